This is an optimization exercise on Yosys and OpenROAD, whose aim is small area, not a production implementation.
The RTL was checked by simulation tests, not by an equivalence proof against the original design.
The runs stand in the order in which they began. Some may have run side by side, so a run need not build on the results above it, and the first need not be the original design.
Some runs may be left out. An edit can pass the tests and still lose a function that they never use.
In runs 14 to 18 the design's own scripts or RTL, not TritonCTS, make the clock network.
No driver is modelled on the clock port, so clock power and skew are understated where the tree is cut down; a real chip needs a root buffer or a tree.
Power figures rest on the tool's default switching activity, not on a simulated workload.

`flow/design.v`:
```
module frame (
    input clk,
    input reset,
    input [7:0] data,
    input tx_en,
    output reg [9:0] frame_out, 
    output reg frame_ready   
);
always @(posedge clk or posedge reset) begin
    if (reset) begin
        frame_out <= 10'b1111111111;
        frame_ready <= 1'b0;
    end
    else if (tx_en) begin
        frame_out <= {1'b1, data, 1'b0};
        frame_ready <= 1'b1;
    end
    else begin
        frame_ready <= 1'b0;
    end
end
endmodule
module baud_counter_TX (
    input clk,
    input reset,
    input frame_ready,
    output reg baud_tick,
    output reg done
);
parameter BAUD_DIV = 10417;
parameter BITS_PER_FRAME = 10;    
reg [13:0] baud_count;
reg [3:0] bit_count;
always @(posedge clk or posedge reset) begin
    if (reset) begin
        baud_count <= 14'b00000000000000;
        baud_tick <= 1'b0;
    end
    else if (frame_ready) begin
        if (baud_count < BAUD_DIV - 1) begin
            baud_count <= baud_count + 1'b1;
            baud_tick <= 1'b0;
        end 
        else begin
            baud_count <= 14'b00000000000000;
            baud_tick <= 1'b1;
        end
    end 
    else begin
        baud_count <= 14'b00000000000000;
        baud_tick <= 1'b0;
    end
end
always @(posedge clk or posedge reset) begin
    if (reset) begin
        bit_count <= 4'b0000;
        done <= 1'b0;
    end 
    else if (frame_ready) begin
        if (baud_tick) begin
            if (bit_count < BITS_PER_FRAME - 2) begin
                bit_count <= bit_count + 1'b1;
                done <= 1'b0;
            end 
            else begin
                bit_count <= 4'b0000;
                done <= 1'b1;
            end
        end
    end 
    else begin
        bit_count <= 4'b0000;
        done <= 1'b0;
    end
end
endmodule
module bit_select (
    input clk,
    input reset,
    input baud_tick,
    input frame_ready,
    output reg [3:0] bit_select
);
always @(posedge clk or posedge reset) begin
    if (reset) begin
        bit_select <= 4'b0000;
    end
    else if (frame_ready) begin
        if (baud_tick) begin
            if (bit_select >= 4'd1 && bit_select <= 4'd8) begin
                bit_select <= bit_select + 1'b1;
            end 
            else if (bit_select == 4'd8) begin
                bit_select <= 4'd1;
            end 
            else begin
                bit_select <= 4'd1;
            end
        end
    end 
    else begin
        bit_select <= 4'b0000;
    end
end
endmodule
module multiplexer (
    input clk,
    input reset,
    input [9:0] frame_data,
    input [3:0] bit_select,
    input frame_ready,
    output reg tx_out,
    output reg busy
);
always @(posedge clk or posedge reset) begin
    if (reset) begin
        tx_out <= 1'b1;    
    end
    else if (frame_ready) begin
        case (bit_select)
            4'b0000: tx_out <= frame_data[0];    
            4'b0001: tx_out <= frame_data[1];    
            4'b0010: tx_out <= frame_data[2];    
            4'b0011: tx_out <= frame_data[3];    
            4'b0100: tx_out <= frame_data[4];    
            4'b0101: tx_out <= frame_data[5];    
            4'b0110: tx_out <= frame_data[6];    
            4'b0111: tx_out <= frame_data[7];    
            4'b1000: tx_out <= frame_data[8];    
            4'b1001: tx_out <= frame_data[9];    
            default: tx_out <= 1'b1;             
        endcase
    end else begin
        tx_out <= 1'b1;    
    end
end
always @(posedge clk or posedge reset) begin
    if (reset) begin
        busy <= 1'b0;
    end else if (frame_ready) begin
        busy <= 1'b1;
    end else begin
        busy <= 1'b0;
    end
end
endmodule
module UART_TX (
    input clk,
    input reset,
    input [7:0] data,
    input tx_en,
    output tx,
    output busy,
    output done
);
wire [9:0] frame_data;
wire frame_ready;
wire baud_tick;
wire [3:0] bit_select;
frame u_frame  (
    .clk(clk),
    .reset(reset),
    .data(data),
    .tx_en(tx_en),
    .frame_out(frame_data),
    .frame_ready(frame_ready)
);
baud_counter_TX u_baud_counter_TX  (
    .clk(clk),
    .reset(reset),
    .frame_ready(frame_ready),
    .baud_tick(baud_tick),
    .done(done)
);
bit_select u_bit_select  (
    .clk(clk),
    .reset(reset),
    .baud_tick(baud_tick),
    .frame_ready(frame_ready),
    .bit_select(bit_select)
);
multiplexer u_multiplexer  (
    .clk(clk),
    .reset(reset),
    .frame_data(frame_data),
    .bit_select(bit_select),
    .frame_ready(frame_ready),
    .tx_out(tx),
    .busy(busy)
);
endmodule
module edge_detector (   
    input clk,
    input reset,
    input rx,
    output reg edge_out
);
    localparam IDLE = 1'b0;
    localparam START = 1'b1; 
    reg cs, ns; 
    always @(posedge clk or posedge reset) begin
        if (reset)
            cs <= IDLE;
        else
            cs <= ns;
    end
    always @(*) begin
        case (cs)
            IDLE: begin
                if (~rx)  
                    ns = START;
                else
                    ns = IDLE;
            end
            START: begin
                if (rx)   
                    ns = IDLE;
                else
                    ns = START;
            end
            default: ns = IDLE;
        endcase
    end
    always @(*) begin
        case (cs)
            IDLE: begin
                edge_out = (~rx) ? 1'b1 : 1'b0;
            end
            START: begin
                edge_out = 1'b0;
            end
            default: edge_out = 1'b0;
        endcase
    end
endmodule
module baud_counter (
    input clk ,
    input reset, 
    input enable,   
    input start_counting ,
    output reg baud_out  
);
    localparam CLK_FREQ = 100_000_000;   
    localparam BAUD_RATE = 9600;         
    localparam COUNTER_MAX = CLK_FREQ / BAUD_RATE;   
    localparam ONE_HALF_BAUD_PERIOD = (COUNTER_MAX * 3) / 2;   
    reg [14:0] counter;
    always @(posedge clk or posedge reset) begin
        if (reset) begin
            counter <= 15'd0;
        end else if (start_counting) begin
            counter <= ONE_HALF_BAUD_PERIOD;   
        end else if (enable && (counter > 0)) begin
            counter <= counter - 1'b1;   
        end else if (enable && (counter == 0)) begin
                counter <= COUNTER_MAX;
        end
    end
    always @(posedge clk or posedge reset) begin
        if (reset)
            baud_out <= 1'b0;
        else
            baud_out <= (counter == 0) && enable;
    end
endmodule
module FSM (
    input clk,     
    input reset,        
    input edge_out,        
    input baud_out,
    input byte_complete,
    input rx,        
    output reg enable_baud,       
    output reg enable_SIPO,   
    output reg start_counting,
    output reg data_valid
);
    localparam  IDLE  = 3'b000,
                START = 3'b001, 
                DATA  = 3'b010,
                STOP  = 3'b011,
                ERR   = 3'b100, 
                DONE  = 3'b101;
    reg [2:0] cs, ns;
    always @ (posedge clk or posedge reset) begin
        if (reset)begin
            cs <= IDLE;
        end else begin
            cs <= ns;
        end
    end
    always @(*) begin
        case (cs)
            IDLE: begin
                if (edge_out)
                    ns = START;
                else
                    ns = IDLE;
            end
            START: begin
                if (baud_out)
                    ns = DATA;
                else
                    ns = START;
            end
            DATA: begin
                if (byte_complete)
                    ns = STOP;
                else
                    ns = DATA;
            end
            STOP: begin
                if (baud_out) begin
                    if (rx == 1'b1)
                        ns = DONE;   
                    else
                        ns = ERR;    
                end else
                    ns = STOP;
            end
            ERR:begin
                ns=ERR;
            end
            DONE:begin
                ns=DONE;
            end
            default: begin
                ns = IDLE;
            end
        endcase
    end
    always @(*) begin
        enable_baud    = 1'b0;
        enable_SIPO    = 1'b0;
        start_counting = 1'b0;
        data_valid     = 1'b0;
        case (cs)
            IDLE: begin
                enable_baud     = 1'b0;
                enable_SIPO     = 1'b0;
                start_counting  = 1'b0;
                data_valid      = 1'b0;
            end
            START: begin
                enable_baud     = 1'b1;
                enable_SIPO     = 1'b0;
                start_counting  = 1'b1;   
                data_valid      = 1'b0;
            end
            DATA: begin
                enable_baud     = 1'b1;
                enable_SIPO     = 1'b1;   
                start_counting  = 1'b0;
                data_valid      = 1'b0;
            end
            STOP: begin
                enable_baud     = 1'b1;
                enable_SIPO     = 1'b0; 
                start_counting  = 1'b0;
                data_valid      = 1'b0;
            end
            ERR: begin
                enable_baud     = 1'b0;
                enable_SIPO     = 1'b0;
                start_counting  = 1'b0;
                data_valid      = 1'b0;   
            end
            DONE: begin
                enable_baud     = 1'b0;
                enable_SIPO     = 1'b0;
                start_counting  = 1'b0;
                data_valid      = 1'b1;   
            end
        endcase
    end    
endmodule
module SIPO_shift_register #(
    parameter WIDTH = 8
)(
    input clk,
    input reset,
    input baud_out,
    input enable_SIPO,
    input rx,
    output reg [WIDTH-1:0] data,
    output reg busy,
    output reg byte_complete
);
    reg [WIDTH-1:0] shift_reg;
    reg [3:0] bit_count;  
    always @(posedge clk or posedge reset) begin
        if (reset) begin
            shift_reg <= {WIDTH{1'b0}};
            bit_count <= 4'd0;
            busy <= 1'b0;
            byte_complete <= 1'b0;
        end 
        else if (enable_SIPO && baud_out) begin
            shift_reg <= {rx, shift_reg[WIDTH-1:1]};
            if (bit_count == 4'd0)
                busy <= 1'b1;
            if (bit_count == WIDTH-1) begin
                bit_count <= 4'd0;
                busy <= 1'b0;
                byte_complete <= 1'b1;   
            end 
            else begin
                bit_count <= bit_count + 1'd1;
            end
        end
    end
    always @(posedge clk or posedge reset) begin
        if (reset) begin
            data <= {WIDTH{1'b0}};
        end else if (enable_SIPO && baud_out && (bit_count == WIDTH-1)) begin
            data <= {rx, shift_reg[WIDTH-1:1]};
        end
    end
endmodule
module UART_RX #(  
    parameter WIDTH = 8
)(
    input clk,
    input reset,
    input rx,
    output [WIDTH-1:0] data,
    output data_valid,
    output busy
);
    wire edge_out;
    wire baud_out;
    wire enable_baud;
    wire enable_SIPO;
    wire start_counting;
    wire byte_complete;
    edge_detector u_edge_detector (
        .clk(clk),
        .reset(reset),
        .rx(rx),
        .edge_out(edge_out)
    );
    baud_counter u_baud_counter (
        .clk(clk),
        .reset(reset),
        .enable(enable_baud),
        .start_counting(start_counting),
        .baud_out(baud_out)
    );
    FSM u_fsm (
        .clk(clk),
        .reset(reset),
        .edge_out(edge_out),
        .baud_out(baud_out),
        .byte_complete(byte_complete),
        .rx(rx),
        .enable_baud(enable_baud),
        .enable_SIPO(enable_SIPO),
        .start_counting(start_counting),
        .data_valid(data_valid)
    );
    SIPO_shift_register #(.WIDTH(WIDTH)) u_SIPO_shift_register  (
        .clk(clk),
        .reset(reset),
        .baud_out(baud_out),
        .enable_SIPO(enable_SIPO),
        .rx(rx),
        .data(data),
        .busy(busy),
        .byte_complete(byte_complete)
    );
endmodule
module UART #(
    parameter WIDTH = 8
)(
    input clk,
    input reset,
    input rx,                     
    output tx,                    
    input [WIDTH-1:0] tx_data,    
    input tx_en,                  
    output tx_busy,               
    output tx_done,               
    output [WIDTH-1:0] rx_data,   
    output rx_data_valid,         
    output rx_busy                
);
UART_TX uart_tx (
    .clk(clk),
    .reset(reset),
    .data(tx_data),
    .tx_en(tx_en),
    .tx(tx),
    .busy(tx_busy),
    .done(tx_done)
);
UART_RX #(.WIDTH(WIDTH)) uart_rx (
    .clk(clk),
    .reset(reset),
    .rx(rx),
    .data(rx_data),
    .data_valid(rx_data_valid),
    .busy(rx_busy)
);
endmodule
```
`flow/run.sh`:
```
#!/bin/bash
# synth_recipe.tcl (not shown) runs the flow's synth.tcl, then flattens the netlist and writes it again
# the make line also repeats each setting of config.mk as NAME=value (left out here)
make -C /OpenROAD-flow-scripts/flow DESIGN_CONFIG=/design/flow/config.mk WORK_HOME=/design/flow/orfs CLKGATE_MAP_FILE= SYNTH_SCRIPT=/design/flow/synth_recipe.tcl finish
```
`flow/config.mk`:
```
export PLATFORM = sky130hd
export DESIGN_NAME = UART
export DESIGN_NICKNAME = UART
export VERILOG_FILES = /design/flow/design.v
export SDC_FILE = /design/flow/constraint.sdc
export NUM_CORES = 4
export LEC_CHECK = 0
export CAP_MARGIN = 20
export CORE_MARGIN = 2
export CORE_UTILIZATION = 40
export SLEW_MARGIN = 20
```
`flow/constraint.sdc`:
```
create_clock -name core_clock -period 10.0 [get_ports {clk}]
set_input_delay 2.0000 -clock core_clock [delete_from_list [all_inputs] [get_ports {clk}]]
set_output_delay 2.0000 -clock core_clock [all_outputs]
set_load 0.01 [all_outputs]
```
==> run summary, run 1 <==
- Status: timing/DRC/antenna clean
- Combinational family with the most area after synthesis: simple AND/OR/NAND/NOR gates
- Final setup fails: 0
- CTS tree: built
- Largest cells by area after synthesis: dfrtp_1 (44%), mux2_2 (7.3%), dfstp_2 (6.8%), ha_1 (3.3%), a211oi_1 (2.3%)
- Final Instance Area: 4436 um2
- Buf/Inv on CP: 1
- Metal2 WL: 3.305 mm
- Primary FF master, synth: dfrtp_1
- Maximum VDD drop: roughly 0.000073 V
- Crit-path max FO: 8
- TNS Setup: 0 ps
- Adder-Cell Fraction of Synth Area: under 10%
- Slew HR: 36.97%
- Startpoint Class: register
- Worst stage delay on the critical path: 550 ps
- Global-route wire length before repair: 12.70 mm
- Total Wirelength: 7.212 mm
- Vias in the first global route: 2,653
- Layout cells sized above 1: 18.16%
- Number of vias per cell: between 5 and 6
- Setup crit end kind: primary output
- N_diodes: 0
- Power Density: 149.2 nW/um2
- Total grt overflow: 0
- Setup Buffers After CTS: 0
- Final period util: about 40%
- WHS Path Cells: 1
- Worst R2R Path Depth: 4
- Final Core Density: 47.78%
- Synth Register Bits: 77
- Placed Cells: 482
- Hold Path Class: register to register
- Slowest cell on crit path: dfrtp_1
- Pleak: 1.858 nW
- Final Critical Period: 4039 ps
- GRT Overall Usage: 15.54%
- Cell taking the most area after synthesis: dfrtp_1
- Hpwl dp: about 4.8 mm
- Clock-pin slew on the worst setup and hold paths: 90 ps
- Hold-fix buffer count after cts: 0
- Yosys warning count: 8
- CP delay by family, top: simple AND/OR/NAND/NOR gates
- Cells after Synth: 341
- IO Count: 25
- Die area: between 10,000 and 15,000 um2
- Max Slew Vio Count: 0
- Clock Latency Late Sink: 350 ps
- RR Endpoint: uart_rx.u_SIPO_shift_register.bit_count[3]$_DFFE_PP0P_
- Met3 wire len: 278 um
- Min-Delay Startpoint: uart_rx.u_SIPO_shift_register.byte_complete$_DFFE_PP0P_
- Largest register by flop count: uart_rx.u_baud_counter.counter
- Die H: 102.0 um
- Largest regs: uart_rx.u_baud_counter.counter (15), uart_tx.u_baud_counter_TX.baud_count (14), uart_tx.u_frame.frame_out (9)
- Max_cap viols: 0
- Final Hold Viols: 0
- Crit-path cells: nor2b_1 -> and2_1 -> clkdlybuf4s50_1
- Cell Rows: 35
- Total CTS buffers: 9
- Worst Hold End: uart_rx.u_SIPO_shift_register.byte_complete$_DFFE_PP0P_
- Required time of the critical path: ~8000 ps
- Wire length on met1: about 3.5 mm
- Pin count of the biggest net entering global routing: 78
- Post-synth EDFFs: 0
- FF-to-FF setup slack: 7880 ps
- Vias: 2,698
- Avg Cell Area, Syn: around 11 um2
- Simple-gate area share of the yosys netlist: 16.75%
- Xor/xnor share of the synthesized area: about 3.0%
- Buffers added on ports: 24
- Root Buffer: clkbuf_8
- Die Wd: 102.0 um
- Final Skew: 14.53 ps
- DRT Pass-1 Iters: 4
- Worst path arrival time: 2040 ps
- Highest metal layer with signal wires: met4
- Fmax: 247.6 MHz
- Final Wtd Congestion: 0.8664
- Asr flop ratio synth: 100.0%
- Max FFs per register: 15
- Initial antenna violation count: 0
- Post-CTS sizing: 0
- Final Net Count: 386
- Syn_nets: around 360
- Post-Layout Cell Count: 498
- Placed Area: around 4200 um2
- Layout area overhead: 15.51%
- Worst-Margin Slew: 945.5 ps
- Mux contribution to synthesized area: 8.113%
- Setup WS pre-CTS: 6367 ps
- Initial Util: between 40 and 50%
- Yosys top cell area share: 43.66%
- Netlist cell types: 59
- Remaining antenna violation count: 0
- WL per Instance: 14.48 um
- Fin worst setup slack: 5961 ps
- Crit path kind: register to primary output
- RSZ-0062 raised after global routing: no
- R2R Path Start: uart_rx.u_fsm.cs[1]$_DFF_PP0_
- DR iter-0 viols: 131
- CTS Buffer Depth: 2
- Synth Area in Compound Gates: 15.12%
- CTS H-Tree Depth: 3
- Drc violations: 0
- CTS Sinks: 77
- Syn Std Cell Area: between 3000 and 4000 um2
- Seq/Total Area, Yosys: 50.51%
- Core Area: 9284 um2
how the worst max path moves through the flow:
| stage | start | to | slack [ps] | depth (start not counted) |
|---|---|---|---|---|
| finish | uart_rx.u_fsm.cs[0]$_DFF_PP0_ | rx_data_valid | 5960 | 3 |
| CTS | uart_rx.u_fsm.cs[0]$_DFF_PP0_ | rx_data_valid | 5950 | 3 |
| detailed placement | uart_rx.u_fsm.cs[0]$_DFF_PP0_ | rx_data_valid | 6370 | 3 |
| global route | uart_rx.u_fsm.cs[0]$_DFF_PP0_ | rx_data_valid | 5790 | 3 |
| floorplan | reset | uart_rx.u_SIPO_shift_register.bit_count[0]$_DFFE_PP0P_ | 6050 | 1 |
| global placement | uart_rx.u_fsm.cs[0]$_DFF_PP0_ | rx_data_valid | 6370 | 3 |
synthesized netlist by cell type, types with 3 or more instances:
| library cell | number |
|---|---|
| a211oi_1 | 12 |
| a21o_1 | 3 |
| a21oi_1 | 12 |
| a2bb2oi_1 | 3 |
| a31oi_1 | 9 |
| a41oi_1 | 4 |
| and2_1 | 4 |
| and3_1 | 3 |
| clkbuf_1 | 9 |
| dfrtp_1 | 67 |
| dfstp_2 | 10 |
| ha_1 | 10 |
| inv_1 | 17 |
| mux2_2 | 25 |
| mux2i_1 | 3 |
| nand2_1 | 11 |
| nand2b_1 | 8 |
| nand3_1 | 12 |
| nand4_1 | 8 |
| nor2_1 | 15 |
| nor2b_1 | 6 |
| nor3_1 | 8 |
| nor3_4 | 3 |
| nor4_1 | 5 |
| o21ai_0 | 16 |
| o2bb2ai_1 | 4 |
| or3_1 | 3 |
| xnor2_1 | 8 |
| xor2_1 | 5 |
per-layer routing:
layer | GRT usage, % | up-vias
met2 | 23.84 | 48
li1 | - | 1308
met1 | 21.63 | 1333
met3 | 4.104 | 9
met4 | 4.923 | 0
met5 | 0 | -
cells in the final DEF (no fill, tap or decap), drive strengths merged, types with 3 or more instances in the layout:
master / count
dfrtp: 67
mux2: 25
nand3: 12
a21oi: 12
a2bb2oi: 3
a41oi: 5
bufinv: 3
inv: 17
nand2b: 8
nor2: 15
clkdlybuf4s50: 24
xnor2: 8
o2bb2ai: 4
clkbuf: 11
and3: 3
nor2b: 6
a31oi: 9
ha: 10
dfstp: 10
nor4: 7
and2: 5
a211oi: 12
xor2: 5
nand4: 9
nor3: 12
or3: 3
nand2: 11
o21ai: 18
mux2i: 3
a21o: 4
metrics by stage:
stage / hold WS (ps) / total power, W
after floorplan: 432.5 / 0.0003631
after global placement: 462.5 / 0.0003763
after detailed placement: 451.0 / 0.0003778
after CTS: 479.6 / 0.0006712
after global routing: 500.2 / 0.0006908
final: 479.1 / 0.0006618
cell type report:
class | count | area (um2)
flip-flops and latches | 77 | 1939
inverters | 17 | 63.81
multi-input cells | 234 | 1774
well taps | 129 | 161.4
fillers | 869 | 4848
clock buffers | 11 | 141.4
repair buffers | 25 | 247.7
clock inverters | 5 | 107.6
cell families (layout without fill, tap and decap cells):
group	Yosys count	after routing
xor+xnor	13	13
fa+ha+maj	10	10
simple gates	101	101
mux	28	28
compound gates	82	82
buf+inv	30	58
flops	77	77
where the power goes:
part	internal, W	leakage [nW]	switching, W	total, W
combinational	0.0000174	0.747	0.0000221	0.0000395
clock	0.000174	0.124	0.000117	0.000291
sequential	0.000322	0.988	0.00000949	0.000331
total	0.000513	1.86	0.000149	0.000662
==> run 2, diff against run 1 <==
==> flow/design.v (replaced) <==
module UART_TX (
    input clk,
    input reset,
    input [7:0] data,
    input tx_en,
    output tx,
    output busy,
    output done
);
reg fr, busy_r, txo, tick, sel;
reg [13:0] cnt;
reg [3:0] bs;
wire wrap = cnt[13] & cnt[11] & cnt[7] & cnt[5] & cnt[4];    
wire last = bs[3] & bs[0];                                    
reg [3:0] bs_n;
always @(*) begin
    if (!fr)
        bs_n = 4'd0;
    else if (tick)
        bs_n = last ? 4'd1 : bs + 4'd1;
    else
        bs_n = bs;
end
reg sel_n;
always @(*) begin
    case (bs_n)
        4'd0: sel_n = 1'b0;
        4'd1: sel_n = data[0];
        4'd2: sel_n = data[1];
        4'd3: sel_n = data[2];
        4'd4: sel_n = data[3];
        4'd5: sel_n = data[4];
        4'd6: sel_n = data[5];
        4'd7: sel_n = data[6];
        4'd8: sel_n = data[7];
        default: sel_n = 1'b1;
    endcase
end
always @(posedge clk or posedge reset) begin
    if (reset) begin
        fr     <= 1'b0;
        busy_r <= 1'b0;
        txo    <= 1'b1;
        bs     <= 4'd0;
    end else begin
        fr     <= tx_en;
        busy_r <= fr;
        txo    <= ~fr | sel;
        bs     <= bs_n;
    end
end
always @(posedge clk) begin
    cnt  <= (~fr | wrap) ? 14'd0 : cnt + 14'd1;
    tick <= fr & wrap;
    sel  <= sel_n;
end
assign tx   = txo;
assign busy = busy_r;
assign done = last;
endmodule
module UART_RX (
    input clk,
    input reset,
    input rx,
    output [7:0] data,
    output data_valid,
    output busy
);
localparam IDLE = 4'd15, DONE = 4'd9, ERR = 4'd10;
reg [3:0] st;
reg [13:0] cnt;
reg [7:0] sh;
wire ev  = cnt[13] & cnt[12] & cnt[11] & cnt[10] & cnt[8] & cnt[3] & cnt[1] & cnt[0];   
wire run = ~st[3] | (st == 4'd8);
always @(posedge clk or posedge reset) begin
    if (reset)
        st <= IDLE;
    else if (st == IDLE) begin
        if (~rx) st <= 4'd0;
    end else if (run && ev) begin
        if (st == 4'd8)
            st <= rx ? DONE : ERR;
        else
            st <= st + 4'd1;
    end
end
always @(posedge clk) begin
    if (st == IDLE)
        cnt <= 14'd0;
    else if (ev)
        cnt <= 14'd5211;
    else
        cnt <= cnt + 14'd1;
    if (ev && ~st[3])
        sh <= {rx, sh[7:1]};
end
assign data       = sh;
assign data_valid = (st == DONE);
assign busy       = ~st[3] & (st[2:0] != 3'd0);
endmodule
module UART #(
    parameter WIDTH = 8
)(
    input clk,
    input reset,
    input rx,
    output tx,
    input [WIDTH-1:0] tx_data,
    input tx_en,
    output tx_busy,
    output tx_done,
    output [WIDTH-1:0] rx_data,
    output rx_data_valid,
    output rx_busy
);
UART_TX uart_tx (
    .clk(clk),
    .reset(reset),
    .data(tx_data),
    .tx_en(tx_en),
    .tx(tx),
    .busy(tx_busy),
    .done(tx_done)
);
UART_RX uart_rx (
    .clk(clk),
    .reset(reset),
    .rx(rx),
    .data(rx_data),
    .data_valid(rx_data_valid),
    .busy(rx_busy)
);
endmodule
==> run 2 against run 1 <==
Against the previous run:
- still clean
- core utilization is 1.7 points higher
- final cell count decreased by 34%
- register-to-register slack better by 120 ps
- synthesized cell count fell by 32%
- hold slack lost 42 ps
- global-route usage decreased by 2.0 points
- critical path depth grew 2
- sequential cell count is 28 lower
- critical path type unchanged
- critical endpoint is now rx_busy
==> run summary, run 2 <==
- Layout cells sized above 1: 7.782% (was 18.16%)
- Most common cell after layout, fill and taps aside: nor2_1 (was dfrtp_1)
- GR Util met1: 18.71% (was 21.63%)
- CTS tree: built (unchanged)
- Vias: 1,647 (was 2,698)
- Most numerous cell in the Yosys netlist: nor2_1 (was dfrtp_1)
- Minimum hold slack: 437.2 ps (was 479.1 ps)
- CTS Buffer Depth: 2 (unchanged)
- Max Slew Vio Count: 0 (unchanged)
- Die Wd: 77.93 um (was 102.0 um)
- Flop pwr share: 57.0% (was 50.1%)
- Startpoint Class: register (unchanged)
- Total grt overflow: 0 (unchanged)
- IO Count: 25 (unchanged)
- GRT met3 Usage: 4.419% (was 4.104%)
- Asr flop ratio synth: 22.45% (was 100.0%)
- Root Buffer: clkbuf_8 (unchanged)
- Min-Delay Startpoint: uart_tx.sel$_DFF_P_ (was uart_rx.u_SIPO_shift_register.byte_complete$_DFFE_PP0P_)
- Avg Cell Area, Syn: 9.463 um2 (was 11.26 um2)
- Total Wirelength: 3.822 mm (was 7.212 mm)
- Total CTS buffers: 5 (was 9)
- Cell taking the most area after synthesis: dfxtp_1 (was dfrtp_1)
- GRT Overall Usage: 13.54% (was 15.54%)
- Fin worst setup slack: 6092 ps (was 5961 ps)
- Final Skew: 8.455 ps (was 14.53 ps)
- Worst setup path startpoint: uart_rx.st[0]$_DFFE_PP1P_ (was uart_rx.u_fsm.cs[0]$_DFF_PP0_)
- N_diodes: 0 (unchanged)
- Psw: 0.0001225 W (was 0.0001489 W)
- Most frequent cells in the layout: nor2_1 (33), dfxtp_1 (30), nand2_1 (26) (was dfrtp_1 (67), mux2_2 (25), clkdlybuf4s50_1 (24))
- Die H: 77.93 um (was 102.0 um)
- Status: timing/DRC/antenna clean (unchanged)
- Initial antenna violation count: 0 (unchanged)
- Worst path arrival time: 1910 ps (was 2040 ps)
- Crit path kind: register to primary output (unchanged)
- Post-synth EDFFs: 8 (was 0)
- Seq/Total Area, Yosys: 51.35% (was 50.51%)
- GR peak layer: met2 (unchanged)
- Final period util: 39.08% (was 40.39%)
- Yosys warning count: 2 (was 8)
- Final Hold Viols: 0 (unchanged)
- Number of vias per cell: 5.037 (was 5.418)
- Required time of the critical path: 8000 ps (about the same)
- Drc violations: 0 (unchanged)
- Primary FF master, synth: dfxtp_1 (was dfrtp_1)
- Synth top cells by count: nor2_1 (33), dfxtp_1 (30), nand2_1 (26), a21oi_1 (12), inv_1 (11) (was dfrtp_1 (67), mux2_2 (25), inv_1 (17), o21ai_0 (16), nor2_1 (15))
- Cells after Synth: 231 (was 341)
- Syn_nets: 249 (was 363)
- Final Net Count: 274 (was 386)
- Clock-pin slew on the worst setup and hold paths: 80 ps (was 90 ps)
- WL per Instance: 11.69 um (was 14.48 um)
- Max_cap viols: 0 (unchanged)
- Vias in the first global route: 1,516 (was 2,653)
- Hpwl dp: 2.747 mm (was 4.812 mm)
- Buffers added on ports: 24 (unchanged)
- Final Wtd Congestion: 0.7870 (was 0.8664)
- Synth Register Bits: 49 (was 77)
- Setup Buffers After CTS: 0 (unchanged)
- CTS H-Tree Depth: 2 (was 3)
- Crit-path max FO: 4 (was 8)
- Sw Share: 27.41% (was 22.50%)
- Met2 usage: 19.83% (was 23.84%)
- Largest cells by area after synthesis: dfxtp_1 (27%), edfxtp_1 (11%), dfrtp_1 (6.9%), dfstp_2 (6.0%), nor2_1 (5.7%) (was dfrtp_1 (44%), mux2_2 (7.3%), dfstp_2 (6.8%), ha_1 (3.3%), a211oi_1 (2.3%))
- RSZ-0062 raised after global routing: no (unchanged)
- Final Critical Period: 3908 ps (was 4039 ps)
- Initial Util: 42.00% (was 41.36%)
- Layout area overhead: 17.92% (was 15.51%)
- Largest regs: uart_rx.cnt (14), uart_tx.cnt (14), uart_rx.sh (8) (was uart_rx.u_baud_counter.counter (15), uart_tx.u_baud_counter_TX.baud_count (14), uart_tx.u_frame.frame_out (9))
- TNS Setup: 0 ps (unchanged)
- Syn Std Cell Area: 2186 um2 (was 3840 um2)
- Clock power share: 26.4% (was 44.0%)
- Worst-Margin Slew: 590.3 ps (was 945.5 ps)
- Yosys top cell area share: 27.48% (was 43.66%)
- Remaining antenna violation count: 0 (unchanged)
- Final setup fails: 0 (unchanged)
- CTS Sinks: 49 (was 77)
- Hold-fix buffer count after cts: 0 (unchanged)
- Setup crit end kind: primary output (unchanged)
- Global-route wire length before repair: 6.637 mm (was 12.70 mm)
- Core Area: 5205 um2 (was 9284 um2)
- Maximum VDD drop: 0.00008019 V (was 0.00007313 V)
- DR iter-0 viols: 112 (was 131)
- Slew HR: 60.50% (was 36.97%)
- Die area: 6072 um2 (was 10,400 um2)
- Internal Power: 0.0003244 W (was 0.0005129 W)
- Post-CTS sizing: 0 (unchanged)
- Fmax: 255.9 MHz (was 247.6 MHz)
- R2R Path Start: uart_rx.cnt[8]$_SDFF_PP0_ (was uart_rx.u_fsm.cs[1]$_DFF_PP0_)
- DRT Pass-1 Iters: 4 (unchanged)
- Clock Latency Late Sink: 300 ps (was 350 ps)
- Power Density: 173.4 nW/um2 (was 149.2 nW/um2)
- Combinational share of power: 16.5% (was 6.0%)
- Netlist cell types: 44 (was 59)
- Cell Rows: 26 (was 35)
- Pleak: 0.9789 nW (was 1.858 nW)
- Setup WS pre-CTS: 6408 ps (was 6367 ps)
- Pin count of the biggest net entering global routing: 16 (was 78)
- Hold Path Class: register to register (unchanged)
-- run 2: changes by cell type after synthesis, moves of 6 or more --
cell and change:
mux2_2 -25, a211oi_1 -12, dfxtp_1 +30, o21ai_0 -7, dfrtp_1 -61, nand2b_1 -7
edfxtp_1 +8, nor2_1 +18, nand2_1 +15, inv_1 -6
-- run 2: metal layers --
metal | wire, um | vias up
met2 | 1621 | 34
met1 | 1969 | 753
li1 | - | 853
met5 | 0 | -
met3 | 171 | 7
met4 | 59 | 0
-- run 2: cell type report --
| type | instances | area [um2] |
|---|---|---|
| fillers | 489 | 2628 |
| flip-flops and latches | 49 | 1122 |
| multi-input cells | 165 | 992.2 |
| repair buffers | 24 | 240.2 |
| well taps | 70 | 87.58 |
| clock buffers | 7 | 86.33 |
| inverters | 11 | 41.29 |
| clock inverters | 1 | 7.507 |
-- run 2: critical path: stages (launching register included) --
cell	delay, ps
dfstp_2	560
inv_1	70
ha_1	200
nor2b_1	160
nor2_1	90
clkdlybuf4s50_1	530
-- run 2: power groups by stage --
stage	combinational, W	clock [W]	sequential [W]
6_report	0.0000738	0.000118	0.000255
5_1_grt	0.0000855	0.000130	0.000260
4_1_cts	0.0000751	0.000123	0.000255
3_5_place_dp	0.0000747	0	0.000259
3_3_place_gp	0.0000732	0	0.000258
2_1_floorplan	0.0000595	0	0.000250
-- run 2: worst paths after layout --
path / to / slack [ps] / depth (start not counted)
hold reg to reg: uart_tx.txo$_DFF_PP1_ / 440 / 1
hold / removal: uart_tx.txo$_DFF_PP1_ / 440 / 1
setup / recovery: rx_busy / 6090 / 5
max in group asynchronous: uart_rx.st[1]$_DFFE_PP1P_ / 7710 / 2
min in group asynchronous: uart_tx.busy_r$_DFF_PP0_ / 1980 / 2
setup reg to reg: uart_rx.sh[2]$_DFFE_PP_ / 8000 / 3
-- run 2: cells by family after synthesis --
kind of cell             Yosys count  synth area share [%]
AND/OR/NAND/NOR                  101                 22.61
flip-flops                        49                 51.35
AO/OA/AOI/OAI                     40                 11.85
XOR/XNOR                          17                 6.812
buffers and inverters             17                 3.263
adder cells (fa/ha/maj)            6                 3.434
multiplexers                       1                0.6867
-- run 2: stage by stage --
step           util (%)  instance area [um2]  std cells  power (W)
2_1_floorplan         -                 2186        231  0.0003096
3_3_place_gp      47.72                 2484        319  0.0003316
3_5_place_dp      47.72                 2484        319  0.0003338
4_1_cts           49.52                 2577        327  0.0004529
5_1_grt           49.52                 2577        327  0.0004751
6_report          49.52                 2577        327  0.0004468
==> run 3, diff against run 2 <==
==> flow/design.v (replaced) <==
module UART_TX (
    input clk,
    input reset,
    input [7:0] data,
    input tx_en,
    output tx,
    output busy,
    output done
);
localparam [13:0] START = 14'd15191, LAST = 14'd8157, LAST_MASK = 14'd8149;
localparam [13:0] POL = 14'b01010101010101;
localparam [3:0] Q0 = 4'd8, Q9 = 4'd9;
reg fr, busy_r, txo, done_r, sel;
reg [13:0] cnt;
reg [3:0] q;
wire wrap = ((cnt ^ LAST ^ POL) & LAST_MASK) == 14'd0;
reg [3:0] q_inc;
always @(*) begin
    case (q)
        4'd8: q_inc = 4'd0;
        4'd0: q_inc = 4'd1;
        4'd1: q_inc = 4'd3;
        4'd3: q_inc = 4'd2;
        4'd2: q_inc = 4'd6;
        4'd6: q_inc = 4'd7;
        4'd7: q_inc = 4'd5;
        4'd5: q_inc = 4'd4;
        4'd4: q_inc = 4'd9;
        4'd9: q_inc = 4'd0;
        default: q_inc = 4'bxxxx;
    endcase
end
reg sel_n;
always @(*) begin
    case (q)
        4'd8: sel_n = 0;
        4'd0: sel_n = data[0];
        4'd1: sel_n = data[1];
        4'd3: sel_n = data[2];
        4'd2: sel_n = data[3];
        4'd6: sel_n = data[4];
        4'd7: sel_n = data[5];
        4'd5: sel_n = data[6];
        4'd4: sel_n = data[7];
        4'd9: sel_n = 1;
        default: sel_n = 1'bx;
    endcase
end
always @(posedge clk or posedge reset) begin
    if (reset) begin
        fr     <= 1'b0;
        busy_r <= 1'b0;
        txo    <= 1'b1;
        done_r <= 1'b0;
    end else begin
        fr     <= tx_en;
        busy_r <= fr;
        txo    <= ~fr | sel;
        done_r <= fr & (q == Q9);
    end
end
always @(posedge clk) begin
    cnt <= (~fr | wrap) ? START ^ POL : {~cnt[12:0], cnt[13] ^ cnt[12] ^ POL[0]};
    q   <= (tx_en & fr) ? (wrap ? q_inc : q) : Q0;
    sel <= sel_n;
end
assign tx   = txo;
assign busy = busy_r;
assign done = done_r;
endmodule
module UART_RX (
    input clk,
    input reset,
    input rx,
    output [7:0] data,
    output data_valid,
    output busy
);
localparam [13:0] SB = 14'd7529, S0 = 14'd7531, END = 14'd9252, END_MASK = 14'd6139;
localparam [13:0] POL = 14'b01010101010101;
localparam [3:0] IDLE = 4'd12,
           HALF = 4'd13,
           R0 = 4'd0,
           R1 = 4'd1,
           R2 = 4'd2,
           R3 = 4'd3,
           R4 = 4'd4,
           R5 = 4'd5,
           R6 = 4'd6,
           R7 = 4'd7,
           BIT8 = 4'd8,
           DONE = 4'd10,
           ERR = 4'd9;
reg [3:0] st;      
reg [13:0] cnt;
reg [7:0] sh;
wire ev = ((cnt ^ END ^ POL) & END_MASK) == 14'd0;
reg shift, busy_n;
always @(*) begin
    case (st)
        R0, R1, R2, R3, R4, R5, R6, R7: shift = 1'b1;
        default: shift = 1'b0;
    endcase
    case (st)
        R1, R2, R3, R4, R5, R6, R7: busy_n = 1'b1;
        default: busy_n = 1'b0;
    endcase
end
always @(posedge clk or posedge reset) begin
    if (reset)
        st <= IDLE;
    else begin
        case (st)
            IDLE: if (~rx) st <= HALF;
            HALF: if (ev) st <= R0;
            R0: if (ev) st <= R1;
            R1: if (ev) st <= R2;
            R2: if (ev) st <= R3;
            R3: if (ev) st <= R4;
            R4: if (ev) st <= R5;
            R5: if (ev) st <= R6;
            R6: if (ev) st <= R7;
            R7: if (ev) st <= BIT8;
            BIT8: if (ev) st <= rx ? DONE : ERR;
            default: ;
        endcase
    end
end
always @(posedge clk) begin
    if (st == IDLE)
        cnt <= S0 ^ POL;
    else if (ev)
        cnt <= SB ^ POL;
    else
        cnt <= {~cnt[12:0], cnt[13] ^ cnt[12] ^ POL[0]};
    if (ev && shift)
        sh <= {rx, sh[7:1]};
end
assign data       = sh;
assign data_valid = (st == DONE);
assign busy       = busy_n;
endmodule
module UART #(
    parameter WIDTH = 8
)(
    input clk,
    input reset,
    input rx,
    output tx,
    input [WIDTH-1:0] tx_data,
    input tx_en,
    output tx_busy,
    output tx_done,
    output [WIDTH-1:0] rx_data,
    output rx_data_valid,
    output rx_busy
);
UART_TX uart_tx (
    .clk(clk),
    .reset(reset),
    .data(tx_data),
    .tx_en(tx_en),
    .tx(tx),
    .busy(tx_busy),
    .done(tx_done)
);
UART_RX uart_rx (
    .clk(clk),
    .reset(reset),
    .rx(rx),
    .data(rx_data),
    .data_valid(rx_data_valid),
    .busy(rx_busy)
);
endmodule
==> run 3 against run 2 <==
Against the previous run:
- fmax grew 5.3%
- sequential power shrank 19%
- clock-buffer cell count shrank 1
- hold slack lost 67 ps
- routed wire length shrank 28%
- register-to-register slack gained 320 ps
- total power shrank 22%
- worst setup slack gained 200 ps
- critical endpoint is now rx_data_valid
==> run summary, run 3 <==
- Required time of the critical path: 8000 ps (about the same)
- Global-route wire length before repair: 4.802 mm (was 6.637 mm)
- Total Wirelength: 2.733 mm (was 3.822 mm)
- Setup WS pre-CTS: 6600 ps (was 6408 ps)
- Synth top cells by count: dfxtp_1 (33), nor2_1 (23), nand2_1 (21), edfxtp_1 (8) (was nor2_1 (33), dfxtp_1 (30), nand2_1 (26), a21oi_1 (12), inv_1 (11))
- Largest cells by area after synthesis: dfxtp_1 (38%), edfxtp_1 (14%), dfrtp_1 (7.3%), nor2_1 (5.0%), dfstp_2 (4.6%) (was dfxtp_1 (27%), edfxtp_1 (11%), dfrtp_1 (6.9%), dfstp_2 (6.0%), nor2_1 (5.7%))
- Vias in the first global route: 1,107 (was 1,516)
- Startpoint Class: register (unchanged)
- Setup Buffers After CTS: 0 (unchanged)
- Clock Latency Late Sink: 290 ps (was 300 ps)
- Most numerous cell in the Yosys netlist: dfxtp_1 (was nor2_1)
- Syn Std Cell Area: 1725 um2 (was 2186 um2)
- Asr flop ratio synth: 16.33% (was 22.45%)
- Drc violations: 0 (unchanged)
- Hold Path Class: register to register (unchanged)
- Worst-Margin Slew: 616.6 ps (was 590.3 ps)
- Slew HR: 58.74% (was 60.50%)
- Final Hold Viols: 0 (unchanged)
- Post-CTS sizing: 0 (unchanged)
- Number of vias per cell: 5.009 (was 5.037)
- CTS Sinks: 49 (unchanged)
- Worst path arrival time: 1710 ps (was 1910 ps)
- Clock-pin slew on the worst setup and hold paths: 80 ps (about the same)
- Core Area: 4086 um2 (was 5205 um2)
- Final Wtd Congestion: 0.8459 (was 0.7870)
- Worst setup path startpoint: uart_rx.st[3]$_DFFE_PP1P_ (was uart_rx.st[0]$_DFFE_PP1P_)
- FF-to-FF setup slack: 8320 ps (was 8000 ps)
- Netlist cell types: 35 (was 44)
- Filler instances: 357 (was 489)
- Hold-fix buffer count after cts: 0 (unchanged)
- IO Count: 25 (unchanged)
- N_diodes: 0 (unchanged)
- Remaining antenna violation count: 0 (unchanged)
- Post-Layout Cell Count: 233 (was 327)
- TNS Setup: 0 ps (unchanged)
- RSZ-0062 raised after global routing: no (unchanged)
- Maximum VDD drop: 0.00007059 V (was 0.00008019 V)
- Most common cell after layout, fill and taps aside: dfxtp_1 (was nor2_1)
- RR Endpoint: uart_rx.sh[0]$_DFFE_PP_ (was uart_rx.sh[2]$_DFFE_PP_)
- Final Skew: 8.494 ps (was 8.455 ps)
- R2R Path Start: uart_rx.cnt[9]$_SDFF_PP0_ (was uart_rx.cnt[8]$_SDFF_PP0_)
- Total grt overflow: 0 (unchanged)
- Synth Register Bits: 49 (unchanged)
- Avg Cell Area, Syn: 10.99 um2 (was 9.463 um2)
- Initial Util: 42.22% (was 42.00%)
- Setup crit end kind: primary output (unchanged)
- Final Core Density: 51.68% (was 49.52%)
- Layout area overhead: 22.41% (was 17.92%)
- Die area: 4855 um2 (was 6072 um2)
- Root Buffer: clkbuf_8 (unchanged)
- Die H: 69.68 um (was 77.93 um)
- Worst R2R Path Depth: 3 (unchanged)
- Pleak: 0.8534 nW (was 0.9789 nW)
- CTS Buffer Depth: 2 (unchanged)
- Yosys top cell area share: 38.29% (was 27.48%)
- DR iter-0 viols: 103 (was 112)
- Final Critical Period: 3711 ps (was 3908 ps)
- GRT Overall Usage: 12.44% (was 13.54%)
- Total CTS buffers: 5 (unchanged)
- Cell Rows: 23 (was 26)
- Post-synth EDFFs: 8 (unchanged)
- Vias: 1,167 (was 1,647)
- Final period util: 37.11% (was 39.08%)
- Die Wd: 69.68 um (was 77.93 um)
- CTS tree: built (unchanged)
- Max Slew Vio Count: 0 (unchanged)
- Syn_nets: 169 (was 249)
- Power Density: 165.9 nW/um2 (was 173.4 nW/um2)
- Placed Area: 2006 um2 (was 2484 um2)
- Seq/Total Area, Yosys: 64.03% (was 51.35%)
- Initial antenna violation count: 0 (unchanged)
- Buffers added on ports: 24 (unchanged)
- Placed Cells: 225 (was 319)
- Crit-path max FO: 13 (was 4)
- Cell taking the most area after synthesis: dfxtp_1 (unchanged)
- Hpwl dp: 2.027 mm (was 2.747 mm)
- Primary FF master, synth: dfxtp_1 (unchanged)
- Status: timing/DRC/antenna clean (unchanged)
- Cells after Synth: 157 (was 231)
- Most frequent cells in the layout: dfxtp_1 (33), clkdlybuf4s50_1 (24), nor2_1 (23) (was nor2_1 (33), dfxtp_1 (30), nand2_1 (26))
- Final setup fails: 0 (unchanged)
- Crit path kind: register to primary output (unchanged)
- Max_cap viols: 0 (unchanged)
- CP Capture Point: rx_data_valid (was rx_busy)
- Largest regs: uart_rx.cnt (14), uart_tx.cnt (14), uart_rx.sh (8) (unchanged)
- Fin worst setup slack: 6289 ps (was 6092 ps)
- WL per Instance: 11.73 um (was 11.69 um)
- Yosys warning count: 2 (unchanged)
- Final Net Count: 194 (was 274)
- DRT Pass-1 Iters: 4 (unchanged)
- CTS H-Tree Depth: 2 (unchanged)
- Pin count of the biggest net entering global routing: 15 (was 16)
- Fmax: 269.5 MHz (was 255.9 MHz)
- Final Instance Area: 2112 um2 (was 2577 um2)
- Layout cells sized above 1: 8.743% (was 7.782%)
run 3: cell count changes after synthesis, sizes merged, moves of 4 or more:
cell / before / now
ha: 6 / 0
xor2: 8 / 2
inv: 11 / 3
nand2: 27 / 21
xnor2: 9 / 0
o21ai: 9 / 5
nand3: 8 / 3
nor2: 33 / 23
and3: 6 / 2
a21oi: 12 / 6
nand4: 5 / 0
run 3: how the worst min path moves through the flow:
stage,start,end,slack [ps],depth (start not counted)
after detailed placement,uart_rx.cnt[2]$_SDFF_PP1_,uart_rx.cnt[3]$_SDFF_PP1_,350,1
after global placement,uart_rx.cnt[2]$_SDFF_PP1_,uart_rx.cnt[3]$_SDFF_PP1_,350,1
after global routing,uart_rx.cnt[0]$_SDFF_PP0_,uart_rx.cnt[1]$_SDFF_PP1_,400,1
after floorplan,uart_rx.cnt[2]$_SDFF_PP1_,uart_rx.cnt[3]$_SDFF_PP1_,340,1
final,uart_rx.cnt[2]$_SDFF_PP1_,uart_rx.cnt[3]$_SDFF_PP1_,370,1
after CTS,uart_rx.cnt[2]$_SDFF_PP1_,uart_rx.cnt[3]$_SDFF_PP1_,370,1
run 3: area by class of cell:
type,count,area (um2),share of cell area [%]
Inverter,3,11.26,0.5332
Tap cell,50,62.56,2.962
Timing Repair Buffer,24,240.2,11.37
Multi-Input combinational cell,99,586.8,27.78
Clock inverter,2,33.78,1.600
Clock buffer,6,72.57,3.436
Sequential cell,49,1105,52.31
run 3: cell families after synthesis:
group,after synthesis,synth area share [%]
flops,49,64.03
buf+inv,9,1.958
mux,5,3.118
xor+xnor,2,1.015
compound gates,20,7.035
simple gates,72,22.84
run 3: through the flow:
step,total power (W),hold WS [ps]
2_1_floorplan,0.0002166,343.4
6_report,0.0003503,370.3
3_5_place_dp,0.0002234,350.5
5_1_grt,0.0003648,395.5
4_1_cts,0.0003545,369.7
3_3_place_gp,0.0002232,345.8
run 3: power by group:
part | internal, W | switching [W] | total [W] | leakage (nW)
registers | 0.000204 | 0.00000297 | 0.000207 | 0.436
logic | 0.00000723 | 0.00000421 | 0.0000114 | 0.365
clock network | 0.0000738 | 0.0000578 | 0.000132 | 0.0528
run 3: layer usage:
layer | vias up | GRT usage [%] | share of wire [%]
met5 | - | 0 | 0
met4 | 0 | 5.769 | 1.8
met3 | 5 | 4.797 | 6.7
met1 | 539 | 15.82 | 49
li1 | 583 | - | -
met2 | 40 | 18.70 | 43
run 3: critical path, cell delays in order (launching register included):
cell and delay [ps]:
dfstp_2 640, nand2_1 90, nor3_1 140, clkdlybuf4s50_1 560
==> run 4, diff against run 3 <==
--- a/flow/config.mk
+++ b/flow/config.mk
@@ -8,4 +8,7 @@
 export CAP_MARGIN = 20
 export CORE_MARGIN = 2
 export CORE_UTILIZATION = 40
+export CTS_BUF_LIST = sky130_fd_sc_hd__clkbuf_16
+export CTS_CLUSTER_DIAMETER = 500
+export CTS_CLUSTER_SIZE = 50
 export SLEW_MARGIN = 20
==> run 4 against run 3 <==
Against the previous run:
- first-iteration DRC count decreased by 1.9%
- sequential share of layout area is 1.4 points lower
- via count grew 0.77%
- synthesized cell count unchanged
- routed wire length is 0.95% higher
- final cell count unchanged
- non-clock buffer count is the same
- clock power grew 36%
- area after synthesis unchanged
- combinational power is essentially flat
- die area did not move
- total power rose by 14%
- largest cell class unchanged
==> run summary, run 4 <==
- Multi-input gate area: 586.8 um2 (unchanged)
- Avg Cell Area, Syn: 10.99 um2 (unchanged)
- Final period util: 36.99% (was 37.11%)
- Crit path kind: register to primary output (unchanged)
- Hold Path Class: register to register (unchanged)
- Synth top cells by count: dfxtp_1 (33), nor2_1 (23), nand2_1 (21), edfxtp_1 (8) (unchanged)
- RSZ-0062 raised after global routing: no (unchanged)
- Sw Share: 17.75% (was 18.55%)
- Setup WS pre-CTS: 6600 ps (unchanged)
- CTS tree: built (unchanged)
- Layout cells sized above 1: 8.743% (unchanged)
- Asr flop ratio synth: 16.33% (unchanged)
- Post-CTS sizing: 0 (unchanged)
- Yosys top cell area share: 38.29% (unchanged)
- Setup Buffers After CTS: 0 (unchanged)
- Minimum hold slack: 365.1 ps (was 370.3 ps)
- Initial Util: 42.22% (unchanged)
- Startpoint Class: register (unchanged)
- WHS Path Cells: 1 (unchanged)
- DRT Pass-1 Iters: 4 (unchanged)
- Worst Hold End: uart_rx.cnt[3]$_SDFF_PP1_ (unchanged)
- Buffers added on ports: 24 (unchanged)
- CTS H-Tree Depth: 2 (unchanged)
- Largest cells by area after synthesis: dfxtp_1 (38%), edfxtp_1 (14%), dfrtp_1 (7.3%), nor2_1 (5.0%), dfstp_2 (4.6%) (unchanged)
- Final Wtd Congestion: 0.8459 (unchanged)
- Synth Register Bits: 49 (unchanged)
- Syn_nets: 169 (unchanged)
- Fmax: 270.3 MHz (was 269.5 MHz)
- Worst setup path startpoint: uart_rx.st[3]$_DFFE_PP1P_ (unchanged)
- Initial antenna violation count: 0 (unchanged)
- Worst path arrival time: 1700 ps (was 1710 ps)
- Setup crit end kind: primary output (unchanged)
- Final Critical Period: 3699 ps (was 3711 ps)
- WL per Instance: 11.84 um (was 11.73 um)
- Register Area: 1105 um2 (unchanged)
- Root Buffer: clkbuf_16 (was clkbuf_8)
- Final setup fails: 0 (unchanged)
- Status: timing/DRC/antenna clean (unchanged)
- Placed Area: 2006 um2 (unchanged)
- Pin count of the biggest net entering global routing: 15 (unchanged)
- Netlist cell types: 35 (unchanged)
- Seq/Total Area, Yosys: 64.03% (unchanged)
- Most numerous cell in the Yosys netlist: dfxtp_1 (unchanged)
- RR Endpoint: uart_rx.sh[0]$_DFFE_PP_ (unchanged)
- Final Skew: 5.546 ps (was 8.494 ps)
- Combinational share of power: 2.9% (was 3.3%)
- CTS Buffer Depth: 2 (unchanged)
- Required time of the critical path: 8000 ps (about the same)
- Clock power share: 45.1% (was 37.6%)
- FF-to-FF setup slack: 8330 ps (was 8320 ps)
- Hpwl dp: 2.027 mm (unchanged)
- Yosys warning count: 2 (unchanged)
- Total grt overflow: 0 (unchanged)
- Post-synth EDFFs: 8 (unchanged)
- Primary FF master, synth: dfxtp_1 (unchanged)
- CTS Sinks: 49 (unchanged)
- Total CTS buffers: 5 (unchanged)
- Final Hold Viols: 0 (unchanged)
- IO Count: 25 (unchanged)
- Number of vias per cell: 5.047 (was 5.009)
- Final Net Count: 194 (unchanged)
- Core Area: 4086 um2 (unchanged)
- Die Wd: 69.68 um (unchanged)
- Maximum VDD drop: 0.00007831 V (was 0.00007059 V)
- Remaining antenna violation count: 0 (unchanged)
- Cell Rows: 23 (unchanged)
- GRT Overall Usage: 12.68% (was 12.44%)
- Worst-Margin Slew: 608.6 ps (was 616.6 ps)
- Min-Delay Startpoint: uart_rx.cnt[2]$_SDFF_PP1_ (unchanged)
- Largest regs: uart_rx.cnt (14), uart_tx.cnt (14), uart_rx.sh (8) (unchanged)
- Max_cap viols: 0 (unchanged)
- Die area: 4855 um2 (unchanged)
- N_diodes: 0 (unchanged)
- TNS Setup: 0 ps (unchanged)
- Layout area overhead: 25.67% (was 22.41%)
- Pleak: 0.8832 nW (was 0.8534 nW)
- Vias: 1,176 (was 1,167)
- Crit-path max FO: 13 (unchanged)
- Worst R2R Path Depth: 3 (unchanged)
- Power Density: 183.8 nW/um2 (was 165.9 nW/um2)
- Syn Std Cell Area: 1725 um2 (unchanged)
- Clock Latency Late Sink: 280 ps (was 290 ps)
- Flop pwr share: 52.1% (was 59.2%)
- Die H: 69.68 um (unchanged)
- Filler instances: 353 (was 357)
- Slew HR: 59.28% (was 58.74%)
- Final Instance Area: 2168 um2 (was 2112 um2)
- Global-route wire length before repair: 4.774 mm (was 4.802 mm)
- Clock-pin slew on the worst setup and hold paths: 60 ps (was 80 ps)
- Cell taking the most area after synthesis: dfxtp_1 (unchanged)
- Vias in the first global route: 1,104 (was 1,107)
- Psw: 0.00007076 W (was 0.00006499 W)
- Most common cell after layout, fill and taps aside: dfxtp_1 (unchanged)
- Max Slew Vio Count: 0 (unchanged)
- Drc violations: 0 (unchanged)
- R2R Path Start: uart_rx.cnt[9]$_SDFF_PP0_ (unchanged)
- Internal Power: 0.0003278 W (was 0.0002853 W)
- Total Wirelength: 2.759 mm (was 2.733 mm)
- Most frequent cells in the layout: dfxtp_1 (33), clkdlybuf4s50_1 (24), nor2_1 (23) (unchanged)
- DR iter-0 viols: 101 (was 103)
- Fin worst setup slack: 6301 ps (was 6289 ps)
- Hold-fix buffer count after cts: 0 (unchanged)
- Cells after Synth: 157 (unchanged)
run 4: cells by family after synthesis:
family / Yosys count / synth area share [%]
xor+xnor: 2 / 1.015
compound gates: 20 / 7.035
buf+inv: 9 / 1.958
flops: 49 / 64.03
mux: 5 / 3.118
simple gates: 72 / 22.84
run 4: layer usage:
metal | track usage [%] | share of wire (%) | routed length, um | vias to the layer above
met1 | 15.43 | 47 | 1303 | 554
met2 | 18.70 | 44 | 1225 | 35
li1 | - | - | - | 582
met4 | 7.692 | 2.9 | 79 | 0
met3 | 5.233 | 5.5 | 151 | 5
met5 | 0 | 0 | 0 | -
run 4: area by class of cell:
class,count,share of cell area [%]
well taps,50,2.885
inverters,3,0.5193
clock buffers,5,5.770
repair buffers,24,11.08
multi-input cells,99,27.06
flip-flops and latches,49,50.95
clock inverters,3,1.731
run 4: worst max path at each step:
stage | end | slack, ps
6_report | rx_data_valid | 6300
5_1_grt | rx_data_valid | 6210
2_1_floorplan | rx_data_valid | 6880
3_3_place_gp | rx_data_valid | 6620
3_5_place_dp | rx_data_valid | 6600
4_1_cts | rx_data_valid | 6290
run 4: worst max-delay path: stages, from the launching register on:
cell and delay (ps):
dfstp_2 630, nand2_1 90, nor3_1 140, clkdlybuf4s50_1 560
run 4: per-stage QoR:
step,total power (W),std cells,util [%]
final,0.0003986,233,53.06
after global routing,0.0004123,233,53.06
after CTS,0.0004042,233,53.06
after detailed placement,0.0002234,225,49.08
after global placement,0.0002232,225,49.08
after floorplan,0.0002166,157,-
run 4: power groups by stage:
stage | clock network [W] | logic, W | registers (W)
final | 0.000180 | 0.0000114 | 0.000208
after global routing | 0.000191 | 0.0000128 | 0.000208
after CTS | 0.000185 | 0.0000117 | 0.000208
after detailed placement | 0 | 0.0000117 | 0.000212
after global placement | 0 | 0.0000115 | 0.000212
after floorplan | 0 | 0.00000570 | 0.000211
==> run 5, diff against run 4 <==
--- a/flow/config.mk
+++ b/flow/config.mk
@@ -8,7 +8,6 @@
 export CAP_MARGIN = 20
 export CORE_MARGIN = 2
 export CORE_UTILIZATION = 40
-export CTS_BUF_LIST = sky130_fd_sc_hd__clkbuf_16
 export CTS_CLUSTER_DIAMETER = 500
 export CTS_CLUSTER_SIZE = 50
 export SLEW_MARGIN = 20
==> run 5 against run 4 <==
Against the previous run:
- cell area down 2.6%
- non-clock buffer count stayed put
- sequential power about the same
- worst setup slack got worse by 12 ps
- synthesized cell count did not move
- sequential share of layout area grew 1.4 points
- critical endpoint unchanged
- hold slack better by 5.2 ps
- clock-buffer cell count increased by 1
- routed wire length down 0.94%
- core utilization shrank 1.4 points
- critical path type unchanged
- final cell count did not move
- die area did not move
- still clean on timing, DRC and antenna
==> run summary, run 5 <==
- Status: timing/DRC/antenna clean (unchanged)
- Final setup fails: 0 (unchanged)
- Fin worst setup slack: 6289 ps (was 6301 ps)
- Maximum VDD drop: 0.00007059 V (was 0.00007831 V)
- Max_cap viols: 0 (unchanged)
- Final Net Count: 194 (unchanged)
- WHS Path Cells: 1 (unchanged)
- Internal Power: 0.0002853 W (was 0.0003278 W)
- Cells after Synth: 157 (unchanged)
- Hold-fix buffer count after cts: 0 (unchanged)
- Max Slew Vio Count: 0 (unchanged)
- IO Count: 25 (unchanged)
- CTS tree: built (unchanged)
- Power Density: 165.9 nW/um2 (was 183.8 nW/um2)
- Most frequent cells in the layout: dfxtp_1 (33), clkdlybuf4s50_1 (24), nor2_1 (23) (unchanged)
- Setup Buffers After CTS: 0 (unchanged)
- Hpwl dp: 2.027 mm (unchanged)
- Post-CTS sizing: 0 (unchanged)
- Clock-pin slew on the worst setup and hold paths: 80 ps (was 60 ps)
- CTS Buffer Depth: 2 (unchanged)
- RSZ-0062 raised after global routing: no (unchanged)
- Pin count of the biggest net entering global routing: 15 (unchanged)
- Flop pwr share: 59.2% (was 52.1%)
- Asr flop ratio synth: 16.33% (unchanged)
- Synth top cells by count: dfxtp_1 (33), nor2_1 (23), nand2_1 (21), edfxtp_1 (8) (unchanged)
- Worst R2R Path Depth: 3 (unchanged)
- Startpoint Class: register (unchanged)
- Yosys warning count: 2 (unchanged)
- Min-Delay Startpoint: uart_rx.cnt[2]$_SDFF_PP1_ (unchanged)
- FF-to-FF setup slack: 8320 ps (was 8330 ps)
- Die H: 69.68 um (unchanged)
- Buffers added on ports: 24 (unchanged)
- Root Buffer: clkbuf_8 (was clkbuf_16)
- R2R Path Start: uart_rx.cnt[9]$_SDFF_PP0_ (unchanged)
- Required time of the critical path: 8000 ps (about the same)
- Slew HR: 58.74% (was 59.28%)
- Clock power share: 37.6% (was 45.1%)
- Die Wd: 69.68 um (unchanged)
- Most numerous cell in the Yosys netlist: dfxtp_1 (unchanged)
- Cell taking the most area after synthesis: dfxtp_1 (unchanged)
- Primary FF master, synth: dfxtp_1 (unchanged)
- Layout area overhead: 22.41% (was 25.67%)
- Crit-path max FO: 13 (unchanged)
- Syn_nets: 169 (unchanged)
- GR Util met1: 15.82% (was 15.43%)
- Initial Util: 42.22% (unchanged)
- Combinational share of power: 3.3% (was 2.9%)
- Global-route wire length before repair: 4.802 mm (was 4.774 mm)
- Netlist cell types: 35 (unchanged)
- GRT Overall Usage: 12.44% (was 12.68%)
- Core Area: 4086 um2 (unchanged)
- Sw Share: 18.55% (was 17.75%)
- Remaining antenna violation count: 0 (unchanged)
- Number of vias per cell: 5.009 (was 5.047)
- Avg Cell Area, Syn: 10.99 um2 (unchanged)
- DRT Pass-1 Iters: 4 (unchanged)
- TNS Setup: 0 ps (unchanged)
- Final Skew: 8.494 ps (was 5.546 ps)
- RR Endpoint: uart_rx.sh[0]$_DFFE_PP_ (unchanged)
- Total CTS buffers: 5 (unchanged)
- GR peak layer: met2 (unchanged)
- WL per Instance: 11.73 um (was 11.84 um)
- Vias in the first global route: 1,107 (was 1,104)
- Cell Rows: 23 (unchanged)
- Worst path arrival time: 1710 ps (was 1700 ps)
- Final Hold Viols: 0 (unchanged)
- GRT met3 Usage: 4.797% (was 5.233%)
- Final Wtd Congestion: 0.8459 (unchanged)
- Total grt overflow: 0 (unchanged)
- Setup crit end kind: primary output (unchanged)
- Largest cells by area after synthesis: dfxtp_1 (38%), edfxtp_1 (14%), dfrtp_1 (7.3%), nor2_1 (5.0%), dfstp_2 (4.6%) (unchanged)
- DR iter-0 viols: 103 (was 101)
- Worst-Margin Slew: 616.6 ps (was 608.6 ps)
- Hold Path Class: register to register (unchanged)
- Final Critical Period: 3711 ps (was 3699 ps)
- Pleak: 0.8534 nW (was 0.8832 nW)
- Layout cells sized above 1: 8.743% (unchanged)
- N_diodes: 0 (unchanged)
- Synth Register Bits: 49 (unchanged)
- Crit path kind: register to primary output (unchanged)
- Initial antenna violation count: 0 (unchanged)
- Drc violations: 0 (unchanged)
- Yosys top cell area share: 38.29% (unchanged)
- Worst Hold End: uart_rx.cnt[3]$_SDFF_PP1_ (unchanged)
- Syn Std Cell Area: 1725 um2 (unchanged)
- Setup WS pre-CTS: 6600 ps (unchanged)
- Psw: 0.00006499 W (was 0.00007076 W)
- Met2 usage: 18.70% (unchanged)
- Vias: 1,167 (was 1,176)
- CTS H-Tree Depth: 2 (unchanged)
- Seq/Total Area, Yosys: 64.03% (unchanged)
- Post-synth EDFFs: 8 (unchanged)
- Clock Latency Late Sink: 290 ps (was 280 ps)
- Final period util: 37.11% (was 36.99%)
- CTS Sinks: 49 (unchanged)
- Die area: 4855 um2 (unchanged)
- Fmax: 269.5 MHz (was 270.3 MHz)
- Largest regs: uart_rx.cnt (14), uart_tx.cnt (14), uart_rx.sh (8) (unchanged)
- Most common cell after layout, fill and taps aside: dfxtp_1 (unchanged)
- Total Wirelength: 2.733 mm (was 2.759 mm)
## run 5: cell counts after synthesis
No cell type changed its count.
## run 5: power groups by stage
stage	Combinational (W)	Sequential, W	Clock [W]
3_3_place_gp	0.0000115	0.000212	0
6_report	0.0000114	0.000207	0.000132
2_1_floorplan	0.00000570	0.000211	0
5_1_grt	0.0000128	0.000208	0.000144
4_1_cts	0.0000117	0.000207	0.000135
3_5_place_dp	0.0000117	0.000212	0
## run 5: cell type report
type                       instances  area, um2
clock buffer                       6      72.57
clock inverter                     2      33.78
fill                             357       1974
inverter                           3      11.26
multi-input combinational         99      586.8
sequential                        49       1105
tap                               50      62.56
timing repair buffer              24      240.2
## run 5: kinds of logic after synthesis
family / synth area share (%)
buf+inv: 1.958
flops: 64.03
compound gates: 7.035
simple gates: 22.84
xor+xnor: 1.015
mux: 3.118
## run 5: how the worst max path moves through the flow
stage | slack [ps] | from | endpoint | cells past startpoint
floorplan | 6880 | uart_rx.st[3]$_DFFE_PP1P_ | rx_data_valid | 3
global placement | 6620 | uart_rx.st[3]$_DFFE_PP1P_ | rx_data_valid | 3
detailed placement | 6600 | uart_rx.st[3]$_DFFE_PP1P_ | rx_data_valid | 3
CTS | 6270 | uart_rx.st[3]$_DFFE_PP1P_ | rx_data_valid | 3
global route | 6180 | uart_rx.st[3]$_DFFE_PP1P_ | rx_data_valid | 3
finish | 6290 | uart_rx.st[3]$_DFFE_PP1P_ | rx_data_valid | 3
## run 5: per-layer routing
layer  part of all wire [%]  wire [um]
met1                     49       1334
met2                     43       1166
met3                    6.7        182
met4                    1.8         49
met5                      0          0
## run 5: worst max-delay path, cell delays in order, from the launching register on
cell             delay, ps
dfstp_2                640
nand2_1                 90
nor3_1                 140
clkdlybuf4s50_1        560
## run 5: stage by stage
stage | total power [W] | utilization, % | area [um2] | std cells | hold slack, ps
6_report | 0.0003503 | 51.68 | 2112 | 233 | 370.3
5_1_grt | 0.0003648 | 51.68 | 2112 | 233 | 395.5
4_1_cts | 0.0003545 | 51.68 | 2112 | 233 | 369.7
3_5_place_dp | 0.0002234 | 49.08 | 2006 | 225 | 350.5
3_3_place_gp | 0.0002232 | 49.08 | 2006 | 225 | 345.8
2_1_floorplan | 0.0002166 | - | 1725 | 157 | 343.4
==> run 6, diff against run 5 <==
--- a/flow/config.mk
+++ b/flow/config.mk
@@ -8,6 +8,6 @@
 export CAP_MARGIN = 20
 export CORE_MARGIN = 2
 export CORE_UTILIZATION = 40
-export CTS_CLUSTER_DIAMETER = 500
-export CTS_CLUSTER_SIZE = 50
+export CTS_CLUSTER_DIAMETER = 200
+export CTS_CLUSTER_SIZE = 25
 export SLEW_MARGIN = 20
==> run 6 against run 5 <==
Against the previous run:
- still clean on timing, DRC and antenna
- combinational power about the same
- via count unchanged
- die area unchanged
- routed wire length unchanged
- sequential cell count unchanged
- largest cell class unchanged
- largest power group unchanged
==> run summary, run 6 <==
- GRT Overall Usage: 12.44% (unchanged)
- Max Slew Vio Count: 0 (unchanged)
- Initial antenna violation count: 0 (unchanged)
- Remaining antenna violation count: 0 (unchanged)
- CTS H-Tree Depth: 2 (unchanged)
- Most common cell after layout, fill and taps aside: dfxtp_1 (unchanged)
- Yosys warning count: 2 (unchanged)
- Setup crit end kind: primary output (unchanged)
- Worst path arrival time: 1710 ps (about the same)
- Most frequent cells in the layout: dfxtp_1 (33), clkdlybuf4s50_1 (24), nor2_1 (23) (unchanged)
- GRT met3 Usage: 4.797% (unchanged)
- Hold Path Class: register to register (unchanged)
- Drc violations: 0 (unchanged)
- Initial Util: 42.22% (unchanged)
- Vias in the first global route: 1,107 (unchanged)
- Total grt overflow: 0 (unchanged)
- Status: timing/DRC/antenna clean (unchanged)
- CTS Sinks: 49 (unchanged)
- Syn_nets: 169 (unchanged)
- IO Count: 25 (unchanged)
- Buffers added on ports: 24 (unchanged)
- Final Core Density: 51.68% (unchanged)
- Post-synth EDFFs: 8 (unchanged)
- Final Skew: 8.494 ps (unchanged)
- Die Wd: 69.68 um (unchanged)
- Die H: 69.68 um (unchanged)
- Final period util: 37.11% (unchanged)
- Setup Buffers After CTS: 0 (unchanged)
- Fmax: 269.5 MHz (unchanged)
- Crit-path cells: nand2_1 -> nor3_1 -> clkdlybuf4s50_1 (unchanged)
- TNS Setup: 0 ps (unchanged)
- Yosys top cell area share: 38.29% (unchanged)
- Global-route wire length before repair: 4.802 mm (unchanged)
- Cell Rows: 23 (unchanged)
- Total Wirelength: 2.733 mm (unchanged)
- RSZ-0062 raised after global routing: no (unchanged)
- Crit-path max FO: 13 (unchanged)
- Core Area: 4086 um2 (unchanged)
- Register Area: 1105 um2 (unchanged)
- DRT Pass-1 Iters: 4 (unchanged)
- Final Wtd Congestion: 0.8459 (unchanged)
- Largest regs: uart_rx.cnt (14), uart_tx.cnt (14), uart_rx.sh (8) (unchanged)
- Layout cells sized above 1: 8.743% (unchanged)
- DR iter-0 viols: 103 (unchanged)
- Die area: 4855 um2 (unchanged)
- Final setup fails: 0 (unchanged)
- CTS Buffer Depth: 2 (unchanged)
- Power Density: 165.9 nW/um2 (unchanged)
- Placed Area: 2006 um2 (unchanged)
- Clock-pin slew on the worst setup and hold paths: 80 ps (about the same)
- GR Util met1: 15.82% (unchanged)
- Final Critical Period: 3711 ps (unchanged)
- Slowest cell on crit path: dfstp_2 (unchanged)
- Required time of the critical path: 8000 ps (about the same)
- Final Hold Viols: 0 (unchanged)
- Seq/Total Area, Yosys: 64.03% (unchanged)
- Layout area overhead: 22.41% (unchanged)
- Primary FF master, synth: dfxtp_1 (unchanged)
- Cells after Synth: 157 (unchanged)
- Final Instance Area: 2112 um2 (unchanged)
- Netlist cell types: 35 (unchanged)
- Total CTS buffers: 5 (unchanged)
- Number of vias per cell: 5.009 (unchanged)
- Worst stage delay on the critical path: 640 ps (about the same)
- Synth top cells by count: dfxtp_1 (33), nor2_1 (23), nand2_1 (21), edfxtp_1 (8) (unchanged)
- Startpoint Class: register (unchanged)
- Largest cells by area after synthesis: dfxtp_1 (38%), edfxtp_1 (14%), dfrtp_1 (7.3%), nor2_1 (5.0%), dfstp_2 (4.6%) (unchanged)
- Vias: 1,167 (unchanged)
- Post-CTS sizing: 0 (unchanged)
- Multi-input gate area: 586.8 um2 (unchanged)
- Avg Cell Area, Syn: 10.99 um2 (unchanged)
- Pin count of the biggest net entering global routing: 15 (unchanged)
- Slew HR: 58.74% (unchanged)
- Worst-Margin Slew: 616.6 ps (unchanged)
- Filler instances: 357 (unchanged)
- Asr flop ratio synth: 16.33% (unchanged)
- Crit path kind: register to primary output (unchanged)
- Hpwl dp: 2.027 mm (unchanged)
- Root Buffer: clkbuf_8 (unchanged)
- Hold-fix buffer count after cts: 0 (unchanged)
- Syn Std Cell Area: 1725 um2 (unchanged)
- Cell taking the most area after synthesis: dfxtp_1 (unchanged)
- CTS tree: built (unchanged)
- Final Net Count: 194 (unchanged)
- Synth Register Bits: 49 (unchanged)
- Met2 usage: 18.70% (unchanged)
- Power Total: 0.0003503 W (unchanged)
- Max_cap viols: 0 (unchanged)
- Most numerous cell in the Yosys netlist: dfxtp_1 (unchanged)
- WL per Instance: 11.73 um (unchanged)
- Pleak: 0.8534 nW (unchanged)
- N_diodes: 0 (unchanged)
- Maximum VDD drop: 0.00007059 V (unchanged)
- Clock Latency Late Sink: 290 ps (about the same)
- GR peak layer: met2 (unchanged)
==> run 6: cell counts in the layout (fill, tap and decap cells not counted) <==
No cell type changed its count.
==> run 6: kinds of logic (layout without fill, tap and decap cells) <==
kind of cell	Yosys count	after routing	synth area share, %
buffers and inverters	9	35	1.958
AND/OR/NAND/NOR	72	72	22.84
XOR/XNOR	2	2	1.015
multiplexers	5	5	3.118
flip-flops	49	49	64.03
AO/OA/AOI/OAI	20	20	7.035
==> run 6: critical path: cells and delay by family (launching register included) <==
family | cells | cell delay [ps]
DFF | 1 | 640
and+or+nand+nor | 2 | 230
buffers and inverters | 1 | 560
==> run 6: layout make-up <==
class	instances	area share, %
clock buffer	6	3.436
clock inverter	2	1.600
inverter	3	0.5332
multi-input combinational	99	27.78
sequential	49	52.31
tap	50	2.962
timing repair buffer	24	11.37
==> run 6: stage by stage <==
| step | hold WS (ps) | setup slack [ps] | instances |
|---|---|---|---|
| 6_report | 370.3 | 6289 | 233 |
| 5_1_grt | 395.5 | 6185 | 233 |
| 4_1_cts | 369.7 | 6271 | 233 |
| 3_5_place_dp | 350.5 | 6600 | 225 |
| 3_3_place_gp | 345.8 | 6625 | 225 |
| 2_1_floorplan | 343.4 | 6875 | 157 |
==> run 6: where the power goes <==
part / internal (W) / switching, W
combinational: 0.00000723 / 0.00000421
clock: 0.0000738 / 0.0000578
sequential: 0.000204 / 0.00000297
==> run 6: metal layers <==
layer	vias up	share of wire, %
li1	583	-
met1	539	49
met2	40	43
met3	5	6.7
met4	0	1.8
met5	-	0
==> run 6: worst paths after layout <==
kind                                            from                        end  depth (start not counted)  slack, ps
hold / removal             uart_rx.cnt[2]$_SDFF_PP1_  uart_rx.cnt[3]$_SDFF_PP1_                          1        370
setup / recovery           uart_rx.st[3]$_DFFE_PP1P_              rx_data_valid                          3       6290
setup reg to reg           uart_rx.cnt[9]$_SDFF_PP0_    uart_rx.sh[0]$_DFFE_PP_                          3       8320
min in group asynchronous                      reset  uart_rx.st[1]$_DFFE_PP0P_                          2       1950
max in group asynchronous                      reset      uart_tx.txo$_DFF_PP1_                          2       7750
hold reg to reg            uart_rx.cnt[2]$_SDFF_PP1_  uart_rx.cnt[3]$_SDFF_PP1_                          1        370
==> run 7, diff against run 6 <==
--- a/flow/config.mk
+++ b/flow/config.mk
@@ -8,6 +8,5 @@
 export CAP_MARGIN = 20
 export CORE_MARGIN = 2
 export CORE_UTILIZATION = 40
-export CTS_CLUSTER_DIAMETER = 200
-export CTS_CLUSTER_SIZE = 25
+export CTS_BUF_LIST = sky130_fd_sc_hd__clkbuf_4
 export SLEW_MARGIN = 20
==> run 7 against run 6 <==
Against the previous run:
- cell area fell by 1.3%
- critical endpoint unchanged
- register-to-register slack barely moved
- core utilization fell by 0.67 points
- combinational power barely moved
- sequential share of layout area rose by 0.69 points
- still clean
==> run summary, run 7 <==
- Number of vias per cell: 5.047 (was 5.009)
- Status: timing/DRC/antenna clean (unchanged)
- Yosys warning count: 2 (unchanged)
- Final setup fails: 0 (unchanged)
- Final Wtd Congestion: 0.8459 (unchanged)
- Hpwl dp: 2.027 mm (unchanged)
- Initial antenna violation count: 0 (unchanged)
- Internal Power: 0.0002665 W (was 0.0002853 W)
- Total Wirelength: 2.711 mm (was 2.733 mm)
- IO Count: 25 (unchanged)
- WL per Instance: 11.64 um (was 11.73 um)
- Crit-path cells: nand2_1 -> nor3_1 -> clkdlybuf4s50_1 (unchanged)
- Placed Cells: 225 (unchanged)
- Root Buffer: clkbuf_4 (was clkbuf_8)
- Fin worst setup slack: 6215 ps (was 6289 ps)
- Hold Path Class: register to register (unchanged)
- Psw: 0.00006102 W (was 0.00006499 W)
- RSZ-0062 raised after global routing: no (unchanged)
- Hold-fix buffer count after cts: 0 (unchanged)
- Global-route wire length before repair: 4.774 mm (was 4.802 mm)
- Cells after Synth: 157 (unchanged)
- Crit-path max FO: 13 (unchanged)
- Die area: 4855 um2 (unchanged)
- Crit path kind: register to primary output (unchanged)
- Largest cells by area after synthesis: dfxtp_1 (38%), edfxtp_1 (14%), dfrtp_1 (7.3%), nor2_1 (5.0%), dfstp_2 (4.6%) (unchanged)
- Pin count of the biggest net entering global routing: 15 (unchanged)
- Slew HR: 59.18% (was 58.74%)
- Syn_nets: 169 (unchanged)
- Layout area overhead: 20.81% (was 22.41%)
- Buf/Inv on CP: 1 (unchanged)
- Remaining antenna violation count: 0 (unchanged)
- Sw Share: 18.63% (was 18.55%)
- Cell taking the most area after synthesis: dfxtp_1 (unchanged)
- Required time of the critical path: 8000 ps (about the same)
- Startpoint Class: register (unchanged)
- Clock-pin slew on the worst setup and hold paths: 120 ps (was 80 ps)
- Yosys top cell area share: 38.29% (unchanged)
- Syn Std Cell Area: 1725 um2 (unchanged)
- Worst stage delay on the critical path: 660 ps (was 640 ps)
- Avg Cell Area, Syn: 10.99 um2 (unchanged)
- Clock power share: 33.2% (was 37.6%)
- CTS H-Tree Depth: 2 (unchanged)
- Flop pwr share: 63.3% (was 59.2%)
- WHS Path Cells: 1 (unchanged)
- TNS Setup: 0 ps (unchanged)
- Synth Register Bits: 49 (unchanged)
- Combinational share of power: 3.5% (was 3.3%)
- Post-Layout Cell Count: 233 (unchanged)
- Die Wd: 69.68 um (unchanged)
- Most common cell after layout, fill and taps aside: dfxtp_1 (unchanged)
- Final Net Count: 194 (unchanged)
- Total grt overflow: 0 (unchanged)
- Post-synth EDFFs: 8 (unchanged)
- WP depth: 3 (unchanged)
- Asr flop ratio synth: 16.33% (unchanged)
- Final period util: 37.85% (was 37.11%)
- GRT Overall Usage: 12.39% (was 12.44%)
- Primary FF master, synth: dfxtp_1 (unchanged)
- Cell Rows: 23 (unchanged)
- DR iter-0 viols: 116 (was 103)
- Synth top cells by count: dfxtp_1 (33), nor2_1 (23), nand2_1 (21), edfxtp_1 (8) (unchanged)
- Register Area: 1105 um2 (unchanged)
- Fmax: 264.2 MHz (was 269.5 MHz)
- Worst R2R Path Depth: 3 (unchanged)
- DRT Pass-1 Iters: 4 (unchanged)
- Buffers added on ports: 24 (unchanged)
- Netlist cell types: 35 (unchanged)
- Most frequent cells in the layout: dfxtp_1 (33), clkdlybuf4s50_1 (24), nor2_1 (23) (unchanged)
- Core Area: 4086 um2 (unchanged)
- CTS Buffer Depth: 2 (unchanged)
- Final Core Density: 51.01% (was 51.68%)
- Pleak: 0.8438 nW (was 0.8534 nW)
- Multi-input gate area: 586.8 um2 (unchanged)
- CTS tree: built (unchanged)
- Seq/Total Area, Yosys: 64.03% (unchanged)
- Setup crit end kind: primary output (unchanged)
- Setup WS pre-CTS: 6600 ps (unchanged)
- Power Density: 157.1 nW/um2 (was 165.9 nW/um2)
- Power Total: 0.0003275 W (was 0.0003503 W)
- Filler instances: 363 (was 357)
- Drc violations: 0 (unchanged)
- Slowest cell on crit path: dfstp_2 (unchanged)
- Total CTS buffers: 5 (unchanged)
- Final Critical Period: 3785 ps (was 3711 ps)
- Vias: 1,176 (was 1,167)
- Initial Util: 42.22% (unchanged)
- Worst-Margin Slew: 610.1 ps (was 616.6 ps)
- CP delay by family, top: flip-flops (unchanged)
- Layout cells sized above 1: 9.290% (was 8.743%)
- Clock Latency Late Sink: 340 ps (was 290 ps)
- Die H: 69.68 um (unchanged)
- Largest regs: uart_rx.cnt (14), uart_tx.cnt (14), uart_rx.sh (8) (unchanged)
- Max_cap viols: 0 (unchanged)
- Final Skew: 9.353 ps (was 8.494 ps)
- Most numerous cell in the Yosys netlist: dfxtp_1 (unchanged)
- Maximum VDD drop: 0.00006225 V (was 0.00007059 V)
- Post-CTS sizing: 0 (unchanged)
- CTS Sinks: 49 (unchanged)
- Worst path arrival time: 1780 ps (was 1710 ps)
- N_diodes: 0 (unchanged)
- Setup Buffers After CTS: 0 (unchanged)
- Max Slew Vio Count: 0 (unchanged)
- Vias in the first global route: 1,115 (was 1,107)
- Final Hold Viols: 0 (unchanged)
## run 7: per-stage QoR
| step | hold slack, ps | instance area (um2) |
|---|---|---|
| 2_1_floorplan | 343.4 | 1725 |
| 3_3_place_gp | 345.8 | 2006 |
| 3_5_place_dp | 350.5 | 2006 |
| 4_1_cts | 380.1 | 2085 |
| 5_1_grt | 409.8 | 2085 |
| 6_report | 380.1 | 2085 |
## run 7: final timing paths
kind / from / end / slack, ps
max: uart_rx.st[3]$_DFFE_PP1P_ / rx_data_valid / 6220
min: uart_rx.cnt[2]$_SDFF_PP1_ / uart_rx.cnt[3]$_SDFF_PP1_ / 380
max reg2reg: uart_rx.cnt[9]$_SDFF_PP0_ / uart_rx.sh[0]$_DFFE_PP_ / 8320
min reg2reg: uart_rx.cnt[2]$_SDFF_PP1_ / uart_rx.cnt[3]$_SDFF_PP1_ / 380
max in group asynchronous: reset / uart_tx.txo$_DFF_PP1_ / 7820
min in group asynchronous: reset / uart_rx.st[1]$_DFFE_PP0P_ / 1890
## run 7: cells by family after synthesis
kind of cell | synth area share [%]
buffers and inverters | 1.958
AND/OR/NAND/NOR | 22.84
multiplexers | 3.118
AO/OA/AOI/OAI | 7.035
XOR/XNOR | 1.015
flip-flops | 64.03
## run 7: metal layers
metal	vias up	global-route usage (%)	share of wire (%)
met4	0	5.769	2.0
met5	-	0	0
met2	36	18.91	44
met1	549	15.48	48
li1	586	-	-
met3	5	4.797	6.2
## run 7: final cells by class
| type | count | area share, % |
|---|---|---|
| Tap cell | 50 | 3.001 |
| Timing Repair Buffer | 24 | 11.52 |
| Clock buffer | 6 | 2.161 |
| Multi-Input combinational cell | 99 | 28.15 |
| Inverter | 3 | 0.5402 |
| Clock inverter | 2 | 1.621 |
| Sequential cell | 49 | 53.00 |
## run 7: power groups by stage
stage	registers, W	logic, W	clock network, W
6_report	0.000207	0.0000114	0.000109
5_1_grt	0.000208	0.0000128	0.000122
4_1_cts	0.000208	0.0000117	0.000114
3_5_place_dp	0.000212	0.0000117	0
3_3_place_gp	0.000212	0.0000115	0
2_1_floorplan	0.000211	0.00000570	0
==> run 8, diff against run 7 <==
==> flow/flow/run.sh (new file) <==
#!/bin/bash
# Layout flow: the standard flow (standard.sh) unchanged except for two
# arguments ORFS takes from the environment:
#  - the port buffers buffer_ports inserts are buf_1 cells;
#  - CTS inserts no dummy loads and builds the tree from clkbuf_4 cells.
# The full output of the flow goes to flow.log in the work folder; ORFS
# keeps each step's own log under orfs/logs/.
set -euo pipefail
export BUFFER_PORTS_ARGS="-buffer_cell sky130_fd_sc_hd__buf_1"
export CTS_ARGS="-sink_clustering_enable -repair_clock_nets -dont_use_dummy_load -buf_list {sky130_fd_sc_hd__clkbuf_2 sky130_fd_sc_hd__clkbuf_4 sky130_fd_sc_hd__clkbuf_8}"
bash standard.sh > flow.log 2>&1
==> flow/standard.sh (new file) <==
#!/bin/bash
# synth_recipe.tcl (not shown) runs the flow's synth.tcl, then flattens the netlist and writes it again
# the make line also repeats each setting of config.mk as NAME=value (left out here)
make -C /OpenROAD-flow-scripts/flow DESIGN_CONFIG=/design/flow/config.mk WORK_HOME=/design/flow/orfs CLKGATE_MAP_FILE= SYNTH_SCRIPT=/design/flow/synth_recipe.tcl "${@:-finish}"
--- a/flow/config.mk
+++ b/flow/config.mk
@@ -8,5 +8,4 @@
 export CAP_MARGIN = 20
 export CORE_MARGIN = 2
 export CORE_UTILIZATION = 40
-export CTS_BUF_LIST = sky130_fd_sc_hd__clkbuf_4
 export SLEW_MARGIN = 20
removed: flow/run.sh
==> run 8 against run 7 <==
Against the previous run:
- cell area decreased by 7.7%
- total power shrank 3.8%
- clock-buffer cell count shrank 1
- sequential cell count unchanged
- final cell count decreased by 1.3%
- clock power decreased by 9%
- register-to-register slack hardly changed
- critical path depth unchanged
- sequential share of layout area grew 4.4 points
- area after synthesis unchanged
- synthesized cell count stayed put
- sequential power hardly changed
- critical path type unchanged
- critical endpoint unchanged
==> run summary, run 8 <==
- Placed Cells: 225 (unchanged)
- Crit path kind: register to primary output (unchanged)
- Max_cap viols: 0 (unchanged)
- Required time of the critical path: 8000 ps (about the same)
- Largest cells by area after synthesis: dfxtp_1 (38%), edfxtp_1 (14%), dfrtp_1 (7.3%), nor2_1 (5.0%), dfstp_2 (4.6%) (unchanged)
- Most frequent cells in the layout: dfxtp_1 (33), buf_1 (24), nor2_1 (23) (was dfxtp_1 (33), clkdlybuf4s50_1 (24), nor2_1 (23))
- Cell Rows: 23 (unchanged)
- Remaining antenna violation count: 0 (unchanged)
- WL per Instance: 12.47 um (was 11.64 um)
- Hpwl dp: 2.141 mm (was 2.027 mm)
- CP delay by family, top: flip-flops (unchanged)
- IO Count: 25 (unchanged)
- RSZ-0062 raised after global routing: no (unchanged)
- Final setup fails: 0 (unchanged)
- CTS Sinks: 49 (unchanged)
- Avg Cell Area, Syn: 10.99 um2 (unchanged)
- CTS H-Tree Depth: 2 (unchanged)
- Max Slew Vio Count: 0 (unchanged)
- DRT Pass-1 Iters: 4 (unchanged)
- Syn_nets: 169 (unchanged)
- Synth top cells by count: dfxtp_1 (33), nor2_1 (23), nand2_1 (21), edfxtp_1 (8) (unchanged)
- Clock-pin slew on the worst setup and hold paths: 90 ps (was 120 ps)
- Hold-fix buffer count after cts: 0 (unchanged)
- Post-synth EDFFs: 8 (unchanged)
- N_diodes: 0 (unchanged)
- CTS tree: built (unchanged)
- Final Skew: 16.10 ps (was 9.353 ps)
- Root Buffer: clkbuf_8 (was clkbuf_4)
- Largest regs: uart_rx.cnt (14), uart_tx.cnt (14), uart_rx.sh (8) (unchanged)
- Total grt overflow: 0 (unchanged)
- GRT Overall Usage: 12.55% (was 12.39%)
- Power Density: 163.7 nW/um2 (was 157.1 nW/um2)
- Synth Register Bits: 49 (unchanged)
- Netlist cell types: 35 (unchanged)
- Total CTS buffers: 5 (unchanged)
- Core Area: 4086 um2 (unchanged)
- Yosys warning count: 2 (unchanged)
- Startpoint Class: register (unchanged)
- Worst stage delay on the critical path: 640 ps (was 660 ps)
- Power Total: 0.0003151 W (was 0.0003275 W)
- Final Net Count: 194 (unchanged)
- Die Wd: 69.68 um (unchanged)
- Most common cell after layout, fill and taps aside: dfxtp_1 (unchanged)
- Buffers added on ports: 24 (unchanged)
- CTS Buffer Depth: 2 (unchanged)
- Hold Path Class: register to register (unchanged)
- Final Wtd Congestion: 0.7639 (was 0.8459)
- Syn Std Cell Area: 1725 um2 (unchanged)
- Final Instance Area: 1924 um2 (was 2085 um2)
- Final Critical Period: 3372 ps (was 3785 ps)
- Initial antenna violation count: 0 (unchanged)
- Most numerous cell in the Yosys netlist: dfxtp_1 (unchanged)
- Number of vias per cell: 5.204 (was 5.047)
- Pin count of the biggest net entering global routing: 15 (unchanged)
- Asr flop ratio synth: 16.33% (unchanged)
- Vias in the first global route: 1,095 (was 1,115)
- Cells after Synth: 157 (unchanged)
- Fmax: 296.6 MHz (was 264.2 MHz)
- Primary FF master, synth: dfxtp_1 (unchanged)
- Post-Layout Cell Count: 230 (was 233)
- Status: timing/DRC/antenna clean (unchanged)
- Total Wirelength: 2.868 mm (was 2.711 mm)
- Vias: 1,197 (was 1,176)
- Setup Buffers After CTS: 0 (unchanged)
- Placed Area: 1856 um2 (was 2006 um2)
- Clock Latency Late Sink: 300 ps (was 340 ps)
- Drc violations: 0 (unchanged)
- Final Hold Viols: 0 (unchanged)
- Crit-path max FO: 13 (unchanged)
- Final period util: 33.72% (was 37.85%)
- Crit-path cells: nand2_1 -> nor3_1 -> buf_1 (was nand2_1 -> nor3_1 -> clkdlybuf4s50_1)
- Post-CTS sizing: 0 (unchanged)
- Die area: 4855 um2 (unchanged)
- Pleak: 0.7715 nW (was 0.8438 nW)
- Yosys top cell area share: 38.29% (unchanged)
- Maximum VDD drop: 0.00005405 V (was 0.00006225 V)
- Setup crit end kind: primary output (unchanged)
- Cell taking the most area after synthesis: dfxtp_1 (unchanged)
- Initial Util: 42.22% (unchanged)
- Seq/Total Area, Yosys: 64.03% (unchanged)
- Worst path arrival time: 1370 ps (was 1780 ps)
- Global-route wire length before repair: 4.767 mm (was 4.774 mm)
- TNS Setup: 0 ps (unchanged)
- Slew HR: 58.20% (was 59.18%)
- DR iter-0 viols: 91 (was 116)
- Layout cells sized above 1: 8.333% (was 9.290%)
- Slowest cell on crit path: dfstp_2 (unchanged)
- Worst-Margin Slew: 624.8 ps (was 610.1 ps)
- Die H: 69.68 um (unchanged)
- Buf/Inv on CP: 1 (unchanged)
- Layout area overhead: 11.53% (was 20.81%)
==> run 8: cell types whose count changed in the layout (fill, tap and decap cells not counted), sizes merged <==
cell	previous run	this run
clkbuf	6	5
bufinv	1	0
clkdlybuf4s50	24	0
clkinv	1	0
buf	0	24
==> run 8: area by class of cell <==
| class | count | area [um2] |
|---|---|---|
| clock buffers | 5 | 68.82 |
| repair buffers | 24 | 90.09 |
| inverters | 3 | 11.26 |
| multi-input cells | 99 | 586.8 |
| fillers | 389 | 2162 |
| flip-flops and latches | 49 | 1105 |
| well taps | 50 | 62.56 |
==> run 8: path summary, 6_finish.rpt <==
kind / start / end / slack [ps] / cells past startpoint
hold reg to reg: uart_rx.cnt[0]$_SDFF_PP0_ / uart_rx.cnt[1]$_SDFF_PP1_ / 370 / 1
min in group asynchronous: reset / uart_tx.busy_r$_DFF_PP0_ / 1610 / 2
max in group asynchronous: reset / uart_tx.txo$_DFF_PP1_ / 8080 / 2
setup / recovery: uart_rx.st[3]$_DFFE_PP1P_ / rx_data_valid / 6630 / 3
hold / removal: uart_rx.cnt[0]$_SDFF_PP0_ / uart_rx.cnt[1]$_SDFF_PP1_ / 370 / 1
setup reg to reg: uart_rx.cnt[9]$_SDFF_PP0_ / uart_rx.sh[6]$_DFFE_PP_ / 8320 / 3
==> run 8: cell families (layout without fill, tap and decap cells) <==
family | count (synthesis) | in the layout | share of synthesized area, %
and+or+nand+nor | 72 | 72 | 22.84
DFF | 49 | 49 | 64.03
AOI/OAI and AO/OA | 20 | 20 | 7.035
buffers and inverters | 9 | 32 | 1.958
muxes | 5 | 5 | 3.118
xor gates and xnor gates | 2 | 2 | 1.015
==> run 8: layer usage <==
layer | wire length, um | global-route usage (%) | vias to the layer above
met5 | 0 | 0 | -
met4 | 52 | 7.051 | 0
met3 | 181 | 4.506 | 5
met2 | 1327 | 20.09 | 34
met1 | 1308 | 14.55 | 575
li1 | - | - | 583
==> run 8: power by group <==
part / internal, W / switching [W] / total, W
clock network: 0.0000451 / 0.0000543 / 0.0000994
registers: 0.000204 / 0.00000289 / 0.000207
logic: 0.00000395 / 0.00000448 / 0.00000843
total: 0.000253 / 0.0000617 / 0.000315
==> run 8: stage by stage <==
step           util, %  worst slack [ps]  hold WS [ps]
4_1_cts          47.09              6599         374.9
6_report         47.09              6628         367.8
2_1_floorplan        -              6875         343.4
3_3_place_gp     45.41              7015         346.0
5_1_grt          47.09              6535         382.0
3_5_place_dp     45.41              6934         355.3
==> run 9, diff against run 8 <==
--- a/flow/flow/run.sh
+++ b/flow/flow/run.sh
@@ -7,5 +7,5 @@
 # keeps each step's own log under orfs/logs/.
 set -euo pipefail
 export BUFFER_PORTS_ARGS="-buffer_cell sky130_fd_sc_hd__buf_1"
-export CTS_ARGS="-sink_clustering_enable -repair_clock_nets -dont_use_dummy_load -buf_list {sky130_fd_sc_hd__clkbuf_2 sky130_fd_sc_hd__clkbuf_4 sky130_fd_sc_hd__clkbuf_8}"
+export CTS_ARGS="-sink_clustering_enable -repair_clock_nets -dont_use_dummy_load -buf_list {sky130_fd_sc_hd__clkbuf_4 sky130_fd_sc_hd__clkbuf_8}"
 bash standard.sh > flow.log 2>&1
==> run 9 against run 8 <==
Against the previous run:
- still clean
- final cell count stayed put
- sequential power is essentially flat
- first-iteration DRC count unchanged
- fmax stayed put
- hold slack unchanged
- critical path type unchanged
==> run summary, run 9 <==
- Avg Cell Area, Syn: 10.99 um2 (unchanged)
- Most numerous cell in the Yosys netlist: dfxtp_1 (unchanged)
- Final Skew: 16.10 ps (unchanged)
- Global-route wire length before repair: 4.767 mm (unchanged)
- Power Density: 163.7 nW/um2 (unchanged)
- Pleak: 0.7715 nW (unchanged)
- Final Instance Area: 1924 um2 (unchanged)
- Synth top cells by count: dfxtp_1 (33), nor2_1 (23), nand2_1 (21), edfxtp_1 (8) (unchanged)
- Fmax: 296.6 MHz (unchanged)
- Syn_nets: 169 (unchanged)
- Pin count of the biggest net entering global routing: 15 (unchanged)
- CTS Sinks: 49 (unchanged)
- Register Area: 1105 um2 (unchanged)
- Slew HR: 58.20% (unchanged)
- Core Area: 4086 um2 (unchanged)
- Cells after Synth: 157 (unchanged)
- Hpwl dp: 2.141 mm (unchanged)
- WL per Instance: 12.47 um (unchanged)
- DR iter-0 viols: 91 (unchanged)
- Number of vias per cell: 5.204 (unchanged)
- Hold-fix buffer count after cts: 0 (unchanged)
- Layout cells sized above 1: 8.333% (unchanged)
- Die Wd: 69.68 um (unchanged)
- Startpoint Class: register (unchanged)
- Total grt overflow: 0 (unchanged)
- Most frequent cells in the layout: dfxtp_1 (33), buf_1 (24), nor2_1 (23) (unchanged)
- CTS H-Tree Depth: 2 (unchanged)
- Clock Latency Late Sink: 300 ps (about the same)
- Yosys warning count: 2 (unchanged)
- Seq/Total Area, Yosys: 64.03% (unchanged)
- Syn Std Cell Area: 1725 um2 (unchanged)
- Initial Util: 42.22% (unchanged)
- RSZ-0062 raised after global routing: no (unchanged)
- CTS Buffer Depth: 2 (unchanged)
- Crit-path max FO: 13 (unchanged)
- Final setup fails: 0 (unchanged)
- Yosys top cell area share: 38.29% (unchanged)
- CTS tree: built (unchanged)
- Buffers added on ports: 24 (unchanged)
- Initial antenna violation count: 0 (unchanged)
- Remaining antenna violation count: 0 (unchanged)
- DRT Pass-1 Iters: 4 (unchanged)
- GRT Overall Usage: 12.55% (unchanged)
- Die area: 4855 um2 (unchanged)
- Vias in the first global route: 1,095 (unchanged)
- Final Hold Viols: 0 (unchanged)
- Vias: 1,197 (unchanged)
- Status: timing/DRC/antenna clean (unchanged)
- Crit path kind: register to primary output (unchanged)
- Post-synth EDFFs: 8 (unchanged)
- Max_cap viols: 0 (unchanged)
- Maximum VDD drop: 0.00005405 V (unchanged)
- Largest cells by area after synthesis: dfxtp_1 (38%), edfxtp_1 (14%), dfrtp_1 (7.3%), nor2_1 (5.0%), dfstp_2 (4.6%) (unchanged)
- Setup Buffers After CTS: 0 (unchanged)
- Setup crit end kind: primary output (unchanged)
- Most common cell after layout, fill and taps aside: dfxtp_1 (unchanged)
- Max Slew Vio Count: 0 (unchanged)
- Final Critical Period: 3372 ps (unchanged)
- Die H: 69.68 um (unchanged)
- Cell Rows: 23 (unchanged)
- Primary FF master, synth: dfxtp_1 (unchanged)
- Asr flop ratio synth: 16.33% (unchanged)
- Final Wtd Congestion: 0.7639 (unchanged)
- Post-CTS sizing: 0 (unchanged)
- N_diodes: 0 (unchanged)
- FF-to-FF setup slack: 8320 ps (about the same)
- Worst-Margin Slew: 624.8 ps (unchanged)
- Placed Area: 1856 um2 (unchanged)
- Root Buffer: clkbuf_8 (unchanged)
- Layout area overhead: 11.53% (unchanged)
- Total CTS buffers: 5 (unchanged)
- Worst path arrival time: 1370 ps (about the same)
- Required time of the critical path: 8000 ps (about the same)
- Placed Cells: 225 (unchanged)
- IO Count: 25 (unchanged)
- TNS Setup: 0 ps (unchanged)
- Largest regs: uart_rx.cnt (14), uart_tx.cnt (14), uart_rx.sh (8) (unchanged)
- Post-Layout Cell Count: 230 (unchanged)
- Total Wirelength: 2.868 mm (unchanged)
- Hold Path Class: register to register (unchanged)
- Multi-input gate area: 586.8 um2 (unchanged)
- Clock-pin slew on the worst setup and hold paths: 90 ps (about the same)
- Final Net Count: 194 (unchanged)
- Final period util: 33.72% (unchanged)
- Drc violations: 0 (unchanged)
- Netlist cell types: 35 (unchanged)
- Synth Register Bits: 49 (unchanged)
- Filler instances: 389 (unchanged)
- Cell taking the most area after synthesis: dfxtp_1 (unchanged)
## run 9: cell counts after synthesis
Identical to the previous run, type by type.
## run 9: per-layer routing
metal	vias up	GRT usage (%)	share of wire, %
met4	0	7.051	1.8
met3	5	4.506	6.3
met2	34	20.09	46
met5	-	0	0
li1	583	-	-
met1	575	14.55	46
## run 9: report_power, final
| group | leakage, nW | internal [W] | total (W) | switching [W] |
|---|---|---|---|---|
| clock | 0.0359 | 0.0000451 | 0.0000994 | 0.0000543 |
| combinational | 0.300 | 0.00000395 | 0.00000843 | 0.00000448 |
| sequential | 0.436 | 0.000204 | 0.000207 | 0.00000289 |
| total | 0.771 | 0.000253 | 0.000315 | 0.0000617 |
## run 9: cell type report
cell class / count / area share, %
Multi-Input combinational cell: 99 / 30.49
Timing Repair Buffer: 24 / 4.681
Tap cell: 50 / 3.251
Clock buffer: 5 / 3.576
Inverter: 3 / 0.5852
Sequential cell: 49 / 57.41
## run 9: through the flow
step           hold WS, ps  worst slack (ps)  utilization, %  total power [W]
2_1_floorplan        343.4              6875               -        0.0002166
3_3_place_gp         346.0              7015           45.41        0.0002199
3_5_place_dp         355.3              6934           45.41        0.0002204
4_1_cts              374.9              6599           47.09        0.0003198
5_1_grt              382.0              6535           47.09        0.0003316
6_report             367.8              6628           47.09        0.0003151
## run 9: final timing paths
check / from / end / cells past startpoint
min: uart_rx.cnt[0]$_SDFF_PP0_ / uart_rx.cnt[1]$_SDFF_PP1_ / 1
min reg2reg: uart_rx.cnt[0]$_SDFF_PP0_ / uart_rx.cnt[1]$_SDFF_PP1_ / 1
max in group asynchronous: reset / uart_tx.txo$_DFF_PP1_ / 2
max: uart_rx.st[3]$_DFFE_PP1P_ / rx_data_valid / 3
min in group asynchronous: reset / uart_tx.busy_r$_DFF_PP0_ / 2
max reg2reg: uart_rx.cnt[9]$_SDFF_PP0_ / uart_rx.sh[6]$_DFFE_PP_ / 3
## run 9: cells by family after synthesis
| logic type | share of synthesized area, % |
|---|---|
| AOI/OAI and AO/OA | 7.035 |
| xor gates and xnor gates | 1.015 |
| buffers and inverters | 1.958 |
| DFF | 64.03 |
| muxes | 3.118 |
| and+or+nand+nor | 22.84 |
## run 9: critical path, stage by stage (launching register included)
cell and delay (ps):
dfstp_2 640, nand2_1 100, nor3_1 150, buf_1 170
==> run 10, diff against run 9 <==
--- a/flow/flow/run.sh
+++ b/flow/flow/run.sh
@@ -7,5 +7,5 @@
 # keeps each step's own log under orfs/logs/.
 set -euo pipefail
 export BUFFER_PORTS_ARGS="-buffer_cell sky130_fd_sc_hd__buf_1"
-export CTS_ARGS="-sink_clustering_enable -repair_clock_nets -dont_use_dummy_load -buf_list {sky130_fd_sc_hd__clkbuf_4 sky130_fd_sc_hd__clkbuf_8}"
+export CTS_ARGS="-sink_clustering_enable -repair_clock_nets -dont_use_dummy_load -buf_list sky130_fd_sc_hd__clkbuf_8"
 bash standard.sh > flow.log 2>&1
==> run 10 against run 9 <==
Against the previous run:
- area after synthesis stayed put
- first-iteration DRC count stayed put
- register-to-register slack hardly changed
- critical path depth stayed put
- critical endpoint unchanged
- highest routed layer unchanged
- critical path type unchanged
- clock-buffer cell count stayed put
- sequential power hardly changed
- combinational power hardly changed
- still clean
==> run summary, run 10 <==
- Vias in the first global route: 1,095 (unchanged)
- Worst stage delay on the critical path: 640 ps (about the same)
- Final setup fails: 0 (unchanged)
- Final Critical Period: 3372 ps (unchanged)
- Simple-gate area share of the yosys netlist: 22.84% (unchanged)
- Hpwl dp: 2.141 mm (unchanged)
- Maximum VDD drop: 0.00005405 V (unchanged)
- Final period util: 33.72% (unchanged)
- Yosys top cell area share: 38.29% (unchanged)
- CTS tree: built (unchanged)
- Post-synth EDFFs: 8 (unchanged)
- Setup Buffers After CTS: 0 (unchanged)
- Hold Path Class: register to register (unchanged)
- CP Capture Point: rx_data_valid (unchanged)
- CTS H-Tree Depth: 2 (unchanged)
- WL per Instance: 12.47 um (unchanged)
- Clock Latency Late Sink: 300 ps (about the same)
- GRT Overall Usage: 12.55% (unchanged)
- Asr flop ratio synth: 16.33% (unchanged)
- RSZ-0062 raised after global routing: no (unchanged)
- Final Net Count: 194 (unchanged)
- Most numerous cell in the Yosys netlist: dfxtp_1 (unchanged)
- Cells after Synth: 157 (unchanged)
- Seq/Total Area, Yosys: 64.03% (unchanged)
- Avg Cell Area, Syn: 10.99 um2 (unchanged)
- Largest cells by area after synthesis: dfxtp_1 (38%), edfxtp_1 (14%), dfrtp_1 (7.3%), nor2_1 (5.0%), dfstp_2 (4.6%) (unchanged)
- Setup crit end kind: primary output (unchanged)
- Synth Area in Compound Gates: 7.034% (unchanged)
- Worst R2R Path Depth: 3 (unchanged)
- TNS Setup: 0 ps (unchanged)
- Pleak: 0.7715 nW (unchanged)
- Most frequent cells in the layout: dfxtp_1 (33), buf_1 (24), nor2_1 (23) (unchanged)
- Synth Register Bits: 49 (unchanged)
- Netlist cell types: 35 (unchanged)
- Post-CTS sizing: 0 (unchanged)
- Worst path arrival time: 1370 ps (about the same)
- DRT Pass-1 Iters: 4 (unchanged)
- DR iter-0 viols: 91 (unchanged)
- Mux contribution to synthesized area: 3.118% (unchanged)
- Die H: 69.68 um (unchanged)
- Sw Share: 19.57% (unchanged)
- Adder-Cell Fraction of Synth Area: 0% (unchanged)
- Register Area: 1105 um2 (unchanged)
- Layout area overhead: 11.53% (unchanged)
- Root Buffer: clkbuf_8 (unchanged)
- Crit-path cells: nand2_1 -> nor3_1 -> buf_1 (unchanged)
- Hold-fix buffer count after cts: 0 (unchanged)
- Slowest cell on crit path: dfstp_2 (unchanged)
- Final Hold Viols: 0 (unchanged)
- Crit-path max FO: 13 (unchanged)
- Combinational share of power: 2.7% (about the same)
- Post-Layout Cell Count: 230 (unchanged)
- Total Wirelength: 2.868 mm (unchanged)
- Clock power share: 31.5% (about the same)
- Global-route wire length before repair: 4.767 mm (unchanged)
- Fmax: 296.6 MHz (unchanged)
- Total grt overflow: 0 (unchanged)
- Syn Std Cell Area: 1725 um2 (unchanged)
- Cell taking the most area after synthesis: dfxtp_1 (unchanged)
- Filler instances: 389 (unchanged)
- Die Wd: 69.68 um (unchanged)
- Max_cap viols: 0 (unchanged)
- Primary FF master, synth: dfxtp_1 (unchanged)
- Pin count of the biggest net entering global routing: 15 (unchanged)
- FF-to-FF setup slack: 8320 ps (about the same)
- Buffers added on ports: 24 (unchanged)
- Flop pwr share: 65.8% (about the same)
- Layout cells sized above 1: 8.333% (unchanged)
- Final Wtd Congestion: 0.7639 (unchanged)
- Number of vias per cell: 5.204 (unchanged)
- Most common cell after layout, fill and taps aside: dfxtp_1 (unchanged)
- Clock-pin slew on the worst setup and hold paths: 90 ps (about the same)
- Max Slew Vio Count: 0 (unchanged)
- Yosys warning count: 2 (unchanged)
- R2R Path Start: uart_rx.cnt[9]$_SDFF_PP0_ (unchanged)
- Worst-Margin Slew: 624.8 ps (unchanged)
- Die area: 4855 um2 (unchanged)
- N_diodes: 0 (unchanged)
- Power Density: 163.7 nW/um2 (unchanged)
- Psw: 0.00006166 W (unchanged)
- Syn_nets: 169 (unchanged)
- Initial antenna violation count: 0 (unchanged)
- CTS Sinks: 49 (unchanged)
- Final Skew: 16.10 ps (unchanged)
- Multi-input gate area: 586.8 um2 (unchanged)
- Placed Cells: 225 (unchanged)
- Total CTS buffers: 5 (unchanged)
- Startpoint Class: register (unchanged)
- Drc violations: 0 (unchanged)
- Slew HR: 58.20% (unchanged)
- Combinational family with the most area after synthesis: simple AND/OR/NAND/NOR gates (unchanged)
- CTS Buffer Depth: 2 (unchanged)
- Cell Rows: 23 (unchanged)
- Initial Util: 42.22% (unchanged)
- Worst setup path startpoint: uart_rx.st[3]$_DFFE_PP1P_ (unchanged)
- Internal Power: 0.0002534 W (unchanged)
- Xor/xnor share of the synthesized area: 1.015% (unchanged)
- Status: timing/DRC/antenna clean (unchanged)
- Largest regs: uart_rx.cnt (14), uart_tx.cnt (14), uart_rx.sh (8) (unchanged)
- Required time of the critical path: 8000 ps (about the same)
- Core Area: 4086 um2 (unchanged)
- Crit path kind: register to primary output (unchanged)
- RR Endpoint: uart_rx.sh[6]$_DFFE_PP_ (unchanged)
- Remaining antenna violation count: 0 (unchanged)
- IO Count: 25 (unchanged)
- Synth top cells by count: dfxtp_1 (33), nor2_1 (23), nand2_1 (21), edfxtp_1 (8) (unchanged)
- Vias: 1,197 (unchanged)
-- run 10: cell counts after synthesis --
No cell type changed its count.
-- run 10: worst min path at each step --
stage | slack (ps) | depth (start not counted) | startpoint | endpoint
after CTS | 370 | 1 | uart_rx.cnt[2]$_SDFF_PP1_ | uart_rx.cnt[3]$_SDFF_PP1_
after global routing | 380 | 1 | uart_rx.cnt[0]$_SDFF_PP0_ | uart_rx.cnt[1]$_SDFF_PP1_
after global placement | 350 | 1 | uart_rx.cnt[2]$_SDFF_PP1_ | uart_rx.cnt[3]$_SDFF_PP1_
after detailed placement | 360 | 1 | uart_rx.cnt[2]$_SDFF_PP1_ | uart_rx.cnt[3]$_SDFF_PP1_
after floorplan | 340 | 1 | uart_rx.cnt[2]$_SDFF_PP1_ | uart_rx.cnt[3]$_SDFF_PP1_
final | 370 | 1 | uart_rx.cnt[0]$_SDFF_PP0_ | uart_rx.cnt[1]$_SDFF_PP1_
-- run 10: layer usage --
| metal | track usage, % | wire (um) | vias to the layer above |
|---|---|---|---|
| met5 | 0 | 0 | - |
| met2 | 20.09 | 1327 | 34 |
| li1 | - | - | 583 |
| met1 | 14.55 | 1308 | 575 |
| met4 | 7.051 | 52 | 0 |
| met3 | 4.506 | 181 | 5 |
-- run 10: stage by stage --
stage	setup WS (ps)	utilization, %	cell area, um2	power [W]	hold slack (ps)
after global routing	6535	47.09	1924	0.0003316	382.0
after floorplan	6875	-	1725	0.0002166	343.4
after CTS	6599	47.09	1924	0.0003198	374.9
after global placement	7015	45.41	1856	0.0002199	346.0
after detailed placement	6934	45.41	1856	0.0002204	355.3
final	6628	47.09	1924	0.0003151	367.8
-- run 10: cells by family (layout without fill, tap and decap cells) --
group	Yosys count	count (layout)
AND/OR/NAND/NOR	72	72
XOR/XNOR	2	2
buffers and inverters	9	32
multiplexers	5	5
flip-flops	49	49
AO/OA/AOI/OAI	20	20
-- run 10: critical path: cells and delay by family, from the launching register on --
family	cells	cell delay, ps
buffers and inverters	1	170
DFF	1	640
and+or+nand+nor	2	250
-- run 10: final cells by class --
class                      instances  area share, %
multi-input combinational         99          30.49
tap                               50          3.251
timing repair buffer              24          4.681
sequential                        49          57.41
clock buffer                       5          3.576
inverter                           3         0.5852
-- run 10: power groups by stage --
stage                     sequential (W)  combinational, W  clock [W]
final                           0.000207        0.00000843  0.0000994
after global routing            0.000208        0.00000952   0.000114
after CTS                       0.000207        0.00000868   0.000104
after detailed placement        0.000212        0.00000864          0
after global placement          0.000212        0.00000825          0
after floorplan                 0.000211        0.00000570          0
==> run 11, diff against run 10 <==
--- a/flow/flow/run.sh
+++ b/flow/flow/run.sh
@@ -7,5 +7,5 @@
 # keeps each step's own log under orfs/logs/.
 set -euo pipefail
 export BUFFER_PORTS_ARGS="-buffer_cell sky130_fd_sc_hd__buf_1"
-export CTS_ARGS="-sink_clustering_enable -repair_clock_nets -dont_use_dummy_load -buf_list sky130_fd_sc_hd__clkbuf_8"
+export CTS_ARGS="-sink_clustering_enable -repair_clock_nets -dont_use_dummy_load -buf_list sky130_fd_sc_hd__clkbuf_16 -sink_clustering_size 50 -sink_clustering_max_diameter 1000"
 bash standard.sh > flow.log 2>&1
==> run 11 against run 10 <==
Against the previous run:
- largest power group unchanged
- critical path type unchanged
- worst setup slack gained 28 ps
- first-iteration DRC count shrank 12%
- die area stayed put
- sequential power hardly changed
- clock power grew 47%
- sequential cell count is the same
- area after synthesis is the same
- synthesized cell count did not move
- hold slack worse by 3.5 ps
- routed wire length fell by 0.35%
- non-clock buffer count unchanged
- critical path depth unchanged
==> run summary, run 11 <==
- DR iter-0 viols: 80 (was 91)
- Worst stage delay on the critical path: 630 ps (was 640 ps)
- Crit-path cells: nand2_1 -> nor3_1 -> buf_1 (unchanged)
- Status: timing/DRC/antenna clean (unchanged)
- Number of vias per cell: 5.148 (was 5.204)
- Sw Share: 18.12% (was 19.57%)
- Hpwl dp: 2.141 mm (unchanged)
- Final Skew: 7.631 ps (was 16.10 ps)
- FF-to-FF setup slack: 8330 ps (was 8320 ps)
- Clock-pin slew on the worst setup and hold paths: 60 ps (was 90 ps)
- Internal Power: 0.0002968 W (was 0.0002534 W)
- Worst R2R Path Depth: 3 (unchanged)
- Yosys top cell area share: 38.29% (unchanged)
- Power Density: 183.0 nW/um2 (was 163.7 nW/um2)
- Combinational share of power: 2.3% (was 2.7%)
- Initial Util: 42.22% (unchanged)
- Buf/Inv on CP: 1 (unchanged)
- Max_cap viols: 0 (unchanged)
- Final Core Density: 48.47% (was 47.09%)
- WHS Path Cells: 1 (unchanged)
- Maximum VDD drop: 0.00007732 V (was 0.00005405 V)
- Syn Std Cell Area: 1725 um2 (unchanged)
- CTS Buffer Depth: 2 (unchanged)
- RR Endpoint: uart_rx.sh[0]$_DFFE_PP_ (was uart_rx.sh[6]$_DFFE_PP_)
- Root Buffer: clkbuf_16 (was clkbuf_8)
- Placed Cells: 225 (unchanged)
- Flop pwr share: 57.3% (was 65.8%)
- Layout area overhead: 14.79% (was 11.53%)
- WL per Instance: 12.43 um (was 12.47 um)
- Worst Hold End: uart_rx.cnt[3]$_SDFF_PP1_ (was uart_rx.cnt[1]$_SDFF_PP1_)
- Buffers added on ports: 24 (unchanged)
- Initial antenna violation count: 0 (unchanged)
- Yosys warning count: 2 (unchanged)
- Pin count of the biggest net entering global routing: 15 (unchanged)
- Primary FF master, synth: dfxtp_1 (unchanged)
- Die area: 4855 um2 (unchanged)
- Most common cell after layout, fill and taps aside: dfxtp_1 (unchanged)
- Core Area: 4086 um2 (unchanged)
- Total CTS buffers: 5 (unchanged)
- Final Hold Viols: 0 (unchanged)
- Cell taking the most area after synthesis: dfxtp_1 (unchanged)
- TNS Setup: 0 ps (unchanged)
- Hold-fix buffer count after cts: 0 (unchanged)
- Cell Rows: 23 (unchanged)
- Vias: 1,184 (was 1,197)
- Total Wirelength: 2.858 mm (was 2.868 mm)
- IO Count: 25 (unchanged)
- RSZ-0062 raised after global routing: no (unchanged)
- Syn_nets: 169 (unchanged)
- Layout cells sized above 1: 8.333% (unchanged)
- Netlist cell types: 35 (unchanged)
- Startpoint Class: register (unchanged)
- Min-Delay Startpoint: uart_rx.cnt[2]$_SDFF_PP1_ (was uart_rx.cnt[0]$_SDFF_PP0_)
- Worst-Margin Slew: 625.3 ps (was 624.8 ps)
- Cells after Synth: 157 (unchanged)
- Final Net Count: 194 (unchanged)
- Most frequent cells in the layout: dfxtp_1 (33), buf_1 (24), nor2_1 (23) (unchanged)
- Fmax: 299.0 MHz (was 296.6 MHz)
- Final period util: 33.44% (was 33.72%)
- Remaining antenna violation count: 0 (unchanged)
- Required time of the critical path: 8000 ps (about the same)
- Setup Buffers After CTS: 0 (unchanged)
- Slew HR: 58.16% (was 58.20%)
- Worst path arrival time: 1340 ps (was 1370 ps)
- Post-Layout Cell Count: 230 (unchanged)
- CP delay by family, top: flip-flops (unchanged)
- Synth Register Bits: 49 (unchanged)
- Pleak: 0.7971 nW (was 0.7715 nW)
- Post-synth EDFFs: 8 (unchanged)
- Die H: 69.68 um (unchanged)
- Power Total: 0.0003625 W (was 0.0003151 W)
- CTS H-Tree Depth: 2 (unchanged)
- Clock power share: 40.4% (was 31.5%)
- Largest cells by area after synthesis: dfxtp_1 (38%), edfxtp_1 (14%), dfrtp_1 (7.3%), nor2_1 (5.0%), dfstp_2 (4.6%) (unchanged)
- N_diodes: 0 (unchanged)
- Final Wtd Congestion: 0.7639 (unchanged)
- Final setup fails: 0 (unchanged)
- Total grt overflow: 0 (unchanged)
- Most numerous cell in the Yosys netlist: dfxtp_1 (unchanged)
- Seq/Total Area, Yosys: 64.03% (unchanged)
- Slowest cell on crit path: dfstp_2 (unchanged)
- Final Critical Period: 3344 ps (was 3372 ps)
- CTS Sinks: 49 (unchanged)
- Clock Latency Late Sink: 280 ps (was 300 ps)
- Hold Path Class: register to register (unchanged)
- Setup crit end kind: primary output (unchanged)
- GRT Overall Usage: 12.36% (was 12.55%)
- CTS tree: built (unchanged)
- Psw: 0.00006568 W (was 0.00006166 W)
- Die Wd: 69.68 um (unchanged)
- Avg Cell Area, Syn: 10.99 um2 (unchanged)
- Vias in the first global route: 1,098 (was 1,095)
- Crit-path max FO: 13 (unchanged)
- R2R Path Start: uart_rx.cnt[9]$_SDFF_PP0_ (unchanged)
- Drc violations: 0 (unchanged)
- Max Slew Vio Count: 0 (unchanged)
- Asr flop ratio synth: 16.33% (unchanged)
- DRT Pass-1 Iters: 4 (unchanged)
- Post-CTS sizing: 0 (unchanged)
- Largest regs: uart_rx.cnt (14), uart_tx.cnt (14), uart_rx.sh (8) (unchanged)
- Global-route wire length before repair: 4.726 mm (was 4.767 mm)
- Synth top cells by count: dfxtp_1 (33), nor2_1 (23), nand2_1 (21), edfxtp_1 (8) (unchanged)
- Crit path kind: register to primary output (unchanged)
==> run 11: through the flow <==
step | hold slack, ps | cell area, um2 | worst slack, ps
after floorplan | 343.4 | 1725 | 6875
after global placement | 346.0 | 1856 | 7015
after detailed placement | 355.3 | 1856 | 6934
after CTS | 369.3 | 1981 | 6628
after global routing | 380.8 | 1981 | 6572
final | 364.4 | 1981 | 6656
==> run 11: cell families after synthesis <==
family	Yosys count	synth area share, %
buffers and inverters	9	1.958
xor gates and xnor gates	2	1.015
muxes	5	3.118
DFF	49	64.03
AOI/OAI and AO/OA	20	7.035
and+or+nand+nor	72	22.84
==> run 11: routing by layer <==
metal	wire length (um)	global-route usage (%)
met1	1322	14.27
met2	1336	20.09
met3	144	4.506
met4	55	6.410
met5	0	0
==> run 11: worst register-to-register path: stages (launching register included) <==
cell and delay, ps:
dfxtp_1 310, and4bb_2 290, nand3_1 160, nor2_1 540
==> run 11: power by group through the flow <==
stage / Combinational, W / Sequential (W) / Clock (W)
global route: 0.00000952 / 0.000208 / 0.000162
CTS: 0.00000868 / 0.000208 / 0.000152
detailed placement: 0.00000864 / 0.000212 / 0
floorplan: 0.00000570 / 0.000211 / 0
global placement: 0.00000825 / 0.000212 / 0
finish: 0.00000841 / 0.000208 / 0.000146
==> run 11: area by class of cell <==
class                      instances  area (um2)
timing repair buffer              24       90.09
tap                               50       62.56
fill                             379        2106
sequential                        49        1105
inverter                           3       11.26
clock buffer                       5       125.1
multi-input combinational         99       586.8
==> run 11: worst max path at each step <==
stage	startpoint	to	slack (ps)	depth (start not counted)
finish	uart_rx.st[3]$_DFFE_PP1P_	rx_data_valid	6660	3
global placement	uart_rx.st[3]$_DFFE_PP1P_	rx_data_valid	7010	3
global route	uart_rx.st[3]$_DFFE_PP1P_	rx_data_valid	6570	3
floorplan	uart_rx.st[3]$_DFFE_PP1P_	rx_data_valid	6880	3
detailed placement	uart_rx.st[3]$_DFFE_PP1P_	rx_data_valid	6930	3
CTS	uart_rx.st[3]$_DFFE_PP1P_	rx_data_valid	6630	3
==> run 12, diff against run 11 <==
--- a/flow/flow/run.sh
+++ b/flow/flow/run.sh
@@ -7,5 +7,5 @@
 # keeps each step's own log under orfs/logs/.
 set -euo pipefail
 export BUFFER_PORTS_ARGS="-buffer_cell sky130_fd_sc_hd__buf_1"
-export CTS_ARGS="-sink_clustering_enable -repair_clock_nets -dont_use_dummy_load -buf_list sky130_fd_sc_hd__clkbuf_16 -sink_clustering_size 50 -sink_clustering_max_diameter 1000"
+export CTS_ARGS="-sink_clustering_enable -repair_clock_nets -dont_use_dummy_load -buf_list sky130_fd_sc_hd__clkbuf_8 -sink_clustering_size 30 -sink_clustering_max_diameter 1000"
 bash standard.sh > flow.log 2>&1
==> run 12 against run 11 <==
Against the previous run:
- clock skew up 8.5 ps
- area after synthesis unchanged
- synthesized cell count unchanged
- register-to-register slack about the same
- total power down 13%
- combinational power about the same
- core utilization down 1.4 points
- clock power down 32%
- critical path depth unchanged
- critical endpoint unchanged
- critical path type unchanged
==> run summary, run 12 <==
- CTS tree: built (unchanged)
- Pin count of the biggest net entering global routing: 15 (unchanged)
- Yosys warning count: 2 (unchanged)
- Global-route wire length before repair: 4.767 mm (was 4.726 mm)
- CP Capture Point: rx_data_valid (unchanged)
- Total grt overflow: 0 (unchanged)
- Crit-path max FO: 13 (unchanged)
- Cell Rows: 23 (unchanged)
- R2R Path Start: uart_rx.cnt[9]$_SDFF_PP0_ (unchanged)
- Final setup fails: 0 (unchanged)
- Most common cell after layout, fill and taps aside: dfxtp_1 (unchanged)
- Die H: 69.68 um (unchanged)
- Worst setup path startpoint: uart_rx.st[3]$_DFFE_PP1P_ (unchanged)
- Final Hold Viols: 0 (unchanged)
- Initial Util: 42.22% (unchanged)
- DR iter-0 viols: 91 (was 80)
- Final period util: 33.72% (was 33.44%)
- Cells after Synth: 157 (unchanged)
- Vias: 1,197 (was 1,184)
- IO Count: 25 (unchanged)
- Worst path arrival time: 1370 ps (was 1340 ps)
- RR Endpoint: uart_rx.sh[6]$_DFFE_PP_ (was uart_rx.sh[0]$_DFFE_PP_)
- DRT Pass-1 Iters: 4 (unchanged)
- Avg Cell Area, Syn: 10.99 um2 (unchanged)
- Netlist cell types: 35 (unchanged)
- Synth top cells by count: dfxtp_1 (33), nor2_1 (23), nand2_1 (21), edfxtp_1 (8) (unchanged)
- Pleak: 0.7715 nW (was 0.7971 nW)
- Setup Buffers After CTS: 0 (unchanged)
- TNS Setup: 0 ps (unchanged)
- Max_cap viols: 0 (unchanged)
- Filler instances: 389 (was 379)
- Layout cells sized above 1: 8.333% (unchanged)
- Number of vias per cell: 5.204 (was 5.148)
- Clock Latency Late Sink: 300 ps (was 280 ps)
- Syn_nets: 169 (unchanged)
- Worst R2R Path Depth: 3 (unchanged)
- Total Wirelength: 2.868 mm (was 2.858 mm)
- Most frequent cells in the layout: dfxtp_1 (33), buf_1 (24), nor2_1 (23) (unchanged)
- Post-synth EDFFs: 8 (unchanged)
- Initial antenna violation count: 0 (unchanged)
- Buffers added on ports: 24 (unchanged)
- Asr flop ratio synth: 16.33% (unchanged)
- Setup WS pre-CTS: 6934 ps (unchanged)
- Status: timing/DRC/antenna clean (unchanged)
- Placed Cells: 225 (unchanged)
- Maximum VDD drop: 0.00005405 V (was 0.00007732 V)
- CTS Sinks: 49 (unchanged)
- Layout area overhead: 11.53% (was 14.79%)
- Remaining antenna violation count: 0 (unchanged)
- N_diodes: 0 (unchanged)
- Hold Path Class: register to register (unchanged)
- Hpwl dp: 2.141 mm (unchanged)
- Largest cells by area after synthesis: dfxtp_1 (38%), edfxtp_1 (14%), dfrtp_1 (7.3%), nor2_1 (5.0%), dfstp_2 (4.6%) (unchanged)
- Power Density: 163.7 nW/um2 (was 183.0 nW/um2)
- Seq/Total Area, Yosys: 64.03% (unchanged)
- Power Total: 0.0003151 W (was 0.0003625 W)
- Crit-path cells: nand2_1 -> nor3_1 -> buf_1 (unchanged)
- Hold-fix buffer count after cts: 0 (unchanged)
- GRT Overall Usage: 12.55% (was 12.36%)
- Slew HR: 58.20% (was 58.16%)
- Setup crit end kind: primary output (unchanged)
- Primary FF master, synth: dfxtp_1 (unchanged)
- Startpoint Class: register (unchanged)
- Clock-pin slew on the worst setup and hold paths: 90 ps (was 60 ps)
- Cell taking the most area after synthesis: dfxtp_1 (unchanged)
- Fmax: 296.6 MHz (was 299.0 MHz)
- FF-to-FF setup slack: 8320 ps (was 8330 ps)
- Required time of the critical path: 8000 ps (about the same)
- Final Net Count: 194 (unchanged)
- CTS H-Tree Depth: 2 (unchanged)
- Syn Std Cell Area: 1725 um2 (unchanged)
- Max Slew Vio Count: 0 (unchanged)
- Post-CTS sizing: 0 (unchanged)
- CTS Buffer Depth: 2 (unchanged)
- Final Skew: 16.10 ps (was 7.631 ps)
- Fin worst setup slack: 6628 ps (was 6656 ps)
- Final Critical Period: 3372 ps (was 3344 ps)
- Core Area: 4086 um2 (unchanged)
- Total CTS buffers: 5 (unchanged)
- Drc violations: 0 (unchanged)
- Most numerous cell in the Yosys netlist: dfxtp_1 (unchanged)
- Final Core Density: 47.09% (was 48.47%)
- Worst stage delay on the critical path: 640 ps (was 630 ps)
- Final Wtd Congestion: 0.7639 (unchanged)
- Post-Layout Cell Count: 230 (unchanged)
- Die Wd: 69.68 um (unchanged)
- Largest regs: uart_rx.cnt (14), uart_tx.cnt (14), uart_rx.sh (8) (unchanged)
- Yosys top cell area share: 38.29% (unchanged)
- RSZ-0062 raised after global routing: no (unchanged)
- WL per Instance: 12.47 um (was 12.43 um)
- Slowest cell on crit path: dfstp_2 (unchanged)
- Die area: 4855 um2 (unchanged)
- Worst-Margin Slew: 624.8 ps (was 625.3 ps)
- Root Buffer: clkbuf_8 (was clkbuf_16)
- Crit path kind: register to primary output (unchanged)
- Synth Register Bits: 49 (unchanged)
- Vias in the first global route: 1,095 (was 1,098)
run 12: cell types whose count changed in the layout (fill, tap and decap cells not counted):
cell	previous run	this run
clkbuf_16	5	0
clkbuf_8	0	5
run 12: cell families after synthesis:
kind of cell | count (synthesis) | synth area share (%)
AOI/OAI and AO/OA | 20 | 7.035
xor gates and xnor gates | 2 | 1.015
buffers and inverters | 9 | 1.958
DFF | 49 | 64.03
muxes | 5 | 3.118
and+or+nand+nor | 72 | 22.84
run 12: how the worst min path moves through the flow:
stage,startpoint,to,slack [ps],cells after the start
floorplan,uart_rx.cnt[2]$_SDFF_PP1_,uart_rx.cnt[3]$_SDFF_PP1_,340,1
global placement,uart_rx.cnt[2]$_SDFF_PP1_,uart_rx.cnt[3]$_SDFF_PP1_,350,1
detailed placement,uart_rx.cnt[2]$_SDFF_PP1_,uart_rx.cnt[3]$_SDFF_PP1_,360,1
CTS,uart_rx.cnt[2]$_SDFF_PP1_,uart_rx.cnt[3]$_SDFF_PP1_,370,1
global route,uart_rx.cnt[0]$_SDFF_PP0_,uart_rx.cnt[1]$_SDFF_PP1_,380,1
finish,uart_rx.cnt[0]$_SDFF_PP0_,uart_rx.cnt[1]$_SDFF_PP1_,370,1
run 12: cell type report:
cell class	count	area, um2	share of cell area, %
flip-flops and latches	49	1105	57.41
multi-input cells	99	586.8	30.49
repair buffers	24	90.09	4.681
clock buffers	5	68.82	3.576
well taps	50	62.56	3.251
inverters	3	11.26	0.5852
run 12: metal layers:
layer  wire length (um)  global-route usage [%]
met3                181                   4.506
met5                  0                       0
met1               1308                   14.55
met2               1327                   20.09
met4                 52                   7.051
run 12: report_power, final:
part	internal [W]	switching, W
clock network	0.0000451	0.0000543
registers	0.000204	0.00000289
logic	0.00000395	0.00000448
total	0.000253	0.0000617
run 12: per-stage QoR:
stage | hold slack, ps | instance area (um2)
2_1_floorplan | 343.4 | 1725
3_3_place_gp | 346.0 | 1856
3_5_place_dp | 355.3 | 1856
4_1_cts | 374.9 | 1924
5_1_grt | 382.0 | 1924
6_report | 367.8 | 1924
run 12: critical path, delay by kind of cell (launching register included):
| family | cells | cell delay, ps |
|---|---|---|
| AND/OR/NAND/NOR | 2 | 250 |
| buffers and inverters | 1 | 170 |
| flip-flops | 1 | 640 |
==> run 13, diff against run 12 <==
--- a/flow/flow/run.sh
+++ b/flow/flow/run.sh
@@ -7,5 +7,5 @@
 # keeps each step's own log under orfs/logs/.
 set -euo pipefail
 export BUFFER_PORTS_ARGS="-buffer_cell sky130_fd_sc_hd__buf_1"
-export CTS_ARGS="-sink_clustering_enable -repair_clock_nets -dont_use_dummy_load -buf_list sky130_fd_sc_hd__clkbuf_8 -sink_clustering_size 30 -sink_clustering_max_diameter 1000"
+export CTS_ARGS="-repair_clock_nets -dont_use_dummy_load -buf_list sky130_fd_sc_hd__clkbuf_16"
 bash standard.sh > flow.log 2>&1
==> run 13 against run 12 <==
Against the previous run:
- still clean on timing, DRC and antenna
- core utilization is 1.4 points higher
- final cell count is the same
- worst setup slack better by 28 ps
- hold slack worse by 3.5 ps
- critical path depth unchanged
- combinational power barely moved
- global-route usage decreased by 0.18 points
- area after synthesis unchanged
- clock skew is 8.5 ps lower
- largest power group unchanged
==> run summary, run 13 <==
- Slowest cell on crit path: dfstp_2 (unchanged)
- GR peak layer: met2 (unchanged)
- Total Wirelength: 2.858 mm (was 2.868 mm)
- Total grt overflow: 0 (unchanged)
- Max Slew Vio Count: 0 (unchanged)
- CTS H-Tree Depth: 2 (unchanged)
- Drc violations: 0 (unchanged)
- Met2 usage: 20.09% (unchanged)
- Core Area: 4086 um2 (unchanged)
- Startpoint Class: register (unchanged)
- Cell taking the most area after synthesis: dfxtp_1 (unchanged)
- Most numerous cell in the Yosys netlist: dfxtp_1 (unchanged)
- Status: timing/DRC/antenna clean (unchanged)
- Hold-fix buffer count after cts: 0 (unchanged)
- Final Skew: 7.631 ps (was 16.10 ps)
- Vias: 1,184 (was 1,197)
- Vias in the first global route: 1,098 (was 1,095)
- Pleak: 0.7971 nW (was 0.7715 nW)
- Remaining antenna violation count: 0 (unchanged)
- Post-CTS sizing: 0 (unchanged)
- Syn_nets: 169 (unchanged)
- Minimum hold slack: 364.4 ps (was 367.8 ps)
- Post-synth EDFFs: 8 (unchanged)
- Slew HR: 58.16% (was 58.20%)
- Final Hold Viols: 0 (unchanged)
- Power Total: 0.0003625 W (was 0.0003151 W)
- Clock Latency Late Sink: 280 ps (was 300 ps)
- Required time of the critical path: 8000 ps (about the same)
- Initial antenna violation count: 0 (unchanged)
- Final Critical Period: 3344 ps (was 3372 ps)
- Die H: 69.68 um (unchanged)
- DRT Pass-1 Iters: 4 (unchanged)
- Most common cell after layout, fill and taps aside: dfxtp_1 (unchanged)
- Netlist cell types: 35 (unchanged)
- Cell Rows: 23 (unchanged)
- Buffers added on ports: 24 (unchanged)
- Fmax: 299.0 MHz (was 296.6 MHz)
- GR Util met1: 14.27% (was 14.55%)
- Cells after Synth: 157 (unchanged)
- Placed Cells: 225 (unchanged)
- Asr flop ratio synth: 16.33% (unchanged)
- Largest regs: uart_rx.cnt (14), uart_tx.cnt (14), uart_rx.sh (8) (unchanged)
- Worst path arrival time: 1340 ps (was 1370 ps)
- Largest cells by area after synthesis: dfxtp_1 (38%), edfxtp_1 (14%), dfrtp_1 (7.3%), nor2_1 (5.0%), dfstp_2 (4.6%) (unchanged)
- Yosys warning count: 2 (unchanged)
- Layout cells sized above 1: 8.333% (unchanged)
- Final setup fails: 0 (unchanged)
- Yosys top cell area share: 38.29% (unchanged)
- RSZ-0062 raised after global routing: no (unchanged)
- Maximum VDD drop: 0.00007732 V (was 0.00005405 V)
- Worst-Margin Slew: 625.3 ps (was 624.8 ps)
- CTS Buffer Depth: 2 (unchanged)
- TNS Setup: 0 ps (unchanged)
- Max_cap viols: 0 (unchanged)
- Post-Layout Cell Count: 230 (unchanged)
- Crit path kind: register to primary output (unchanged)
- Primary FF master, synth: dfxtp_1 (unchanged)
- DR iter-0 viols: 80 (was 91)
- Crit-path cells: nand2_1 -> nor3_1 -> buf_1 (unchanged)
- Clock-pin slew on the worst setup and hold paths: 60 ps (was 90 ps)
- Syn Std Cell Area: 1725 um2 (unchanged)
- GRT Overall Usage: 12.36% (was 12.55%)
- Seq/Total Area, Yosys: 64.03% (unchanged)
- Setup crit end kind: primary output (unchanged)
- Final Wtd Congestion: 0.7639 (unchanged)
- WL per Instance: 12.43 um (was 12.47 um)
- Global-route wire length before repair: 4.726 mm (was 4.767 mm)
- Final period util: 33.44% (was 33.72%)
- Root Buffer: clkbuf_16 (was clkbuf_8)
- Total CTS buffers: 5 (unchanged)
- Setup Buffers After CTS: 0 (unchanged)
- Number of vias per cell: 5.148 (was 5.204)
- Synth top cells by count: dfxtp_1 (33), nor2_1 (23), nand2_1 (21), edfxtp_1 (8) (unchanged)
- Synth Register Bits: 49 (unchanged)
- IO Count: 25 (unchanged)
- Hold Path Class: register to register (unchanged)
- N_diodes: 0 (unchanged)
- Die Wd: 69.68 um (unchanged)
- CTS Sinks: 49 (unchanged)
- Most frequent cells in the layout: dfxtp_1 (33), buf_1 (24), nor2_1 (23) (unchanged)
- Filler instances: 379 (was 389)
- Hpwl dp: 2.141 mm (unchanged)
- Power Density: 183.0 nW/um2 (was 163.7 nW/um2)
- Worst stage delay on the critical path: 630 ps (was 640 ps)
- Avg Cell Area, Syn: 10.99 um2 (unchanged)
- Pin count of the biggest net entering global routing: 15 (unchanged)
- Crit-path max FO: 13 (unchanged)
- Final Net Count: 194 (unchanged)
- GRT met3 Usage: 4.506% (unchanged)
- Layout area overhead: 14.79% (was 11.53%)
- CTS tree: built (unchanged)
- Die area: 4855 um2 (unchanged)
- Initial Util: 42.22% (unchanged)
-- run 13: through the flow --
step                area (um2)  utilization (%)  setup slack [ps]
floorplan                 1725                -              6875
global placement          1856            45.41              7015
detailed placement        1856            45.41              6934
CTS                       1981            48.47              6628
global route              1981            48.47              6572
finish                    1981            48.47              6656
-- run 13: kinds of logic after synthesis --
family,share of synthesized area [%]
AND/OR/NAND/NOR,22.84
flip-flops,64.03
AO/OA/AOI/OAI,7.035
buffers and inverters,1.958
multiplexers,3.118
XOR/XNOR,1.015
-- run 13: worst paths after layout --
kind	from	depth (start not counted)	to	slack [ps]
min in group asynchronous	reset	2	uart_tx.busy_r$_DFF_PP0_	1630
max in group asynchronous	reset	2	uart_tx.txo$_DFF_PP1_	8080
max	uart_rx.st[3]$_DFFE_PP1P_	3	rx_data_valid	6660
min	uart_rx.cnt[2]$_SDFF_PP1_	1	uart_rx.cnt[3]$_SDFF_PP1_	360
max reg2reg	uart_rx.cnt[9]$_SDFF_PP0_	3	uart_rx.sh[0]$_DFFE_PP_	8330
min reg2reg	uart_rx.cnt[2]$_SDFF_PP1_	1	uart_rx.cnt[3]$_SDFF_PP1_	360
-- run 13: area by class of cell --
cell class / instances / area (um2) / share of cell area (%)
Multi-Input combinational cell: 99 / 586.8 / 29.63
Sequential cell: 49 / 1105 / 55.78
Timing Repair Buffer: 24 / 90.09 / 4.548
Inverter: 3 / 11.26 / 0.5685
Tap cell: 50 / 62.56 / 3.159
Clock buffer: 5 / 125.1 / 6.317
-- run 13: metal layers --
metal / vias up / share of wire, % / wire, um
li1: 584 / - / -
met1: 570 / 46 / 1322
met2: 26 / 47 / 1336
met3: 4 / 5.0 / 144
met4: 0 / 1.9 / 55
met5: - / 0 / 0
-- run 13: power by group --
group | leakage (nW) | switching, W | internal (W)
sequential | 0.436 | 0.00000289 | 0.000205
clock | 0.0616 | 0.0000583 | 0.0000882
combinational | 0.300 | 0.00000446 | 0.00000395
total | 0.797 | 0.0000657 | 0.000297
-- run 13: critical path: cells and delay by family, from the launching register on --
family        cells  cell delay [ps]
buf+inv           1              170
flops             1              630
simple gates      2              250
==> run 14, diff against run 13 <==
==> flow/flow/run.sh (replaced) <==
#!/bin/bash
# Layout flow: the standard flow (standard.sh) unchanged except for
# settings ORFS takes from the environment:
#  - the port buffers that buffer_ports inserts are buf_1 cells;
#  - the clock tree is a single clkbuf_8 that the clock port drives and
#    that drives every register's clock pin (cts_hook.tcl, sourced by ORFS
#    just before its CTS step, replaces the H-tree TritonCTS would build).
# The full output of the flow goes to flow.log in the work folder; ORFS
# keeps each step's own log under orfs/logs/.
set -euo pipefail
export BUFFER_PORTS_ARGS="-buffer_cell sky130_fd_sc_hd__buf_1"
export PRE_CTS_TCL="$PWD/flow/cts_hook.tcl"
export CLK_GROUPS=4
export CLK_CELL=sky130_fd_sc_hd__clkbuf_4
bash standard.sh > flow.log 2>&1
==> flow/flow/cts_hook.tcl (new file) <==
# Sourced by ORFS's cts.tcl just before it calls clock_tree_synthesis.
# The design has under 50 registers, so instead of TritonCTS's H-tree
# (a root buffer and four leaf buffers) the clock port drives a few
# buffers directly, each driving the registers in one part of the core.
# CLK_GROUPS (1, 2 or 4) and CLK_CELL choose how many and which cell.
rename clock_tree_synthesis orfs_clock_tree_synthesis
proc clock_tree_synthesis { args } {
  set ngroups $::env(CLK_GROUPS)
  set cell $::env(CLK_CELL)
  set block [ord::get_db_block]
  set dbu [$block getDbUnitsPerMicron]
  set sinks {}
  foreach pin [get_pins -of_objects [get_nets clk] -filter "direction == input"] {
    set inst [[sta::sta_to_db_pin $pin] getInst]
    set box [$inst getBBox]
    set x [expr { ([$box xMin] + [$box xMax]) / 2.0 / $dbu }]
    set y [expr { ([$box yMin] + [$box yMax]) / 2.0 / $dbu }]
    lappend sinks [list $pin $x $y]
  }
  # split into groups: halves by x, then each half by y
  set groups [list $sinks]
  if { $ngroups >= 2 } {
    set s [lsort -real -index 1 $sinks]
    set h [expr { [llength $s] / 2 }]
    set groups [list [lrange $s 0 [expr { $h - 1 }]] [lrange $s $h end]]
  }
  if { $ngroups >= 4 } {
    set ng {}
    foreach g $groups {
      set s [lsort -real -index 2 $g]
      set h [expr { [llength $s] / 2 }]
      lappend ng [lrange $s 0 [expr { $h - 1 }]] [lrange $s $h end]
    }
    set groups $ng
  }
  set i 0
  foreach g $groups {
    set pins {}
    set sx 0.0
    set sy 0.0
    foreach e $g {
      lappend pins [lindex $e 0]
      set sx [expr { $sx + [lindex $e 1] }]
      set sy [expr { $sy + [lindex $e 2] }]
    }
    set n [llength $g]
    insert_buffer -buffer_cell $cell -net clk -load_pins $pins \
      -location [list [expr { $sx / $n }] [expr { $sy / $n }]] \
      -buffer_name clkbuf_leaf_$i -net_name clknet_leaf_$i
    incr i
  }
  set_propagated_clock [all_clocks]
}
==> run 14 against run 13 <==
Against the previous run:
- sequential share of layout area is 2.8 points higher
- clock skew barely moved
- critical path depth unchanged
- sequential power about the same
- sequential cell count did not move
- synthesized cell count did not move
- fmax increased by 2.6%
==> run summary, run 14 <==
- Hold Path Class: register to register (unchanged)
- R2R Path Start: uart_rx.cnt[9]$_SDFF_PP0_ (unchanged)
- DRT Pass-1 Iters: 4 (unchanged)
- Syn Std Cell Area: 1725 um2 (unchanged)
- Seq/Total Area, Yosys: 64.03% (unchanged)
- Avg Cell Area, Syn: 10.99 um2 (unchanged)
- GRT Overall Usage: 11.11% (was 12.36%)
- Max Slew Vio Count: 0 (unchanged)
- Synth Register Bits: 49 (unchanged)
- Worst R2R Path Depth: 3 (unchanged)
- Cells after Synth: 157 (unchanged)
- N_diodes: 0 (unchanged)
- Filler instances: 393 (was 379)
- Buf/Inv on CP: 1 (unchanged)
- CP Capture Point: rx_data_valid (unchanged)
- Layout cells sized above 1: 7.821% (was 8.333%)
- Crit-path max FO: 13 (unchanged)
- WP depth: 3 (unchanged)
- Die area: 4855 um2 (unchanged)
- Fmax: 306.9 MHz (was 299.0 MHz)
- Hold-fix buffer count after cts: 0 (unchanged)
- Initial Util: 42.22% (unchanged)
- Total Wirelength: 2.820 mm (was 2.858 mm)
- Final Net Count: 193 (was 194)
- Largest regs: uart_rx.cnt (14), uart_tx.cnt (14), uart_rx.sh (8) (unchanged)
- Drc violations: 0 (unchanged)
- Final Core Density: 46.14% (was 48.47%)
- RR Endpoint: uart_rx.sh[6]$_DFFE_PP_ (was uart_rx.sh[0]$_DFFE_PP_)
- Final period util: 32.59% (was 33.44%)
- Final Hold Viols: 0 (unchanged)
- Primary FF master, synth: dfxtp_1 (unchanged)
- Layout area overhead: 9.282% (was 14.79%)
- Remaining antenna violation count: 0 (unchanged)
- Synth top cells by count: dfxtp_1 (33), nor2_1 (23), nand2_1 (21), edfxtp_1 (8) (unchanged)
- Pin count of the biggest net entering global routing: 14 (was 15)
- Worst-Margin Slew: 624.2 ps (was 625.3 ps)
- Die Wd: 69.68 um (unchanged)
- Yosys warning count: 2 (unchanged)
- Final Critical Period: 3259 ps (was 3344 ps)
- Clock Latency Late Sink: 170 ps (was 280 ps)
- Max_cap viols: 0 (unchanged)
- Buffers added on ports: 24 (unchanged)
- Vias: 1,189 (was 1,184)
- Register Area: 1105 um2 (unchanged)
- Final Skew: 7.690 ps (was 7.631 ps)
- Netlist cell types: 35 (unchanged)
- IO Count: 25 (unchanged)
- Number of vias per cell: 5.192 (was 5.148)
- Crit-path cells: nand2_1 -> nor3_1 -> buf_1 (unchanged)
- Placed Area: 1856 um2 (unchanged)
- Setup Buffers After CTS: 0 (unchanged)
- Worst path arrival time: 1260 ps (was 1340 ps)
- Yosys top cell area share: 38.29% (unchanged)
- Die H: 69.68 um (unchanged)
- DR iter-0 viols: 99 (was 80)
- Startpoint Class: register (unchanged)
- Power Total: 0.0002780 W (was 0.0003625 W)
- Largest cells by area after synthesis: dfxtp_1 (38%), edfxtp_1 (14%), dfrtp_1 (7.3%), nor2_1 (5.0%), dfstp_2 (4.6%) (unchanged)
- Cell Rows: 23 (unchanged)
- RSZ-0062 raised after global routing: no (unchanged)
- Placed Cells: 225 (unchanged)
- Post-synth EDFFs: 8 (unchanged)
- Worst stage delay on the critical path: 650 ps (was 630 ps)
- Most common cell after layout, fill and taps aside: dfxtp_1 (unchanged)
- FF-to-FF setup slack: 8320 ps (was 8330 ps)
- Post-CTS sizing: 0 (unchanged)
- Final Wtd Congestion: 0.7639 (unchanged)
- Pleak: 0.7539 nW (was 0.7971 nW)
- Slowest cell on crit path: dfstp_2 (unchanged)
- WL per Instance: 12.31 um (was 12.43 um)
- Hpwl dp: 2.141 mm (unchanged)
- TNS Setup: 0 ps (unchanged)
- Maximum VDD drop: 0.00007656 V (was 0.00007732 V)
- Most numerous cell in the Yosys netlist: dfxtp_1 (unchanged)
- Multi-input gate area: 586.8 um2 (unchanged)
- Asr flop ratio synth: 16.33% (unchanged)
- Final setup fails: 0 (unchanged)
- Syn_nets: 169 (unchanged)
- Worst setup path startpoint: uart_rx.st[3]$_DFFE_PP1P_ (unchanged)
- Vias in the first global route: 1,082 (was 1,098)
- Final Instance Area: 1886 um2 (was 1981 um2)
- Setup crit end kind: primary output (unchanged)
- Total grt overflow: 0 (unchanged)
- Power Density: 147.4 nW/um2 (was 183.0 nW/um2)
- Most frequent cells in the layout: dfxtp_1 (33), buf_1 (24), nor2_1 (23) (unchanged)
- Clock-pin slew on the worst setup and hold paths: 110 ps (was 60 ps)
- Crit path kind: register to primary output (unchanged)
- Post-Layout Cell Count: 229 (was 230)
- Slew HR: 58.23% (was 58.16%)
- Global-route wire length before repair: 4.671 mm (was 4.726 mm)
- Status: timing/DRC/antenna clean (unchanged)
- CP delay by family, top: flip-flops (unchanged)
- Cell taking the most area after synthesis: dfxtp_1 (unchanged)
- Core Area: 4086 um2 (unchanged)
- Required time of the critical path: 8000 ps (about the same)
- Initial antenna violation count: 0 (unchanged)
-- run 14: changes by cell type in the layout (fill, tap and decap cells not counted), sizes merged --
cell    delta
clkbuf     -1
-- run 14: how the worst min path moves through the flow --
stage	depth (start not counted)	endpoint	start
after CTS	1	uart_rx.cnt[3]$_SDFF_PP1_	uart_rx.cnt[2]$_SDFF_PP1_
after floorplan	1	uart_rx.cnt[3]$_SDFF_PP1_	uart_rx.cnt[2]$_SDFF_PP1_
final	1	uart_rx.cnt[3]$_SDFF_PP1_	uart_rx.cnt[2]$_SDFF_PP1_
after global placement	1	uart_rx.cnt[3]$_SDFF_PP1_	uart_rx.cnt[2]$_SDFF_PP1_
after detailed placement	1	uart_rx.cnt[3]$_SDFF_PP1_	uart_rx.cnt[2]$_SDFF_PP1_
after global routing	1	uart_rx.cnt[3]$_SDFF_PP1_	uart_rx.cnt[2]$_SDFF_PP1_
-- run 14: per-layer routing --
layer  track usage [%]  vias up  wire length [um]
met2             19.76       29              1325
met4             1.496        0                40
li1                  -      584                 -
met1             14.46      572              1282
met5                 0        -                 0
met3             2.035        4               172
-- run 14: where the power goes --
group | switching [W] | total (W) | internal (W) | leakage, nW
logic | 0.00000447 | 0.00000842 | 0.00000395 | 0.300
registers | 0.00000289 | 0.000207 | 0.000204 | 0.436
clock network | 0.0000430 | 0.0000623 | 0.0000192 | 0.0184
total | 0.0000504 | 0.000278 | 0.000228 | 0.754
-- run 14: logic make-up after synthesis --
| logic type | after synthesis | share of synthesized area [%] |
|---|---|---|
| DFF | 49 | 64.03 |
| AOI/OAI and AO/OA | 20 | 7.035 |
| muxes | 5 | 3.118 |
| xor gates and xnor gates | 2 | 1.015 |
| buffers and inverters | 9 | 1.958 |
| and+or+nand+nor | 72 | 22.84 |
-- run 14: per-stage QoR --
step	hold slack, ps	setup WS, ps
floorplan	343.4	6875
global placement	346.0	7015
detailed placement	355.3	6934
CTS	382.8	6719
global route	397.0	6652
finish	377.8	6741
-- run 14: layout make-up, without the clock buffers --
| type | instances | area share, % |
|---|---|---|
| inverters | 3 | 0.5972 |
| multi-input cells | 99 | 31.12 |
| flip-flops and latches | 49 | 58.59 |
| well taps | 50 | 3.318 |
| repair buffers | 24 | 4.778 |
==> run 15, diff against run 14 <==
==> flow/flow/run.sh (replaced) <==
#!/bin/bash
# Layout flow: the standard flow (standard.sh) unchanged except for
# settings ORFS takes from the environment:
#  - the port buffers that buffer_ports inserts are buf_1 cells;
#  - the clock tree is four clkbuf_4 cells that the clock port drives
#    directly, each driving the clock pins of the registers in one quarter
#    of the core (cts_hook.tcl, sourced by ORFS just before its CTS step,
#    replaces the H-tree TritonCTS would build).
# The full output of the flow goes to flow.log in the work folder; ORFS
# keeps each step's own log under orfs/logs/.
set -euo pipefail
export BUFFER_PORTS_ARGS="-buffer_cell sky130_fd_sc_hd__buf_1"
export PRE_CTS_TCL="$PWD/flow/cts_hook.tcl"
export CLK_GROUPS=4
export CLK_CELL=sky130_fd_sc_hd__clkbuf_4
bash standard.sh > flow.log 2>&1
==> run 15 against run 14 <==
Against the previous run:
- still clean
- global-route usage stayed put
- sequential cell count stayed put
- sequential share of layout area stayed put
- clock skew stayed put
- synthesized cell count stayed put
- die area stayed put
- routed wire length stayed put
- critical path depth stayed put
- total power stayed put
- via count stayed put
- fmax stayed put
- area after synthesis stayed put
- largest cell class unchanged
==> run summary, run 15 <==
- Placed Area: 1856 um2 (unchanged)
- N_diodes: 0 (unchanged)
- Hold Path Class: register to register (unchanged)
- Core Area: 4086 um2 (unchanged)
- Final Wtd Congestion: 0.7639 (unchanged)
- Largest regs: uart_rx.cnt (14), uart_tx.cnt (14), uart_rx.sh (8) (unchanged)
- Buffers added on ports: 24 (unchanged)
- Die area: 4855 um2 (unchanged)
- WL per Instance: 12.31 um (unchanged)
- FF-to-FF setup slack: 8320 ps (about the same)
- Yosys top cell area share: 38.29% (unchanged)
- Pin count of the biggest net entering global routing: 14 (unchanged)
- Synth top cells by count: dfxtp_1 (33), nor2_1 (23), nand2_1 (21), edfxtp_1 (8) (unchanged)
- Hold-fix buffer count after cts: 0 (unchanged)
- Die Wd: 69.68 um (unchanged)
- Vias in the first global route: 1,082 (unchanged)
- Post-synth EDFFs: 8 (unchanged)
- Vias: 1,189 (unchanged)
- Maximum VDD drop: 0.00007656 V (unchanged)
- Synth Register Bits: 49 (unchanged)
- Global-route wire length before repair: 4.671 mm (unchanged)
- Slew HR: 58.23% (unchanged)
- Status: timing/DRC/antenna clean (unchanged)
- Layout cells sized above 1: 7.821% (unchanged)
- Drc violations: 0 (unchanged)
- Final setup fails: 0 (unchanged)
- Syn_nets: 169 (unchanged)
- Total Wirelength: 2.820 mm (unchanged)
- Seq/Total Area, Yosys: 64.03% (unchanged)
- Filler instances: 393 (unchanged)
- Final period util: 32.59% (unchanged)
- Avg Cell Area, Syn: 10.99 um2 (unchanged)
- Worst path arrival time: 1260 ps (about the same)
- Primary FF master, synth: dfxtp_1 (unchanged)
- Max_cap viols: 0 (unchanged)
- Initial antenna violation count: 0 (unchanged)
- Max Slew Vio Count: 0 (unchanged)
- RSZ-0062 raised after global routing: no (unchanged)
- Cell taking the most area after synthesis: dfxtp_1 (unchanged)
- Startpoint Class: register (unchanged)
- Final Critical Period: 3259 ps (unchanged)
- Fmax: 306.9 MHz (unchanged)
- GRT Overall Usage: 11.11% (unchanged)
- Most common cell after layout, fill and taps aside: dfxtp_1 (unchanged)
- Hpwl dp: 2.141 mm (unchanged)
- TNS Setup: 0 ps (unchanged)
- Die H: 69.68 um (unchanged)
- Number of vias per cell: 5.192 (unchanged)
- Initial Util: 42.22% (unchanged)
- Netlist cell types: 35 (unchanged)
- Asr flop ratio synth: 16.33% (unchanged)
- Cell Rows: 23 (unchanged)
- Largest cells by area after synthesis: dfxtp_1 (38%), edfxtp_1 (14%), dfrtp_1 (7.3%), nor2_1 (5.0%), dfstp_2 (4.6%) (unchanged)
- Most numerous cell in the Yosys netlist: dfxtp_1 (unchanged)
- Setup Buffers After CTS: 0 (unchanged)
- Crit path kind: register to primary output (unchanged)
- Final Skew: 7.690 ps (unchanged)
- Total grt overflow: 0 (unchanged)
- DRT Pass-1 Iters: 4 (unchanged)
- Remaining antenna violation count: 0 (unchanged)
- Clock-pin slew on the worst setup and hold paths: 110 ps (about the same)
- IO Count: 25 (unchanged)
- Final Net Count: 193 (unchanged)
- Clock Latency Late Sink: 170 ps (about the same)
- Cells after Synth: 157 (unchanged)
- Layout area overhead: 9.282% (unchanged)
- Final Hold Viols: 0 (unchanged)
- Post-CTS sizing: 0 (unchanged)
- Setup crit end kind: primary output (unchanged)
- DR iter-0 viols: 99 (unchanged)
- Pleak: 0.7539 nW (unchanged)
- Most frequent cells in the layout: dfxtp_1 (33), buf_1 (24), nor2_1 (23) (unchanged)
- Syn Std Cell Area: 1725 um2 (unchanged)
- Final Instance Area: 1886 um2 (unchanged)
- Worst-Margin Slew: 624.2 ps (unchanged)
- Yosys warning count: 2 (unchanged)
- Crit-path max FO: 13 (unchanged)
- Power Density: 147.4 nW/um2 (unchanged)
- Required time of the critical path: 8000 ps (about the same)
==> run 15: kinds of logic (layout without fill, tap and decap cells) <==
group | after synthesis | count (layout) | share of synthesized area, %
AO/OA/AOI/OAI | 20 | 20 | 7.035
buffers and inverters | 9 | 31 | 1.958
AND/OR/NAND/NOR | 72 | 72 | 22.84
multiplexers | 5 | 5 | 3.118
flip-flops | 49 | 49 | 64.03
XOR/XNOR | 2 | 2 | 1.015
==> run 15: report_power, final <==
| group | switching, W | internal [W] |
|---|---|---|
| registers | 0.00000289 | 0.000204 |
| clock network | 0.0000430 | 0.0000192 |
| logic | 0.00000447 | 0.00000395 |
==> run 15: final cells by class, without the clock buffers <==
| cell class | count | area, um2 | area share (%) |
|---|---|---|---|
| repair buffers | 24 | 90.09 | 4.778 |
| flip-flops and latches | 49 | 1105 | 58.59 |
| well taps | 50 | 62.56 | 3.318 |
| multi-input cells | 99 | 586.8 | 31.12 |
| inverters | 3 | 11.26 | 0.5972 |
==> run 15: path summary, 6_finish.rpt <==
path,startpoint,endpoint,cells past startpoint
setup / recovery,uart_rx.st[3]$_DFFE_PP1P_,rx_data_valid,3
hold / removal,uart_rx.cnt[2]$_SDFF_PP1_,uart_rx.cnt[3]$_SDFF_PP1_,1
setup reg to reg,uart_rx.cnt[9]$_SDFF_PP0_,uart_rx.sh[6]$_DFFE_PP_,3
hold reg to reg,uart_rx.cnt[2]$_SDFF_PP1_,uart_rx.cnt[3]$_SDFF_PP1_,1
max in group asynchronous,reset,uart_tx.txo$_DFF_PP1_,2
min in group asynchronous,reset,uart_tx.busy_r$_DFF_PP0_,2
==> run 15: per-stage QoR <==
step	utilization (%)	cells	worst slack (ps)	power [W]	hold slack (ps)
finish	46.14	229	6741	0.0002780	377.8
global route	46.14	229	6652	0.0002931	397.0
CTS	46.14	229	6719	0.0002827	382.8
detailed placement	45.41	225	6934	0.0002204	355.3
global placement	45.41	225	7015	0.0002199	346.0
floorplan	-	157	6875	0.0002166	343.4
==> run 15: critical path: stages, from the launching register on <==
cell and delay, ps:
dfstp_2 650, nand2_1 100, nor3_1 150, buf_1 170
==> run 15: layer usage <==
metal,up-vias,GRT usage [%],part of all wire (%)
li1,584,-,-
met1,572,14.46,45
met2,29,19.76,47
met3,4,2.035,6.1
met4,0,1.496,1.4
met5,-,0,0
==> run 16, diff against run 15 <==
--- a/flow/design.v
+++ b/flow/design.v
@@ -56,7 +56,7 @@
         fr     <= tx_en;
         busy_r <= fr;
         txo    <= ~fr | sel;
-        done_r <= fr & (q == Q9);
+        done_r <= (q == Q9);
     end
 end
 always @(posedge clk) begin
==> flow/flow/run.sh (replaced) <==
#!/bin/bash
# Layout flow: the standard flow (standard.sh) with these changes:
#  - synthesis is the standard flow's (synth_recipe.tcl) with abc_override.tcl added,
#    so that ABC maps the logic with flow/area.abc (area-oriented) instead
#    of ORFS's abc_speed.script;
#  - the port buffers that buffer_ports inserts are buf_1 cells;
#  - the clock tree is four clkbuf_4 cells that the clock port drives
#    directly, each driving the clock pins of the registers in one quarter
#    of the core (cts_hook.tcl, sourced by ORFS just before its CTS step,
#    replaces the H-tree TritonCTS would build).
# The full output of the flow goes to flow.log in the work folder; ORFS
# keeps each step's own log under orfs/logs/.
set -euo pipefail
W=$PWD
{ head -n 1 synth_recipe.tcl
  echo "source $W/flow/abc_override.tcl"
  tail -n +2 synth_recipe.tcl; } > area_synth.tcl
sed "s|/synth_recipe.tcl|/area_synth.tcl|g" standard.sh > area_standard.sh
export AREA_ABC_SCRIPT="$W/flow/area.abc"
export BUFFER_PORTS_ARGS="-buffer_cell sky130_fd_sc_hd__buf_1"
export PRE_CTS_TCL="$W/flow/cts_hook.tcl"
export CLK_GROUPS=4
export CLK_CELL=sky130_fd_sc_hd__clkbuf_4
bash area_standard.sh > flow.log 2>&1
==> flow/flow/abc_override.tcl (new file) <==
# Sourced by the synthesis script right after the standard flow's first line. ORFS maps
# the logic with "abc -script abc_speed.script ..."; this runs the same abc
# command with the script flow/area.abc instead, which restructures the
# logic with &deepsyn and maps it for area (the design has several ns of
# slack at its clock period). Everything else in the synthesis, including
# the flip-flop mapping that happens before abc, is unchanged.
proc abc { args } {
  set i [lsearch -exact $args -script]
  if { $i >= 0 } {
    lset args [expr { $i + 1 }] $::env(AREA_ABC_SCRIPT)
  }
  yosys abc {*}$args
}
==> flow/flow/area.abc (new file) <==
&get -n
&st
&deepsyn -J 1000
&dch -f
&nf -R 1000 -p
&put
topo
--- a/flow/flow/cts_hook.tcl
+++ b/flow/flow/cts_hook.tcl
@@ -2,7 +2,7 @@
 # The design has under 50 registers, so instead of TritonCTS's H-tree
 # (a root buffer and four leaf buffers) the clock port drives a few
 # buffers directly, each driving the registers in one part of the core.
-# CLK_GROUPS (1, 2 or 4) and CLK_CELL choose how many and which cell.
+# CLK_GROUPS (1 to 4) and CLK_CELL choose how many and which cell.
 rename clock_tree_synthesis orfs_clock_tree_synthesis
 proc clock_tree_synthesis { args } {
   set ngroups $::env(CLK_GROUPS)
@@ -17,14 +17,21 @@
     set y [expr { ([$box yMin] + [$box yMax]) / 2.0 / $dbu }]
     lappend sinks [list $pin $x $y]
   }
-  # split into groups: halves by x, then each half by y
+  # split into groups: 1 to 3 bands by x; for 4, halves by x, then each
+  # half by y
   set groups [list $sinks]
-  if { $ngroups >= 2 } {
+  if { $ngroups == 2 || $ngroups == 3 } {
+    set s [lsort -real -index 1 $sinks]
+    set n [llength $s]
+    set groups {}
+    for { set g 0 } { $g < $ngroups } { incr g } {
+      lappend groups [lrange $s [expr { $g * $n / $ngroups }] [expr { ($g + 1) * $n / $ngroups - 1 }]]
+    }
+  }
+  if { $ngroups >= 4 } {
     set s [lsort -real -index 1 $sinks]
     set h [expr { [llength $s] / 2 }]
     set groups [list [lrange $s 0 [expr { $h - 1 }]] [lrange $s $h end]]
-  }
-  if { $ngroups >= 4 } {
     set ng {}
     foreach g $groups {
       set s [lsort -real -index 2 $g]
==> run 16 against run 15 <==
Against the previous run:
- combinational power shrank 15%
- critical path type unchanged
- via count down 11%
- still clean
- total power is 0.46% lower
- first-iteration DRC count fell by 27%
- core utilization up 1.1 points
- sequential cell count unchanged
- worst setup slack better by 110 ps
- highest routed layer unchanged
- register-to-register slack lost 320 ps
==> run summary, run 16 <==
- Largest cells by area after synthesis: dfxtp_1 (42%), edfxtp_1 (15%), dfrtp_1 (7.9%), nor2_1 (6.4%), dfstp_2 (5.0%) (was dfxtp_1 (38%), edfxtp_1 (14%), dfrtp_1 (7.3%), nor2_1 (5.0%), dfstp_2 (4.6%))
- Fin worst setup slack: 6848 ps (was 6741 ps)
- Status: timing/DRC/antenna clean (unchanged)
- Final period util: 31.52% (was 32.59%)
- Sw Share: 18.06% (was 18.12%)
- Crit-path max FO: 7 (was 13)
- Global-route wire length before repair: 4.333 mm (was 4.671 mm)
- Syn_nets: 154 (was 169)
- Fmax: 317.2 MHz (was 306.9 MHz)
- Vias in the first global route: 1,039 (was 1,082)
- Combinational family with the most area after synthesis: simple AND/OR/NAND/NOR gates (unchanged)
- Cell Rows: 22 (was 23)
- Final Critical Period: 3152 ps (was 3259 ps)
- Flop pwr share: 74.8% (was 74.6%)
- GRT Overall Usage: 12.13% (was 11.11%)
- Final Net Count: 184 (was 193)
- Seq/Total Area, Yosys: 70.08% (was 64.03%)
- Number of vias per cell: 4.844 (was 5.192)
- Die area: 4460 um2 (was 4855 um2)
- Worst path arrival time: 1150 ps (was 1260 ps)
- Clock-pin slew on the worst setup and hold paths: 120 ps (was 110 ps)
- Pin count of the biggest net entering global routing: 14 (unchanged)
- Metal2 WL: 1.269 mm (was 1.325 mm)
- Internal Power: 0.0002267 W (was 0.0002276 W)
- Synth Register Bits: 49 (unchanged)
- Psw: 0.00004997 W (was 0.00005038 W)
- Pleak: 0.6469 nW (was 0.7539 nW)
- Xor/xnor share of the synthesized area: 1.667% (was 1.015%)
- Cells after Synth: 142 (was 157)
- Netlist cell types: 27 (was 35)
- Hpwl dp: 1.905 mm (was 2.141 mm)
- Worst-Margin Slew: 654.2 ps (was 624.2 ps)
- Hold-fix buffer count after cts: 0 (unchanged)
- Initial Util: 42.42% (was 42.22%)
- Combinational share of power: 2.6% (was 3.0%)
- Wire length on met1: 1.049 mm (was 1.282 mm)
- Max Slew Vio Count: 0 (unchanged)
- Setup Buffers After CTS: 0 (unchanged)
- IO Count: 25 (unchanged)
- Max_cap viols: 0 (unchanged)
- Synth top cells by count: dfxtp_1 (33), nor2_1 (27), nand2_1 (14), nor3_1 (9), edfxtp_1 (8) (was dfxtp_1 (33), nor2_1 (23), nand2_1 (21), edfxtp_1 (8))
- RR Endpoint: uart_tx.q[1]$_SDFFE_PN0P_ (was uart_rx.sh[6]$_DFFE_PP_)
- Final Instance Area: 1757 um2 (was 1886 um2)
- Layout cells sized above 1: 4.118% (was 7.821%)
- Most frequent cells in the layout: dfxtp_1 (33), nor2_1 (27), buf_1 (24) (was dfxtp_1 (33), buf_1 (24), nor2_1 (23))
- Die Wd: 66.78 um (was 69.68 um)
- Met3 wire len: 114 um (was 172 um)
- Setup WS pre-CTS: 7066 ps (was 6934 ps)
- Power Total: 0.0002767 W (was 0.0002780 W)
- Yosys warning count: 2 (unchanged)
- N_diodes: 0 (unchanged)
- Synth Area in Compound Gates: 5.476% (was 7.034%)
- Asr flop ratio synth: 16.33% (unchanged)
- Placed Area: 1727 um2 (was 1856 um2)
- Primary FF master, synth: dfxtp_1 (unchanged)
- Vias: 1,056 (was 1,189)
- Cell taking the most area after synthesis: dfxtp_1 (unchanged)
- Simple-gate area share of the yosys netlist: 22.30% (was 22.84%)
- TNS Setup: 0 ps (unchanged)
- Worst Hold End: uart_rx.cnt[3]$_SDFF_PP1_ (unchanged)
- Core Area: 3716 um2 (was 4086 um2)
- Drc violations: 0 (unchanged)
- Power Density: 157.5 nW/um2 (was 147.4 nW/um2)
- Die H: 66.78 um (was 69.68 um)
- Clock Latency Late Sink: 170 ps (about the same)
- Final Wtd Congestion: 0.7774 (was 0.7639)
- DRT Pass-1 Iters: 4 (unchanged)
- Adder-Cell Fraction of Synth Area: 0% (unchanged)
- Initial antenna violation count: 0 (unchanged)
- Worst R2R Path Depth: 5 (was 3)
- FF-to-FF setup slack: 8000 ps (was 8320 ps)
- Setup crit end kind: primary output (unchanged)
- Most numerous cell in the Yosys netlist: dfxtp_1 (unchanged)
- Buffers added on ports: 24 (unchanged)
- Maximum VDD drop: 0.00008185 V (was 0.00007656 V)
- Remaining antenna violation count: 0 (unchanged)
- Total Wirelength: 2.466 mm (was 2.820 mm)
- Post-CTS sizing: 0 (unchanged)
- Startpoint Class: register (unchanged)
- WL per Instance: 11.31 um (was 12.31 um)
- Clock power share: 22.7% (was 22.4%)
- Final Skew: 11.24 ps (was 7.690 ps)
- Post-synth EDFFs: 8 (unchanged)
- Layout area overhead: 11.43% (was 9.282%)
- Final Hold Viols: 0 (unchanged)
- R2R Path Start: uart_tx.cnt[0]$_SDFF_PP0_ (was uart_rx.cnt[9]$_SDFF_PP0_)
- Syn Std Cell Area: 1577 um2 (was 1725 um2)
- WHS Path Cells: 1 (unchanged)
- Hold Path Class: register to register (unchanged)
- Yosys top cell area share: 41.90% (was 38.29%)
- Highest metal layer with signal wires: met4 (unchanged)
- Final setup fails: 0 (unchanged)
- Min-Delay Startpoint: uart_rx.cnt[2]$_SDFF_PP1_ (unchanged)
- Total grt overflow: 0 (unchanged)
- RSZ-0062 raised after global routing: no (unchanged)
- Largest regs: uart_rx.cnt (14), uart_tx.cnt (14), uart_rx.sh (8) (unchanged)
- Crit path kind: register to primary output (unchanged)
- Avg Cell Area, Syn: 11.10 um2 (was 10.99 um2)
- Most common cell after layout, fill and taps aside: dfxtp_1 (unchanged)
- DR iter-0 viols: 72 (was 99)
- Required time of the critical path: 8000 ps (about the same)
- Slew HR: 56.30% (was 58.23%)
- Final Core Density: 47.27% (was 46.14%)
- Mux contribution to synthesized area: 0% (was 3.118%)
## run 16: cells by family after synthesis
family,count (synthesis)
flops,49
xor+xnor,3
compound gates,15
buf+inv,2
simple gates,73
## run 16: how the worst max path moves through the flow
stage,startpoint,end,slack [ps],cells after the start
final,uart_rx.st[2]$_DFFE_PP1P_,rx_data_valid,6850,3
after global routing,uart_rx.st[2]$_DFFE_PP1P_,rx_data_valid,6800,3
after CTS,uart_rx.st[2]$_DFFE_PP1P_,rx_data_valid,6840,3
after detailed placement,uart_rx.st[2]$_DFFE_PP1P_,rx_data_valid,7070,3
after global placement,uart_rx.st[2]$_DFFE_PP1P_,rx_data_valid,7100,3
after floorplan,uart_rx.st[2]$_DFFE_PP1P_,rx_data_valid,7200,2
## run 16: power by group through the flow
stage | logic [W] | clock network (W) | registers, W
after floorplan | 0.00000401 | 0 | 0.000211
after global placement | 0.00000703 | 0 | 0.000211
after detailed placement | 0.00000739 | 0 | 0.000211
after CTS | 0.00000744 | 0.0000667 | 0.000207
after global routing | 0.00000843 | 0.0000748 | 0.000208
final | 0.00000716 | 0.0000627 | 0.000207
## run 16: routing by layer
layer  vias to the layer above  track usage [%]
li1                        545                -
met1                       493            14.86
met2                        14            23.13
met3                         4            1.689
met4                         0            1.276
met5                         -                0
## run 16: layout make-up, without the clock buffers
cell class / count / area [um2]
Fill cell: 361 / 1959
Multi-Input combinational cell: 91 / 464.2
Inverter: 2 / 7.507
Tap cell: 48 / 60.06
Sequential cell: 49 / 1105
Timing Repair Buffer: 24 / 90.09
## run 16: worst max-delay path, cell delays in order, from the launching register on
cell     delay [ps]
dfstp_2         600
nor2_1           70
and3_1          180
buf_1           120
## run 16: stage by stage
step | cells | hold WS, ps
6_report | 218 | 382.1
3_5_place_dp | 214 | 367.0
5_1_grt | 218 | 400.3
2_1_floorplan | 142 | 353.1
3_3_place_gp | 214 | 359.6
4_1_cts | 218 | 388.4
==> run 17, diff against run 16 <==
--- a/flow/design.v
+++ b/flow/design.v
@@ -78,7 +78,7 @@
 );
 localparam [13:0] SB = 14'd7529, S0 = 14'd7531, END = 14'd9252, END_MASK = 14'd6139;
 localparam [13:0] POL = 14'b01010101010101;
-localparam [3:0] IDLE = 4'd12,
+localparam [3:0] IDLE = 4'd9,
            HALF = 4'd13,
            R0 = 4'd0,
            R1 = 4'd1,
@@ -90,7 +90,7 @@
            R7 = 4'd7,
            BIT8 = 4'd8,
            DONE = 4'd10,
-           ERR = 4'd9;
+           ERR = 4'd12;
 reg [3:0] st;      
 reg [13:0] cnt;
 reg [7:0] sh;
==> run 17 against run 16 <==
Against the previous run:
- combinational power down 0.6%
- largest power group unchanged
- core utilization rose by 0.067 points
- hold slack worse by 9.5 ps
==> run summary, run 17 <==
- GRT Overall Usage: 11.30% (was 12.13%)
- Yosys top cell area share: 41.84% (was 41.90%)
- Setup crit end kind: primary output (unchanged)
- Synth top cells by count: dfxtp_1 (33), nor2_1 (25), nand2_1 (17), edfxtp_1 (8) (was dfxtp_1 (33), nor2_1 (27), nand2_1 (14), nor3_1 (9), edfxtp_1 (8))
- Netlist cell types: 32 (was 27)
- Syn Std Cell Area: 1579 um2 (was 1577 um2)
- Slew HR: 44.68% (was 56.30%)
- Final Hold Viols: 0 (unchanged)
- Largest cells by area after synthesis: dfxtp_1 (42%), edfxtp_1 (15%), dfrtp_1 (7.9%), nor2_1 (5.9%), dfstp_2 (5.0%) (was dfxtp_1 (42%), edfxtp_1 (15%), dfrtp_1 (7.9%), nor2_1 (6.4%), dfstp_2 (5.0%))
- Seq/Total Area, Yosys: 69.97% (was 70.08%)
- RSZ-0062 raised after global routing: no (unchanged)
- Max_cap viols: 0 (unchanged)
- Adder-Cell Fraction of Synth Area: 0% (unchanged)
- Crit-path cells: nand2b_1 -> nor2_1 -> and2_0 -> buf_1 (was nor2_1 -> and3_1 -> buf_1)
- Die area: 4466 um2 (was 4460 um2)
- RR Endpoint: uart_rx.st[2]$_DFFE_PP0P_ (was uart_tx.q[1]$_SDFFE_PN0P_)
- Layout cells sized above 1: 4.268% (was 4.118%)
- Vias in the first global route: 963 (was 1,039)
- Worst-Margin Slew: 828.1 ps (was 654.2 ps)
- Buf/Inv on CP: 1 (unchanged)
- Status: timing/DRC/antenna clean (unchanged)
- TNS Setup: 0 ps (unchanged)
- Clock Latency Late Sink: 180 ps (was 170 ps)
- Number of vias per cell: 4.849 (was 4.844)
- Final Net Count: 178 (was 184)
- Final Core Density: 47.34% (was 47.27%)
- Largest regs: uart_rx.cnt (14), uart_tx.cnt (14), uart_rx.sh (8) (unchanged)
- Initial antenna violation count: 0 (unchanged)
- Die H: 66.83 um (was 66.78 um)
- IO Count: 25 (unchanged)
- Final Critical Period: 3253 ps (was 3152 ps)
- CP delay by family, top: flip-flops (unchanged)
- Simple-gate area share of the yosys netlist: 19.89% (was 22.30%)
- Synth Area in Compound Gates: 6.181% (was 5.476%)
- WHS Path Cells: 1 (unchanged)
- Xor/xnor share of the synthesized area: 1.664% (was 1.667%)
- Final setup fails: 0 (unchanged)
- Primary FF master, synth: dfxtp_1 (unchanged)
- DR iter-0 viols: 75 (was 72)
- Cell taking the most area after synthesis: dfxtp_1 (unchanged)
- Mux contribution to synthesized area: 2.060% (was 0%)
- Cells after Synth: 136 (was 142)
- Avg Cell Area, Syn: 11.61 um2 (was 11.10 um2)
- Fmax: 307.4 MHz (was 317.2 MHz)
- Filler instances: 347 (was 361)
- Required time of the critical path: 8000 ps (about the same)
- Most common cell after layout, fill and taps aside: dfxtp_1 (unchanged)
- Power Density: 157.6 nW/um2 (was 157.5 nW/um2)
- Yosys warning count: 2 (unchanged)
- Clock-pin slew on the worst setup and hold paths: 120 ps (about the same)
- Setup Buffers After CTS: 0 (unchanged)
- Max Slew Vio Count: 0 (unchanged)
- Worst stage delay on the critical path: 570 ps (was 600 ps)
- WP depth: 4 (was 3)
- Crit-path max FO: 4 (was 7)
- Vias: 1,028 (was 1,056)
- Startpoint Class: register (unchanged)
- Cell Rows: 22 (unchanged)
- Combinational family with the most area after synthesis: simple AND/OR/NAND/NOR gates (unchanged)
- Hpwl dp: 1.842 mm (was 1.905 mm)
- FF-to-FF setup slack: 7620 ps (was 8000 ps)
- Most frequent cells in the layout: dfxtp_1 (33), nor2_1 (25), buf_1 (24) (was dfxtp_1 (33), nor2_1 (27), buf_1 (24))
- Remaining antenna violation count: 0 (unchanged)
- Pin count of the biggest net entering global routing: 14 (unchanged)
- Final Skew: 10.65 ps (was 11.24 ps)
- Min-Delay Startpoint: uart_rx.cnt[0]$_SDFF_PP0_ (was uart_rx.cnt[2]$_SDFF_PP1_)
- Asr flop ratio synth: 16.33% (unchanged)
- Initial Util: 42.49% (was 42.42%)
- Final Wtd Congestion: 0.8679 (was 0.7774)
- R2R Path Start: uart_rx.cnt[7]$_SDFF_PP0_ (was uart_tx.cnt[0]$_SDFF_PP0_)
- Layout area overhead: 11.41% (was 11.43%)
- N_diodes: 0 (unchanged)
- Worst Hold End: uart_rx.cnt[1]$_SDFF_PP1_ (was uart_rx.cnt[3]$_SDFF_PP1_)
- Total Wirelength: 2.428 mm (was 2.466 mm)
- Global-route wire length before repair: 4.160 mm (was 4.333 mm)
- Buffers added on ports: 24 (unchanged)
- Slowest cell on crit path: dfstp_2 (unchanged)
- Worst R2R Path Depth: 8 (was 5)
- Worst path arrival time: 1250 ps (was 1150 ps)
- Drc violations: 0 (unchanged)
- Final period util: 32.53% (was 31.52%)
- Post-CTS sizing: 0 (unchanged)
- Hold-fix buffer count after cts: 0 (unchanged)
- Post-synth EDFFs: 8 (unchanged)
- DRT Pass-1 Iters: 4 (unchanged)
- Die Wd: 66.83 um (was 66.78 um)
- Syn_nets: 148 (was 154)
- Synth Register Bits: 49 (unchanged)
- Pleak: 0.6644 nW (was 0.6469 nW)
- Hold Path Class: register to register (unchanged)
- Most numerous cell in the Yosys netlist: dfxtp_1 (unchanged)
- Core Area: 3716 um2 (unchanged)
- WL per Instance: 11.45 um (was 11.31 um)
- Total grt overflow: 0 (unchanged)
- Crit path kind: register to primary output (unchanged)
- Maximum VDD drop: 0.00009790 V (was 0.00008185 V)
==> run 17: cells by family (layout without fill, tap and decap cells) <==
logic type,count (synthesis),after routing
xor gates and xnor gates,3,3
buffers and inverters,1,29
and+or+nand+nor,67,67
DFF,49,49
AOI/OAI and AO/OA,13,13
muxes,3,3
==> run 17: final cells by class, without the clock buffers <==
cell class,instances,area (um2),area share (%)
inverter,1,3.754,0.2134
sequential,49,1105,62.80
tap,48,60.06,3.414
timing repair buffer,24,90.09,5.121
multi-input combinational,86,470.5,26.74
==> run 17: metrics by stage <==
stage,std cells,area (um2),power [W],hold slack (ps),setup WS (ps)
final,212,1759,0.0002772,372.6,6747
after global routing,212,1759,0.0002893,386.2,6609
after CTS,212,1759,0.0002815,383.1,6736
after detailed placement,208,1729,0.0002183,362.6,6963
after global placement,208,1729,0.0002179,348.8,7001
after floorplan,136,1579,0.0002145,343.4,7097
==> run 17: worst max path at each step <==
stage                                         start            end  slack, ps
after floorplan           uart_rx.st[3]$_DFFE_PP1P_  rx_data_valid       7100
after global placement    uart_rx.st[3]$_DFFE_PP1P_  rx_data_valid       7000
after detailed placement  uart_rx.st[3]$_DFFE_PP1P_  rx_data_valid       6960
after CTS                 uart_rx.st[3]$_DFFE_PP1P_  rx_data_valid       6740
after global routing      uart_rx.st[3]$_DFFE_PP1P_  rx_data_valid       6610
final                     uart_rx.st[3]$_DFFE_PP1P_  rx_data_valid       6750
==> run 17: metal layers <==
layer / wire, um / share of wire [%] / track usage, % / up-vias
li1: - / - / - / 529
met1: 1139 / 47 / 14.84 / 480
met2: 1129 / 46 / 19.75 / 15
met3: 123 / 5.1 / 2.196 / 4
met4: 36 / 1.5 / 1.531 / 0
met5: 0 / 0 / 0 / -
==> run 17: power by group <==
group	switching [W]	leakage (nW)	internal, W	total (W)
Combinational	0.00000411	0.212	0.00000301	0.00000712
Clock	0.0000442	0.0184	0.0000193	0.0000635
Sequential	0.00000219	0.434	0.000204	0.000207
Total	0.0000505	0.664	0.000227	0.000277
==> run 17: worst register-to-register path: cells and delay by family, from the launching register on <==
kind / cells / cell delay (ps)
AOI/OAI and AO/OA: 2 / 240
xor gates and xnor gates: 1 / 180
DFF: 1 / 330
and+or+nand+nor: 5 / 1530
==> run 18, diff against run 17 <==
--- a/flow/design.v
+++ b/flow/design.v
@@ -78,67 +78,46 @@
 );
 localparam [13:0] SB = 14'd7529, S0 = 14'd7531, END = 14'd9252, END_MASK = 14'd6139;
 localparam [13:0] POL = 14'b01010101010101;
-localparam [3:0] IDLE = 4'd9,
-           HALF = 4'd13,
-           R0 = 4'd0,
-           R1 = 4'd1,
-           R2 = 4'd2,
-           R3 = 4'd3,
-           R4 = 4'd4,
-           R5 = 4'd5,
-           R6 = 4'd6,
-           R7 = 4'd7,
-           BIT8 = 4'd8,
-           DONE = 4'd10,
-           ERR = 4'd12;
-reg [3:0] st;      
+localparam [2:0] IDLE = 3'd4,
+           HALF = 3'd0,
+           FIRST = 3'd1,
+           DATA = 3'd3,
+           DONE = 3'd2,
+           ERR = 3'd7;
+reg [2:0] st;
 reg [13:0] cnt;
-reg [7:0] sh;
-wire ev = ((cnt ^ END ^ POL) & END_MASK) == 14'd0;
-reg shift, busy_n;
-always @(*) begin
-    case (st)
-        R0, R1, R2, R3, R4, R5, R6, R7: shift = 1'b1;
-        default: shift = 1'b0;
-    endcase
-    case (st)
-        R1, R2, R3, R4, R5, R6, R7: busy_n = 1'b1;
-        default: busy_n = 1'b0;
-    endcase
-end
+reg [8:0] sh;
+wire ev   = ((cnt ^ END ^ POL) & END_MASK) == 14'd0;
+wire idle = (st == IDLE);
+wire full = sh[0];
 always @(posedge clk or posedge reset) begin
     if (reset)
         st <= IDLE;
     else begin
         case (st)
-            IDLE: if (~rx) st <= HALF;
-            HALF: if (ev) st <= R0;
-            R0: if (ev) st <= R1;
-            R1: if (ev) st <= R2;
-            R2: if (ev) st <= R3;
-            R3: if (ev) st <= R4;
-            R4: if (ev) st <= R5;
-            R5: if (ev) st <= R6;
-            R6: if (ev) st <= R7;
-            R7: if (ev) st <= BIT8;
-            BIT8: if (ev) st <= rx ? DONE : ERR;
+            IDLE:  if (~rx) st <= HALF;
+            HALF:  if (ev) st <= FIRST;
+            FIRST: if (ev) st <= DATA;
+            DATA:  if (ev && full) st <= rx ? DONE : ERR;
             default: ;
         endcase
     end
 end
 always @(posedge clk) begin
-    if (st == IDLE)
+    if (idle)
         cnt <= S0 ^ POL;
     else if (ev)
         cnt <= SB ^ POL;
     else
         cnt <= {~cnt[12:0], cnt[13] ^ cnt[12] ^ POL[0]};
-    if (ev && shift)
-        sh <= {rx, sh[7:1]};
+    if (idle)
+        sh <= 9'b1_0000_0000;
+    else if (ev && (st == FIRST || (st == DATA && !full)))
+        sh <= {rx, sh[8:1]};
 end
-assign data       = sh;
+assign data       = sh[8:1];
 assign data_valid = (st == DONE);
-assign busy       = busy_n;
+assign busy       = (st == DATA) & ~full;
 endmodule
 module UART #(
     parameter WIDTH = 8
==> run 18 against run 17 <==
Against the previous run:
- still clean on timing, DRC and antenna
- worst setup slack got worse by 41 ps
- clock skew fell by 0.82 ps
- register-to-register slack got worse by 20 ps
- cell area fell by 1.8%
- hold slack improved by 17 ps
- clock power fell by 0.9%
- core utilization fell by 0.53 points
- critical path type unchanged
- largest power group unchanged
==> run summary, run 18 <==
- Post-CTS sizing: 0 (unchanged)
- Maximum VDD drop: 0.00007274 V (was 0.00009790 V)
- Min-Delay Startpoint: uart_tx.cnt[8]$_SDFF_PP0_ (was uart_rx.cnt[0]$_SDFF_PP0_)
- Vias in the first global route: 1,058 (was 963)
- RSZ-0062 raised after global routing: no (unchanged)
- N_diodes: 0 (unchanged)
- Buffers added on ports: 24 (unchanged)
- Startpoint Class: register (unchanged)
- DRT Pass-1 Iters: 4 (unchanged)
- Final Wtd Congestion: 0.7752 (was 0.8679)
- Syn_nets: 158 (was 148)
- Hold Path Class: register to register (unchanged)
- Status: timing/DRC/antenna clean (unchanged)
- Layout area overhead: 11.65% (was 11.41%)
- Worst-Margin Slew: 660.4 ps (was 828.1 ps)
- Post-synth EDFFs: 0 (was 8)
- FF-to-FF setup slack: 7600 ps (was 7620 ps)
- Die area: 4380 um2 (was 4466 um2)
- R2R Path Start: uart_rx.cnt[9]$_SDFF_PP0_ (was uart_rx.cnt[7]$_SDFF_PP0_)
- Remaining antenna violation count: 0 (unchanged)
- Synth Register Bits: 49 (unchanged)
- Drc violations: 0 (unchanged)
- Pleak: 0.6668 nW (was 0.6644 nW)
- Most common cell after layout, fill and taps aside: dfxtp_1 (unchanged)
- Number of vias per cell: 5.009 (was 4.849)
- Power Density: 159.6 nW/um2 (was 157.6 nW/um2)
- Final Hold Viols: 0 (unchanged)
- Layout cells sized above 1: 3.448% (was 4.268%)
- Crit path kind: register to primary output (unchanged)
- IO Count: 25 (unchanged)
- Initial Util: 41.93% (was 42.49%)
- Pin count of the biggest net entering global routing: 14 (unchanged)
- Final Critical Period: 3294 ps (was 3253 ps)
- Seq/Total Area, Yosys: 65.86% (was 69.97%)
- Synth top cells by count: dfxtp_1 (42), nor2_1 (22), nand2_1 (20), a22o_1 (8) (was dfxtp_1 (33), nor2_1 (25), nand2_1 (17), edfxtp_1 (8))
- Slew HR: 55.97% (was 44.68%)
- WHS Path Cells: 1 (unchanged)
- Setup Buffers After CTS: 0 (unchanged)
- Avg Cell Area, Syn: 10.59 um2 (was 11.61 um2)
- Primary FF master, synth: dfxtp_1 (unchanged)
- Cell taking the most area after synthesis: dfxtp_1 (unchanged)
- Core Area: 3689 um2 (was 3716 um2)
- Fin worst setup slack: 6706 ps (was 6747 ps)
- Setup WS pre-CTS: 6935 ps (was 6963 ps)
- Die Wd: 66.18 um (was 66.83 um)
- Final Skew: 9.825 ps (was 10.65 ps)
- Total Wirelength: 2.447 mm (was 2.428 mm)
- GRT Overall Usage: 12.11% (was 11.30%)
- Hpwl dp: 1.861 mm (was 1.842 mm)
- Syn Std Cell Area: 1546 um2 (was 1579 um2)
- Setup crit end kind: primary output (unchanged)
- TNS Setup: 0 ps (unchanged)
- Met3 wire len: 129 um (was 123 um)
- Netlist cell types: 29 (was 32)
- Most numerous cell in the Yosys netlist: dfxtp_1 (unchanged)
- Final period util: 32.94% (was 32.53%)
- Worst path arrival time: 1290 ps (was 1250 ps)
- Max Slew Vio Count: 0 (unchanged)
- Largest regs: uart_rx.cnt (14), uart_tx.cnt (14), uart_rx.sh (9) (was uart_rx.cnt (14), uart_tx.cnt (14), uart_rx.sh (8))
- DR iter-0 viols: 105 (was 75)
- Largest cells by area after synthesis: dfxtp_1 (54%), dfrtp_1 (8.1%), nor2_1 (5.3%), nand2_1 (4.9%), a22o_1 (4.5%) (was dfxtp_1 (42%), edfxtp_1 (15%), dfrtp_1 (7.9%), nor2_1 (5.9%), dfstp_2 (5.0%))
- Most frequent cells in the layout: dfxtp_1 (42), buf_1 (24), nor2_1 (22) (was dfxtp_1 (33), nor2_1 (25), buf_1 (24))
- Vias: 1,112 (was 1,028)
- Highest metal layer with signal wires: met4 (unchanged)
- Yosys top cell area share: 54.37% (was 41.84%)
- Worst R2R Path Depth: 8 (unchanged)
- Initial antenna violation count: 0 (unchanged)
- Final Net Count: 188 (was 178)
- Yosys warning count: 2 (unchanged)
- Total grt overflow: 0 (unchanged)
- Max_cap viols: 0 (unchanged)
- Global-route wire length before repair: 4.409 mm (was 4.160 mm)
- Metal2 WL: 1.157 mm (was 1.129 mm)
- Required time of the critical path: 8000 ps (about the same)
- Clock-pin slew on the worst setup and hold paths: 110 ps (was 120 ps)
- Hold-fix buffer count after cts: 0 (unchanged)
- Crit-path max FO: 6 (was 4)
- Cell Rows: 22 (unchanged)
- Cells after Synth: 146 (was 136)
- Fmax: 303.6 MHz (was 307.4 MHz)
- Filler instances: 367 (was 347)
- WL per Instance: 11.02 um (was 11.45 um)
- Final setup fails: 0 (unchanged)
- Asr flop ratio synth: 14.29% (was 16.33%)
- Clock Latency Late Sink: 170 ps (was 180 ps)
- Worst Hold End: uart_tx.cnt[9]$_SDFF_PP1_ (was uart_rx.cnt[1]$_SDFF_PP1_)
- Wire length on met1: 1.124 mm (was 1.139 mm)
- RR Endpoint: uart_rx.sh[7]$_SDFFE_PN0P_ (was uart_rx.st[2]$_DFFE_PP0P_)
- Die H: 66.18 um (was 66.83 um)
[run 18: changes by cell type in the layout (fill, tap and decap cells not counted), sizes merged, moves of 2 or more]
cell	before	now
dfxtp	33	42
nand3	4	6
a22o	0	8
a21oi	3	6
o211ai	0	2
mux2	2	0
clkinv	1	4
nor2	25	22
nand2	17	20
edfxtp	8	0
a41oi	0	2
nand2b	5	3
[run 18: per-layer routing]
| metal | vias up | track usage (%) |
|---|---|---|
| met5 | - | 0 |
| met4 | 0 | 1.276 |
| met3 | 4 | 2.044 |
| met2 | 18 | 20.75 |
| met1 | 521 | 16.56 |
| li1 | 569 | - |
[run 18: per-stage QoR]
stage | utilization [%] | power, W | cell area (um2) | hold slack [ps] | cells
6_report | 46.81 | 0.0002756 | 1727 | 389.9 | 222
2_1_floorplan | - | 0.0002128 | 1546 | 353.1 | 146
3_5_place_dp | 46.00 | 0.0002173 | 1697 | 363.4 | 218
3_3_place_gp | 46.00 | 0.0002168 | 1697 | 357.3 | 218
5_1_grt | 46.81 | 0.0002902 | 1727 | 413.1 | 222
4_1_cts | 46.81 | 0.0002793 | 1727 | 393.2 | 222
[run 18: area by class of cell, without the clock buffers]
type	instances	area [um2]	area share, %
inverters	4	15.01	0.8696
multi-input cells	93	513.0	29.71
flip-flops and latches	49	1018	58.99
well taps	48	60.06	3.478
repair buffers	24	90.09	5.217
[run 18: worst max-delay path by stage]
stage / to / slack, ps / cells past startpoint / from
after global routing: rx_busy / 6640 / 3 / uart_rx.st[1]$_DFFE_PP0P_
after CTS: rx_busy / 6710 / 3 / uart_rx.st[1]$_DFFE_PP0P_
after floorplan: rx_busy / 6990 / 2 / uart_rx.st[1]$_DFFE_PP0P_
after global placement: rx_busy / 6990 / 3 / uart_rx.st[1]$_DFFE_PP0P_
after detailed placement: rx_busy / 6930 / 3 / uart_rx.st[1]$_DFFE_PP0P_
final: rx_busy / 6710 / 3 / uart_rx.st[1]$_DFFE_PP0P_
[run 18: logic make-up (layout without fill, tap and decap cells)]
group | count (synthesis) | in the layout | share of synthesized area, %
AOI/OAI and AO/OA | 24 | 24 | 11.49
xor gates and xnor gates | 2 | 2 | 1.133
buffers and inverters | 4 | 32 | 0.9706
DFF | 49 | 49 | 65.86
muxes | 1 | 1 | 0.6473
and+or+nand+nor | 66 | 66 | 19.90
[run 18: critical path, stage by stage (launching register included)]
cell      delay (ps)
dfrtp_1          450
clkinv_1         160
nor4b_1          330
buf_1            190
[run 18: power breakdown]
group	internal (W)	leakage, nW	switching, W
Sequential	0.000201	0.429	0.00000324
Clock	0.0000192	0.0184	0.0000436
Combinational	0.00000373	0.219	0.00000495
Total	0.000224	0.667	0.0000518

re-timing with driven ports:
The flow's constraints put no driver on any port. The routed layouts listed below were extracted and timed again, unchanged, in two steps. Step 1 (the two cells are an assumption about what drives the block):
set clk [get_ports {clk}]
set_driving_cell -lib_cell sky130_fd_sc_hd__clkbuf_16 $clk
set_driving_cell -lib_cell sky130_fd_sc_hd__buf_2 [delete_from_list [all_inputs] $clk]
Step 2 adds t to the input delays and takes it off the output delays; t is the mean of the earliest and latest rising clock arrival at the registers after step 1. Input paths then give back, and output paths get back, about the clock's delay inside the block. Slacks: ideal ports / drivers / drivers and shift; pairs: ideal ports / drivers.
run	shift t [ns]	setup slack, ns	worst hold slack (ns)	clock arrival spread, ns
run 1	0.378	5.961 / 5.930 / 6.308	0.479 / 0.479 / 0.479	0.015 / 0.015
run 2	0.321	6.092 / 6.066 / 6.386	0.437 / 0.437 / 0.437	0.008 / 0.009
run 3	0.312	6.289 / 6.263 / 6.576	0.370 / 0.370 / 0.370	0.009 / 0.009
run 4	0.313	6.301 / 6.269 / 6.582	0.365 / 0.365 / 0.365	0.006 / 0.006
run 5	0.312	6.289 / 6.263 / 6.576	0.370 / 0.370 / 0.370	0.009 / 0.009
run 6	0.312	6.289 / 6.263 / 6.576	0.370 / 0.370 / 0.370	0.009 / 0.009
run 7	0.361	6.215 / 6.192 / 6.553	0.380 / 0.380 / 0.380	0.010 / 0.009
run 8	0.312	6.628 / 6.603 / 6.915	0.368 / 0.368 / 0.368	0.017 / 0.016
run 9	0.312	6.628 / 6.603 / 6.915	0.368 / 0.368 / 0.368	0.017 / 0.016
run 10	0.312	6.628 / 6.603 / 6.915	0.368 / 0.368 / 0.368	0.017 / 0.016
run 11	0.303	6.656 / 6.626 / 6.930	0.364 / 0.364 / 0.364	0.009 / 0.009
run 12	0.312	6.628 / 6.603 / 6.915	0.368 / 0.368 / 0.368	0.017 / 0.016
run 13	0.303	6.656 / 6.626 / 6.930	0.364 / 0.364 / 0.364	0.009 / 0.009
run 14	0.209	6.741 / 6.698 / 6.907	0.378 / 0.378 / 0.378	0.008 / 0.008
run 15	0.209	6.741 / 6.698 / 6.907	0.378 / 0.378 / 0.378	0.008 / 0.008
run 16	0.210	6.848 / 6.806 / 7.016	0.382 / 0.382 / 0.382	0.011 / 0.012
run 17	0.211	6.747 / 6.705 / 6.917	0.373 / 0.373 / 0.373	0.011 / 0.011
run 18	0.210	6.706 / 6.665 / 6.875	0.390 / 0.390 / 0.390	0.011 / 0.012
After both steps setup and hold are still met in every run listed.
